What follows belongs to an exercise in optimizing a design on an open flow for a short achievable clock period and few clock cycles; a production flow would make more cautious choices. The RTL was checked by simulation tests, not by an equivalence proof against the original design. Order is by start time. A run may have started before the one above it ended, and the first run may already hold edits. The series may have gaps, and a smaller design here may also do less where the tests do not look.

==> design.v <==
`timescale 1ns / 1ps
module ALU(
    input [31:0] srcA,
    input [31:0] srcB,
    input [3:0] alu_fun,
    output logic [31:0] result
    );
    always_comb begin
        case (alu_fun)
            4'b0000: result = srcA + srcB;
            4'b1000: result = srcA - srcB;
            4'b0110: result = srcA | srcB;
            4'b0111: result = srcA & srcB;
            4'b0100: result = srcA ^ srcB;
            4'b0101: result = srcA >> srcB[4:0];
            4'b0001: result = srcA << srcB[4:0];
            4'b1101: result = $signed(srcA) >>> srcB[4:0];
            4'b0010: begin
                if ( $signed(srcA) < $signed(srcB) )
                    result = 32'd1;
                else 
                    result = 32'd0;
            end
            4'b0011: begin
                if ( srcA < srcB )
                    result = 32'd1;
                else 
                    result = 32'd0;
            end
            4'b1001: result = srcA;
            default: result = 32'd42;
        endcase
    end
endmodule
`timescale 1ns / 1ps
module BRANCH_ADDR_GEN(
    input [31:0] PC,
    input [31:0] JType,
    input [31:0] BType,
    input [31:0] IType,
    input [31:0] rs1,
    output logic [31:0] jal,
    output logic [31:0] branch,
    output logic [31:0] jalr
    );
    always_comb begin
        jal = PC + JType;
        branch = PC + BType;
        jalr = rs1 + IType;
    end
endmodule
`timescale 1ns / 1ps
module BRANCH_COND_GEN(
    input [31:0] rs1,
    input [31:0] rs2,
    output logic br_eq,
    output logic br_lt,
    output logic br_ltu
    );
    always_comb begin
        if (rs1 == rs2) begin
            br_eq = 1;
        end
        else 
            br_eq = 0;
        if ($signed(rs1) < $signed(rs2)) begin
            br_lt = 1;
        end
        else 
            br_lt = 0;
        if (rs1 < rs2) begin
            br_ltu = 1;
        end
        else 
            br_ltu = 0;
    end
endmodule
`timescale 1ns / 1ps
module CU_DCDR(
    input [2:0] ir14_12,
    input ir30,
    input [6:0] ir6_0,
    input int_taken,
    input br_eq,
    input br_lt,
    input br_ltu,
    output logic [3:0] alu_fun,
    output logic [1:0] alu_srcA,
    output logic [2:0] alu_srcB,
    output logic [2:0] pcSource,
    output logic [1:0] rf_wr_sel
    );
    always_comb begin
        alu_fun = 0;
        alu_srcA = 0;
        alu_srcB = 0;
        pcSource = 0;
        rf_wr_sel = 0;
        if (int_taken == 1'b1) begin
            pcSource = 3'd4;
        end
        else begin 
            case(ir6_0)
                7'b0110011: begin
                    rf_wr_sel = 2'b11;
                    alu_fun = {ir30, ir14_12};
                end
                7'b0000011:begin
                    rf_wr_sel = 2'b10;
                    alu_srcB = 2'b01;
                end
                7'b1100111: begin
                    case(ir14_12)
                        3'b000: begin
                            pcSource = 1;
                        end
                    endcase
                end
                7'b0010011: begin
                    rf_wr_sel = 2'b11;
                    alu_srcB = 3'b001;
                    if (ir14_12 == 3'b101) begin 
                        alu_fun = {ir30, ir14_12};
                    end
                    else begin
                        alu_fun = {1'b0, ir14_12};
                    end
                end
                7'b0100011: begin
                    alu_srcB = 2'b10;
                    case(ir14_12)
                        3'b000: begin
                        end
                        3'b001: begin
                        end
                        3'b010: begin
                        end
                    endcase
                end
                7'b1100011: begin
                    case(ir14_12)
                        3'b000: begin
                            if (br_eq == 1'b1) begin
                                pcSource = 3'd2;
                            end
                        end
                        3'b101: begin
                            if (br_lt == 1'b0 || br_eq == 1'b1)
                                pcSource = 3'd2;
                        end
                        3'b111: begin
                            if (br_ltu == 1'b0 || br_eq == 1'b1)
                                pcSource = 3'd2;
                        end
                        3'b100: begin
                            if (br_lt == 1'b1) begin
                                pcSource = 3'd2;
                            end
                        end
                        3'b110: begin
                            if (br_ltu == 1'b1) begin
                                pcSource = 3'd2;
                            end
                        end
                        3'b001: begin
                            if (br_eq == 1'b0)
                                pcSource = 3'd2;
                        end
                    endcase
                end
                7'b0110111: begin
                    rf_wr_sel = 2'b11;
                    alu_fun = 4'b1001;
                    alu_srcA = 2'b01;
                end
                7'b0010111: begin
                    rf_wr_sel = 2'b11;
                    alu_fun = 4'b0000;
                    alu_srcA = 2'b01;
                    alu_srcB = 3'b011;
                end
                7'b1101111: begin
                    pcSource = 3'b011;
                    alu_srcB = 3'b001;                
                end
                7'b1110011: begin
                    rf_wr_sel = 1'b1;
                    alu_fun = 4'b1001;
                    alu_srcB = 3'b100;
                    if (ir14_12 == 3'b011) begin
                        alu_fun = 4'b0111;
                    end
                    if (ir14_12 == 3'b010) begin
                        alu_fun = 4'b0110;
                    end
                    if(ir14_12 == 0) begin
                        rf_wr_sel = 0;
                        pcSource = 3'd5;
                    end
                end
                default: begin
                    alu_fun = 1111;
                end
            endcase
        end
    end
endmodule
`timescale 1ns / 1ps
module CU_FSM(
    input RST, 
    input INTR,
    input [6:0] ir6_0,
    input [2:0] ir14_12,
    input CLK,
    output logic PCWrite,
    output logic regWrite,
    output logic memWE2,
    output logic memRDEN1,
    output logic memRDEN2,
    output logic reset,
    output logic csr_WE,
    output logic int_taken,
    output logic mret_exec
    );
    typedef enum {ST_INIT, ST_FETCH, ST_EXEC, ST_WRITEBACK, ST_INTRPT} STATES;
    STATES PS, NS;
    always_ff @(posedge CLK) begin
        if (RST == 1'b1)
            PS <= ST_INIT;
        else
            PS <= NS;
    end
    always_comb begin
        PCWrite = 0;
        regWrite = 0;
        memWE2 = 0;
        memRDEN1 = 0;
        memRDEN2 = 0;
        reset = 0;
        csr_WE = 0;
        int_taken = 0;
        mret_exec = 0;
        case(PS)
            ST_INIT: begin
                NS = ST_FETCH;
                reset = 1'b1;
            end
            ST_FETCH: begin
                NS = ST_EXEC;
                memRDEN1 = 1'b1;
            end
            ST_EXEC: begin
                if (ir6_0 == 7'b0000011) begin
                    NS = ST_WRITEBACK;
                    PCWrite = 1'b0;
                    memRDEN2 = 1'b1;
                end
                else begin
                    if (INTR == 1'b1)
                        NS = ST_INTRPT;
                    else begin
                        NS = ST_FETCH;
                    end
                    PCWrite = 1'b1;
                    case (ir6_0)
                        7'b0110011: begin
                            regWrite = 1'b1;
                        end
                        7'b0010011: begin
                            regWrite = 1'b1;
                        end
                        7'b1100111: begin
                            regWrite = 1'b1;
                        end
                        7'b0100011: begin
                            memWE2 = 1'b1;
                        end
                        7'b1100011: begin
                        end
                        7'b0110111: begin
                            regWrite = 1'b1;
                        end
                        7'b0010111: begin
                            regWrite = 1'b1;
                        end
                        7'b1101111: begin
                            memRDEN1 = 1'b1; 
                            regWrite = 1'b1;
                        end
                        7'b1110011: begin
                            regWrite = 1'b1;
                            csr_WE = 1'b1;
                            if (ir14_12 == 3'b000) begin
                                regWrite = 1'b0;
                                mret_exec = 1'b1;
                            end
                        end
                        default: begin
                            PCWrite = 1'b1;
                            memRDEN1 = 1'b1;
                        end
                    endcase
                end
            end
            ST_WRITEBACK: begin
                if (INTR == 1'b1)
                    NS = ST_INTRPT;
                else begin
                    NS = ST_FETCH;
                end
                PCWrite = 1'b1;
                regWrite = 1'b1;
            end
            ST_INTRPT: begin
                NS = ST_FETCH;
                PCWrite = 1'b1;
                int_taken = 1'b1;
            end
            default: begin
                NS = ST_INIT;
            end
        endcase                   
    end
endmodule
`timescale 1ns / 1ps
module IMMED_GEN(
    input [31:7] INSTRUCT,
    output logic [31:0] U_TYPE,
    output logic [31:0] I_TYPE,
    output logic [31:0] S_TYPE,
    output logic [31:0] J_TYPE,
    output logic [31:0] B_TYPE
    );
    always_comb begin
        U_TYPE = { INSTRUCT[31:12], {12{1'b0}} };
        I_TYPE = { {21{INSTRUCT[31]}}, INSTRUCT[30:20] };
        S_TYPE = { {21{INSTRUCT[31]}}, INSTRUCT[30:25], INSTRUCT[11:7] };
        B_TYPE = { {20{INSTRUCT[31]}}, INSTRUCT[7], INSTRUCT[30:25], INSTRUCT[11:8], 1'b0 };
        J_TYPE = { {12{INSTRUCT[31]}}, INSTRUCT[19:12], INSTRUCT[20], 
            INSTRUCT[30:21], 1'b0 };
    end
endmodule
`timescale 1ns / 1ps
module PC(
    input PC_WRITE,
    input PC_RST,
    input [31:0] PC_DIN,
    input clk,
    output logic [31:0] PC_COUNT
    );
    always @ (posedge clk) begin
        if (PC_RST == 1'b1) 
            PC_COUNT <= 0;
        else if (PC_WRITE == 1'b1)
            PC_COUNT <= PC_DIN;
    end
endmodule
`timescale 1ns / 1ps
module REG_FILE(
    input [4:0] RF_ADR1,
    input [4:0] RF_ADR2,
    input RF_EN,
    input [4:0] RF_WA,
    input [31:0] RF_WD,
    input clk,
    output logic [31:0] RF_RS1,
    output logic [31:0] RF_RS2
    );
    logic [31:0] ram [0:31];
    assign  RF_RS1 = (RF_ADR1 == 5'd0) ? 32'd0 : ram[RF_ADR1];
    assign  RF_RS2 = (RF_ADR2 == 5'd0) ? 32'd0 : ram[RF_ADR2];
    always @ (posedge clk) begin
        if (RF_EN) begin
            if (RF_WA != 1'd0) begin
                ram[RF_WA] <= RF_WD;
            end
        end
    end
endmodule
`timescale 1ns / 1ps
module MEM_IF(
    input [31:0] ADDR,
    input [1:0] SIZE,
    input SIGN,
    input [31:0] WD,
    input [31:0] RAW,
    output logic [13:0] WORD_ADDR,
    output logic [3:0] BE,
    output logic [31:0] DIN,
    output logic [31:0] RD
    );
    logic [31:0] shifted;
    assign WORD_ADDR = ADDR[15:2];
    always_comb begin
        case (SIZE)
            2'b00: begin
                BE = 4'b0001 << ADDR[1:0];
                DIN = {4{WD[7:0]}};
            end
            2'b01: begin
                BE = ADDR[1] ? 4'b1100 : 4'b0011;
                DIN = {2{WD[15:0]}};
            end
            default: begin
                BE = 4'b1111;
                DIN = WD;
            end
        endcase
    end
    always_comb begin
        shifted = RAW >> {ADDR[1:0], 3'b000};
        case (SIZE)
            2'b00: RD = SIGN ? {24'd0, shifted[7:0]} : {{24{shifted[7]}}, shifted[7:0]};
            2'b01: RD = SIGN ? {16'd0, shifted[15:0]} : {{16{shifted[15]}}, shifted[15:0]};
            default: RD = RAW;
        endcase
    end
endmodule
`timescale 1ns / 1ps
module OTTER_MCU(
    input RST,
    input CLK,
    output [13:0] MEM_ADDR1,
    output MEM_RDEN1,
    input [31:0] MEM_DOUT1,
    output [13:0] MEM_ADDR2,
    output MEM_RDEN2,
    output MEM_WE2,
    output [3:0] MEM_BE2,
    output [31:0] MEM_DIN2,
    input [31:0] MEM_DOUT2
    );
    logic [31:0] jalr, branch, jal;
    logic MTVEC, MEPC, reset, PCWrite;
    logic [2:0] pcSource;
    logic [31:0] PC_4, PC_OUT, PC_DIN;
    logic [1:0] MEM_SIZE;
    logic MEM_SIGN, memRDEN1, memRDEN2, memWE2;
    logic [31:0] ir, DOUT2;
    logic [13:0] PC_15_2;
    logic [31:0] wd, rs1, rs2;
    logic [1:0] rf_wr_sel;
    logic csr_RD, regWrite;
    logic [4:0] adr1, adr2, wa;
    logic [24:0] INSTRUCT;
    logic [31:0] U_TYPE, I_TYPE, S_TYPE, J_TYPE, B_TYPE;
    logic [1:0] alu_srcA;
    logic [2:0] alu_srcB;
    logic [3:0] alu_fun;
    logic [31:0] srcA, srcB, result;
    logic br_eq, br_lt, br_ltu;
    logic csr_WE, int_taken, mret_exec;
    assign MTVEC = 0;
    assign MEPC = 0;
    always_comb begin
        case (pcSource)
            3'b000: PC_DIN = PC_4;
            3'b001: PC_DIN = jalr;
            3'b010: PC_DIN = branch;
            3'b011: PC_DIN = jal;
            3'b100: PC_DIN = MTVEC;
            3'b101: PC_DIN = MEPC;
            default: PC_DIN = 32'h42424242;
        endcase   
    end
    PC pc(.PC_WRITE(PCWrite), .PC_RST(reset), .PC_DIN(PC_DIN), .clk(CLK), .PC_COUNT(PC_OUT)); 
    assign PC_4 = PC_OUT + 4;
    assign MEM_SIZE = ir[13:12];
    assign MEM_SIGN = ir[14];
    assign PC_15_2 = {PC_OUT[15:2]};
    assign MEM_ADDR1 = PC_15_2;
    assign MEM_RDEN1 = memRDEN1;
    assign ir = MEM_DOUT1;
    assign MEM_RDEN2 = memRDEN2;
    assign MEM_WE2 = memWE2;
    MEM_IF mem_if(.ADDR(result), .SIZE(MEM_SIZE), .SIGN(MEM_SIGN), .WD(rs2),
        .RAW(MEM_DOUT2), .WORD_ADDR(MEM_ADDR2), .BE(MEM_BE2), .DIN(MEM_DIN2), .RD(DOUT2));
    assign csr_RD = 0;
    always_comb begin
        case (rf_wr_sel)
            2'b00: wd = PC_4;
            2'b01: wd = csr_RD;
            2'b10: wd = DOUT2;
            2'b11: wd = result;
        endcase       
    end
    assign adr1 = ir[19:15];
    assign adr2 = ir[24:20];
    assign wa = ir[11:7];
    REG_FILE reg_file(.RF_ADR1(adr1), .RF_ADR2(adr2), .RF_EN(regWrite), .RF_WA(wa), .RF_WD(wd), 
        .clk(CLK), .RF_RS1(rs1), .RF_RS2(rs2));
    assign INSTRUCT = ir[31:7];
    IMMED_GEN immed_gen(.INSTRUCT(INSTRUCT), .U_TYPE(U_TYPE), .I_TYPE(I_TYPE), 
    .S_TYPE(S_TYPE), .J_TYPE(J_TYPE), .B_TYPE(B_TYPE));
    BRANCH_ADDR_GEN branch_addr_gen(.PC(PC_OUT), .JType(J_TYPE), .BType(B_TYPE), .IType(I_TYPE), 
    .rs1(rs1), .jal(jal), .branch(branch), .jalr(jalr));
    BRANCH_COND_GEN branch_cond_gen(.rs1(rs1), .rs2(rs2), .br_eq(br_eq), .br_lt(br_lt), .br_ltu(br_ltu));
    always_comb begin
        case (alu_srcA)
            2'b00: srcA = rs1;
            2'b01: srcA = U_TYPE;
            2'b10: srcA = ~rs1;
            default: srcA = 32'h000ADEAD;
        endcase
    end
    always_comb begin
        case (alu_srcB)
            3'b000: srcB = rs2;
            3'b001: srcB = I_TYPE;
            3'b010: srcB = S_TYPE;
            3'b011: srcB = PC_OUT;
            3'b100: srcB = csr_RD;
            default: srcB = 32'h000BDEAD;
        endcase
    end
    ALU alu(.srcA(srcA), .srcB(srcB), .alu_fun(alu_fun), .result(result));
    CU_FSM cu_fsm(.RST(RST), .INTR(1'b0), .ir6_0(ir[6:0]), .ir14_12(ir[14:12]), .CLK(CLK), .PCWrite(PCWrite), .regWrite(regWrite), .memWE2(memWE2), 
        .memRDEN1(memRDEN1), .memRDEN2(memRDEN2), .reset(reset), .csr_WE(csr_WE), .int_taken(int_taken), .mret_exec(mret_exec));
    CU_DCDR cu_dcdr(.ir14_12(ir[14:12]), .ir30(ir[30]), .ir6_0(ir[6:0]), .int_taken(int_taken), .br_eq(br_eq), .br_lt(br_lt), .br_ltu(br_ltu), 
        .alu_fun(alu_fun), .alu_srcA(alu_srcA), .alu_srcB(alu_srcB), .pcSource(pcSource), .rf_wr_sel(rf_wr_sel)); 
endmodule
==> run.sh <==
#!/bin/bash
# synth_recipe.tcl (not shown) runs the flow's synth.tcl, then flattens the netlist and writes it again
# the make line also repeats each setting of config.mk as NAME=value (left out here)
make -C /OpenROAD-flow-scripts/flow DESIGN_CONFIG=/design/flow/config.mk WORK_HOME=/design/flow/orfs CLKGATE_MAP_FILE= SYNTH_SCRIPT=/design/flow/synth_recipe.tcl finish
==> config.mk <==
export PLATFORM = sky130hd
export DESIGN_NAME = OTTER_MCU
export DESIGN_NICKNAME = OTTER_MCU
export VERILOG_FILES = /design/flow/design.v
export SDC_FILE = /design/flow/constraint.sdc
export NUM_CORES = 4
export LEC_CHECK = 0
export CAP_MARGIN = 20
export CORE_MARGIN = 2
export CORE_UTILIZATION = 40
export SLEW_MARGIN = 20
==> constraint.sdc <==
create_clock -name core_clock -period 11.0 [get_ports {CLK}]
set_input_delay 2.2000 -clock core_clock [delete_from_list [all_inputs] [get_ports {CLK}]]
set_output_delay 2.2000 -clock core_clock [all_outputs]
set_load 0.01 [all_outputs]
==> summary.md, run 1 <==
| Metric | Value |
|---|---|
| CP cell instances | clkdlybuf4s50_1 > and4b_1 > and3_1 > a31o_1 > buf_4 > nor4_4 > a21o_2 > ha_1 > inv_1 > fa_1 > a21oi_1 > o21bai_1 > a21oi_1 > o2111ai_1 > o21ai_0 > a21oi_1 > o31ai_1 > o21ai_0 > nand3_2 > buf_4 > nor2_1 > o21ai_0 > clkdlybuf4s50_1 |
| Drt total wl | approximately 270,000 um |
| Min Tclk post-route | 10.79 ns |
| Post CTS Setup Buffer Count | 0 |
| R2R Path Start | reg_file.ram[23][7] |
| CP Capture Type | primary output |
| Slew margin rel. | 20.0% |
| CTS tree | built |
| Die width | just over 400 um |
| Placer Congestion | 1.05 |
| H-tree Lvls | 3 |
| First-pass GRT wire length | between 300,000 and 400,000 um |
| Worst reg-to-reg path cell count | 26 |
| Average wire per standard cell | between 30 and 40 um |
| Layout overhead on the synthesized area | 14.2% |
| Die H | slightly above 400 um |
| Hold-fix buffers, CTS | 0 |
| Initial core utilization | between 40% and 50% |
| Cell family with most CP delay | compound AO/OA/AOI/OAI gates |
| Fin crit share | roughly 98% |
| CORE AREA | approximately 160,000 um2 |
| Rows | between 100 and 150 |
| Final hold vios | 0 |
| Final Setup Violations | 0 |
| Clk_skew | just under 0.1 ns |
| Data arrival, critical path | around 8.6 ns |
| Max Freq | 92.6 MHz |
| Vias in the first global route | between 40,000 and 50,000 |
| # nets final | between 5,000 and 6,000 |
| Synth top area share | 47.1% |
| R2R setup slack | 3.40 ns |
| Max cap viols | 0 |
| CP Buf/Inv Count | 5 |
| Most used DFF post-synth | edfxtp_1 |
| CP required | 8.80 ns |
| Antenna violations before repair | 16 |
| Ys Warns | 10 |
| Post-synthesis area per instance | 13.0 um2 |
| Commonest cells post-synth | 1,024 x edfxtp_1, 450 x mux4_2, 378 x mux2i_1 |
| Post-CTS resize count | 0 |
| Worst-Skew Late Latency | between 0.7 and 0.8 ns |
| Total CTS buffers | 110 |
| Crit path max-delay cell type | clkdlybuf4s50_1 |
| Routed Antenna Nets | 0 |
| Async S/R FF share, synth | 0% |
| Worst Hold Depth | 2 |
| Initial DRC Count | approximately 7,700 |
| Post-synthesis register bit count | 1,058 |
| Syn Std Cell Area | approximately 65,000 um2 |
| Share of cells above drive strength 1 | between 20% and 30% |
| Worst Setup Path Type | input port to primary output |
| Largest net degree at the start of global routing | between 60 and 70 |
| Most common cell in the netlist | edfxtp_1 |
| RSZ-0062 raised after global routing | false |
| Total iterations of the first detailed-routing run | 8 |
| Worst Tran Pin Value | 1.20 ns |
| Worst setup SP type | input port |
| CTS Sinks | between 1,000 and 1,500 |
| Maximum clock insertion buffer count | 3 |
| Sequential area share after synthesis | between 40% and 50% |
| Tot GR Track Use | about a third |
| Critical Path Max Stage Delay | around 0.55 ns |
| Worst R2R End | reg_file.ram[5][27] |
| IO Pins | 133 |
| Grt ovf | 0 |
| Critical Path Fanout Max | 7 |
| Min-Delay Endpoint | pc.PC_COUNT[29] |
| DIE AREA | roughly 170,000 um2 |
| Hold path startpoint | pc.PC_COUNT[29] |
| Clk pin slew, worst setup/hold paths | about 0.050 ns |
| Setup TNS | 0 ns |
| Top cells by area, synth | edfxtp_1 47%, mux4_2 16%, mux2i_1 5.8% |
| Synth unique cells | 118 |
| Vias/cell | 6.65 |
| Port Buf Inserts | between 100 and 150 |
| CTS root buf | clkbuf_16 |
| Hold crit path type | register to register |
| Vias post-DR | between 50,000 and 60,000 |
| FILL cells | roughly 15,000 |
| Post-synth EDFFs | 1,024 |
| Gate Count Post-Synth | between 5,000 and 6,000 |
| Area leader, netlist | edfxtp_1 |
| Slew Limit Fails | 0 |
| Detail Placement HPWL | between 150,000 and 200,000 um |
| Residual DRC | 0 |
| Status | finished clean |
## per-layer routing
| metal | track usage (%) | up-vias | wire length [um] |
|---|---|---|---|
| li1 | - | 20600 | - |
| met1 | 41.0 | 25600 | 101000 |
| met2 | 49.7 | 3361 | 123000 |
| met3 | 8.15 | 773 | 31100 |
| met4 | 17.7 | 18 | 18300 |
| met5 | 0 | - | 115 |
## sequential cells by signal, summed over array words and instances (netlist names)
name / cells
reg_file.ram: 1024
pc.PC_COUNT: 32
cu_fsm.PS: 2
## through the flow
step           instances  setup slack [ns]  area (um2)  utilization, %  hold slack [ns]
6_report            7572             0.206       74600            45.9            0.580
5_1_grt             7568            0.0457       74600            45.9            0.596
4_1_cts             7566             0.268       74500            45.9            0.575
3_5_place_dp        7367             0.306       70900            43.7            0.566
3_3_place_gp        7365             0.287       70800            43.6            0.560
2_1_floorplan       5063            0.0307       65400               -            0.463
## worst register-to-register path: stages, from the launching register on
cell	delay [ns]
edfxtp_1	0.38
mux4_2	0.51
mux4_2	0.49
mux2_2	0.35
nand2_1	0.20
nor2_1	0.07
a221o_1	0.37
ha_1	0.41
inv_1	0.07
a21oi_1	0.20
nor2_1	0.06
nor2_1	0.14
o2111ai_1	0.35
o21ai_0	0.47
a21oi_1	0.18
o31ai_1	0.44
o21ai_0	0.20
nand3_2	0.15
buf_4	0.13
buf_4	0.25
mux2i_1	0.11
mux2i_1	0.30
and2_4	0.27
o31ai_4	0.08
buf_4	0.27
o211ai_1	0.46
buf_4	0.41
## worst max-delay path by stage
stage | startpoint | to | slack (ns) | cells past startpoint
detailed placement | MEM_DOUT1[20] | MEM_BE2[1] | 0.31 | 24
CTS | MEM_DOUT1[20] | MEM_BE2[1] | 0.27 | 24
finish | MEM_DOUT1[2] | MEM_BE2[3] | 0.21 | 23
floorplan | MEM_DOUT1[20] | MEM_BE2[1] | 0.03 | 26
global route | MEM_DOUT1[23] | MEM_BE2[1] | 0.05 | 23
global placement | MEM_DOUT1[20] | MEM_BE2[3] | 0.29 | 24
## cell families (layout without fill, tap and decap cells)
| group | after synthesis | in the layout | synth area share (%) |
|---|---|---|---|
| xor gates and xnor gates | 101 | 101 | 1.35 |
| other | 1 | 36 | 0.00574 |
| buffers and inverters | 526 | 856 | 4.10 |
| and+or+nand+nor | 1084 | 1084 | 7.81 |
| AOI/OAI and AO/OA | 1179 | 1179 | 12.3 |
| DFF | 1058 | 1058 | 48.1 |
| adders and majority gates | 204 | 204 | 3.96 |
| muxes | 879 | 879 | 22.3 |
## placed cells by master (no fill, tap or decap), types with 34 or more instances in the layout
| cell | count |
|---|---|
| mux2i_1 | 376 |
| xnor2_1 | 66 |
| edfxtp_1 | 1024 |
| a22oi_1 | 132 |
| and3_1 | 42 |
| o22ai_1 | 41 |
| nand3_1 | 100 |
| inv_1 | 136 |
| nand2_1 | 311 |
| a21oi_1 | 273 |
| a21o_1 | 49 |
| buf_4 | 341 |
| a31oi_1 | 40 |
| a211oi_1 | 65 |
| o211ai_1 | 38 |
| mux4_2 | 450 |
| clkbuf_16 | 110 |
| mux2_2 | 41 |
| nand2b_1 | 36 |
| xor2_1 | 35 |
| nor2_1 | 317 |
| nor2_4 | 35 |
| dfxtp_1 | 34 |
| o21ai_0 | 202 |
| ha_1 | 200 |
| a221oi_1 | 45 |
| nor3_1 | 71 |
| clkdlybuf4s50_1 | 124 |
## area by class of cell
cell class / instances / area, um2 / share of cell area [%]
Antenna cell: 4 / 10.0 / 0.0134
Clock buffer: 132 / 2840 / 3.80
Tap cell: 2175 / 2720 / 3.65
Timing Repair Buffer: 502 / 4510 / 6.05
Inverter: 155 / 587 / 0.787
Sequential cell: 1058 / 31400 / 42.2
Multi-Input combinational cell: 3479 / 31700 / 42.6
Clock inverter: 67 / 734 / 0.985
Testbench counts, summed over its fixed seeds: cycles 111,030.
Power of run 1 is not shown: the default activity estimate is doubtful for this run.
==> inputs of run 2 (changes only) <==
==> design.v (replaced) <==
`timescale 1ns / 1ps
module REG_FILE(
    input clk,
    input [4:0] RF_ADR1,
    input [4:0] RF_ADR2,
    input RF_EN,
    input [4:0] RF_WA,
    input [31:0] RF_WD,
    output logic [31:0] RF_RS1,
    output logic [31:0] RF_RS2
    );
    logic [31:0] ram [1:31];
    assign RF_RS1 = (RF_ADR1 == 5'd0) ? 32'd0 : ram[RF_ADR1];
    assign RF_RS2 = (RF_ADR2 == 5'd0) ? 32'd0 : ram[RF_ADR2];
    always_ff @(posedge clk) begin
        if (RF_EN && RF_WA != 5'd0)
            ram[RF_WA] <= RF_WD;
    end
endmodule
`timescale 1ns / 1ps
module OTTER_MCU(
    input RST,
    input CLK,
    output [13:0] MEM_ADDR1,
    output MEM_RDEN1,
    input [31:0] MEM_DOUT1,
    output [13:0] MEM_ADDR2,
    output MEM_RDEN2,
    output MEM_WE2,
    output [3:0] MEM_BE2,
    output [31:0] MEM_DIN2,
    input [31:0] MEM_DOUT2
    );
    logic [31:0] fpc;            
    logic        stall;          
    logic        dv;             
    logic [31:0] dpc;
    logic        ev;
    logic [31:0] epc, e_a, e_b, e_imm, e_toff;
    logic        e_fa_m, e_fa_w, e_fb_m, e_fb_w;
    logic        e_a_pc, e_a_zero, e_b_imm;
    logic        e_sub, e_f_add, e_f_sll, e_f_slt, e_f_sltu, e_f_xor, e_f_sr, e_sra,
                 e_f_or, e_f_and;
    logic        e_br, e_jal, e_jalr, e_load, e_store, e_wen;
    logic [2:0]  e_f3;
    logic [4:0]  e_rd;
    logic        mv, m_wen, m_load;
    logic [4:0]  m_rd;
    logic [31:0] m_res;
    logic [2:0]  m_f3;
    logic [1:0]  m_alo;
    logic [31:0] wb;
    assign MEM_ADDR1 = fpc[15:2];
    assign MEM_RDEN1 = ~stall;
    wire [31:0] inst = MEM_DOUT1;
    wire [6:0] opc = inst[6:0];
    wire [2:0] f3  = inst[14:12];
    wire [4:0] rd  = inst[11:7];
    wire [4:0] rs1 = inst[19:15];
    wire [4:0] rs2 = inst[24:20];
    wire d_lui   = (opc == 7'b0110111);
    wire d_auipc = (opc == 7'b0010111);
    wire d_jal   = (opc == 7'b1101111);
    wire d_jalr  = (opc == 7'b1100111);
    wire d_br    = (opc == 7'b1100011);
    wire d_load  = (opc == 7'b0000011);
    wire d_store = (opc == 7'b0100011);
    wire d_opimm = (opc == 7'b0010011);
    wire d_op    = (opc == 7'b0110011);
    wire d_alu   = d_op | d_opimm;
    wire d_use1 = ~(d_lui | d_auipc | d_jal);
    wire d_use2 = d_br | d_store | d_op;
    wire d_wen  = (d_lui | d_auipc | d_jal | d_jalr | d_load | d_alu) & (rd != 5'd0);
    wire [31:0] imm_i = {{21{inst[31]}}, inst[30:20]};
    wire [31:0] imm_s = {{21{inst[31]}}, inst[30:25], inst[11:7]};
    wire [31:0] imm_b = {{20{inst[31]}}, inst[7], inst[30:25], inst[11:8], 1'b0};
    wire [31:0] imm_u = {inst[31:12], 12'd0};
    wire [31:0] imm_j = {{12{inst[31]}}, inst[19:12], inst[20], inst[30:21], 1'b0};
    logic [31:0] d_imm, d_toff;
    always_comb begin
        if (d_lui | d_auipc)      d_imm = imm_u;
        else if (d_jal | d_jalr)  d_imm = 32'd4;
        else if (d_store)         d_imm = imm_s;
        else                      d_imm = imm_i;
        if (d_br)                 d_toff = imm_b;
        else if (d_jal)           d_toff = imm_j;
        else                      d_toff = imm_i;
    end
    wire [31:0] rf_a, rf_b;
    wire        rf_we;
    wire [31:0] rf_wd;
    REG_FILE reg_file(.clk(CLK), .RF_ADR1(rs1), .RF_ADR2(rs2), .RF_EN(rf_we),
        .RF_WA(m_rd), .RF_WD(rf_wd), .RF_RS1(rf_a), .RF_RS2(rf_b));
    wire d_fa_m = d_use1 & ev & e_wen & (rs1 == e_rd);
    wire d_fb_m = d_use2 & ev & e_wen & (rs2 == e_rd);
    wire d_fa_w = d_use1 & mv & m_wen & (rs1 == m_rd);
    wire d_fb_w = d_use2 & mv & m_wen & (rs2 == m_rd);
    wire ld_haz = ev & e_load & (d_fa_m | d_fb_m);
    wire [31:0] fa = e_fa_m ? m_res : (e_fa_w ? wb : e_a);
    wire [31:0] fb = e_fb_m ? m_res : (e_fb_w ? wb : e_b);
    wire [31:0] opA = e_a_pc ? epc : (e_a_zero ? 32'd0 : fa);
    wire [31:0] opB = e_b_imm ? e_imm : fb;
    wire [31:0] sum = opA + (e_sub ? ~opB : opB) + {31'd0, e_sub};
    wire        eq  = (opA == opB);
    wire        lt  = ($signed(opA) < $signed(opB));
    wire        ltu = (opA < opB);
    wire [4:0]  sh  = opB[4:0];
    wire [31:0] sll = opA << sh;
    wire [31:0] srv = $signed({e_sra & opA[31], opA}) >>> sh;
    wire [31:0] res = ({32{e_f_add}}  & sum)
                    | ({32{e_f_sll}}  & sll)
                    | ({32{e_f_slt}}  & {31'd0, lt})
                    | ({32{e_f_sltu}} & {31'd0, ltu})
                    | ({32{e_f_xor}}  & (opA ^ opB))
                    | ({32{e_f_sr}}   & srv)
                    | ({32{e_f_or}}   & (opA | opB))
                    | ({32{e_f_and}}  & (opA & opB));
    logic cond;
    always_comb begin
        case (e_f3[2:1])
            2'b00:   cond = eq;
            2'b10:   cond = lt;
            default: cond = ltu;
        endcase
        cond = cond ^ e_f3[0];
    end
    wire [31:0] tgt = (e_jalr ? fa : epc) + e_toff;
    wire redirect = ev & ~stall & (e_jal | e_jalr | (e_br & cond));
    assign MEM_ADDR2 = sum[15:2];
    assign MEM_RDEN2 = ev & e_load;
    assign MEM_WE2   = ev & e_store & ~stall;
    logic [3:0]  be;
    logic [31:0] din;
    always_comb begin
        case (e_f3[1:0])
            2'b00: begin
                be  = 4'b0001 << sum[1:0];
                din = {4{fb[7:0]}};
            end
            2'b01: begin
                be  = sum[1] ? 4'b1100 : 4'b0011;
                din = {2{fb[15:0]}};
            end
            default: begin
                be  = 4'b1111;
                din = fb;
            end
        endcase
    end
    assign MEM_BE2  = be;
    assign MEM_DIN2 = din;
    logic [31:0] ld;
    always_comb begin
        logic [31:0] shd;
        shd = MEM_DOUT2 >> {m_alo, 3'b000};
        case (m_f3[1:0])
            2'b00:   ld = m_f3[2] ? {24'd0, shd[7:0]}  : {{24{shd[7]}}, shd[7:0]};
            2'b01:   ld = m_f3[2] ? {16'd0, shd[15:0]} : {{16{shd[15]}}, shd[15:0]};
            default: ld = MEM_DOUT2;
        endcase
    end
    assign rf_wd = m_load ? ld : m_res;
    assign rf_we = mv & m_wen;
    always_ff @(posedge CLK) begin
        if (RST) begin
            fpc   <= 32'd0;
            dv    <= 1'b0;
            ev    <= 1'b0;
            mv    <= 1'b0;
            stall <= 1'b0;
        end else begin
            mv <= ev & ~stall;
            if (stall) begin
                stall <= 1'b0;
            end else begin
                ev    <= dv & ~redirect;
                stall <= dv & ~redirect & ld_haz;
                if (redirect) begin
                    fpc <= tgt;
                    dv  <= 1'b0;
                end else begin
                    fpc <= fpc + 32'd4;
                    dv  <= 1'b1;
                end
            end
        end
    end
    always_ff @(posedge CLK) begin
        m_wen  <= e_wen;
        m_load <= e_load;
        m_rd   <= e_rd;
        m_res  <= res;
        m_f3   <= e_f3;
        m_alo  <= sum[1:0];
        if (rf_we) wb <= rf_wd;
        if (stall) begin
            e_a    <= fa;
            e_b    <= fb;
            e_fa_w <= e_fa_m;
            e_fa_m <= 1'b0;
            e_fb_w <= e_fb_m;
            e_fb_m <= 1'b0;
        end else begin
            if (!redirect) dpc <= fpc;
            epc      <= dpc;
            e_a      <= rf_a;
            e_b      <= rf_b;
            e_imm    <= d_imm;
            e_toff   <= d_toff;
            e_fa_m   <= d_fa_m;
            e_fa_w   <= d_fa_w & ~d_fa_m;
            e_fb_m   <= d_fb_m;
            e_fb_w   <= d_fb_w & ~d_fb_m;
            e_a_pc   <= d_auipc | d_jal | d_jalr;
            e_a_zero <= d_lui;
            e_b_imm  <= ~(d_op | d_br);
            e_sub    <= d_op & (f3 == 3'b000) & inst[30];
            e_f_add  <= ~d_alu | (f3 == 3'b000);
            e_f_sll  <= d_alu & (f3 == 3'b001);
            e_f_slt  <= d_alu & (f3 == 3'b010);
            e_f_sltu <= d_alu & (f3 == 3'b011);
            e_f_xor  <= d_alu & (f3 == 3'b100);
            e_f_sr   <= d_alu & (f3 == 3'b101);
            e_sra    <= inst[30];
            e_f_or   <= d_alu & (f3 == 3'b110);
            e_f_and  <= d_alu & (f3 == 3'b111);
            e_br     <= d_br & (f3[2:1] != 2'b01);
            e_jal    <= d_jal;
            e_jalr   <= d_jalr;
            e_load   <= d_load;
            e_store  <= d_store;
            e_wen    <= d_wen;
            e_f3     <= f3;
            e_rd     <= rd;
        end
    end
endmodule
--- a/config.mk
+++ b/config.mk
@@ -5,7 +5,11 @@
 export SDC_FILE = /design/flow/constraint.sdc
 export NUM_CORES = 4
 export LEC_CHECK = 0
+export ABC_CLOCK_PERIOD_IN_PS = 3000
 export CAP_MARGIN = 20
 export CORE_MARGIN = 2
 export CORE_UTILIZATION = 40
+export GPL_TIMING_DRIVEN = 1
+export SETUP_SLACK_MARGIN = 5
 export SLEW_MARGIN = 20
+export TNS_END_PERCENT = 100
==> summary.md, run 2 <==
| Metric | Value |
|---|---|
| CTS tree | built |
| Sequential area share after synthesis | 54.1% (+5.9 points) |
| Top reg by flops | reg_file.ram |
| Rows | 153 (+3.4%) |
| Final Setup Violations | 0 (unchanged) |
| Max Freq | 158 MHz (+71%) |
| Detail Placement HPWL | 166,000 um (-13%) |
| Routed Antenna Nets | 0 (unchanged) |
| Initial DRC Count | 6,614 (-14%) |
| Final hold vios | 0 (unchanged) |
| IO Pins | 133 (unchanged) |
| Gate Count Post-Synth | 5,136 (+2.1%) |
| R2R Path Start | e_fb_w |
| Share of cells above drive strength 1 | 24.0% (+2.0 points) |
| Synth unique cells | 95 (-19%) |
| Port Buf Inserts | 132 (unchanged) |
| CP Capture Type | primary output |
| Initial core utilization | 40.4% (+0.15 points) |
| Ys Warns | 2 (-8) |
| Vias/cell | 6.47 (-2.7%) |
| Die H | 423 um (+3.7%) |
| Most used DFF post-synth | edfxtp_1 |
| Post-synthesis register bit count | 1,315 (+24%) |
| CORE AREA | 174,000 um2 (+7.3%) |
| DIE AREA | 179,000 um2 (+7.6%) |
| Clk_skew | 0.0425 ns (-0.0567 ns) |
| CP required | 8.80 ns (about the same) |
| Area leader, netlist | edfxtp_1 |
| Top cells by area, synth | edfxtp_1 50%, mux4_2 15%, mux2i_1 5.5% |
| Hold crit path type | register to register |
| Worst setup SP type | register |
| Most common cell in the netlist | edfxtp_1 |
| Status | finished clean |
| Post-synthesis area per instance | 13.7 um2 (+5.5%) |
| Total iterations of the first detailed-routing run | 7 (-1) |
| Worst-Skew Late Latency | 0.79 ns (+0.02 ns) |
| H-tree Lvls | 4 (+1) |
| CTS root buf | clkbuf_16 |
| Placer Congestion | 0.962 (-8.7%) |
| Worst Tran Pin Value | 1.20 ns (+0.00114 ns) |
| Worst Setup Path Type | register to primary output |
| Commonest non-fill, non-tap cell in the layout | edfxtp_1 |
| Maximum clock insertion buffer count | 3 (unchanged) |
| Syn Std Cell Area | 70,300 um2 (+7.7%) |
| FILL cells | 15,400 (+5.7%) |
| Average wire per standard cell | 33.9 um (-6.1%) |
| Grt ovf | 0 (unchanged) |
| Layout overhead on the synthesized area | 15.1% |
| Critical Path Fanout Max | 7 (unchanged) |
| Commonest cells post-synth | 1,167 x edfxtp_1, 475 x mux4_2, 387 x mux2i_1 |
| Hold-fix buffers, CTS | 0 (unchanged) |
| Setup TNS | 0 ns (unchanged) |
| RSZ-0062 raised after global routing | true |
| First-pass GRT wire length | 365,000 um (-3.5%) |
| Hold path startpoint | e_wen |
| # nets final | 5,517 (-1.1%) |
| Largest register FFs | 992 (-3.1%) |
| Tot GR Track Use | 28.6% (-3.4 points) |
| CTS Sinks | 1,315 (+24%) |
| Post-synth EDFFs | 1,167 (+14%) |
| Slew margin rel. | 19.8% (-0.19 points) |
| Synth top area share | 49.8% (+2.8 points) |
| Antenna violations before repair | 26 (+10) |
| Max cap viols | 0 (unchanged) |
| Fin crit share | 57.4% (-41 points) |
| Clk pin slew, worst setup/hold paths | 0.06 ns (about the same) |
| Min Tclk post-route | 6.32 ns (-4.48 ns) |
| Vias post-DR | 50,100 (-0.59%) |
| Commonest cells after routing, fill and taps aside | 1,167 x edfxtp_1, 475 x mux4_2, 383 x mux2i_1 |
| Residual DRC | 0 (unchanged) |
| Largest net degree at the start of global routing | 108 (+61%) |
| Slew Limit Fails | 0 (unchanged) |
| Total CTS buffers | 141 (+28%) |
| Vias in the first global route | 48,100 (-0.77%) |
| Drt total wl | 262,000 um (-4.1%) |
| Data arrival, critical path | 4.12 ns (-4.47 ns) |
| Async S/R FF share, synth | 0% (unchanged) |
| Die width | 423 um (+3.7%) |
| Setup crit start | e_fb_w |
run 2: cell count changes in the layout (fill, tap and decap cells not counted), sizes merged, moves of 43 or more:
cell | previous run | this run
a22oi | 135 | 48
buf | 377 | 293
clkbuf | 133 | 195
dfxtp | 34 | 148
edfxtp | 1024 | 1167
mux2 | 45 | 100
nand2 | 311 | 369
nor2 | 356 | 313
run 2: cell type report:
cell class,count,area (um2),share of cell area (%)
Antenna cell,8,20.0,0.0247
Sequential cell,1315,38000,47.0
Clock buffer,193,3880,4.79
Inverter,125,504,0.623
Timing Repair Buffer,415,3920,4.84
Clock inverter,63,536,0.662
Multi-Input combinational cell,3292,31100,38.5
Tap cell,2325,2910,3.59
run 2: worst paths after layout:
check,endpoint,slack [ns],depth (start not counted)
worst max-delay path,MEM_ADDR2[13],4.68,16
worst min-delay path,m_wen,0.38,0
worst max register to register,m_res[28],5.24,15
worst min register to register,m_wen,0.38,0
run 2: kinds of logic (layout without fill, tap and decap cells):
group | Yosys count | after routing | share of synthesized area [%]
AOI/OAI and AO/OA | 1097 | 1097 | 10.2
DFF | 1315 | 1315 | 54.1
muxes | 963 | 963 | 22.4
adders and majority gates | 161 | 161 | 2.89
xor gates and xnor gates | 97 | 97 | 1.21
buffers and inverters | 531 | 796 | 3.19
and+or+nand+nor | 972 | 974 | 6.12
other | 0 | 8 | 0
run 2: layer usage:
layer	global-route usage (%)	vias up	share of wire [%]
met3	5.59	589	9.8
met4	14.9	6	5.8
met1	37.9	25800	38
li1	-	20700	-
met5	0	-	0.017
met2	44.8	3034	46
run 2: repair_timing:
item / 4_1_cts / 5_1_grt
gates cloned: 13 / 0
buffers inserted: 88 / 22
endpoints found under the setup margin: 66 / 56
gates resized for setup: 180 / 50
pin swaps: 53 / 30
run 2: critical path: stages (launching register included):
cell and delay, ns:
dfxtp_4 0.37, buf_12 0.14, buf_4 0.11, mux2i_1 0.17
o21a_2 0.23, nor2_1 0.07, a21oi_2 0.19, xnor2_1 0.21
ha_4 0.27, and4_4 0.19, a221o_1 0.33, a211o_1 0.29
nor2_2 0.14, a21oi_4 0.09, a21boi_2 0.22, xnor2_2 0.14
buf_2 0.16
run 2: per-stage QoR:
stage | std cells | util [%] | instance area (um2) | worst slack (ns) | hold slack [ns]
5_1_grt | 7731 | 46.5 | 80900 | 4.57 | 0.384
2_1_floorplan | 5136 | - | 70300 | 4.96 | 0.340
4_1_cts | 7705 | 46.2 | 80500 | 4.74 | 0.374
3_5_place_dp | 7348 | 42.8 | 74500 | 3.68 | 0.355
6_report | 7736 | 46.5 | 80900 | 4.68 | 0.376
3_3_place_gp | 7348 | 42.8 | 74500 | 3.71 | 0.351
Testbench counts for the RTL of run 2, summed over its fixed seeds: cycles 69,734.
Power of run 2 is not shown: the default activity estimate is doubtful for this run.
==> inputs of run 3 (changes only) <==
==> design.v (replaced) <==
`timescale 1ns / 1ps
module REG_FILE(
    input clk,
    input [4:0] RF_ADR1,
    input [4:0] RF_ADR2,
    input RF_EN,
    input [4:0] RF_WA,
    input [31:0] RF_WD,
    output logic [31:0] RF_RS1,
    output logic [31:0] RF_RS2
    );
    logic [31:0] ram [1:31];
    assign RF_RS1 = (RF_ADR1 == 5'd0) ? 32'd0 : ram[RF_ADR1];
    assign RF_RS2 = (RF_ADR2 == 5'd0) ? 32'd0 : ram[RF_ADR2];
    always_ff @(posedge clk) begin
        if (RF_EN && RF_WA != 5'd0)
            ram[RF_WA] <= RF_WD;
    end
endmodule
`timescale 1ns / 1ps
module OTTER_MCU(
    input RST,
    input CLK,
    output [13:0] MEM_ADDR1,
    output MEM_RDEN1,
    input [31:0] MEM_DOUT1,
    output [13:0] MEM_ADDR2,
    output MEM_RDEN2,
    output MEM_WE2,
    output [3:0] MEM_BE2,
    output [31:0] MEM_DIN2,
    input [31:0] MEM_DOUT2
    );
    localparam NB = 4;           
    logic [31:0] fpc;            
    logic        iv, i_pred;     
    logic [31:0] ipc;
    logic [NB-1:0] i_hit;
    logic        dv, d_pred;     
    logic [31:0] ir, dpc;
    logic [NB-1:0] d_hit;
    logic [NB-1:0] bt_v;
    logic [29:0]   bt_tag [0:NB-1];
    logic [31:0]   bt_tgt [0:NB-1];
    logic [1:0]    bt_ptr;       
    logic          bi_v;         
    logic [29:0]   bi_tag;
    logic [31:0]   bi_tgt;
    logic        ev, e_pred;
    logic [NB-1:0] e_hit;
    logic [31:0] epc, e_a, e_b, e_sd, e_imm, e_toff;
    logic [1:0]  e_acnt, e_bcnt;  
    logic        e_sub, e_f_add, e_f_sll, e_f_slt, e_f_sltu, e_f_xor, e_f_sr, e_sra,
                 e_f_or, e_f_and, e_f_link;
    logic        e_br, e_jal, e_jalr, e_load, e_store, e_wen;
    logic [2:0]  e_f3;
    logic [4:0]  e_rd;
    logic        mv, m_wen, m_load, m_we, m_re;
    logic [4:0]  m_rd;
    logic [31:0] m_res, m_din;
    logic [13:0] m_addr;
    logic [3:0]  m_be;
    logic [2:0]  m_f3;
    logic [1:0]  m_alo;
    logic        wv, w_wen, w_load;
    logic [4:0]  w_rd;
    logic [31:0] w_res;
    logic [2:0]  w_f3;
    logic [1:0]  w_alo;
    wire stall = (e_acnt != 2'd0) | (e_bcnt != 2'd0);
    assign MEM_ADDR1 = fpc[15:2];
    assign MEM_RDEN1 = ~stall;
    logic [NB-1:0] f_hit;
    logic [31:0]   f_ptgt;
    always_comb begin
        f_ptgt = 32'd0;
        for (int i = 0; i < NB; i++) begin
            f_hit[i] = bt_v[i] & (bt_tag[i] == fpc[31:2]);
            f_ptgt = f_ptgt | ({32{f_hit[i]}} & bt_tgt[i]);
        end
    end
    wire f_pred = |f_hit;
    wire [6:0] opc = ir[6:0];
    wire [2:0] f3  = ir[14:12];
    wire [4:0] rd  = ir[11:7];
    wire [4:0] rs1 = ir[19:15];
    wire [4:0] rs2 = ir[24:20];
    wire d_lui   = (opc == 7'b0110111);
    wire d_auipc = (opc == 7'b0010111);
    wire d_jal   = (opc == 7'b1101111);
    wire d_jalr  = (opc == 7'b1100111);
    wire d_br    = (opc == 7'b1100011);
    wire d_load  = (opc == 7'b0000011);
    wire d_store = (opc == 7'b0100011);
    wire d_opimm = (opc == 7'b0010011);
    wire d_op    = (opc == 7'b0110011);
    wire d_alu   = d_op | d_opimm;
    wire d_use1 = ~(d_lui | d_auipc | d_jal);
    wire d_use2 = d_br | d_store | d_op;
    wire d_wen  = (d_lui | d_auipc | d_jal | d_jalr | d_load | d_alu) & (rd != 5'd0);
    wire [31:0] imm_i = {{21{ir[31]}}, ir[30:20]};
    wire [31:0] imm_s = {{21{ir[31]}}, ir[30:25], ir[11:7]};
    wire [31:0] imm_b = {{20{ir[31]}}, ir[7], ir[30:25], ir[11:8], 1'b0};
    wire [31:0] imm_u = {ir[31:12], 12'd0};
    wire [31:0] imm_j = {{12{ir[31]}}, ir[19:12], ir[20], ir[30:21], 1'b0};
    wire [31:0] rf_a, rf_b;
    wire        rf_we;
    wire [31:0] w_wd;
    REG_FILE reg_file(.clk(CLK), .RF_ADR1(rs1), .RF_ADR2(rs2), .RF_EN(rf_we),
        .RF_WA(w_rd), .RF_WD(w_wd), .RF_RS1(rf_a), .RF_RS2(rf_b));
    wire d_fa_e = ev & e_wen & (rs1 == e_rd);
    wire d_fb_e = ev & e_wen & (rs2 == e_rd);
    wire d_fa_m = mv & m_wen & (rs1 == m_rd);
    wire d_fb_m = mv & m_wen & (rs2 == m_rd);
    wire d_fa_w = wv & w_wen & (rs1 == w_rd);
    wire d_fb_w = wv & w_wen & (rs2 == w_rd);
    wire [32:0] sum33 = {1'b0, e_a} + {1'b0, e_b ^ {32{e_sub}}} + {32'd0, e_sub};
    wire [31:0] sum = sum33[31:0];
    wire        ltu = ~sum33[32];
    wire        lt  = (e_a[31] ^ e_b[31]) ? e_a[31] : ltu;
    wire        eq  = (e_a == e_b);
    wire [4:0]  sh  = e_b[4:0];
    wire [31:0] sll = e_a << sh;
    wire [31:0] srv = $signed({e_sra & e_a[31], e_a}) >>> sh;
    wire [31:0] seq = epc + 32'd4;
    wire [31:0] res = ({32{e_f_add}}  & sum)
                    | ({32{e_f_sll}}  & sll)
                    | ({32{e_f_slt}}  & {31'd0, lt})
                    | ({32{e_f_sltu}} & {31'd0, ltu})
                    | ({32{e_f_xor}}  & (e_a ^ e_b))
                    | ({32{e_f_sr}}   & srv)
                    | ({32{e_f_or}}   & (e_a | e_b))
                    | ({32{e_f_and}}  & (e_a & e_b))
                    | ({32{e_f_link}} & seq);
    logic cond;
    always_comb begin
        case (e_f3[2:1])
            2'b00:   cond = eq;
            2'b10:   cond = lt;
            default: cond = ltu;
        endcase
        cond = cond ^ e_f3[0];
    end
    wire [31:0] agu  = e_a + e_imm;
    wire [31:0] btgt = epc + e_toff;
    wire [31:0] rtgt = e_pred ? seq : (e_jalr ? agu : btgt);
    wire taken    = e_jal | e_jalr | (e_br & cond);
    wire e_go     = ev & ~stall;
    wire redirect = e_go & (taken ^ e_pred);
    logic [3:0] be;
    always_comb begin
        case (e_f3[1:0])
            2'b00:   be = 4'b0001 << agu[1:0];
            2'b01:   be = agu[1] ? 4'b1100 : 4'b0011;
            default: be = 4'b1111;
        endcase
    end
    assign MEM_ADDR2 = m_addr;
    assign MEM_RDEN2 = m_re;
    assign MEM_WE2   = m_we;
    assign MEM_BE2   = m_be;
    assign MEM_DIN2  = m_din;
    logic [31:0] ld;
    always_comb begin
        logic [31:0] shd;
        shd = MEM_DOUT2 >> {w_alo, 3'b000};
        case (w_f3[1:0])
            2'b00:   ld = w_f3[2] ? {24'd0, shd[7:0]}  : {{24{shd[7]}}, shd[7:0]};
            2'b01:   ld = w_f3[2] ? {16'd0, shd[15:0]} : {{16{shd[15]}}, shd[15:0]};
            default: ld = MEM_DOUT2;
        endcase
    end
    assign w_wd  = w_load ? ld : w_res;
    assign rf_we = wv & w_wen;
    wire [31:0] fa = d_fa_e ? res : d_fa_m ? m_res : d_fa_w ? w_wd : rf_a;
    wire [31:0] fb = d_fb_e ? res : d_fb_m ? m_res : d_fb_w ? w_wd : rf_b;
    function automatic [31:0] repl(input [31:0] v, input [1:0] sz);
        case (sz)
            2'b00:   repl = {4{v[7:0]}};
            2'b01:   repl = {2{v[15:0]}};
            default: repl = v;
        endcase
    endfunction
    always_ff @(posedge CLK) begin
        if (RST) begin
            fpc    <= 32'd0;
            iv     <= 1'b0;
            dv     <= 1'b0;
            ev     <= 1'b0;
            mv     <= 1'b0;
            m_we   <= 1'b0;
            wv     <= 1'b0;
            e_acnt <= 2'd0;
            e_bcnt <= 2'd0;
            bt_v   <= '0;
            bt_ptr <= '0;
            bi_v   <= 1'b0;
        end else begin
            mv   <= e_go;
            m_we <= e_go & e_store;
            wv   <= mv;
            bi_v <= e_go & taken & ~e_pred & (e_br | e_jal);
            if (bi_v) begin
                bt_v[bt_ptr] <= 1'b1;
                bt_ptr <= bt_ptr + 1'b1;
            end
            if (stall) begin
                if (e_acnt != 2'd0) e_acnt <= e_acnt - 2'd1;
                if (e_bcnt != 2'd0) e_bcnt <= e_bcnt - 2'd1;
            end else begin
                if (e_go & e_pred & ~taken) bt_v <= bt_v & ~e_hit;
                ev <= dv & ~redirect;
                e_acnt <= (dv & ~redirect & d_use1 & d_fa_e & e_load) ? 2'd2 :
                          (dv & ~redirect & d_use1 & ~d_fa_e & d_fa_m & m_load) ? 2'd1 : 2'd0;
                e_bcnt <= (dv & ~redirect & d_use2 & d_fb_e & e_load) ? 2'd2 :
                          (dv & ~redirect & d_use2 & ~d_fb_e & d_fb_m & m_load) ? 2'd1 : 2'd0;
                if (redirect) begin
                    fpc <= rtgt;
                    iv  <= 1'b0;
                    dv  <= 1'b0;
                end else begin
                    fpc <= f_pred ? f_ptgt : fpc + 32'd4;
                    iv  <= 1'b1;
                    dv  <= iv;
                end
            end
        end
    end
    always_ff @(posedge CLK) begin
        w_wen  <= m_wen;
        w_load <= m_load;
        w_rd   <= m_rd;
        w_res  <= m_res;
        w_f3   <= m_f3;
        w_alo  <= m_alo;
        m_wen  <= e_wen;
        m_load <= e_load;
        m_re   <= e_go & e_load;
        m_rd   <= e_rd;
        m_res  <= res;
        m_f3   <= e_f3;
        m_alo  <= agu[1:0];
        m_addr <= agu[15:2];
        m_be   <= be;
        m_din  <= e_sd;
        bi_tag <= epc[31:2];
        bi_tgt <= btgt;
        if (bi_v) begin
            bt_tag[bt_ptr] <= bi_tag;
            bt_tgt[bt_ptr] <= bi_tgt;
        end
        if (stall) begin
            if (e_acnt == 2'd1) e_a <= w_wd;
            if (e_bcnt == 2'd1) begin
                e_b  <= w_wd;
                e_sd <= repl(w_wd, e_f3[1:0]);
            end
        end else begin
            begin
                ipc    <= fpc;
                i_pred <= f_pred;
                i_hit  <= f_hit;
                ir     <= MEM_DOUT1;
                dpc    <= ipc;
                d_pred <= i_pred;
                d_hit  <= i_hit;
            end
            epc      <= dpc;
            e_pred   <= d_pred;
            e_hit    <= d_hit;
            e_a      <= d_lui ? 32'd0 : (d_auipc ? dpc : fa);
            e_b      <= (d_op | d_br | d_store) ? fb : (d_lui | d_auipc) ? imm_u : imm_i;
            e_sd     <= repl(fb, f3[1:0]);
            e_imm    <= d_store ? imm_s : imm_i;
            e_toff   <= d_br ? imm_b : imm_j;
            e_sub    <= (d_op & (((f3 == 3'b000) & ir[30]) | (f3[2:1] == 2'b01)))
                      | (d_opimm & (f3[2:1] == 2'b01)) | d_br;
            e_f_add  <= (d_alu & (f3 == 3'b000)) | d_lui | d_auipc;
            e_f_sll  <= d_alu & (f3 == 3'b001);
            e_f_slt  <= d_alu & (f3 == 3'b010);
            e_f_sltu <= d_alu & (f3 == 3'b011);
            e_f_xor  <= d_alu & (f3 == 3'b100);
            e_f_sr   <= d_alu & (f3 == 3'b101);
            e_sra    <= ir[30];
            e_f_or   <= d_alu & (f3 == 3'b110);
            e_f_and  <= d_alu & (f3 == 3'b111);
            e_f_link <= d_jal | d_jalr;
            e_br     <= d_br & (f3[2:1] != 2'b01);
            e_jal    <= d_jal;
            e_jalr   <= d_jalr;
            e_load   <= d_load;
            e_store  <= d_store;
            e_wen    <= d_wen;
            e_f3     <= f3;
            e_rd     <= rd;
        end
    end
endmodule
==> summary.md, run 3 <==
| Metric | Value |
|---|---|
| # nets final | 6,530 (+18%) |
| Detail Placement HPWL | 223,000 um (+34%) |
| Max cap viols | 0 (unchanged) |
| Worst setup SP type | register |
| Ys Warns | 2 (unchanged) |
| Rows | 173 (+13%) |
| FILL cells | 19,500 (+27%) |
| Die width | 476 um (+13%) |
| Slew Limit Fails | 0 (unchanged) |
| Tot GR Track Use | 29.0% (+0.37 points) |
| Most used DFF post-synth | edfxtp_1 |
| Hold-fix buffers, CTS | 0 (unchanged) |
| Initial core utilization | 40.2% (-0.15 points) |
| Port Buf Inserts | 132 (unchanged) |
| Most common cell in the netlist | edfxtp_1 |
| Antenna violations before repair | 21 (-19%) |
| Die H | 476 um (+13%) |
| Largest net degree at the start of global routing | 114 (+5.6%) |
| Dpl ws | 4.95 ns (+1.27 ns) |
| Min Tclk post-route | 5.52 ns (-0.800 ns) |
| CORE AREA | 222,000 um2 (+27%) |
| Synth unique cells | 108 (+14%) |
| Commonest non-fill, non-tap cell in the layout | edfxtp_1 |
| Layout overhead on the synthesized area | 12.5% |
| Grt ovf | 0 (unchanged) |
| Clk_skew | 0.0586 ns (+0.0161 ns) |
| RSZ-0062 raised after global routing | false |
| Critical Path Fanout Max | 36 (+29) |
| Share of cells above drive strength 1 | 19.6% (-4.4 points) |
| Placer Congestion | 0.995 (+3.4%) |
| Top reg by flops | reg_file.ram |
| Largest register FFs | 992 (unchanged) |
| Routed Antenna Nets | 0 (unchanged) |
| Drt total wl | 336,000 um (+28%) |
| Gate Count Post-Synth | 6,217 (+21%) |
| Setup TNS | 0 ns (unchanged) |
| Data arrival, critical path | 6.28 ns (+2.16 ns) |
| IO Pins | 133 (unchanged) |
| Status | finished clean |
| Initial DRC Count | 7,731 (+17%) |
| CTS root buf | clkbuf_16 |
| Slew margin rel. | 14.3% (-5.5 points) |
| Fin crit share | 50.2% (-7.3 points) |
| Largest regs | reg_file.ram: 992 flops, bt_tgt: 128 flops, bt_tag: 120 flops |
| Max Freq | 181 MHz (+14%) |
| GR peak layer | met2 |
| Final Setup Violations | 0 (unchanged) |
| Area leader, netlist | edfxtp_1 |
| Top cells by area, synth | edfxtp_1 51%, mux4_2 15%, dfxtp_1 5.8% |
| Vias in the first global route | 58,900 (+22%) |
| Maximum clock insertion buffer count | 3 (unchanged) |
| GR Layer Usage met2 | 45.6% (+0.72 points) |
| CTS tree | built |
| Total CTS buffers | 188 (+33%) |
| Async S/R FF share, synth | 0% (unchanged) |
| Vias post-DR | 60,400 (+21%) |
| Worst-Skew Late Latency | 0.88 ns (+0.09 ns) |
| Synth top area share | 51.4% (+1.6 points) |
| Worst Setup Path Type | register to register |
| Post-synthesis area per instance | 14.3 um2 (+4.8%) |
| DIE AREA | 227,000 um2 (+27%) |
| Commonest cells post-synth | 1,528 x edfxtp_1, 590 x mux4_2, 416 x nor2_1 |
| Residual DRC | 0 (unchanged) |
| Hold crit path type | register to register |
| Storage cell area | 51,100 um2 (+34%) |
| Total iterations of the first detailed-routing run | 7 (unchanged) |
| Average wire per standard cell | 35.6 um (+5.0%) |
| Grt met3 use | 5.14% (-0.44 points) |
| Global routing usage on met1 | 38.0% (+0.095 points) |
| Syn Std Cell Area | 89,200 um2 (+27%) |
| Sequential area share after synthesis | 57.3% (+3.2 points) |
| Final hold vios | 0 (unchanged) |
| Setup ws final | 5.48 ns (+0.800 ns) |
| Post-CTS resize count | 0 (-100%) |
| CTS Sinks | 1,788 (+36%) |
| Vias/cell | 6.40 (-1.1%) |
| Post CTS Setup Buffer Count | 0 (-100%) |
| CP required | 11.76 ns (+2.96 ns) |
| Area of the multi-input gates | 35,800 um2 (+15%) |
| Commonest cells after routing, fill and taps aside | 1,528 x edfxtp_1, 590 x mux4_2, 386 x nor2_1 |
| Post-synthesis register bit count | 1,788 (+36%) |
| CP Capture Type | register |
| Worst Tran Pin Value | 1.28 ns (+0.0839 ns) |
| H-tree Lvls | 4 (unchanged) |
| First-pass GRT wire length | 466,000 um (+28%) |
| Post-synth EDFFs | 1,528 (+31%) |
| Clk pin slew, worst setup/hold paths | 0.07 ns (about the same) |
run 3: changes by cell type in the layout (fill, tap and decap cells not counted), sizes merged, moves of 59 or more:
cell	before	now
a211oi	89	148
buf	293	210
dfxtp	148	260
edfxtp	1167	1528
mux2i	388	209
mux4	475	598
nor2	313	417
xnor2	66	127
xor2	31	182
run 3: through the flow:
stage	cell area, um2	utilization, %	instances	hold slack (ns)
global route	100000	45.2	9426	0.338
detailed placement	94100	42.4	9072	0.313
CTS	100000	45.2	9418	0.327
global placement	94100	42.4	9072	0.316
floorplan	89200	-	6217	0.310
finish	100000	45.2	9430	0.327
run 3: final cells by class:
type	count	share of cell area (%)
Clock buffer	251	5.01
Tap cell	2975	3.71
Inverter	152	0.576
Multi-Input combinational cell	3819	35.7
Antenna cell	9	0.0224
Clock inverter	95	1.09
Sequential cell	1788	50.9
Timing Repair Buffer	341	2.99
run 3: path summary, 6_finish.rpt:
kind / from / end / slack, ns / cells past startpoint
hold reg to reg: m_f3[0] / w_f3[0] / 0.33 / 0
setup / recovery: e_b[0] / e_bcnt[1] / 5.48 / 13
setup reg to reg: e_b[0] / e_bcnt[1] / 5.48 / 13
hold / removal: m_f3[0] / w_f3[0] / 0.33 / 0
run 3: layer usage:
metal,part of all wire [%],wire (um)
met1,38,128000
met3,9.0,30300
met5,0.0080,27
met4,6.7,22500
met2,46,155000
run 3: worst max-delay path: stages (launching register included):
cell and delay [ns]:
edfxtp_1 0.32, buf_4 0.45, mux2_2 0.44, fa_1 0.46
a211oi_1 0.34, o211ai_2 0.20, and4bb_2 0.30, o2111ai_2 0.53
a211oi_2 0.20, nor3_4 0.69, mux2_4 0.55, nor2_1 0.57
nand4_1 0.17, a21oi_1 0.16
run 3: kinds of logic after synthesis:
group	synth area share, %
fa+ha+maj	2.47
simple gates	5.95
buf+inv	3.10
flops	57.3
xor+xnor	3.03
mux	18.1
compound gates	10.1
Testbench counts for the RTL of run 3, summed over its fixed seeds: cycles 69,064.
Power of run 3 is not shown: the default activity estimate is doubtful for this run.
==> inputs of run 4 (changes only) <==
==> design.v (replaced) <==
`timescale 1ns / 1ps
module REG_FILE(
    input clk,
    input [4:0] RF_ADR1,
    input [4:0] RF_ADR2,
    input RF_EN,
    input [4:0] RF_WA,
    input [31:0] RF_WD,
    output logic [31:0] RF_RS1,
    output logic [31:0] RF_RS2
    );
    logic [31:0] ram [1:31];
    assign RF_RS1 = (RF_ADR1 == 5'd0) ? 32'd0 : ram[RF_ADR1];
    assign RF_RS2 = (RF_ADR2 == 5'd0) ? 32'd0 : ram[RF_ADR2];
    always_ff @(posedge clk) begin
        if (RF_EN && RF_WA != 5'd0)
            ram[RF_WA] <= RF_WD;
    end
endmodule
`timescale 1ns / 1ps
module OTTER_MCU(
    input RST,
    input CLK,
    output [13:0] MEM_ADDR1,
    output MEM_RDEN1,
    input [31:0] MEM_DOUT1,
    output [13:0] MEM_ADDR2,
    output MEM_RDEN2,
    output MEM_WE2,
    output [3:0] MEM_BE2,
    output [31:0] MEM_DIN2,
    input [31:0] MEM_DOUT2
    );
    localparam NB = 4;           
    logic [31:0] fpc;            
    logic        stall;          
    logic        dv;             
    logic [31:0] dpc;
    logic        d_pred;         
    logic [NB-1:0] d_hit;
    logic [NB-1:0] bt_v;
    logic [29:0]   bt_tag [0:NB-1];
    logic [31:0]   bt_tgt [0:NB-1];
    logic [1:0]    bt_ptr;       
    logic        ev, e_pred;
    logic [NB-1:0] e_hit;
    logic [31:0] epc, e_a, e_b, e_sd, e_imm, e_toff;
    logic        e_lda, e_ldb;   
    logic        e_sub, e_f_add, e_f_sll, e_f_slt, e_f_sltu, e_f_xor, e_f_sr, e_sra,
                 e_f_or, e_f_and, e_f_link;
    logic        e_br, e_jal, e_jalr, e_load, e_store, e_wen;
    logic [2:0]  e_f3;
    logic [4:0]  e_rd;
    logic        mv, m_wen, m_load;
    logic [4:0]  m_rd;
    logic [31:0] m_res;
    logic [2:0]  m_f3;
    logic [1:0]  m_alo;
    assign MEM_ADDR1 = fpc[15:2];
    assign MEM_RDEN1 = ~stall;
    logic [NB-1:0] f_hit;
    logic [31:0]   f_ptgt;
    always_comb begin
        f_ptgt = 32'd0;
        for (int i = 0; i < NB; i++) begin
            f_hit[i] = bt_v[i] & (bt_tag[i] == fpc[31:2]);
            f_ptgt = f_ptgt | ({32{f_hit[i]}} & bt_tgt[i]);
        end
    end
    wire f_pred = |f_hit;
    wire [31:0] inst = MEM_DOUT1;
    wire [6:0] opc = inst[6:0];
    wire [2:0] f3  = inst[14:12];
    wire [4:0] rd  = inst[11:7];
    wire [4:0] rs1 = inst[19:15];
    wire [4:0] rs2 = inst[24:20];
    wire d_lui   = (opc == 7'b0110111);
    wire d_auipc = (opc == 7'b0010111);
    wire d_jal   = (opc == 7'b1101111);
    wire d_jalr  = (opc == 7'b1100111);
    wire d_br    = (opc == 7'b1100011);
    wire d_load  = (opc == 7'b0000011);
    wire d_store = (opc == 7'b0100011);
    wire d_opimm = (opc == 7'b0010011);
    wire d_op    = (opc == 7'b0110011);
    wire d_alu   = d_op | d_opimm;
    wire d_use1 = ~(d_lui | d_auipc | d_jal);
    wire d_use2 = d_br | d_store | d_op;
    wire d_wen  = (d_lui | d_auipc | d_jal | d_jalr | d_load | d_alu) & (rd != 5'd0);
    wire [31:0] imm_i = {{21{inst[31]}}, inst[30:20]};
    wire [31:0] imm_s = {{21{inst[31]}}, inst[30:25], inst[11:7]};
    wire [31:0] imm_b = {{20{inst[31]}}, inst[7], inst[30:25], inst[11:8], 1'b0};
    wire [31:0] imm_u = {inst[31:12], 12'd0};
    wire [31:0] imm_j = {{12{inst[31]}}, inst[19:12], inst[20], inst[30:21], 1'b0};
    wire [31:0] rf_a, rf_b;
    wire        rf_we;
    wire [31:0] rf_wd;
    REG_FILE reg_file(.clk(CLK), .RF_ADR1(rs1), .RF_ADR2(rs2), .RF_EN(rf_we),
        .RF_WA(m_rd), .RF_WD(rf_wd), .RF_RS1(rf_a), .RF_RS2(rf_b));
    wire d_fa_m = ev & e_wen & (rs1 == e_rd);
    wire d_fb_m = ev & e_wen & (rs2 == e_rd);
    wire d_fa_w = mv & m_wen & (rs1 == m_rd);
    wire d_fb_w = mv & m_wen & (rs2 == m_rd);
    wire ld_haz = ev & e_load & ((d_use1 & d_fa_m) | (d_use2 & d_fb_m));
    wire [31:0] sum = e_a + (e_sub ? ~e_b : e_b) + {31'd0, e_sub};
    wire        eq  = (e_a == e_b);
    wire        lt  = ($signed(e_a) < $signed(e_b));
    wire        ltu = (e_a < e_b);
    wire [4:0]  sh  = e_b[4:0];
    wire [31:0] sll = e_a << sh;
    wire [31:0] srv = $signed({e_sra & e_a[31], e_a}) >>> sh;
    wire [31:0] seq = epc + 32'd4;
    wire [31:0] res = ({32{e_f_add}}  & sum)
                    | ({32{e_f_sll}}  & sll)
                    | ({32{e_f_slt}}  & {31'd0, lt})
                    | ({32{e_f_sltu}} & {31'd0, ltu})
                    | ({32{e_f_xor}}  & (e_a ^ e_b))
                    | ({32{e_f_sr}}   & srv)
                    | ({32{e_f_or}}   & (e_a | e_b))
                    | ({32{e_f_and}}  & (e_a & e_b))
                    | ({32{e_f_link}} & seq);
    logic cond;
    always_comb begin
        case (e_f3[2:1])
            2'b00:   cond = eq;
            2'b10:   cond = lt;
            default: cond = ltu;
        endcase
        cond = cond ^ e_f3[0];
    end
    wire [31:0] agu  = e_a + e_imm;
    wire [31:0] btgt = epc + e_toff;
    wire [31:0] tgt  = e_jalr ? agu : btgt;
    wire taken    = e_jal | e_jalr | (e_br & cond);
    wire redirect = ev & ~stall & (taken ^ e_pred);
    wire bt_ins   = ev & ~stall & taken & ~e_pred & (e_br | e_jal);
    assign MEM_ADDR2 = agu[15:2];
    assign MEM_RDEN2 = ev & e_load;
    assign MEM_WE2   = ev & e_store & ~stall;
    logic [3:0] be;
    always_comb begin
        case (e_f3[1:0])
            2'b00:   be = 4'b0001 << agu[1:0];
            2'b01:   be = agu[1] ? 4'b1100 : 4'b0011;
            default: be = 4'b1111;
        endcase
    end
    assign MEM_BE2  = be;
    assign MEM_DIN2 = e_sd;
    logic [31:0] ld;
    always_comb begin
        logic [31:0] shd;
        shd = MEM_DOUT2 >> {m_alo, 3'b000};
        case (m_f3[1:0])
            2'b00:   ld = m_f3[2] ? {24'd0, shd[7:0]}  : {{24{shd[7]}}, shd[7:0]};
            2'b01:   ld = m_f3[2] ? {16'd0, shd[15:0]} : {{16{shd[15]}}, shd[15:0]};
            default: ld = MEM_DOUT2;
        endcase
    end
    assign rf_wd = m_load ? ld : m_res;
    assign rf_we = mv & m_wen;
    wire [31:0] fa = d_fa_m ? res : (d_fa_w ? rf_wd : rf_a);
    wire [31:0] fb = d_fb_m ? res : (d_fb_w ? rf_wd : rf_b);
    function automatic [31:0] repl(input [31:0] v, input [1:0] sz);
        case (sz)
            2'b00:   repl = {4{v[7:0]}};
            2'b01:   repl = {2{v[15:0]}};
            default: repl = v;
        endcase
    endfunction
    always_ff @(posedge CLK) begin
        if (RST) begin
            fpc    <= 32'd0;
            dv     <= 1'b0;
            ev     <= 1'b0;
            mv     <= 1'b0;
            stall  <= 1'b0;
            bt_v   <= '0;
            bt_ptr <= '0;
        end else begin
            mv <= ev & ~stall;
            if (stall) begin
                stall <= 1'b0;
            end else begin
                ev    <= dv & ~redirect;
                stall <= dv & ~redirect & ld_haz;
                if (redirect) begin
                    fpc <= taken ? tgt : seq;
                    dv  <= 1'b0;
                end else begin
                    fpc <= f_pred ? f_ptgt : fpc + 32'd4;
                    dv  <= 1'b1;
                end
                if (bt_ins) begin
                    bt_v[bt_ptr] <= 1'b1;
                    bt_ptr <= bt_ptr + 1'b1;
                end else if (ev & e_pred & ~taken) begin
                    bt_v <= bt_v & ~e_hit;
                end
            end
        end
    end
    always_ff @(posedge CLK) begin
        m_wen  <= e_wen;
        m_load <= e_load;
        m_rd   <= e_rd;
        m_res  <= res;
        m_f3   <= e_f3;
        m_alo  <= agu[1:0];
        if (bt_ins) begin
            bt_tag[bt_ptr] <= epc[31:2];
            bt_tgt[bt_ptr] <= btgt;
        end
        if (stall) begin
            if (e_lda) e_a <= rf_wd;
            if (e_ldb) begin
                e_b  <= rf_wd;
                e_sd <= repl(rf_wd, e_f3[1:0]);
            end
            e_lda <= 1'b0;
            e_ldb <= 1'b0;
        end else begin
            if (!redirect) begin
                dpc    <= fpc;
                d_pred <= f_pred;
                d_hit  <= f_hit;
            end
            epc      <= dpc;
            e_pred   <= d_pred;
            e_hit    <= d_hit;
            e_a      <= d_lui ? 32'd0 : (d_auipc ? dpc : fa);
            e_b      <= (d_op | d_br | d_store) ? fb : (d_lui | d_auipc) ? imm_u : imm_i;
            e_sd     <= repl(fb, f3[1:0]);
            e_imm    <= d_store ? imm_s : imm_i;
            e_toff   <= d_br ? imm_b : imm_j;
            e_lda    <= d_use1 & d_fa_m;
            e_ldb    <= d_use2 & d_fb_m;
            e_sub    <= d_op & (f3 == 3'b000) & inst[30];
            e_f_add  <= (d_alu & (f3 == 3'b000)) | d_lui | d_auipc;
            e_f_sll  <= d_alu & (f3 == 3'b001);
            e_f_slt  <= d_alu & (f3 == 3'b010);
            e_f_sltu <= d_alu & (f3 == 3'b011);
            e_f_xor  <= d_alu & (f3 == 3'b100);
            e_f_sr   <= d_alu & (f3 == 3'b101);
            e_sra    <= inst[30];
            e_f_or   <= d_alu & (f3 == 3'b110);
            e_f_and  <= d_alu & (f3 == 3'b111);
            e_f_link <= d_jal | d_jalr;
            e_br     <= d_br & (f3[2:1] != 2'b01);
            e_jal    <= d_jal;
            e_jalr   <= d_jalr;
            e_load   <= d_load;
            e_store  <= d_store;
            e_wen    <= d_wen;
            e_f3     <= f3;
            e_rd     <= rd;
        end
    end
endmodule
==> summary.md, run 4 <==
| Metric | Value |
|---|---|
| Worst Tran Pin Value | 1.24 ns (-0.0384 ns) |
| Die H | 462 um (-3.1%) |
| Metal-1 WL | 124,000 um (-3.0%) |
| Setup TNS | 0 ns (unchanged) |
| Cell family with most CP delay | buffers and inverters |
| Maximum clock insertion buffer count | 3 (unchanged) |
| Status | finished clean |
| Met3 WL | 36,000 um (+19%) |
| Initial core utilization | 40.3% (+0.12 points) |
| Worst-Skew Late Latency | 0.84 ns (-0.04 ns) |
| Total iterations of the first detailed-routing run | 8 (+1) |
| Synth Area in Compound Gates | 10.3% (+0.23 points) |
| Commonest non-fill, non-tap cell in the layout | edfxtp_1 |
| Total CTS buffers | 166 (-12%) |
| Most common cell in the netlist | edfxtp_1 |
| Hold WS | 0.380 ns (+0.0525 ns) |
| Area leader, netlist | edfxtp_1 |
| RSZ-0062 raised after global routing | true |
| Max Used Layer | met5 |
| Post-Synth XOR/XNOR Area | 3.06% (+0.030 points) |
| CP Capture Type | primary output |
| Commonest cells after routing, fill and taps aside | 1,459 x edfxtp_1, 610 x mux4_2, 337 x nor2_1 |
| Max cap viols | 0 (unchanged) |
| IO Pins | 133 (unchanged) |
| Syn Std Cell Area | 83,800 um2 (-6.1%) |
| Worst Setup Path Type | register to primary output |
| # nets final | 6,258 (-4.2%) |
| CP required | 8.80 ns (-2.96 ns) |
| CTS Sinks | 1,547 (-13%) |
| Largest regs | reg_file.ram: 992 flops, bt_tgt: 128 flops, bt_tag: 120 flops |
| CTS tree | built |
| Antenna violations before repair | 16 (-24%) |
| Synth unique cells | 103 (-4.6%) |
| Layout overhead on the synthesized area | 12.3% |
| Slew margin rel. | 16.7% (+2.4 points) |
| Async S/R FF share, synth | 0% (unchanged) |
| Final Setup Violations | 0 (unchanged) |
| Fin crit share | 55.1% (+5.0 points) |
| Port Buf Inserts | 132 (unchanged) |
| Largest net degree at the start of global routing | 112 (-1.8%) |
| Placer Congestion | 1.01 (+1.4%) |
| Simple-Gate Fraction of Synth Area | 6.19% (+0.24 points) |
| Largest register FFs | 992 (unchanged) |
| Die width | 462 um (-3.1%) |
| Met2 Wirelength | 144,000 um (-7.3%) |
| Adder-cell area share of the yosys netlist | 2.98% (+0.52 points) |
| CP cell instances | buf_4 > ha_2 > o21ai_0 > o21ai_1 > nand4_1 > and2_2 > xnor2_4 > clkdlybuf4s50_1 |
| Critical Path Fanout Max | 13 (-64%) |
| Clk pin slew, worst setup/hold paths | 0.07 ns (about the same) |
| Residual DRC | 0 (unchanged) |
| Most used DFF post-synth | edfxtp_1 |
| Rows | 167 (-3.5%) |
| Post-synthesis register bit count | 1,547 (-13%) |
| Initial DRC Count | 9,366 (+21%) |
| First-pass GRT wire length | 446,000 um (-4.3%) |
| DIE AREA | 213,000 um2 (-6.0%) |
| Slew Limit Fails | 0 (unchanged) |
| Post-synth EDFFs | 1,459 (-4.5%) |
| Gate Count Post-Synth | 5,931 (-4.6%) |
| Synth top area share | 52.3% (+0.87 points) |
| Min Tclk post-route | 6.07 ns (+0.548 ns) |
| CTS root buf | clkbuf_16 |
| Crit path max-delay cell type | clkdlybuf4s50_1 |
| Worst setup SP type | register |
| Grt ovf | 0 (unchanged) |
| Commonest cells post-synth | 1,459 x edfxtp_1, 610 x mux4_2, 371 x nor2_1 |
| Max Freq | 165 MHz (-9.0%) |
| Ys Warns | 2 (unchanged) |
| Tot GR Track Use | 29.9% (+0.93 points) |
| Top reg by flops | reg_file.ram |
| Hold crit path type | register to register |
| Final hold vios | 0 (unchanged) |
| Post-synthesis area per instance | 14.1 um2 (-1.6%) |
| Average wire per standard cell | 36.3 um (+2.0%) |
| Critical Path Max Stage Delay | 0.59 ns (-0.10 ns) |
| CORE AREA | 208,000 um2 (-6.4%) |
| Clk_skew | 0.0685 ns (+0.00985 ns) |
| Vias in the first global route | 56,100 (-4.8%) |
| Share of cells above drive strength 1 | 20.4% (+0.83 points) |
| Detail Placement HPWL | 214,000 um (-4.3%) |
| Vias post-DR | 59,100 (-2.1%) |
| Sequential area share after synthesis | 54.4% (-2.9 points) |
| H-tree Lvls | 4 (unchanged) |
| CP Buf/Inv Count | 2 (+1) |
| Hold-fix buffers, CTS | 0 (unchanged) |
| Data arrival, critical path | 3.87 ns (-2.41 ns) |
| Top cells by area, synth | edfxtp_1 52%, mux4_2 16%, ha_1 2.9% |
| Drt total wl | 324,000 um (-3.6%) |
| Routed Antenna Nets | 0 (unchanged) |
| Post-synthesis mux area share | 19.7% (+1.6 points) |
| Vias/cell | 6.63 (+3.5%) |
| Largest family of logic cells by synthesized area | multiplexers |
run 4: changes by cell type in the layout (fill, tap and decap cells not counted), moves of 22 or more:
cell       delta
dfxtp_1     -163
xor2_1       -77
edfxtp_1     -69
a211oi_1     -64
xnor2_1      +55
nor2_1       -49
inv_1        +40
o21ai_0      -39
a22oi_1      +27
clkbuf_1     -25
clkbuf_16    -22
nand4_1      +22
o211ai_1     -22
run 4: final timing paths:
kind	startpoint	endpoint	slack, ns	cells past startpoint
setup / recovery	e_a[4]	MEM_ADDR2[12]	4.93	8
hold / removal	e_load	m_load	0.38	0
setup reg to reg	e_a[21]	bt_tag[1][22]	5.12	13
hold reg to reg	e_load	m_load	0.38	0
run 4: worst reg2reg max path, cell delays in order (launching register included):
cell	delay, ns
edfxtp_1	0.49
buf_4	0.36
inv_1	0.09
ha_1	0.34
nor4_1	0.79
nand4_1	0.39
nor3_1	0.35
o31ai_1	0.14
a31oi_1	0.44
a21oi_2	0.10
buf_4	0.28
nor3_4	0.55
and2_4	0.59
buf_4	0.54
run 4: metal layers:
metal | up-vias | track usage (%)
met3 | 716 | 6.67
met1 | 30500 | 40.8
met5 | - | 0
met2 | 3996 | 44.8
met4 | 8 | 15.9
li1 | 23900 | -
run 4: repair_timing:
action	4_1_cts	5_1_grt
setup endpoints to repair	42	118
setup buffers	6	2
gates resized for setup	20	9
pin swaps	4	3
run 4: layout make-up:
cell class | instances | area [um2]
clock inverter | 103 | 1010
fill | 18200 | 114000
tap | 2788 | 3490
antenna | 4 | 10.0
clock buffer | 195 | 4260
timing repair buffer | 346 | 3040
sequential | 1547 | 45600
inverter | 184 | 698
multi-input combinational | 3749 | 35900
run 4: stage by stage:
stage	area (um2)	cells	utilization, %	setup slack, ns
finish	94000	8916	45.3	4.93
global route	94000	8913	45.3	4.91
CTS	93900	8906	45.2	4.86
detailed placement	88500	8602	42.6	4.56
global placement	88500	8602	42.6	4.49
floorplan	83800	5931	-	5.51
run 4: cells by family (layout without fill, tap and decap cells):
family          after synthesis  in the layout
flops                      1547           1547
simple gates               1102           1102
compound gates             1279           1279
xor+xnor                    293            293
mux                         877            877
fa+ha+maj                   198            198
buf+inv                     635            828
other cells                   0              4
Testbench counts for the RTL of run 4, summed over its fixed seeds: cycles 63,114.
Power of run 4 is not shown: the default activity estimate is doubtful for this run.
==> inputs of run 5 (changes only) <==
==> design.v (replaced) <==
`timescale 1ns / 1ps
module REG_FILE(
    input clk,
    input [4:0] RF_ADR1,
    input [4:0] RF_ADR2,
    input RF_EN,
    input [4:0] RF_WA,
    input [31:0] RF_WD,
    output logic [31:0] RF_RS1,
    output logic [31:0] RF_RS2
    );
    logic [31:0] ram [1:31];
    assign RF_RS1 = (RF_ADR1 == 5'd0) ? 32'd0 : ram[RF_ADR1];
    assign RF_RS2 = (RF_ADR2 == 5'd0) ? 32'd0 : ram[RF_ADR2];
    always_ff @(posedge clk) begin
        if (RF_EN && RF_WA != 5'd0)
            ram[RF_WA] <= RF_WD;
    end
endmodule
`timescale 1ns / 1ps
module OTTER_MCU(
    input RST,
    input CLK,
    output [13:0] MEM_ADDR1,
    output MEM_RDEN1,
    input [31:0] MEM_DOUT1,
    output [13:0] MEM_ADDR2,
    output MEM_RDEN2,
    output MEM_WE2,
    output [3:0] MEM_BE2,
    output [31:0] MEM_DIN2,
    input [31:0] MEM_DOUT2
    );
    localparam NB = 4;           
    localparam SPRED_BNE = 1'b1;
    logic [31:0] fpc;            
    logic        iv, i_pred;     
    logic [31:0] ipc;
    logic [NB-1:0] i_hit;
    logic        dv, d_pred, d_bp;  
    logic [31:0] ir, dpc;
    logic [NB-1:0] d_hit;
    logic [NB-1:0] bt_v;
    logic [29:0]   bt_tag [0:NB-1];
    logic [31:0]   bt_tgt [0:NB-1];
    logic [1:0]    bt_ptr;       
    logic          bi_v;         
    logic [29:0]   bi_tag;
    logic [31:0]   bi_tgt;
    logic        ev, e_pred, e_bp;  
    logic [NB-1:0] e_hit;
    logic [31:0] epc, e_a, e_b, e_bn, e_sd, e_imm, e_toff;  
    logic [1:0]  e_acnt, e_bcnt;  
    logic        e_sub, e_f_add, e_f_sll, e_f_slt, e_f_sltu, e_f_xor, e_f_sr, e_sra,
                 e_f_or, e_f_and, e_f_link;
    logic        e_br, e_jal, e_jalr, e_load, e_store, e_wen;
    logic [2:0]  e_f3;
    logic [4:0]  e_rd;
    logic        mv, m_wen, m_load, m_we, m_re;
    logic [4:0]  m_rd;
    logic [31:0] m_res, m_din;
    logic [13:0] m_addr;
    logic [3:0]  m_be;
    logic [2:0]  m_f3;
    logic [1:0]  m_alo;
    logic        wv, w_wen, w_load;
    logic [4:0]  w_rd;
    logic [31:0] w_res;
    logic [2:0]  w_f3;
    logic [1:0]  w_alo;
    wire stall = ev & ((e_acnt != 2'd0) | (e_bcnt != 2'd0));
    assign MEM_ADDR1 = fpc[15:2];
    assign MEM_RDEN1 = ~stall;
    logic [NB-1:0] f_hit;
    logic [31:0]   f_ptgt;
    always_comb begin
        f_ptgt = 32'd0;
        for (int i = 0; i < NB; i++) begin
            f_hit[i] = bt_v[i] & (bt_tag[i] == fpc[31:2]);
            f_ptgt = f_ptgt | ({32{f_hit[i]}} & bt_tgt[i]);
        end
    end
    wire f_pred = |f_hit;
    wire [31:0] inst = MEM_DOUT1;
    wire i_jal = (inst[6:0] == 7'b1101111);
    wire i_br  = (inst[6:0] == 7'b1100011) & (inst[14:13] != 2'b01);
    wire i_st  = iv & ~i_pred & (i_jal | (i_br & (inst[31] | SPRED_BNE & (inst[14:12] == 3'b001))));
    wire [31:0] i_off = i_jal ? {{12{inst[31]}}, inst[19:12], inst[20], inst[30:21], 1'b0}
                              : {{20{inst[31]}}, inst[7], inst[30:25], inst[11:8], 1'b0};
    wire [31:0] i_tgt = ipc + i_off;
    wire [6:0] opc = ir[6:0];
    wire [2:0] f3  = ir[14:12];
    wire [4:0] rd  = ir[11:7];
    wire [4:0] rs1 = ir[19:15];
    wire [4:0] rs2 = ir[24:20];
    wire d_lui   = (opc == 7'b0110111);
    wire d_auipc = (opc == 7'b0010111);
    wire d_jal   = (opc == 7'b1101111);
    wire d_jalr  = (opc == 7'b1100111);
    wire d_br    = (opc == 7'b1100011);
    wire d_load  = (opc == 7'b0000011);
    wire d_store = (opc == 7'b0100011);
    wire d_opimm = (opc == 7'b0010011);
    wire d_op    = (opc == 7'b0110011);
    wire d_alu   = d_op | d_opimm;
    wire d_use1 = ~(d_lui | d_auipc | d_jal);
    wire d_use2 = d_br | d_store | d_op;
    wire d_wen  = (d_lui | d_auipc | d_jal | d_jalr | d_load | d_alu) & (rd != 5'd0);
    wire [31:0] imm_i = {{21{ir[31]}}, ir[30:20]};
    wire [31:0] imm_s = {{21{ir[31]}}, ir[30:25], ir[11:7]};
    wire [31:0] imm_b = {{20{ir[31]}}, ir[7], ir[30:25], ir[11:8], 1'b0};
    wire [31:0] imm_u = {ir[31:12], 12'd0};
    wire [31:0] imm_j = {{12{ir[31]}}, ir[19:12], ir[20], ir[30:21], 1'b0};
    wire [31:0] rf_a, rf_b;
    wire        rf_we;
    wire [31:0] w_wd;
    REG_FILE reg_file(.clk(CLK), .RF_ADR1(rs1), .RF_ADR2(rs2), .RF_EN(rf_we),
        .RF_WA(w_rd), .RF_WD(w_wd), .RF_RS1(rf_a), .RF_RS2(rf_b));
    wire d_fa_e = ev & e_wen & (rs1 == e_rd);
    wire d_fb_e = ev & e_wen & (rs2 == e_rd);
    wire d_fa_m = mv & m_wen & (rs1 == m_rd);
    wire d_fb_m = mv & m_wen & (rs2 == m_rd);
    wire d_fa_w = wv & w_wen & (rs1 == w_rd);
    wire d_fb_w = wv & w_wen & (rs2 == w_rd);
    wire [32:0] sum33 = {1'b0, e_a} + {1'b0, e_bn} + {32'd0, e_sub};
    wire [31:0] sum = sum33[31:0];
    wire        ltu = ~sum33[32];
    wire        lt  = (e_a[31] ^ e_b[31]) ? e_a[31] : ltu;
    wire        eq  = (e_a == e_b);
    wire [4:0]  sh  = e_b[4:0];
    wire [31:0] sll = e_a << sh;
    wire [31:0] srv = $signed({e_sra & e_a[31], e_a}) >>> sh;
    wire [31:0] seq = epc + 32'd4;
    wire [31:0] res = ({32{e_f_add}}  & sum)
                    | ({32{e_f_sll}}  & sll)
                    | ({32{e_f_slt}}  & {31'd0, lt})
                    | ({32{e_f_sltu}} & {31'd0, ltu})
                    | ({32{e_f_xor}}  & (e_a ^ e_b))
                    | ({32{e_f_sr}}   & srv)
                    | ({32{e_f_or}}   & (e_a | e_b))
                    | ({32{e_f_and}}  & (e_a & e_b))
                    | ({32{e_f_link}} & seq);
    logic cond;
    always_comb begin
        case (e_f3[2:1])
            2'b00:   cond = eq;
            2'b10:   cond = lt;
            default: cond = ltu;
        endcase
        cond = cond ^ e_f3[0];
    end
    wire [31:0] agu  = e_a + e_imm;
    wire [31:0] btgt = epc + e_toff;
    wire [31:0] rtgt = e_pred ? seq : (e_jalr ? agu : btgt);
    wire taken    = e_jal | e_jalr | (e_br & cond);
    wire e_go     = ev & ~stall;
    wire redirect = e_go & (taken ^ e_pred);
    logic [3:0] be;
    always_comb begin
        case (e_f3[1:0])
            2'b00:   be = 4'b0001 << agu[1:0];
            2'b01:   be = agu[1] ? 4'b1100 : 4'b0011;
            default: be = 4'b1111;
        endcase
    end
    assign MEM_ADDR2 = m_addr;
    assign MEM_RDEN2 = m_re;
    assign MEM_WE2   = m_we;
    assign MEM_BE2   = m_be;
    assign MEM_DIN2  = m_din;
    logic [31:0] ld;
    always_comb begin
        logic [31:0] shd;
        shd = MEM_DOUT2 >> {w_alo, 3'b000};
        case (w_f3[1:0])
            2'b00:   ld = w_f3[2] ? {24'd0, shd[7:0]}  : {{24{shd[7]}}, shd[7:0]};
            2'b01:   ld = w_f3[2] ? {16'd0, shd[15:0]} : {{16{shd[15]}}, shd[15:0]};
            default: ld = MEM_DOUT2;
        endcase
    end
    assign w_wd  = w_load ? ld : w_res;
    assign rf_we = wv & w_wen;
    wire [31:0] fa = d_fa_e ? res : d_fa_m ? m_res : d_fa_w ? w_wd : rf_a;
    wire [31:0] fb = d_fb_e ? res : d_fb_m ? m_res : d_fb_w ? w_wd : rf_b;
    wire [31:0] d_bv  = (d_op | d_br | d_store) ? fb : (d_lui | d_auipc) ? imm_u : imm_i;
    wire        d_sub = (d_op & (((f3 == 3'b000) & ir[30]) | (f3[2:1] == 2'b01)))
                      | (d_opimm & (f3[2:1] == 2'b01)) | d_br;
    function automatic [31:0] repl(input [31:0] v, input [1:0] sz);
        case (sz)
            2'b00:   repl = {4{v[7:0]}};
            2'b01:   repl = {2{v[15:0]}};
            default: repl = v;
        endcase
    endfunction
    always_ff @(posedge CLK) begin
        if (RST) begin
            fpc    <= 32'd0;
            iv     <= 1'b0;
            dv     <= 1'b0;
            ev     <= 1'b0;
            mv     <= 1'b0;
            m_we   <= 1'b0;
            wv     <= 1'b0;
            e_acnt <= 2'd0;
            e_bcnt <= 2'd0;
            bt_v   <= '0;
            bt_ptr <= '0;
            bi_v   <= 1'b0;
        end else begin
            mv   <= e_go;
            m_we <= e_go & e_store;
            wv   <= mv;
            bi_v <= e_go & taken & ~e_bp & (e_br | e_jal);
            if (bi_v) begin
                bt_v[bt_ptr] <= 1'b1;
                bt_ptr <= bt_ptr + 1'b1;
            end
            if (stall) begin
                if (e_acnt != 2'd0) e_acnt <= e_acnt - 2'd1;
                if (e_bcnt != 2'd0) e_bcnt <= e_bcnt - 2'd1;
            end else begin
                if (e_go & e_bp & ~taken) bt_v <= bt_v & ~e_hit;
                ev <= dv & ~redirect;
                e_acnt <= (d_use1 & d_fa_e & e_load) ? 2'd2 :
                          (d_use1 & ~d_fa_e & d_fa_m & m_load) ? 2'd1 : 2'd0;
                e_bcnt <= (d_use2 & d_fb_e & e_load) ? 2'd2 :
                          (d_use2 & ~d_fb_e & d_fb_m & m_load) ? 2'd1 : 2'd0;
                if (redirect) begin
                    fpc <= rtgt;
                    iv  <= 1'b0;
                    dv  <= 1'b0;
                end else if (i_st) begin
                    fpc <= i_tgt;
                    iv  <= 1'b0;
                    dv  <= 1'b1;
                end else begin
                    fpc <= f_pred ? f_ptgt : fpc + 32'd4;
                    iv  <= 1'b1;
                    dv  <= iv;
                end
            end
        end
    end
    always_ff @(posedge CLK) begin
        w_wen  <= m_wen;
        w_load <= m_load;
        w_rd   <= m_rd;
        w_res  <= m_res;
        w_f3   <= m_f3;
        w_alo  <= m_alo;
        m_wen  <= e_wen;
        m_load <= e_load;
        m_re   <= e_go & e_load;
        m_rd   <= e_rd;
        m_res  <= res;
        m_f3   <= e_f3;
        m_alo  <= agu[1:0];
        m_addr <= agu[15:2];
        m_be   <= be;
        m_din  <= e_sd;
        bi_tag <= epc[31:2];
        bi_tgt <= btgt;
        if (bi_v) begin
            bt_tag[bt_ptr] <= bi_tag;
            bt_tgt[bt_ptr] <= bi_tgt;
        end
        if (stall) begin
            if (e_acnt == 2'd1) e_a <= w_wd;
            if (e_bcnt == 2'd1) begin
                e_b  <= w_wd;
                e_bn <= w_wd ^ {32{e_sub}};
                e_sd <= repl(w_wd, e_f3[1:0]);
            end
        end else begin
            begin
                ipc    <= fpc;
                i_pred <= f_pred;
                i_hit  <= f_hit;
                ir     <= inst;
                dpc    <= ipc;
                d_pred <= i_pred | i_st;
                d_bp   <= i_pred;
                d_hit  <= i_hit;
            end
            epc      <= dpc;
            e_pred   <= d_pred;
            e_bp     <= d_bp;
            e_hit    <= d_hit;
            e_a      <= d_lui ? 32'd0 : (d_auipc ? dpc : fa);
            e_b      <= d_bv;
            e_bn     <= d_bv ^ {32{d_sub}};
            e_sd     <= repl(fb, f3[1:0]);
            e_imm    <= d_store ? imm_s : imm_i;
            e_toff   <= d_br ? imm_b : imm_j;
            e_sub    <= d_sub;
            e_f_add  <= (d_alu & (f3 == 3'b000)) | d_lui | d_auipc;
            e_f_sll  <= d_alu & (f3 == 3'b001);
            e_f_slt  <= d_alu & (f3 == 3'b010);
            e_f_sltu <= d_alu & (f3 == 3'b011);
            e_f_xor  <= d_alu & (f3 == 3'b100);
            e_f_sr   <= d_alu & (f3 == 3'b101);
            e_sra    <= ir[30];
            e_f_or   <= d_alu & (f3 == 3'b110);
            e_f_and  <= d_alu & (f3 == 3'b111);
            e_f_link <= d_jal | d_jalr;
            e_br     <= d_br & (f3[2:1] != 2'b01);
            e_jal    <= d_jal;
            e_jalr   <= d_jalr;
            e_load   <= d_load;
            e_store  <= d_store;
            e_wen    <= d_wen;
            e_f3     <= f3;
            e_rd     <= rd;
        end
    end
endmodule
==> flow/run.sh (new file) <==
#!/bin/bash
set -euo pipefail
bash standard.sh SETUP_SLACK_MARGIN=7 finish > standard.log 2>&1
==> standard.sh (new file) <==
#!/bin/bash
# synth_recipe.tcl (not shown) runs the flow's synth.tcl, then flattens the netlist and writes it again
# the make line also repeats each setting of config.mk as NAME=value (left out here)
make -C /OpenROAD-flow-scripts/flow DESIGN_CONFIG=/design/flow/config.mk WORK_HOME=/design/flow/orfs CLKGATE_MAP_FILE= SYNTH_SCRIPT=/design/flow/synth_recipe.tcl "${@:-finish}"
removed: run.sh
==> summary.md, run 5 <==
| Metric | Value |
|---|---|
| CP required | 11.76 ns (+2.96 ns) |
| Async S/R FF share, synth | 0% (unchanged) |
| Max Freq | 201 MHz (+22%) |
| CTS Sinks | 1,822 (+18%) |
| Largest regs | reg_file.ram: 992 flops, bt_tgt: 128 flops, bt_tag: 120 flops |
| Critical Path Fanout Max | 3 (-10) |
| Vias/cell | 6.60 (-0.42%) |
| Top cells by area, synth | edfxtp_1 50%, mux4_2 15%, dfxtp_1 5.6% |
| Detail Placement HPWL | 232,000 um (+8.7%) |
| Hold WS | 0.329 ns (-0.0505 ns) |
| Rows | 177 (+6.0%) |
| Status | finished clean |
| Data arrival, critical path | 5.73 ns (+1.86 ns) |
| CTS tree | built |
| Share of cells above drive strength 1 | 26.8% (+6.3 points) |
| Top reg by flops | reg_file.ram |
| Fin crit share | 45.1% (-10 points) |
| Commonest non-fill, non-tap cell in the layout | edfxtp_1 |
| Routed Antenna Nets | 0 (unchanged) |
| Layout overhead on the synthesized area | 19.0% |
| Worst-Skew Late Latency | 0.88 ns (+0.04 ns) |
| Commonest cells after routing, fill and taps aside | 1,562 x edfxtp_1, 631 x mux4_2, 387 x nor2_1 |
| Sequential area share after synthesis | 55.9% (+1.5 points) |
| Hold crit path type | register to register |
| Largest net degree at the start of global routing | 95 (-15%) |
| H-tree Lvls | 4 (unchanged) |
| Grt ovf | 0 (unchanged) |
| Placer Congestion | 0.998 (-1.0%) |
| Vias in the first global route | 63,200 (+13%) |
| First-pass GRT wire length | 506,000 um (+14%) |
| Post-synth EDFFs | 1,562 (+7.1%) |
| Initial core utilization | 40.1% (-0.19 points) |
| Post-synthesis register bit count | 1,822 (+18%) |
| R2R setup slack | 6.50 ns (+1.38 ns) |
| # nets final | 7,295 (+17%) |
| Post-synthesis area per instance | 14.0 um2 (-1.2%) |
| Worst Tran Pin Value | 1.14 ns (-0.101 ns) |
| Average wire per standard cell | 36.2 um (-0.26%) |
| Most used DFF post-synth | edfxtp_1 |
| Most common cell in the netlist | edfxtp_1 |
| Total CTS buffers | 193 (+16%) |
| Worst Setup Path Type | input port to register |
| Setup TNS | 0 ns (unchanged) |
| Commonest cells post-synth | 1,562 x edfxtp_1, 631 x mux4_2, 427 x nor2_1 |
| CP Capture Type | register |
| Synth unique cells | 95 (-7.8%) |
| Die H | 487 um (+5.4%) |
| Total iterations of the first detailed-routing run | 6 (-2) |
| CORE AREA | 232,000 um2 (+12%) |
| Port Buf Inserts | 132 (unchanged) |
| DIE AREA | 237,000 um2 (+11%) |
| Clk_skew | 0.0990 ns (+0.0305 ns) |
| FILL cells | 20,000 (+9.8%) |
| Clk pin slew, worst setup/hold paths | 0.06 ns (about the same) |
| Die width | 487 um (+5.4%) |
| Area leader, netlist | edfxtp_1 |
| RSZ-0062 raised after global routing | true |
| Initial DRC Count | 10,900 (+16%) |
| Largest register FFs | 992 (unchanged) |
| Maximum clock insertion buffer count | 3 (unchanged) |
| Ys Warns | 2 (unchanged) |
| Final hold vios | 0 (unchanged) |
| Syn Std Cell Area | 93,200 um2 (+11%) |
| Min Tclk post-route | 4.97 ns (-1.10 ns) |
| Gate Count Post-Synth | 6,674 (+13%) |
| Final Setup Violations | 0 (unchanged) |
| IO Pins | 133 (unchanged) |
| Tot GR Track Use | 30.4% (+0.47 points) |
| CTS root buf | clkbuf_16 |
| Worst setup SP type | input port |
| Vias post-DR | 67,600 (+14%) |
| Drt total wl | 371,000 um (+15%) |
| Hold-fix buffers, CTS | 0 (unchanged) |
| Max cap viols | 0 (unchanged) |
| Slew Limit Fails | 0 (unchanged) |
| Slew margin rel. | 23.8% (+7.1 points) |
| Synth top area share | 50.4% (-2.0 points) |
| Antenna violations before repair | 27 (+11) |
| Residual DRC | 0 (unchanged) |
## run 5: cell types whose count changed in the layout (fill, tap and decap cells not counted), moves of 40 or more
cell | before | now
buf_4 | 207 | 362
dfxtp_1 | 86 | 228
edfxtp_1 | 1459 | 1562
xnor2_1 | 180 | 250
o21ai_1 | 7 | 71
o211ai_1 | 59 | 115
nor2_1 | 337 | 387
a221oi_1 | 56 | 10
buf_6 | 4 | 44
## run 5: critical path, cell delays in order
cell and delay, ns:
buf_8 0.10, nor2b_4 0.09, nand4_1 0.19, nor2_4 0.20
buf_6 0.13, mux2_4 0.31, ha_4 0.17, fa_2 0.35
a21oi_2 0.16, nand4b_1 0.21, a31oi_4 0.14, buf_6 0.15
a311oi_4 0.32, o21bai_1 0.14, a21o_1 0.19, a211oi_2 0.18
o31a_1 0.18, nor3_2 0.04, a221o_1 0.28
## run 5: final cells by class
| type | instances | area (um2) | area share, % |
|---|---|---|---|
| flip-flops and latches | 1822 | 52200 | 47.1 |
| multi-input cells | 4194 | 40800 | 36.8 |
| repair buffers | 618 | 6380 | 5.76 |
| clock buffers | 243 | 5250 | 4.74 |
| well taps | 3043 | 3810 | 3.44 |
| clock inverters | 117 | 1460 | 1.32 |
| inverters | 175 | 758 | 0.684 |
| repair inverters | 19 | 121 | 0.110 |
| diodes | 13 | 32.5 | 0.0294 |
## run 5: kinds of logic (layout without fill, tap and decap cells)
logic type | Yosys count | count (layout) | share of synthesized area (%)
other cells | 0 | 13 | 0
buf+inv | 665 | 1172 | 2.95
compound gates | 1479 | 1483 | 10.6
simple gates | 1269 | 1270 | 6.36
flops | 1822 | 1822 | 55.9
mux | 890 | 892 | 18.1
xor+xnor | 343 | 343 | 3.23
fa+ha+maj | 206 | 206 | 2.81
## run 5: path summary, 6_finish.rpt
kind,from,endpoint,cells after the start
worst max register to register,epc[9],fpc[30],11
worst min-delay path,m_f3[0],w_f3[0],0
worst min register to register,m_f3[0],w_f3[0],0
worst max-delay path,MEM_DOUT1[4],fpc[23],19
## run 5: per-stage QoR
step	instances	instance area, um2	worst slack, ns	utilization, %
2_1_floorplan	6674	93700	5.61	-
3_3_place_gp	9524	98400	3.98	42.4
3_5_place_dp	9524	98400	4.01	42.4
4_1_cts	10100	109000	6.05	46.8
5_1_grt	10200	111000	5.90	47.7
6_report	10200	111000	6.03	47.7
## run 5: timing repair
action	CTS	global route
setup buffers	164	136
resized for setup	419	195
cloned	37	9
pin swaps	94	129
setup endpoints to repair	761	232
## run 5: metal layers
layer  GRT usage [%]  wire length [um]  vias up
met5               0               111        -
met4            15.7             23800       16
met3            6.99             43700      924
met2            45.1            162000     4775
met1            41.7            141000    34600
li1                -                 -    27300
Testbench counts for the RTL of run 5, summed over its fixed seeds: cycles 65,102.
Power of run 5 is not shown: the default activity estimate is doubtful for this run.
==> inputs of run 6 (changes only) <==
--- a/design.v
+++ b/design.v
@@ -54,6 +54,8 @@
     logic        e_sub, e_f_add, e_f_sll, e_f_slt, e_f_sltu, e_f_xor, e_f_sr, e_sra,
                  e_f_or, e_f_and, e_f_link;
     logic        e_br, e_jal, e_jalr, e_load, e_store, e_wen;
+    logic        j_v;            
+    logic [31:0] j_tgt;
     logic [2:0]  e_f3;
     logic [4:0]  e_rd;
     logic        mv, m_wen, m_load, m_we, m_re;
@@ -151,8 +153,9 @@
     end
     wire [31:0] agu  = e_a + e_imm;
     wire [31:0] btgt = epc + e_toff;
-    wire [31:0] rtgt = e_pred ? seq : (e_jalr ? agu : btgt);
-    wire taken    = e_jal | e_jalr | (e_br & cond);
+    wire [31:0] rtgt = e_pred ? seq : btgt;
+    wire taken    = e_jal | (e_br & cond);
+    wire jsq      = e_go & e_jalr;
     wire e_go     = ev & ~stall;
     wire redirect = e_go & (taken ^ e_pred);
     logic [3:0] be;
@@ -206,7 +209,9 @@
             bt_v   <= '0;
             bt_ptr <= '0;
             bi_v   <= 1'b0;
+            j_v    <= 1'b0;
         end else begin
+            j_v  <= jsq;
             mv   <= e_go;
             m_we <= e_go & e_store;
             wv   <= mv;
@@ -220,12 +225,16 @@
                 if (e_bcnt != 2'd0) e_bcnt <= e_bcnt - 2'd1;
             end else begin
                 if (e_go & e_bp & ~taken) bt_v <= bt_v & ~e_hit;
-                ev <= dv & ~redirect;
+                ev <= dv & ~redirect & ~jsq;
                 e_acnt <= (d_use1 & d_fa_e & e_load) ? 2'd2 :
                           (d_use1 & ~d_fa_e & d_fa_m & m_load) ? 2'd1 : 2'd0;
                 e_bcnt <= (d_use2 & d_fb_e & e_load) ? 2'd2 :
                           (d_use2 & ~d_fb_e & d_fb_m & m_load) ? 2'd1 : 2'd0;
-                if (redirect) begin
+                if (j_v) begin
+                    fpc <= j_tgt;
+                    iv  <= 1'b0;
+                    dv  <= 1'b0;
+                end else if (redirect | jsq) begin
                     fpc <= rtgt;
                     iv  <= 1'b0;
                     dv  <= 1'b0;
@@ -258,6 +267,7 @@
         m_addr <= agu[15:2];
         m_be   <= be;
         m_din  <= e_sd;
+        j_tgt  <= agu;
         bi_tag <= epc[31:2];
         bi_tgt <= btgt;
         if (bi_v) begin
==> summary.md, run 6 <==
| Metric | Value |
|---|---|
| Status | finished clean |
| Synth unique cells | 98 (+3.2%) |
| Most used DFF post-synth | edfxtp_1 |
| Detail Placement HPWL | 225,000 um (-3.1%) |
| Worst-Skew Late Latency | 0.92 ns (+0.04 ns) |
| Top reg by flops | reg_file.ram |
| Storage cell area | 52,500 um2 (+0.65%) |
| Largest regs | reg_file.ram: 992 flops, bt_tgt: 128 flops, bt_tag: 120 flops |
| Metal-1 WL | 137,000 um (-2.4%) |
| Vias/cell | 6.57 (-0.39%) |
| Min-Delay Endpoint | w_f3[1] |
| Ys Warns | 2 (unchanged) |
| Setup TNS | 0 ns (unchanged) |
| Data arrival, critical path | 5.83 ns (+0.10 ns) |
| Post-Layout Cell Count | 10,400 (+1.1%) |
| Gate Count Post-Synth | 6,702 (+0.42%) |
| Total iterations of the first detailed-routing run | 6 (unchanged) |
| FILL cells | 19,600 (-2.0%) |
| CTS tree | built |
| Final hold vios | 0 (unchanged) |
| Residual DRC | 0 (unchanged) |
| Worst R2R End | fpc[19] |
| Slew margin rel. | 26.0% (+2.2 points) |
| Die width | 487 um (about the same) |
| Top cells by area, synth | edfxtp_1 50%, mux4_2 15%, dfxtp_1 5.9% |
| Worst Setup Path Type | input port to register |
| Max cap viols | 0 (unchanged) |
| R2R Path Start | e_a[17] |
| Largest register FFs | 992 (unchanged) |
| Port Buf Inserts | 132 (unchanged) |
| R2R setup slack | 6.60 ns (+0.10 ns) |
| Maximum clock insertion buffer count | 3 (unchanged) |
| Die H | 487 um (about the same) |
| Post-synthesis area per instance | 13.9 um2 (-0.23%) |
| Setup crit start | MEM_DOUT1[4] |
| Met3 WL | 44,300 um (+1.2%) |
| Commonest non-fill, non-tap cell in the layout | edfxtp_1 |
| CP Capture Type | register |
| Synth top area share | 50.3% (-0.093 points) |
| Initial core utilization | 40.2% (about the same) |
| Post-synthesis register bit count | 1,839 (+0.93%) |
| Final Setup Violations | 0 (unchanged) |
| Syn Std Cell Area | 93,300 um2 (+0.19%) |
| RSZ-0062 raised after global routing | true |
| Fin crit share | 45.9% (+0.78 points) |
| H-tree Lvls | 4 (unchanged) |
| Hold path startpoint | m_f3[1] |
| Layout overhead on the synthesized area | 20.8% |
| CTS Sinks | 1,839 (+0.93%) |
| Hold WS | 0.325 ns (-0.00401 ns) |
| Tot GR Track Use | 30.5% (+0.14 points) |
| Commonest cells after routing, fill and taps aside | 1,562 x edfxtp_1, 620 x mux4_2, 426 x nor2_1 |
| Worst Tran Pin Value | 1.11 ns (-0.0363 ns) |
| Clk_skew | 0.123 ns (+0.0242 ns) |
| # placed instances | 9,567 (+0.45%) |
| Grt ovf | 0 (unchanged) |
| Total CTS buffers | 196 (+1.6%) |
| Critical Path Fanout Max | 5 (+2) |
| Met2 Wirelength | 166,000 um (+2.0%) |
| Slew Limit Fails | 0 (unchanged) |
| Initial DRC Count | 10,400 (-4.6%) |
| Vias in the first global route | 64,400 (+1.9%) |
| Hold crit path type | register to register |
| Max Used Layer | met5 |
| Async S/R FF share, synth | 0% (unchanged) |
| Drt total wl | 374,000 um (+0.90%) |
| Placer Congestion | 0.994 (-0.42%) |
| Worst reg-to-reg path cell count | 17 (+6) |
| CORE AREA | 232,000 um2 (about the same) |
| DIE AREA | 237,000 um2 (+0.19%) |
| IO Pins | 133 (unchanged) |
| Share of cells above drive strength 1 | 28.6% (+1.9 points) |
| Sequential area share after synthesis | 56.2% (+0.26 points) |
| Vias post-DR | 68,100 (+0.71%) |
| CP required | 11.77 ns (about the same) |
| Largest net degree at the start of global routing | 149 (+57%) |
| Max Freq | 198 MHz (-1.7%) |
| Worst setup SP type | input port |
| Area leader, netlist | edfxtp_1 |
| Clk pin slew, worst setup/hold paths | 0.07 ns (about the same) |
| Min Tclk post-route | 5.05 ns (+0.0859 ns) |
| Antenna violations before repair | 33 (+22%) |
| Commonest cells post-synth | 1,562 x edfxtp_1, 620 x mux4_2, 471 x nor2_1 |
| Post-synth EDFFs | 1,562 (unchanged) |
| Area of the multi-input gates | 41,300 um2 (+1.2%) |
| Routed Antenna Nets | 0 (unchanged) |
| First-pass GRT wire length | 510,000 um (+0.75%) |
| Average wire per standard cell | 36.1 um (-0.21%) |
| CTS root buf | clkbuf_16 |
| Worst Hold Depth | 0 (unchanged) |
| Most common cell in the netlist | edfxtp_1 |
| Rows | 177 (unchanged) |
| # nets final | 7,404 (+1.5%) |
## run 6: cell types whose count changed after synthesis, sizes merged, moves of 22 or more
cell	before	now
nand4	100	67
clkbuf	293	267
xor2	83	117
o211ai	115	88
a221oi	18	45
o221ai	59	16
nand2	364	393
inv	172	143
buf	197	230
a22oi	91	61
a21oi	321	374
xnor2	260	238
nor2	427	471
## run 6: metrics by stage
step	instance area (um2)	utilization, %	setup WS, ns
after floorplan	94200	-	5.51
after global placement	98600	42.5	4.17
after detailed placement	98700	42.5	4.23
after CTS	110000	47.5	5.91
after global routing	113000	48.5	5.83
final	113000	48.5	5.95
## run 6: repair_timing
| item | 4_1_cts | 5_1_grt |
|---|---|---|
| gates resized for setup | 572 | 283 |
| cloned | 44 | 8 |
| hold buffers | 0 | 0 |
| hold endpoints to repair | 0 | 0 |
| setup endpoints to repair | 740 | 324 |
| setup buffers | 243 | 115 |
| pin swaps | 135 | 199 |
## run 6: critical path: stages
cell and delay [ns]:
buf_8 0.10, nor2b_4 0.09, nand4_1 0.15, nor2_4 0.14, buf_12 0.13, buf_8 0.10
buf_6 0.11, nor2b_4 0.05, buf_6 0.12, a21o_1 0.18, ha_4 0.26, buf_6 0.13
a21o_1 0.18, a21o_1 0.16, a21oi_2 0.17, o21ai_2 0.11, a221oi_4 0.41, buf_4 0.19
o31ai_4 0.06, a21o_1 0.21, a21oi_2 0.15, xor2_1 0.15, o211ai_1 0.09, and3_1 0.16
## run 6: area by class of cell
cell class                 instances  share of cell area (%)
antenna                           13                  0.0289
timing repair buffer             710                    6.93
clock buffer                     246                    4.62
timing repair inverter             4                  0.0300
tap                             3043                    3.38
multi-input combinational       4235                    36.6
clock inverter                   122                    1.26
sequential                      1839                    46.6
inverter                         146                   0.514
## run 6: cell families after synthesis
logic type,after synthesis,share of synthesized area (%)
AO/OA/AOI/OAI,1451,10.2
flip-flops,1839,56.2
multiplexers,883,17.9
XOR/XNOR,355,3.33
AND/OR/NAND/NOR,1325,6.54
buffers and inverters,643,3.08
adder cells (fa/ha/maj),206,2.80
## run 6: worst max path at each step
stage,to,cells past startpoint
final,fpc[28],24
after global routing,fpc[28],24
after CTS,fpc[19],19
after detailed placement,fpc[31],18
after global placement,fpc[31],18
after floorplan,fpc[19],18
## run 6: per-layer routing
layer / vias to the layer above / global-route usage [%]
met5: - / 0
met4: 14 / 18.1
met3: 1064 / 7.60
met2: 4863 / 46.0
met1: 34800 / 39.9
li1: 27400 / -
Testbench counts for the RTL of run 6, summed over its fixed seeds: cycles 65,634.
Power of run 6 is not shown: the default activity estimate is doubtful for this run.
==> inputs of run 7 (changes only) <==
--- a/design.v
+++ b/design.v
@@ -49,13 +49,11 @@
     logic [31:0]   bi_tgt;
     logic        ev, e_pred, e_bp;  
     logic [NB-1:0] e_hit;
-    logic [31:0] epc, e_a, e_b, e_bn, e_sd, e_imm, e_toff;  
+    logic [31:0] epc, e_seq, e_btgt, e_a, e_b, e_bn, e_sd, e_imm;  
     logic [1:0]  e_acnt, e_bcnt;  
     logic        e_sub, e_f_add, e_f_sll, e_f_slt, e_f_sltu, e_f_xor, e_f_sr, e_sra,
                  e_f_or, e_f_and, e_f_link;
     logic        e_br, e_jal, e_jalr, e_load, e_store, e_wen;
-    logic        j_v;            
-    logic [31:0] j_tgt;
     logic [2:0]  e_f3;
     logic [4:0]  e_rd;
     logic        mv, m_wen, m_load, m_we, m_re;
@@ -70,7 +68,7 @@
     logic [31:0] w_res;
     logic [2:0]  w_f3;
     logic [1:0]  w_alo;
-    wire stall = ev & ((e_acnt != 2'd0) | (e_bcnt != 2'd0));
+    logic stall;                 
     assign MEM_ADDR1 = fpc[15:2];
     assign MEM_RDEN1 = ~stall;
     logic [NB-1:0] f_hit;
@@ -84,12 +82,6 @@
     end
     wire f_pred = |f_hit;
     wire [31:0] inst = MEM_DOUT1;
-    wire i_jal = (inst[6:0] == 7'b1101111);
-    wire i_br  = (inst[6:0] == 7'b1100011) & (inst[14:13] != 2'b01);
-    wire i_st  = iv & ~i_pred & (i_jal | (i_br & (inst[31] | SPRED_BNE & (inst[14:12] == 3'b001))));
-    wire [31:0] i_off = i_jal ? {{12{inst[31]}}, inst[19:12], inst[20], inst[30:21], 1'b0}
-                              : {{20{inst[31]}}, inst[7], inst[30:25], inst[11:8], 1'b0};
-    wire [31:0] i_tgt = ipc + i_off;
     wire [6:0] opc = ir[6:0];
     wire [2:0] f3  = ir[14:12];
     wire [4:0] rd  = ir[11:7];
@@ -113,6 +105,9 @@
     wire [31:0] imm_b = {{20{ir[31]}}, ir[7], ir[30:25], ir[11:8], 1'b0};
     wire [31:0] imm_u = {ir[31:12], 12'd0};
     wire [31:0] imm_j = {{12{ir[31]}}, ir[19:12], ir[20], ir[30:21], 1'b0};
+    wire [31:0] d_tgt = dpc + (d_jal ? imm_j : imm_b);
+    wire d_brv = d_br & (f3[2:1] != 2'b01);
+    wire d_st  = dv & ~d_pred & (d_jal | (d_brv & (ir[31] | SPRED_BNE & (f3 == 3'b001))));
     wire [31:0] rf_a, rf_b;
     wire        rf_we;
     wire [31:0] w_wd;
@@ -132,7 +127,7 @@
     wire [4:0]  sh  = e_b[4:0];
     wire [31:0] sll = e_a << sh;
     wire [31:0] srv = $signed({e_sra & e_a[31], e_a}) >>> sh;
-    wire [31:0] seq = epc + 32'd4;
+    wire [31:0] seq = e_seq;
     wire [31:0] res = ({32{e_f_add}}  & sum)
                     | ({32{e_f_sll}}  & sll)
                     | ({32{e_f_slt}}  & {31'd0, lt})
@@ -152,10 +147,9 @@
         cond = cond ^ e_f3[0];
     end
     wire [31:0] agu  = e_a + e_imm;
-    wire [31:0] btgt = epc + e_toff;
-    wire [31:0] rtgt = e_pred ? seq : btgt;
-    wire taken    = e_jal | (e_br & cond);
-    wire jsq      = e_go & e_jalr;
+    wire [31:0] btgt = e_btgt;
+    wire [31:0] rtgt = e_pred ? seq : (e_jalr ? agu : btgt);
+    wire taken    = e_jal | e_jalr | (e_br & cond);
     wire e_go     = ev & ~stall;
     wire redirect = e_go & (taken ^ e_pred);
     logic [3:0] be;
@@ -185,6 +179,10 @@
     assign rf_we = wv & w_wen;
     wire [31:0] fa = d_fa_e ? res : d_fa_m ? m_res : d_fa_w ? w_wd : rf_a;
     wire [31:0] fb = d_fb_e ? res : d_fb_m ? m_res : d_fb_w ? w_wd : rf_b;
+    wire [1:0] n_acnt = (d_use1 & d_fa_e & e_load) ? 2'd2 :
+                        (d_use1 & ~d_fa_e & d_fa_m & m_load) ? 2'd1 : 2'd0;
+    wire [1:0] n_bcnt = (d_use2 & d_fb_e & e_load) ? 2'd2 :
+                        (d_use2 & ~d_fb_e & d_fb_m & m_load) ? 2'd1 : 2'd0;
     wire [31:0] d_bv  = (d_op | d_br | d_store) ? fb : (d_lui | d_auipc) ? imm_u : imm_i;
     wire        d_sub = (d_op & (((f3 == 3'b000) & ir[30]) | (f3[2:1] == 2'b01)))
                       | (d_opimm & (f3[2:1] == 2'b01)) | d_br;
@@ -206,12 +204,11 @@
             wv     <= 1'b0;
             e_acnt <= 2'd0;
             e_bcnt <= 2'd0;
+            stall  <= 1'b0;
             bt_v   <= '0;
             bt_ptr <= '0;
             bi_v   <= 1'b0;
-            j_v    <= 1'b0;
         end else begin
-            j_v  <= jsq;
             mv   <= e_go;
             m_we <= e_go & e_store;
             wv   <= mv;
@@ -223,25 +220,21 @@
             if (stall) begin
                 if (e_acnt != 2'd0) e_acnt <= e_acnt - 2'd1;
                 if (e_bcnt != 2'd0) e_bcnt <= e_bcnt - 2'd1;
+                stall <= (e_acnt == 2'd2) | (e_bcnt == 2'd2);
             end else begin
                 if (e_go & e_bp & ~taken) bt_v <= bt_v & ~e_hit;
-                ev <= dv & ~redirect & ~jsq;
-                e_acnt <= (d_use1 & d_fa_e & e_load) ? 2'd2 :
-                          (d_use1 & ~d_fa_e & d_fa_m & m_load) ? 2'd1 : 2'd0;
-                e_bcnt <= (d_use2 & d_fb_e & e_load) ? 2'd2 :
-                          (d_use2 & ~d_fb_e & d_fb_m & m_load) ? 2'd1 : 2'd0;
-                if (j_v) begin
-                    fpc <= j_tgt;
-                    iv  <= 1'b0;
-                    dv  <= 1'b0;
-                end else if (redirect | jsq) begin
+                ev <= dv & ~redirect;
+                e_acnt <= n_acnt;
+                e_bcnt <= n_bcnt;
+                stall  <= dv & ~redirect & ((n_acnt != 2'd0) | (n_bcnt != 2'd0));
+                if (redirect) begin
                     fpc <= rtgt;
                     iv  <= 1'b0;
                     dv  <= 1'b0;
-                end else if (i_st) begin
-                    fpc <= i_tgt;
+                end else if (d_st) begin
+                    fpc <= d_tgt;
                     iv  <= 1'b0;
-                    dv  <= 1'b1;
+                    dv  <= 1'b0;
                 end else begin
                     fpc <= f_pred ? f_ptgt : fpc + 32'd4;
                     iv  <= 1'b1;
@@ -267,7 +260,6 @@
         m_addr <= agu[15:2];
         m_be   <= be;
         m_din  <= e_sd;
-        j_tgt  <= agu;
         bi_tag <= epc[31:2];
         bi_tgt <= btgt;
         if (bi_v) begin
@@ -288,12 +280,14 @@
                 i_hit  <= f_hit;
                 ir     <= inst;
                 dpc    <= ipc;
-                d_pred <= i_pred | i_st;
+                d_pred <= i_pred;
                 d_bp   <= i_pred;
                 d_hit  <= i_hit;
             end
             epc      <= dpc;
-            e_pred   <= d_pred;
+            e_pred   <= d_pred | d_st;
+            e_seq    <= dpc + 32'd4;
+            e_btgt   <= d_tgt;
             e_bp     <= d_bp;
             e_hit    <= d_hit;
             e_a      <= d_lui ? 32'd0 : (d_auipc ? dpc : fa);
@@ -301,7 +295,6 @@
             e_bn     <= d_bv ^ {32{d_sub}};
             e_sd     <= repl(fb, f3[1:0]);
             e_imm    <= d_store ? imm_s : imm_i;
-            e_toff   <= d_br ? imm_b : imm_j;
             e_sub    <= d_sub;
             e_f_add  <= (d_alu & (f3 == 3'b000)) | d_lui | d_auipc;
             e_f_sll  <= d_alu & (f3 == 3'b001);
==> summary.md, run 7 <==
| Metric | Value |
|---|---|
| Share of cells above drive strength 1 | 24.5% (-4.1 points) |
| Total CTS buffers | 196 (unchanged) |
| Worst reg-to-reg path cell count | 11 (-6) |
| CP required | 11.55 ns (-0.22 ns) |
| Grt ovf | 0 (unchanged) |
| R2R Path Start | e_b[0] |
| DIE AREA | 236,000 um2 (-0.42%) |
| Met3 WL | 39,900 um (-9.8%) |
| Maximum clock insertion buffer count | 3 (unchanged) |
| Rows | 176 (-0.56%) |
| Detail Placement HPWL | 228,000 um (+1.4%) |
| Post-synth EDFFs | 1,609 (+3.0%) |
| Worst R2R End | e_sd[26] |
| Area leader, netlist | edfxtp_1 |
| Critical Path Fanout Max | 3 (-2) |
| Most used DFF post-synth | edfxtp_1 |
| R2R setup slack | 6.95 ns (+0.35 ns) |
| Routed Antenna Nets | 0 (unchanged) |
| H-tree Lvls | 4 (unchanged) |
| Setup crit start | MEM_DOUT2[10] |
| Die H | 486 um (-0.21%) |
| Synth unique cells | 95 (-3.1%) |
| CTS Sinks | 1,870 (+1.7%) |
| Post-synthesis register bit count | 1,870 (+1.7%) |
| Vias post-DR | 65,300 (-4.1%) |
| Final hold vios | 0 (unchanged) |
| Drt total wl | 361,000 um (-3.6%) |
| Status | finished clean |
| Slew margin rel. | 11.9% (-14 points) |
| Max Used Layer | met5 |
| Worst Tran Pin Value | 1.31 ns (+0.201 ns) |
| Most common cell in the netlist | edfxtp_1 |
| Largest net degree at the start of global routing | 174 (+17%) |
| Clk_skew | 0.0677 ns (-0.0555 ns) |
| Min Tclk post-route | 4.10 ns (-0.953 ns) |
| Residual DRC | 0 (unchanged) |
| Critical Path Sink | e_bn[10] |
| Post-synthesis area per instance | 14.4 um2 (+3.6%) |
| Vias/cell | 6.60 (+0.44%) |
| Worst Hold Depth | 0 (unchanged) |
| Hold crit path type | register to register |
| Ys Warns | 2 (unchanged) |
| Largest register FFs | 992 (unchanged) |
| Sequential area share after synthesis | 57.6% (+1.4 points) |
| Clk pin slew, worst setup/hold paths | 0.06 ns (about the same) |
| Setup TNS | 0 ns (unchanged) |
| Placer Congestion | 1.01 (+1.7%) |
| Max cap viols | 0 (unchanged) |
| # placed instances | 9,309 (-2.7%) |
| Top cells by area, synth | edfxtp_1 52%, mux4_2 15%, dfxtp_1 5.6% |
| Average wire per standard cell | 36.4 um (+0.93%) |
| Top reg by flops | reg_file.ram |
| Vias in the first global route | 62,400 (-3.1%) |
| Metal-1 WL | 134,000 um (-2.1%) |
| Worst Setup Path Type | input port to register |
| Slew Limit Fails | 0 (unchanged) |
| CP Capture Type | register |
| Met2 Wirelength | 162,000 um (-1.9%) |
| # nets final | 6,930 (-6.4%) |
| CORE AREA | 231,000 um2 (-0.75%) |
| Fin crit share | 37.3% (-8.7 points) |
| Worst-Skew Late Latency | 0.88 ns (-0.04 ns) |
| Antenna violations before repair | 33 (unchanged) |
| Async S/R FF share, synth | 0% (unchanged) |
| Initial DRC Count | 9,620 (-7.3%) |
| CTS root buf | clkbuf_16 |
| Final instance area | 108,000 um2 (-3.8%) |
| Worst setup SP type | input port |
| Tot GR Track Use | 29.8% (-0.70 points) |
| Final Setup Violations | 0 (unchanged) |
| Syn Std Cell Area | 92,900 um2 (-0.42%) |
| Initial core utilization | 40.3% (+0.13 points) |
| RSZ-0062 raised after global routing | true |
| Placement Cell Area | 98,300 um2 (-0.41%) |
| Port Buf Inserts | 132 (unchanged) |
| Die width | 486 um (-0.21%) |
| Commonest cells after routing, fill and taps aside | 1,609 x edfxtp_1, 616 x mux4_2, 376 x nor2_1 |
| First-pass GRT wire length | 496,000 um (-2.7%) |
| Synth top area share | 52.0% (+1.7 points) |
| Layout overhead on the synthesized area | 16.6% |
| Post-Layout Cell Count | 9,891 (-4.5%) |
| Gate Count Post-Synth | 6,443 (-3.9%) |
| CTS tree | built |
| Commonest non-fill, non-tap cell in the layout | edfxtp_1 |
| IO Pins | 133 (unchanged) |
| Max Freq | 244 MHz (+23%) |
| Data arrival, critical path | 4.65 ns (-1.18 ns) |
| Commonest cells post-synth | 1,609 x edfxtp_1, 616 x mux4_2, 407 x nor2_1 |
| Largest regs | reg_file.ram: 992 flops, bt_tgt: 128 flops, bt_tag: 120 flops |
| Total iterations of the first detailed-routing run | 6 (unchanged) |
| Hold WS | 0.322 ns (-0.00349 ns) |
-- run 7: worst min path at each step --
stage,from,slack [ns],end
CTS,epc[12],0.32,bi_tag[10]
global route,epc[19],0.34,bi_tag[17]
finish,epc[12],0.32,bi_tag[10]
detailed placement,m_f3[1],0.32,w_f3[1]
floorplan,m_alo[0],0.31,w_alo[0]
global placement,m_f3[1],0.31,w_f3[1]
-- run 7: critical path, cell delays in order --
cell and delay [ns]:
clkdlybuf4s50_1 0.43, o21ai_0 0.90, o2bb2ai_4 0.12, a22oi_1 0.26, a21oi_1 0.11, a21o_1 0.23, a22oi_2 0.17, xor2_1 0.15
o21ai_0 0.08
-- run 7: cells by family after synthesis --
family	Yosys count	share of synthesized area, %
mux	858	17.6
xor+xnor	316	2.98
compound gates	1385	10.3
fa+ha+maj	177	2.42
simple gates	1202	6.17
flops	1870	57.6
buf+inv	635	2.91
-- run 7: repair_timing --
action | 4_1_cts | 5_1_grt
buffers inserted | 113 | 57
gates resized for setup | 257 | 155
pin swaps | 29 | 70
cloned | 29 | 6
setup endpoints to repair | 587 | 368
hold buffers | 0 | 0
-- run 7: routing by layer --
layer,vias up,track usage (%)
li1,26400,-
met1,33600,39.3
met2,4431,45.7
met3,915,6.79
met4,10,16.6
met5,-,0
-- run 7: per-stage QoR --
stage / setup WS (ns) / util (%)
after CTS: 6.86 / 46.5
after global routing: 6.82 / 47.0
after floorplan: 6.37 / -
after global placement: 5.18 / 42.6
final: 6.90 / 47.0
after detailed placement: 5.12 / 42.6
-- run 7: cell type report --
cell class / instances / area (um2)
Multi-Input combinational cell: 3942 / 38500
Antenna cell: 11 / 27.5
Sequential cell: 1870 / 53600
Clock inverter: 91 / 995
Clock buffer: 274 / 5440
Tap cell: 3026 / 3790
Timing Repair inverter: 15 / 93.8
Timing Repair Buffer: 505 / 5230
Fill cell: 19800 / 122000
Inverter: 157 / 691
Testbench counts for the RTL of run 7, summed over its fixed seeds: cycles 67,399.
Power of run 7 is not shown: the default activity estimate is doubtful for this run.
==> inputs of run 8 (changes only) <==
--- a/design.v
+++ b/design.v
@@ -54,6 +54,8 @@
     logic        e_sub, e_f_add, e_f_sll, e_f_slt, e_f_sltu, e_f_xor, e_f_sr, e_sra,
                  e_f_or, e_f_and, e_f_link;
     logic        e_br, e_jal, e_jalr, e_load, e_store, e_wen;
+    logic        j_v;            
+    logic [31:0] j_tgt;
     logic [2:0]  e_f3;
     logic [4:0]  e_rd;
     logic        mv, m_wen, m_load, m_we, m_re;
@@ -148,8 +150,9 @@
     end
     wire [31:0] agu  = e_a + e_imm;
     wire [31:0] btgt = e_btgt;
-    wire [31:0] rtgt = e_pred ? seq : (e_jalr ? agu : btgt);
-    wire taken    = e_jal | e_jalr | (e_br & cond);
+    wire [31:0] rtgt = e_pred ? seq : btgt;
+    wire taken    = e_jal | (e_br & cond);
+    wire jsq      = e_go & e_jalr;
     wire e_go     = ev & ~stall;
     wire redirect = e_go & (taken ^ e_pred);
     logic [3:0] be;
@@ -208,7 +211,9 @@
             bt_v   <= '0;
             bt_ptr <= '0;
             bi_v   <= 1'b0;
+            j_v    <= 1'b0;
         end else begin
+            j_v  <= jsq;
             mv   <= e_go;
             m_we <= e_go & e_store;
             wv   <= mv;
@@ -223,11 +228,15 @@
                 stall <= (e_acnt == 2'd2) | (e_bcnt == 2'd2);
             end else begin
                 if (e_go & e_bp & ~taken) bt_v <= bt_v & ~e_hit;
-                ev <= dv & ~redirect;
+                ev <= dv & ~redirect & ~jsq;
                 e_acnt <= n_acnt;
                 e_bcnt <= n_bcnt;
-                stall  <= dv & ~redirect & ((n_acnt != 2'd0) | (n_bcnt != 2'd0));
-                if (redirect) begin
+                stall  <= dv & ~redirect & ~jsq & ((n_acnt != 2'd0) | (n_bcnt != 2'd0));
+                if (j_v) begin
+                    fpc <= j_tgt;
+                    iv  <= 1'b0;
+                    dv  <= 1'b0;
+                end else if (redirect | jsq) begin
                     fpc <= rtgt;
                     iv  <= 1'b0;
                     dv  <= 1'b0;
@@ -260,6 +269,7 @@
         m_addr <= agu[15:2];
         m_be   <= be;
         m_din  <= e_sd;
+        j_tgt  <= agu;
         bi_tag <= epc[31:2];
         bi_tgt <= btgt;
         if (bi_v) begin
==> summary.md, run 8 <==
| Metric | Value |
|---|---|
| Status | finished clean |
| Simple-Gate Fraction of Synth Area | 5.54% (-0.63 points) |
| Hold path startpoint | epc[6] |
| Share of cells above drive strength 1 | 27.9% (+3.4 points) |
| Data arrival, critical path | 4.82 ns (+0.17 ns) |
| R2R Path Start | ir[2] |
| R2R setup slack | 6.86 ns (-0.09 ns) |
| Synth Area in Compound Gates | 10.3% (-0.019 points) |
| Vias post-DR | 65,600 (+0.42%) |
| Max cap viols | 0 (unchanged) |
| FILL cells | 19,700 (-0.59%) |
| CTS tree | built |
| # nets final | 7,023 (+1.3%) |
| Tot GR Track Use | 28.9% (-0.94 points) |
| Ys Warns | 2 (unchanged) |
| Final Setup Violations | 0 (unchanged) |
| CTS Sinks | 1,887 (+0.91%) |
| Worst-Skew Late Latency | 0.88 ns (about the same) |
| Syn Std Cell Area | 93,300 um2 (+0.39%) |
| Synth top area share | 51.8% (-0.20 points) |
| Post-synthesis register bit count | 1,887 (+0.91%) |
| Top reg by flops | reg_file.ram |
| Largest net degree at the start of global routing | 104 (-40%) |
| Die width | 487 um (+0.19%) |
| Gate Count Post-Synth | 6,430 (-0.20%) |
| Worst Tran Pin Value | 1.22 ns (-0.0918 ns) |
| Synth unique cells | 94 (-1.1%) |
| Critical Path Fanout Max | 6 (+3) |
| Min Tclk post-route | 4.25 ns (+0.154 ns) |
| CORE AREA | 232,000 um2 (+0.76%) |
| Vias in the first global route | 62,000 (-0.56%) |
| Top cells by area, synth | edfxtp_1 52%, mux4_2 15%, dfxtp_1 6.0% |
| Most used DFF post-synth | edfxtp_1 |
| Crit path max-delay cell type | mux4_2 |
| Setup crit start | MEM_DOUT2[15] |
| Residual DRC | 0 (unchanged) |
| CTS root buf | clkbuf_16 |
| Async S/R FF share, synth | 0% (unchanged) |
| Critical Path Sink | e_bn[26] |
| Commonest non-fill, non-tap cell in the layout | edfxtp_1 |
| Antenna violations before repair | 32 (-3.0%) |
| RSZ-0062 raised after global routing | true |
| Port Buf Inserts | 132 (unchanged) |
| Worst Setup Path Type | input port to register |
| Slew margin rel. | 18.6% (+6.7 points) |
| Post-synth EDFFs | 1,609 (unchanged) |
| Slew Limit Fails | 0 (unchanged) |
| Area leader, netlist | edfxtp_1 |
| H-tree Lvls | 4 (unchanged) |
| Detail Placement HPWL | 216,000 um (-5.4%) |
| Worst reg-to-reg path cell count | 19 (+8) |
| Vias/cell | 6.55 (-0.86%) |
| First-pass GRT wire length | 485,000 um (-2.3%) |
| Total CTS buffers | 200 (+2.0%) |
| Most common cell in the netlist | edfxtp_1 |
| Fin crit share | 38.7% (+1.4 points) |
| Initial core utilization | 40.2% (-0.15 points) |
| Rows | 177 (+0.57%) |
| Clk_skew | 0.0865 ns (+0.0188 ns) |
| CP cell instances | buf_8 > mux2_4 > mux4_2 > a31oi_4 > buf_6 > buf_12 > buf_4 > nand2_2 > o21ai_4 > o22ai_2 > nor2_2 > o2bb2ai_2 > a221oi_2 > xnor2_1 > a21oi_1 |
| Largest family of logic cells by synthesized area | multiplexers |
| Routed Antenna Nets | 0 (unchanged) |
| Final hold vios | 0 (unchanged) |
| Largest register FFs | 992 (unchanged) |
| Post-synthesis mux area share | 17.8% (+0.16 points) |
| Placer Congestion | 1.01 (+0.31%) |
| CP required | 11.57 ns (+0.02 ns) |
| Layout overhead on the synthesized area | 18.6% |
| Post-synthesis area per instance | 14.5 um2 (+0.59%) |
| Setup ws final | 6.75 ns (-0.154 ns) |
| Maximum clock insertion buffer count | 3 (unchanged) |
| Critical Path Max Stage Delay | 0.50 ns (-0.40 ns) |
| Worst R2R End | fpc[30] |
| Total iterations of the first detailed-routing run | 9 (+3) |
| IO Pins | 133 (unchanged) |
| Initial DRC Count | 9,724 (+1.1%) |
| Grt ovf | 0 (unchanged) |
| Setup TNS | 0 ns (unchanged) |
| Average wire per standard cell | 35.4 um (-2.9%) |
| Post-Synth XOR/XNOR Area | 3.16% (+0.19 points) |
| Sequential area share after synthesis | 57.8% (+0.14 points) |
| Commonest cells after routing, fill and taps aside | 1,609 x edfxtp_1, 618 x mux4_2, 342 x buf_4 |
| Drt total wl | 355,000 um (-1.6%) |
| DIE AREA | 237,000 um2 (+0.39%) |
| Worst setup SP type | input port |
| CP Capture Type | register |
| Max Freq | 235 MHz (-3.6%) |
| Adder-cell area share of the yosys netlist | 2.41% (-0.0094 points) |
| Die H | 487 um (+0.19%) |
| Clk pin slew, worst setup/hold paths | 0.06 ns (about the same) |
| Dpl ws | 4.84 ns (-0.271 ns) |
| Commonest cells post-synth | 1,609 x edfxtp_1, 618 x mux4_2, 371 x nor2_1 |
| Largest regs | reg_file.ram: 992 flops, bt_tgt: 128 flops, bt_tag: 120 flops |
| Hold crit path type | register to register |
run 8: cell types whose count changed in the layout (fill, tap and decap cells not counted), moves of 21 or more:
| cell | before | now |
|---|---|---|
| buf_4 | 282 | 342 |
| a21oi_1 | 257 | 236 |
| buf_6 | 23 | 50 |
| o21ai_0 | 186 | 150 |
| a221oi_1 | 46 | 23 |
| nor2_1 | 376 | 334 |
| nand4_1 | 97 | 76 |
| xnor2_1 | 237 | 265 |
| o21ai_1 | 34 | 80 |
run 8: layout make-up:
| type | instances | area [um2] | share of cell area [%] |
|---|---|---|---|
| Antenna cell | 21 | 52.6 | 0.0475 |
| Clock buffer | 244 | 5260 | 4.76 |
| Clock inverter | 133 | 1340 | 1.21 |
| Inverter | 183 | 843 | 0.762 |
| Multi-Input combinational cell | 3885 | 39100 | 35.3 |
| Sequential cell | 1887 | 54000 | 48.8 |
| Tap cell | 3043 | 3810 | 3.44 |
| Timing Repair Buffer | 601 | 6160 | 5.57 |
| Timing Repair inverter | 22 | 135 | 0.122 |
run 8: how the worst min path moves through the flow:
stage,to,slack [ns],cells after the start
after global placement,w_f3[1],0.31,0
after CTS,bi_tag[4],0.32,0
final,bi_tag[4],0.32,0
after detailed placement,w_f3[0],0.32,0
after global routing,bi_tag[4],0.33,0
after floorplan,w_f3[0],0.31,0
run 8: through the flow:
| step | std cells | util, % | hold slack [ns] | instance area (um2) |
|---|---|---|---|---|
| 3_3_place_gp | 9292 | 42.3 | 0.314 | 98200 |
| 3_5_place_dp | 9292 | 42.3 | 0.318 | 98200 |
| 4_1_cts | 9887 | 46.6 | 0.319 | 108000 |
| 2_1_floorplan | 6430 | - | 0.310 | 93600 |
| 5_1_grt | 10000 | 47.6 | 0.327 | 111000 |
| 6_report | 10000 | 47.6 | 0.321 | 111000 |
run 8: timing repair:
action / in CTS / in global routing
pin swaps: 102 / 146
hold buffers: 0 / 0
setup buffers: 183 / 94
resized for setup: 411 / 270
gates cloned: 35 / 14
endpoints found under the setup margin: 813 / 356
run 8: logic make-up (layout without fill, tap and decap cells):
kind of cell | count (synthesis) | count (layout)
simple gates | 1096 | 1101
buf+inv | 665 | 1183
other cells | 0 | 21
compound gates | 1390 | 1392
mux | 878 | 878
xor+xnor | 337 | 337
fa+ha+maj | 177 | 177
flops | 1887 | 1887
run 8: metal layers:
layer  track usage, %  up-vias  part of all wire (%)
met4             16.5       14                   7.0
met3             6.78      984                    11
met1             37.7    33700                    37
li1                 -    26400                     -
met2             44.3     4426                    45
met5                0        -                 0.026
run 8: worst max-delay path: cells and delay by family:
kind	cells	cell delay, ns
AO/OA/AOI/OAI	6	0.96
XOR/XNOR	1	0.16
buffers and inverters	4	0.49
multiplexers	2	0.77
AND/OR/NAND/NOR	2	0.23
Testbench counts for the RTL of run 8, summed over its fixed seeds: cycles 67,931.
Power of run 8 is not shown: the default activity estimate is doubtful for this run.
==> inputs of run 9 (changes only) <==
--- a/design.v
+++ b/design.v
@@ -54,8 +54,6 @@
     logic        e_sub, e_f_add, e_f_sll, e_f_slt, e_f_sltu, e_f_xor, e_f_sr, e_sra,
                  e_f_or, e_f_and, e_f_link;
     logic        e_br, e_jal, e_jalr, e_load, e_store, e_wen;
-    logic        j_v;            
-    logic [31:0] j_tgt;
     logic [2:0]  e_f3;
     logic [4:0]  e_rd;
     logic        mv, m_wen, m_load, m_we, m_re;
@@ -150,9 +148,8 @@
     end
     wire [31:0] agu  = e_a + e_imm;
     wire [31:0] btgt = e_btgt;
-    wire [31:0] rtgt = e_pred ? seq : btgt;
-    wire taken    = e_jal | (e_br & cond);
-    wire jsq      = e_go & e_jalr;
+    wire [31:0] rtgt = e_pred ? seq : (e_jalr ? agu : btgt);
+    wire taken    = e_jal | e_jalr | (e_br & cond);
     wire e_go     = ev & ~stall;
     wire redirect = e_go & (taken ^ e_pred);
     logic [3:0] be;
@@ -211,9 +208,7 @@
             bt_v   <= '0;
             bt_ptr <= '0;
             bi_v   <= 1'b0;
-            j_v    <= 1'b0;
         end else begin
-            j_v  <= jsq;
             mv   <= e_go;
             m_we <= e_go & e_store;
             wv   <= mv;
@@ -228,15 +223,11 @@
                 stall <= (e_acnt == 2'd2) | (e_bcnt == 2'd2);
             end else begin
                 if (e_go & e_bp & ~taken) bt_v <= bt_v & ~e_hit;
-                ev <= dv & ~redirect & ~jsq;
+                ev <= dv & ~redirect;
                 e_acnt <= n_acnt;
                 e_bcnt <= n_bcnt;
-                stall  <= dv & ~redirect & ~jsq & ((n_acnt != 2'd0) | (n_bcnt != 2'd0));
-                if (j_v) begin
-                    fpc <= j_tgt;
-                    iv  <= 1'b0;
-                    dv  <= 1'b0;
-                end else if (redirect | jsq) begin
+                stall  <= dv & ~redirect & ((n_acnt != 2'd0) | (n_bcnt != 2'd0));
+                if (redirect) begin
                     fpc <= rtgt;
                     iv  <= 1'b0;
                     dv  <= 1'b0;
@@ -269,7 +260,6 @@
         m_addr <= agu[15:2];
         m_be   <= be;
         m_din  <= e_sd;
-        j_tgt  <= agu;
         bi_tag <= epc[31:2];
         bi_tgt <= btgt;
         if (bi_v) begin
==> flow/run.sh (replaced) <==
#!/bin/bash
set -euo pipefail
bash standard.sh SETUP_SLACK_MARGIN=8.5 finish > standard.log 2>&1
==> summary.md, run 9 <==
| Metric | Value |
|---|---|
| Hold crit path type | register to register |
| Vias/cell | 6.67 (+1.9%) |
| Area of the multi-input gates | 42,200 um2 (+8.2%) |
| Syn Std Cell Area | 92,900 um2 (-0.39%) |
| Clk_skew | 0.0670 ns (-0.0195 ns) |
| Area leader, netlist | edfxtp_1 |
| Synth unique cells | 95 (+1.1%) |
| Routed Antenna Nets | 0 (unchanged) |
| Sequential area share after synthesis | 57.6% (-0.14 points) |
| Grt ovf | 0 (unchanged) |
| CP required | 11.64 ns (+0.07 ns) |
| Top cells by area, synth | edfxtp_1 52%, mux4_2 15%, dfxtp_1 5.6% |
| First-pass GRT wire length | 533,000 um (+10%) |
| Final Setup Violations | 0 (unchanged) |
| Share of cells above drive strength 1 | 38.6% (+11 points) |
| Drt total wl | 396,000 um (+12%) |
| Critical Path Fanout Max | 5 (-1) |
| Initial core utilization | 40.3% (+0.15 points) |
| Storage cell area | 53,700 um2 (-0.50%) |
| Fin crit share | 38.6% (-0.087 points) |
| Detail Placement HPWL | 228,000 um (+5.4%) |
| Setup TNS | 0 ns (unchanged) |
| Hold-fix buffers, CTS | 0 (unchanged) |
| Status | finished clean |
| Commonest cells after routing, fill and taps aside | 1,609 x edfxtp_1, 616 x mux4_2, 470 x buf_4 |
| Rows | 176 (-0.56%) |
| Tot GR Track Use | 32.4% (+3.5 points) |
| Average wire per standard cell | 37.7 um (+6.6%) |
| Ys Warns | 2 (unchanged) |
| Top reg by flops | reg_file.ram |
| Residual DRC | 0 (unchanged) |
| Post-synth EDFFs | 1,609 (unchanged) |
| FILL cells | 18,500 (-5.7%) |
| Async S/R FF share, synth | 0% (unchanged) |
| Worst Setup Path Type | input port to register |
| Initial DRC Count | 10,100 (+4.0%) |
| Placer Congestion | 1.01 (-0.12%) |
| Die width | 486 um (-0.19%) |
| Worst Tran Pin Value | 1.20 ns (-0.0122 ns) |
| Slew margin rel. | 19.2% (+0.65 points) |
| Largest register FFs | 992 (unchanged) |
| Port Buf Inserts | 132 (unchanged) |
| Commonest cells post-synth | 1,609 x edfxtp_1, 616 x mux4_2, 407 x nor2_1 |
| Worst-Skew Late Latency | 0.91 ns (+0.03 ns) |
| Most common cell in the netlist | edfxtp_1 |
| Total iterations of the first detailed-routing run | 8 (-1) |
| Synth top area share | 52.0% (+0.20 points) |
| CTS tree | built |
| RSZ-0062 raised after global routing | true |
| Clk pin slew, worst setup/hold paths | 0.06 ns (about the same) |
| CORE AREA | 231,000 um2 (-0.75%) |
| Worst reg-to-reg path cell count | 15 (-4) |
| Hold WS | 0.329 ns (+0.00797 ns) |
| CTS Sinks | 1,870 (-0.90%) |
| Max cap viols | 0 (unchanged) |
| Vias post-DR | 70,000 (+6.7%) |
| CP Capture Type | register |
| Final hold vios | 0 (unchanged) |
| Post-synthesis area per instance | 14.4 um2 (-0.59%) |
| Worst setup SP type | input port |
| Data arrival, critical path | 4.88 ns (+0.06 ns) |
| Commonest non-fill, non-tap cell in the layout | edfxtp_1 |
| Layout overhead on the synthesized area | 29.5% |
| Slew Limit Fails | 0 (unchanged) |
| Antenna violations before repair | 26 (-19%) |
| DIE AREA | 236,000 um2 (-0.39%) |
| Gate Count Post-Synth | 6,443 (+0.20%) |
| Die H | 486 um (-0.19%) |
| Most used DFF post-synth | edfxtp_1 |
| # nets final | 7,518 (+7.0%) |
| Max Freq | 236 MHz (+0.23%) |
| Largest regs | reg_file.ram: 992 flops, bt_tgt: 128 flops, bt_tag: 120 flops |
| IO Pins | 133 (unchanged) |
| CTS root buf | clkbuf_16 |
| Post-synthesis register bit count | 1,870 (-0.90%) |
| Worst Hold Depth | 0 (unchanged) |
| Total CTS buffers | 200 (unchanged) |
| Maximum clock insertion buffer count | 3 (unchanged) |
| Largest net degree at the start of global routing | 70 (-33%) |
| H-tree Lvls | 4 (unchanged) |
| Vias in the first global route | 65,500 (+5.5%) |
| Min Tclk post-route | 4.24 ns (-0.00955 ns) |
==> run 9: cell types whose count changed after synthesis, sizes merged, moves of 13 or more <==
| cell | delta |
|---|---|
| o21ai | -36 |
| inv | -28 |
| a211oi | +16 |
| o221ai | -23 |
| nor2 | +36 |
| a211o | -16 |
| mux2i | -18 |
| buf | -13 |
| dfxtp | -17 |
| a21oi | +13 |
| nand4 | +21 |
| xnor2 | -32 |
==> run 9: cells by family (layout without fill, tap and decap cells) <==
logic type,Yosys count,in the layout,synth area share [%]
compound gates,1385,1391,10.3
xor+xnor,316,316,2.98
fa+ha+maj,177,177,2.42
buf+inv,635,1630,2.91
flops,1870,1870,57.6
mux,858,861,17.6
other cells,0,15,0
simple gates,1202,1204,6.17
==> run 9: worst paths after layout <==
| kind | from | endpoint | slack (ns) |
|---|---|---|---|
| setup / recovery | MEM_DOUT2[31] | e_sd[26] | 6.76 |
| hold / removal | m_f3[0] | w_f3[0] | 0.33 |
| setup reg to reg | e_b[1] | e_sd[27] | 6.96 |
| hold reg to reg | m_f3[0] | w_f3[0] | 0.33 |
==> run 9: per-stage QoR <==
stage | utilization [%] | std cells | instance area [um2] | worst slack (ns)
3_5_place_dp | 42.9 | 9312 | 98900 | 5.33
6_report | 52.2 | 10500 | 120000 | 6.76
4_1_cts | 50.4 | 10300 | 116000 | 6.92
3_3_place_gp | 42.9 | 9312 | 98900 | 5.41
5_1_grt | 52.2 | 10500 | 120000 | 6.85
2_1_floorplan | - | 6443 | 94400 | 6.37
==> run 9: per-layer routing <==
layer  wire, um  vias up  global-route usage [%]
met1     143000    35800                    41.9
met3      48400     1152                    8.48
li1           -    27600                       -
met2     176000     5347                    49.3
met5         64        -                       0
met4      28700       10                    18.5
==> run 9: cell type report <==
type	instances	share of cell area (%)
Clock inverter	119	1.16
Timing Repair Buffer	1060	10.6
Antenna cell	15	0.0312
Inverter	157	0.625
Sequential cell	1870	44.6
Multi-Input combinational cell	3949	35.1
Clock buffer	257	4.47
Timing Repair inverter	37	0.253
Tap cell	3026	3.15
==> run 9: timing repair <==
item | in CTS | in global routing
gates resized for setup | 1524 | 420
pin swaps | 270 | 236
setup buffers | 475 | 184
setup endpoints to repair | 2220 | 1652
gates cloned | 101 | 25
==> run 9: critical path: stages <==
cell,delay [ns]
buf_6,0.09
mux4_2,0.51
nand2_2,0.10
o21a_4,0.19
o31a_1,0.18
buf_4,0.14
buf_12,0.12
buf_12,0.12
a21o_4,0.15
o221ai_4,0.11
o21ai_2,0.11
nand2_1,0.09
o211ai_1,0.32
buf_4,0.32
o311ai_2,0.12
Testbench counts for the RTL of run 9, summed over its fixed seeds: cycles 67,399.
Power of run 9 is not shown: the default activity estimate is doubtful for this run.
==> inputs of run 10 (changes only) <==
--- a/config.mk
+++ b/config.mk
@@ -5,10 +5,10 @@
 export SDC_FILE = /design/flow/constraint.sdc
 export NUM_CORES = 4
 export LEC_CHECK = 0
-export ABC_CLOCK_PERIOD_IN_PS = 3000
+export ABC_CLOCK_PERIOD_IN_PS = 2000
 export CAP_MARGIN = 20
 export CORE_MARGIN = 2
-export CORE_UTILIZATION = 40
+export CORE_UTILIZATION = 50
 export GPL_TIMING_DRIVEN = 1
 export SETUP_SLACK_MARGIN = 5
 export SLEW_MARGIN = 20
==> summary.md, run 10 <==
| Metric | Value |
|---|---|
| Status | finished clean |
| Commonest non-fill, non-tap cell in the layout | edfxtp_1 |
| Tot GR Track Use | 39.8% (+7.5 points) |
| Total iterations of the first detailed-routing run | 8 (unchanged) |
| Worst-Skew Late Latency | 0.90 ns (about the same) |
| Gate Count Post-Synth | 6,443 (unchanged) |
| Max Freq | 248 MHz (+5.1%) |
| Most used DFF post-synth | edfxtp_1 |
| Ys Warns | 2 (unchanged) |
| Total CTS buffers | 193 (-3.5%) |
| Max cap viols | 0 (unchanged) |
| Post-synthesis register bit count | 1,870 (unchanged) |
| Largest register FFs | 992 (unchanged) |
| Vias/cell | 6.99 (+4.9%) |
| Drt total wl | 389,000 um (-1.7%) |
| Clk pin slew, worst setup/hold paths | 0.06 ns (about the same) |
| CP Capture Type | register |
| Worst setup SP type | input port |
| Syn Std Cell Area | 92,900 um2 (unchanged) |
| Largest net degree at the start of global routing | 132 (+89%) |
| Vias in the first global route | 65,200 (-0.33%) |
| Maximum clock insertion buffer count | 3 (unchanged) |
| Setup TNS | 0 ns (unchanged) |
| Area leader, netlist | edfxtp_1 |
| H-tree Lvls | 4 (unchanged) |
| Sequential area share after synthesis | 57.6% (unchanged) |
| Residual DRC | 0 (unchanged) |
| CTS root buf | clkbuf_16 |
| CP required | 11.59 ns (-0.05 ns) |
| Layout overhead on the synthesized area | 29.2% |
| Final hold vios | 0 (unchanged) |
| Rows | 158 (-10%) |
| Fin crit share | 36.7% (-1.9 points) |
| Async S/R FF share, synth | 0% (unchanged) |
| Routed Antenna Nets | 0 (unchanged) |
| Die width | 435 um (-10%) |
| RSZ-0062 raised after global routing | true |
| Worst Setup Path Type | input port to register |
| CORE AREA | 185,000 um2 (-20%) |
| Post-synthesis area per instance | 14.4 um2 (unchanged) |
| Initial core utilization | 50.2% (+9.9 points) |
| Detail Placement HPWL | 223,000 um (-1.9%) |
| Placer Congestion | 1.03 (+1.8%) |
| Slew margin rel. | 22.8% (+3.6 points) |
| Largest regs | reg_file.ram: 992 flops, bt_tgt: 128 flops, bt_tag: 120 flops |
| DIE AREA | 189,000 um2 (-20%) |
| Grt ovf | 0 (unchanged) |
| # nets final | 7,568 (+0.67%) |
| Port Buf Inserts | 132 (unchanged) |
| Top cells by area, synth | edfxtp_1 52%, mux4_2 15%, dfxtp_1 5.6% |
| Slew Limit Fails | 0 (unchanged) |
| Commonest cells after routing, fill and taps aside | 1,609 x edfxtp_1, 616 x mux4_2, 474 x buf_4 |
| IO Pins | 133 (unchanged) |
| CTS tree | built |
| Initial DRC Count | 10,400 (+2.6%) |
| Critical Path Fanout Max | 6 (+1) |
| Average wire per standard cell | 39.0 um (+3.3%) |
| Synth top area share | 52.0% (unchanged) |
| Worst Tran Pin Value | 1.15 ns (-0.0505 ns) |
| Min Tclk post-route | 4.04 ns (-0.207 ns) |
| Die H | 435 um (-10%) |
| Antenna violations before repair | 21 (-19%) |
| Top reg by flops | reg_file.ram |
| Post-synth EDFFs | 1,609 (unchanged) |
| Most common cell in the netlist | edfxtp_1 |
| CTS Sinks | 1,870 (unchanged) |
| Hold crit path type | register to register |
| Share of cells above drive strength 1 | 39.1% (+0.55 points) |
| First-pass GRT wire length | 526,000 um (-1.3%) |
| Vias post-DR | 69,800 (-0.24%) |
| Clk_skew | 0.0621 ns (-0.00490 ns) |
| Data arrival, critical path | 4.62 ns (-0.26 ns) |
| Commonest cells post-synth | 1,609 x edfxtp_1, 616 x mux4_2, 407 x nor2_1 |
| Final Setup Violations | 0 (unchanged) |
| Synth unique cells | 95 (unchanged) |
run 10: cell types whose count changed in the layout (fill, tap and decap cells not counted), moves of 9 or more:
cell     change
buf_12      +33
mux2i_2     -10
o21ai_1     +12
buf_2        -9
buf_6       +36
o21ai_2     -10
run 10: kinds of logic after synthesis:
group | after synthesis | synth area share [%]
buffers and inverters | 635 | 2.91
adders and majority gates | 177 | 2.42
AOI/OAI and AO/OA | 1385 | 10.3
muxes | 858 | 17.6
DFF | 1870 | 57.6
xor gates and xnor gates | 316 | 2.98
and+or+nand+nor | 1202 | 6.17
run 10: final cells by class:
type	instances	area, um2
inverters	157	732
repair inverters	35	289
diodes	7	17.5
well taps	2480	3100
repair buffers	1122	13700
fillers	13200	64900
clock inverters	114	1110
flip-flops and latches	1870	53700
multi-input cells	3946	42300
clock buffers	249	5130
run 10: through the flow:
step,hold WS [ns],setup WS [ns],cells,util (%),instance area (um2)
floorplan,0.310,6.37,6443,-,94400
global placement,0.311,4.94,8768,53.1,98200
detailed placement,0.315,5.11,8769,53.1,98200
CTS,0.329,7.06,9755,62.6,116000
global route,0.340,6.86,9974,64.9,120000
finish,0.326,6.96,9980,64.9,120000
run 10: path summary, 6_finish.rpt:
kind	slack (ns)	endpoint	startpoint	cells after the start
worst max-delay path	6.96	e_bn[17]	MEM_DOUT2[31]	14
worst min register to register	0.33	w_alo[1]	m_alo[1]	0
worst min-delay path	0.33	w_alo[1]	m_alo[1]	0
worst max register to register	6.97	fpc[17]	e_a[0]	15
run 10: metal layers:
layer / vias to the layer above / GRT usage, % / wire length (um)
li1: 27700 / - / -
met1: 35600 / 52.5 / 138000
met2: 5172 / 59.5 / 171000
met3: 1280 / 9.34 / 46700
met4: 12 / 25.9 / 33100
met5: - / 0.0504 / 84
run 10: worst max-delay path, cell delays in order:
cell      delay, ns
buf_6          0.10
buf_6          0.10
mux2_4         0.25
a22oi_2        0.24
o21a_4         0.21
buf_6          0.11
o31ai_4        0.06
buf_12         0.19
o221ai_4       0.14
a311oi_2       0.12
a21o_1         0.26
a221oi_2       0.34
xor2_1         0.20
a21oi_1        0.09
run 10: what timing repair did:
item | in CTS | in global routing
gates cloned | 92 | 29
gates resized for setup | 1518 | 493
pin swaps | 318 | 263
buffers inserted | 531 | 189
endpoints found under the setup margin | 2266 | 1537
hold buffers | 0 | 0
Power of run 10 is not shown: the default activity estimate is doubtful for this run.
==> inputs of run 11 (changes only) <==
==> flow/run.sh (replaced) <==
#!/bin/bash
set -euo pipefail
bash standard.sh SETUP_SLACK_MARGIN=9 finish > standard.log 2>&1
--- a/config.mk
+++ b/config.mk
@@ -5,10 +5,10 @@
 export SDC_FILE = /design/flow/constraint.sdc
 export NUM_CORES = 4
 export LEC_CHECK = 0
-export ABC_CLOCK_PERIOD_IN_PS = 2000
+export ABC_CLOCK_PERIOD_IN_PS = 1500
 export CAP_MARGIN = 20
 export CORE_MARGIN = 2
-export CORE_UTILIZATION = 50
+export CORE_UTILIZATION = 60
 export GPL_TIMING_DRIVEN = 1
 export SETUP_SLACK_MARGIN = 5
 export SLEW_MARGIN = 20
==> summary.md, run 11 <==
| Metric | Value |
|---|---|
| Largest register FFs | 992 (unchanged) |
| Total CTS buffers | 190 (-1.6%) |
| Tot GR Track Use | 48.0% (+8.2 points) |
| Initial DRC Count | 13,400 (+29%) |
| Die H | 398 um (-8.6%) |
| CP Buf/Inv Count | 4 (unchanged) |
| Maximum clock insertion buffer count | 3 (unchanged) |
| Syn Std Cell Area | 92,900 um2 (unchanged) |
| Clk_skew | 0.0745 ns (+0.0124 ns) |
| Slew Limit Fails | 0 (unchanged) |
| Crit path max-delay cell type | mux4_2 |
| Critical Path Sink | e_sd[26] |
| Synth unique cells | 95 (unchanged) |
| Post-synthesis area per instance | 14.4 um2 (unchanged) |
| CP cell instances | buf_6 > mux4_2 > nand2_1 > o21a_2 > o31a_1 > buf_4 > buf_12 > a21o_4 > o221ai_4 > o21ai_2 > nand2_1 > o211ai_1 > buf_4 > o311ai_2 |
| Async S/R FF share, synth | 0% (unchanged) |
| Commonest non-fill, non-tap cell in the layout | edfxtp_1 |
| Worst Tran Pin Value | 1.26 ns (+0.105 ns) |
| Storage cell area | 53,700 um2 (about the same) |
| Final Setup Violations | 0 (unchanged) |
| Worst Setup Path Type | input port to register |
| Critical Path Fanout Max | 6 (unchanged) |
| Layout overhead on the synthesized area | 29.3% (about the same) |
| Data arrival, critical path | 4.84 ns (+0.22 ns) |
| CTS Sinks | 1,870 (unchanged) |
| CTS root buf | clkbuf_16 |
| Status | finished clean |
| Max Freq | 237 MHz (-4.4%) |
| Detail Placement HPWL | 213,000 um (-4.6%) |
| Total iterations of the first detailed-routing run | 14 (+6) |
| Setup TNS | 0 ns (unchanged) |
| # nets final | 7,520 (-0.63%) |
| H-tree Lvls | 4 (unchanged) |
| Average wire per standard cell | 41.2 um (+5.7%) |
| CTS tree | built |
| Placer Congestion | 1.06 (+3.2%) |
| Hold crit path type | register to register |
| CP Capture Type | register |
| Vias post-DR | 72,200 (+3.5%) |
| Worst R2R End | e_sd[26] |
| Post-synth EDFFs | 1,609 (unchanged) |
| Area leader, netlist | edfxtp_1 |
| Drt total wl | 392,000 um (+0.69%) |
| Post-synthesis register bit count | 1,870 (unchanged) |
| Max cap viols | 0 (unchanged) |
| Critical Path Stages | 14 (unchanged) |
| Worst reg-to-reg path cell count | 11 (-4) |
| Top cells by area, synth | edfxtp_1 52%, mux4_2 15%, dfxtp_1 5.6% |
| CP required | 11.62 ns (+0.03 ns) |
| Residual DRC | 0 (unchanged) |
| Port Buf Inserts | 132 (unchanged) |
| Vias in the first global route | 67,200 (+3.0%) |
| Share of cells above drive strength 1 | 39.7% (+0.54 points) |
| Top reg by flops | reg_file.ram |
| Initial core utilization | 60.4% (+10 points) |
| Synth top area share | 52.0% (unchanged) |
| Worst Hold Depth | 0 (unchanged) |
| Gate Count Post-Synth | 6,443 (unchanged) |
| Vias/cell | 7.59 (+8.6%) |
| First-pass GRT wire length | 524,000 um (-0.42%) |
| Largest regs | reg_file.ram: 992 flops, bt_tgt: 128 flops, bt_tag: 120 flops |
| Most common cell in the netlist | edfxtp_1 |
| Worst-Skew Late Latency | 0.89 ns (about the same) |
| Area of the multi-input gates | 42,900 um2 (+1.5%) |
| Largest net degree at the start of global routing | 109 (-17%) |
| Final hold vios | 0 (unchanged) |
| Fin crit share | 38.4% (+1.7 points) |
| R2R setup slack | 6.83 ns (-0.14 ns) |
| Grt ovf | 0 (unchanged) |
| Slew margin rel. | 15.3% (-7.6 points) |
| Worst setup SP type | input port |
| Most used DFF post-synth | edfxtp_1 |
| Clk pin slew, worst setup/hold paths | 0.07 ns (about the same) |
| Critical Path Max Stage Delay | 0.54 ns (+0.20 ns) |
| Die width | 398 um (-8.6%) |
| Hold-fix buffers, CTS | 0 (unchanged) |
| Routed Antenna Nets | 0 (unchanged) |
| IO Pins | 133 (unchanged) |
| Commonest cells after routing, fill and taps aside | 1,609 x edfxtp_1, 616 x mux4_2, 437 x buf_4 |
| Setup crit start | MEM_DOUT2[31] |
| DIE AREA | 158,000 um2 (-17%) |
| Cell family with most CP delay | compound AO/OA/AOI/OAI gates |
| Commonest cells post-synth | 1,609 x edfxtp_1, 616 x mux4_2, 407 x nor2_1 |
| FILL cells | 8,527 (-36%) |
| Ys Warns | 2 (unchanged) |
| Rows | 144 (-8.9%) |
| Min Tclk post-route | 4.22 ns (+0.187 ns) |
| RSZ-0062 raised after global routing | true |
| Antenna violations before repair | 41 (+95%) |
| CORE AREA | 154,000 um2 (-17%) |
| Sequential area share after synthesis | 57.6% (unchanged) |
[run 11: cell counts after synthesis]
No cell type changed its count.
[run 11: layout make-up]
cell class / count / share of cell area, %
multi-input cells: 3949 / 35.7
well taps: 2044 / 2.13
clock inverters: 120 / 1.27
repair buffers: 1072 / 11.1
diodes: 26 / 0.0541
clock buffers: 234 / 4.19
inverters: 157 / 0.617
repair inverters: 37 / 0.243
flip-flops and latches: 1870 / 44.7
[run 11: kinds of logic (layout without fill, tap and decap cells)]
kind of cell	after synthesis	count (layout)	share of synthesized area [%]
muxes	858	860	17.6
DFF	1870	1870	57.6
and+or+nand+nor	1202	1205	6.17
other	0	26	0
xor gates and xnor gates	316	316	2.98
adders and majority gates	177	177	2.42
buffers and inverters	635	1620	2.91
AOI/OAI and AO/OA	1385	1391	10.3
[run 11: worst min-delay path by stage]
stage,startpoint,to,slack (ns)
after floorplan,m_alo[0],w_alo[0],0.31
after global placement,m_alo[1],w_alo[1],0.31
after detailed placement,m_alo[0],w_alo[0],0.31
after CTS,m_alo[0],w_alo[0],0.32
after global routing,m_f3[1],w_f3[1],0.33
final,m_alo[0],w_alo[0],0.32
[run 11: per-stage QoR]
stage          instance area, um2  instances  util (%)  hold slack, ns  setup WS [ns]
2_1_floorplan               95000       6443         -           0.310           6.37
3_3_place_gp                97800       8307      63.6           0.310           5.51
3_5_place_dp                97900       8308      63.6           0.312           5.37
4_1_cts                    116000       9287      75.4           0.322           6.97
5_1_grt                    120000       9487      78.1           0.333           6.79
6_report                   120000       9509      78.1           0.320           6.78
[run 11: routing by layer]
metal,vias up,part of all wire (%),track usage [%]
met5,-,0.074,0
met4,18,9.7,35.0
met3,2005,16,19.5
li1,27600,-,-
met2,6985,42,68.1
met1,35600,32,59.7
[run 11: timing repair]
| action | in CTS | in global routing |
|---|---|---|
| gates resized for setup | 1641 | 476 |
| pin swaps | 308 | 257 |
| setup endpoints to repair | 2740 | 1846 |
| cloned | 107 | 20 |
| setup buffers | 518 | 175 |
Power of run 11 is not shown: the default activity estimate is doubtful for this run.
==> inputs of run 12 (changes only) <==
==> flow/run.sh (replaced) <==
#!/bin/bash
set -euo pipefail
bash standard.sh SETUP_SLACK_MARGIN=7.5 finish > standard.log 2>&1
--- a/config.mk
+++ b/config.mk
@@ -5,11 +5,12 @@
 export SDC_FILE = /design/flow/constraint.sdc
 export NUM_CORES = 4
 export LEC_CHECK = 0
-export ABC_CLOCK_PERIOD_IN_PS = 1500
+export ABC_CLOCK_PERIOD_IN_PS = 2000
 export CAP_MARGIN = 20
 export CORE_MARGIN = 2
-export CORE_UTILIZATION = 60
+export CORE_UTILIZATION = 50
 export GPL_TIMING_DRIVEN = 1
+export PLACE_DENSITY_LB_ADDON = 0.1
 export SETUP_SLACK_MARGIN = 5
 export SLEW_MARGIN = 20
 export TNS_END_PERCENT = 100
==> summary.md, run 12 <==
| Metric | Value |
|---|---|
| Sequential area share after synthesis | 57.6% (unchanged) |
| Status | finished clean |
| IO Pins | 133 (unchanged) |
| RSZ-0062 raised after global routing | true |
| CP required | 11.59 ns (-0.03 ns) |
| Worst-Skew Late Latency | 0.91 ns (+0.02 ns) |
| Setup ws final | 6.82 ns (+0.0395 ns) |
| Routed Antenna Nets | 0 (unchanged) |
| Largest net degree at the start of global routing | 180 (+65%) |
| Min Tclk post-route | 4.18 ns (-0.0395 ns) |
| Top reg by flops | reg_file.ram |
| Commonest cells after routing, fill and taps aside | 1,609 x edfxtp_1, 616 x mux4_2, 456 x buf_4 |
| Commonest cells post-synth | 1,609 x edfxtp_1, 616 x mux4_2, 407 x nor2_1 |
| Clk pin slew, worst setup/hold paths | 0.06 ns (about the same) |
| Ys Warns | 2 (unchanged) |
| Setup TNS | 0 ns (unchanged) |
| # nets final | 7,311 (-2.8%) |
| Initial core utilization | 50.2% (-10 points) |
| Layout overhead on the synthesized area | 23.7% |
| Hold crit path type | register to register |
| Largest register FFs | 992 (unchanged) |
| Critical Path Sink | e_sd[27] |
| Worst setup SP type | input port |
| Port Buf Inserts | 132 (unchanged) |
| Final Setup Violations | 0 (unchanged) |
| Final hold vios | 0 (unchanged) |
| Share of cells above drive strength 1 | 34.7% (-5.0 points) |
| Initial DRC Count | 10,700 (-20%) |
| Critical Path Fanout Max | 3 (-3) |
| Rows | 158 (+9.7%) |
| Synth unique cells | 95 (unchanged) |
| Tot GR Track Use | 38.2% (-9.8 points) |
| Async S/R FF share, synth | 0% (unchanged) |
| Vias in the first global route | 64,300 (-4.3%) |
| Residual DRC | 0 (unchanged) |
| Area leader, netlist | edfxtp_1 |
| Total iterations of the first detailed-routing run | 6 (-8) |
| Post-synthesis area per instance | 14.4 um2 (unchanged) |
| Hold WS | 0.318 ns (-0.00234 ns) |
| Detail Placement HPWL | 220,000 um (+3.4%) |
| Util after Layout | 62.1% (-16 points) |
| Slew margin rel. | 5.96% (-9.3 points) |
| Syn Std Cell Area | 92,900 um2 (unchanged) |
| Clk_skew | 0.0572 ns (-0.0173 ns) |
| CTS Sinks | 1,870 (unchanged) |
| Synth top area share | 52.0% (unchanged) |
| Worst R2R End | fpc[31] |
| DIE AREA | 189,000 um2 (+20%) |
| Setup crit start | MEM_DOUT2[31] |
| Die width | 435 um (+9.4%) |
| Worst Tran Pin Value | 1.41 ns (+0.153 ns) |
| Data arrival, critical path | 4.77 ns (-0.07 ns) |
| Top cells by area, synth | edfxtp_1 52%, mux4_2 15%, dfxtp_1 5.6% |
| Post-synthesis register bit count | 1,870 (unchanged) |
| Vias/cell | 7.01 (-7.7%) |
| Total CTS buffers | 197 (+3.7%) |
| Grt ovf | 0 (unchanged) |
| Worst Setup Path Type | input port to register |
| Largest regs | reg_file.ram: 992 flops, bt_tgt: 128 flops, bt_tag: 120 flops |
| Most common cell in the netlist | edfxtp_1 |
| Dpl ws | 4.94 ns (-0.426 ns) |
| CTS root buf | clkbuf_16 |
| R2R Path Start | ir[4] |
| Slew Limit Fails | 0 (unchanged) |
| Maximum clock insertion buffer count | 3 (unchanged) |
| Vias post-DR | 68,200 (-5.6%) |
| R2R setup slack | 6.94 ns (+0.11 ns) |
| Max cap viols | 0 (unchanged) |
| Hold-fix buffers, CTS | 0 (unchanged) |
| Commonest non-fill, non-tap cell in the layout | edfxtp_1 |
| Most used DFF post-synth | edfxtp_1 |
| Post-synth EDFFs | 1,609 (unchanged) |
| CORE AREA | 185,000 um2 (+20%) |
| Max Freq | 239 MHz (+0.95%) |
| First-pass GRT wire length | 506,000 um (-3.3%) |
| CP Capture Type | register |
| Die H | 435 um (+9.4%) |
| Average wire per standard cell | 38.2 um (-7.2%) |
| CTS tree | built |
| Drt total wl | 372,000 um (-5.0%) |
| Worst reg-to-reg path cell count | 17 (+6) |
| Gate Count Post-Synth | 6,443 (unchanged) |
| Antenna violations before repair | 22 (-46%) |
| H-tree Lvls | 4 (unchanged) |
| Placer Congestion | 1.03 (-3.5%) |
| Fin crit share | 38.0% (-0.36 points) |
-- run 12: cell counts after synthesis --
Identical to the previous run, type by type.
-- run 12: worst max-delay path, cell delays in order --
cell      delay, ns
buf_6          0.09
mux4_2         0.54
a31oi_4        0.21
buf_6          0.14
o21ai_2        0.06
a22o_4         0.26
buf_12         0.13
a221o_1        0.36
a22oi_2        0.20
nand2_1        0.09
o211ai_1       0.32
nand3_1        0.16
-- run 12: worst min-delay path by stage --
| stage | start | endpoint | slack (ns) | depth (start not counted) |
|---|---|---|---|---|
| final | m_alo[0] | w_alo[0] | 0.32 | 0 |
| after CTS | m_alo[0] | w_alo[0] | 0.33 | 0 |
| after global placement | m_f3[1] | w_f3[1] | 0.31 | 0 |
| after detailed placement | m_f3[1] | w_f3[1] | 0.31 | 0 |
| after floorplan | m_alo[0] | w_alo[0] | 0.31 | 0 |
| after global routing | m_alo[0] | w_alo[0] | 0.32 | 0 |
-- run 12: cell families after synthesis --
| group | Yosys count | share of synthesized area [%] |
|---|---|---|
| mux | 858 | 17.6 |
| simple gates | 1202 | 6.17 |
| xor+xnor | 316 | 2.98 |
| flops | 1870 | 57.6 |
| compound gates | 1385 | 10.3 |
| buf+inv | 635 | 2.91 |
| fa+ha+maj | 177 | 2.42 |
-- run 12: through the flow --
stage / area (um2) / std cells
after detailed placement: 97900 / 8771
after floorplan: 93800 / 6443
after global placement: 97900 / 8769
after CTS: 111000 / 9541
after global routing: 115000 / 9723
final: 115000 / 9735
-- run 12: cell type report --
class	instances	area [um2]
Sequential cell	1870	53700
Multi-Input combinational cell	3946	41000
Fill cell	13700	70100
Antenna cell	12	30.0
Inverter	157	736
Timing Repair inverter	27	199
Clock inverter	115	1290
Clock buffer	259	5460
Timing Repair Buffer	869	9530
Tap cell	2480	3100
-- run 12: timing repair --
item	CTS	global route
endpoints found under the hold margin	0	0
setup buffers	334	169
gates cloned	62	13
resized for setup	1026	484
endpoints found under the setup margin	1080	777
pin swaps	194	219
-- run 12: per-layer routing --
layer	vias to the layer above	part of all wire [%]	wire [um]	track usage [%]
li1	27200	-	-	-
met2	5109	45	167000	58.3
met5	-	0.020	76	0
met1	34600	35	132000	49.5
met4	12	7.9	29300	23.4
met3	1277	12	44200	9.18
Power of run 12 is not shown: the default activity estimate is doubtful for this run.

## afterwards: timing with drivers on the ports
No port has a modelled driver above. Below, the same layouts with a new extraction and two added sets of constraints. Step 1 sets driving cells, clkbuf_16 on the clock port and buf_2 on the other inputs (assumed; they add their load-dependent delay and slew). Step 2 moves the port delays by t, midway between the first and last clock arrival at a register: inputs arrive t later, outputs are due t later. That takes back most of the time a late clock gives input paths. a / b / c = ideal ports / drivers / drivers and shift; a / b = the first two.
| run | shift t [ns] | setup WS [ns] | cell pins on the clock port's net |
|---|---|---|---|
| run 1 | 0.807 | 0.206 / 0.145 / 0.145 | 1 |
| run 2 | 0.853 | 4.682 / 4.598 / 4.858 | 1 |
| run 3 | 0.941 | 5.482 / 5.482 / 4.829 | 1 |
| run 4 | 0.896 | 4.935 / 4.850 / 4.496 | 1 |
| run 5 | 0.918 | 6.035 / 6.076 / 5.158 | 1 |
| run 6 | 0.936 | 5.949 / 5.991 / 5.055 | 1 |
| run 7 | 0.939 | 6.901 / 6.950 / 6.018 | 1 |
| run 8 | 0.932 | 6.747 / 6.791 / 5.858 | 1 |
| run 9 | 0.963 | 6.757 / 6.798 / 5.835 | 1 |
| run 10 | 0.958 | 6.964 / 6.966 / 6.061 | 1 |
| run 11 | 0.933 | 6.777 / 6.826 / 5.892 | 1 |
| run 12 | 0.960 | 6.817 / 6.867 / 5.907 | 1 |
After both steps every run listed still meets setup and hold. The setup slack of run 9, which loses most, moves by +0.041 ns with the drivers and by -0.922 ns with both steps.
